What follows belongs to an exercise in optimizing a design on an open flow for small area; a production flow would make more cautious choices. RTL that was checked went through simulation tests only; none was proved equivalent to the original. Runs are listed by start time; runs that overlapped did not see each other's results, and the first one shown may already differ from the original design. The series may have gaps, and a smaller design here may also do less where the tests do not look. No functional check of the RTL was part of runs 8, 9, 17, 18 and 21. In runs 7 to 15 and 17 to 23 the design's own scripts or RTL, not TritonCTS, make the clock network. The clock input has no modelled driver; a real chip could not lean on it and would need a root buffer or a full tree.

`flow/design.v`:
```
module SAM (str, mode, clk, reset, msg, frame);
	input str;
	input mode;
	input clk;
	input reset;
	output reg [31:0] msg;
	output reg frame;
	reg [3:0] n;
	reg [31:0] d;
	reg [31:0] capsN;
	reg [2:0] counter0;		 
	reg [15:0] counter1;		 
	reg [15:0] counter2;
	reg [15:0] countZeros;
	reg [15:0] countOnes;
	reg [5:0] bitPeriod;
	reg prevBit;
	reg [15:0] msgSize;
	reg configured;
	reg stop_count;
	reg [15:0] cz, co;
	reg [5:0] bp;
	reg pb;
	reg boundary;
	always @(*) begin
		cz = countZeros;
		co = countOnes;
		bp = bitPeriod;
		pb = prevBit;
		if (!stop_count) begin
			if (str) co = countOnes + 16'd1;
			else begin
				cz = countZeros + 16'd1;
				pb = 1'b1;
			end
			bp = bitPeriod + 6'd1;
		end
		boundary = pb & str;
	end
	always @(posedge clk, negedge reset) begin
		if (!reset) begin
			msg <= 32'b0;
			frame <= 1'b0;
			n <= 4'b0;
			d <= 32'b0;
			capsN <= 32'b0;
			counter0 <= 3'b100;
			counter1 <= 16'b0;
			counter2 <= 16'b0;
			countZeros <= 16'b0;
			countOnes <= 16'b0;
			bitPeriod <= 6'b0;
			prevBit <= 1'b0;
			msgSize <= 16'b0;
			configured <= 1'b0;
			stop_count <= 1'b0;
		end
		else if (mode) begin
			if (counter0 != 3'b000) begin
				n[counter0-1] <= str;
				counter0 <= counter0 - 3'b001;
				if (counter0 == 3'b001) begin
					counter1 <= 16'd1 << {n[3:1], str};	 
					counter2 <= 16'd1 << {n[3:1], str};
				end
			end
			else if (counter1 != 16'b0) begin
				if (counter1 <= 16'd32) d[counter1-1] <= str;
				counter1 <= counter1 - 16'd1;
			end
			else if (counter2 != 16'b0) begin
				if (counter2 <= 16'd32) capsN[counter2-1] <= str;
				counter2 <= counter2 - 16'd1;
			end
			configured <= 1'b1;
		end
		else if (configured) begin
			countZeros <= cz;
			countOnes <= co;
			bitPeriod <= bp;
			prevBit <= pb;
			if (bp > 6'b111100) begin
				frame <= 1'b0;
				stop_count <= 1'b1;
			end
			else if (boundary & (bp < 6'd10)) begin
				frame <= 1'b0;
			end
			else if (boundary) begin
				frame <= 1'b1;
				if (msgSize != 16'b0) begin
					if (cz < co) msg <= (~d) | capsN;	 
					else msg <= d | capsN;			 
				end
				prevBit <= 1'b0;
				countZeros <= 16'b0;
				countOnes <= 16'b0;
				bitPeriod <= 6'b0;
				msgSize <= msgSize + 16'd1;
				stop_count <= 1'b0;
			end
		end
	end
endmodule
```
`flow/constraint.sdc`:
```
create_clock -name core_clock -period 10.0 [get_ports {clk}]
set_input_delay 2.0000 -clock core_clock [delete_from_list [all_inputs] [get_ports {clk}]]
set_output_delay 2.0000 -clock core_clock [all_outputs]
set_load 0.01 [all_outputs]
```
`flow/run.sh`:
```
#!/bin/bash
# synth_recipe.tcl (not shown) runs the flow's synth.tcl, then flattens the netlist and writes it again
# the make line also repeats each setting of config.mk as NAME=value (left out here)
make -C /OpenROAD-flow-scripts/flow DESIGN_CONFIG=/design/flow/config.mk WORK_HOME=/design/flow/orfs CLKGATE_MAP_FILE= SYNTH_SCRIPT=/design/flow/synth_recipe.tcl finish
```
`flow/config.mk`:
```
export PLATFORM = sky130hd
export DESIGN_NAME = SAM
export DESIGN_NICKNAME = SAM
export VERILOG_FILES = /design/flow/design.v
export SDC_FILE = /design/flow/constraint.sdc
export NUM_CORES = 4
export LEC_CHECK = 0
export CAP_MARGIN = 20
export CORE_MARGIN = 2
export CORE_UTILIZATION = 40
export SLEW_MARGIN = 20
```
==> results.yml, run 1 <==
clock_tree:
  postCtsHoldBufs: 0
  cts_buffers: 17
  post_cts_repair_timing_setup_buffer_count: 0
  clk-insertion-delay-late_ns: 0.45
  htree_levels: 4
  tritoncts_num_sinks: 192
  gates_resized_cts_repair: 0
  clkSlewWorstSetupHoldPaths_ns: 0.08
  clockBufferDepth: 2
  tritoncts_clock_tree: "built"
  root_buffer: "sky130_fd_sc_hd__clkbuf_16"
sta:
  final.min_clock_period_ns: 5.75
  setup-tns-final_ns: 0
  max_slew.worst_pin.slew_ns: 0.982
  timing.max_slew.rel_slack_pct: 33.6
  setup_repair_after_global_routing_missed_its_margin: "false"
  timing.final.crit_share_pct: 57.5
  achievable-frequency_mhz: 174
  finalMaxSlewViolations: 0
  final-setup-viol-count: 0
  report.final.hold_viol_count: 0
  final.setup.worst_slack_ns: 4.25
  clock_skew_ns: 0.0204
floorplanning:
  fp-row-count: 62
  starting_density_of_the_core_pct: 40.7
  floorplan.io_pins: 37
  die-width_um: 175
  die-height_um: 175
  core_area_sq_mm: 0.0287
  die-area_sq_mm: 0.0306
cells_and_area:
  fill_cells: 2828
  design.final.nets: 1327
  drive_above_1_share_pct: 8.08
  area_growth_syn_to_layout_pct: 10.4
  n_antenna_cell: 0
synth:
  synth_seq_area_share_pct: 41.1
  synth_area_leader_cell: "sky130_fd_sc_hd__dfrtp_1"
  synthesized_area_sq_mm: 0.0117
  synth_area_per_cell_sq_um: 9.00
  netlist-cell-type-count: 72
  async_reset_ff_share_pct: 100
  synth_top_area_share_pct: 40.9
  number_of_nets_produced_by_synthesis: 1340
  synth_seq_cells: 192
  top_count_cell_post_synth: "sky130_fd_sc_hd__dfrtp_1"
  ys.warnings.count: 1
  synth.cells.most_frequent: "sky130_fd_sc_hd__dfrtp_1, sky130_fd_sc_hd__nor2_1, sky130_fd_sc_hd__nand2_1"
  post_synth_inst_count: 1299
  synth_enable_flop_cells: 0
  synthTopCellsByArea: "sky130_fd_sc_hd__dfrtp_1, sky130_fd_sc_hd__xnor2_1, sky130_fd_sc_hd__nor2_1"
  synth_top_flop_cell: "sky130_fd_sc_hd__dfrtp_1"
drt:
  drt-total-wl_um: 27700
  drtIter0Drc: 728
  routed_wire_length_per_instance_um: 16.4
  routed-via-count: 9358
  via_per_inst: 5.56
  firstDrtPassIters: 5
  drtAntennaViolNets: 0
  drc_errors: 0
global_route:
  grt_start_max_net_pins: 117
  antenna_found_initial: 0
  globalRouteOverflowTotal: 0
  grt_pass1_wl_um: 46800
  grtUsageTotal_pct: 18.7
  first_global_vias: 9073
placement:
  port-buffer-count: 36
  finalWeightedCongestion: 0.868
  place_worst_setup_slack_ns: 3.80
  dp_hpwl_um: 18600
worst_setup_path:
  critical_path_peak_fanout: 77
  cpLargestDelayFamily: "simple AND/OR/NAND/NOR gates"
  startpoint_type: "input pin"
  worstSetupEndpointType: "flop"
  setup.worst_path.class: "input pin to flop"
  crit_path_top_delay_cell: "sky130_fd_sc_hd__buf_4"
  setup.reg_to_reg.worst_slack_ns: 5.21
  worstSetupStartpoint: "str"
  required_ns: 10.33
  worst_ep_arrival_time_ns: 6.08
  crit_path_cell_trace: "buf_2 > buf_4 > nor2_1 > and4_1 > and4_1 > and3_1 > and3_1 > xor2_1 > ha_1 > a21o_1 > a21o_1 > a21oi_1 > o21ai_0 > a21oi_4 > buf_4 > xnor2_1 > a21oi_1"
  worst-path-buf-inv: 3
  rr_startpoint: "counter1[0]"
  worst_path_largest_cell_delay_ns: 0.58
run_status:
  status: "timing/DRC/antenna clean"
min_path:
  worst_hold_path_type: "flop to flop"
  holdCritStartpoint: "msgSize[15]"
flow_run:
  max_cap_viol_count: 0
-- placed cells by master (no fill, tap or decap), drive strengths merged, types with 5 or more instances in the layout --
master,n
xor2,39
buf,15
mux2,66
clkdlybuf4s50,34
nand4,42
nand3,43
nand2,125
o22ai,6
o21ai,96
nor3b,6
xnor2,74
and3,20
ha,37
dfrtp,191
nor2b,12
nor4b,5
nor2,153
or2,5
a31oi,14
a22o,10
and4,7
o21a,6
nor3,31
inv,32
clkinv,9
a21oi,63
o31ai,19
nor4,28
or3,13
nand2b,13
clkbuf,19
-- per-stage QoR --
| step | area (sq um) | std cells | hold slack (ns) | util (%) |
|---|---|---|---|---|
| after floorplan | 11700 | 1299 | 0.443 | - |
| after global placement | 12300 | 1650 | 0.460 | 42.8 |
| after detailed placement | 12300 | 1650 | 0.464 | 42.8 |
| after CTS | 12900 | 1682 | 0.476 | 44.9 |
| after global routing | 12900 | 1683 | 0.488 | 44.9 |
| final | 12900 | 1683 | 0.472 | 44.9 |
-- flip-flops by register name, indices dropped and copies added (netlist names), 3 cells and up --
signal / flops
capsN: 32
counter2: 16
msgSize: 16
counter1: 16
bitPeriod: 6
countZeros: 16
msg: 32
n: 3
d: 32
countOnes: 16
counter0: 3
-- layer usage --
| layer | up-vias | wire length [um] | GRT usage [%] |
|---|---|---|---|
| met5 | - | 0 | 0 |
| met4 | 0 | 457 | 5.03 |
| met3 | 31 | 960 | 3.22 |
| met2 | 181 | 12500 | 29.4 |
| met1 | 4561 | 13700 | 26.6 |
| li1 | 4585 | - | - |
-- final timing paths --
| kind | endpoint | cells past startpoint |
|---|---|---|
| worst max register to register | d[25] | 14 |
| worst max-delay path | msg[2] | 17 |
| min in group asynchronous | n[1] | 1 |
| worst min register to register | msgSize[15] | 1 |
| max in group asynchronous | d[25] | 2 |
| worst min-delay path | msgSize[15] | 1 |
-- layout make-up --
cell class | count | area (sq um) | share of cell area [%]
Timing Repair Buffer | 50 | 462 | 3.58
Sequential cell | 192 | 4810 | 37.3
Clock inverter | 14 | 171 | 1.33
Inverter | 28 | 105 | 0.815
Clock buffer | 18 | 429 | 3.33
Multi-Input combinational cell | 997 | 6450 | 50.0
Tap cell | 384 | 480 | 3.72
-- worst reg2reg max path: cells and delay by family, from the launching register on --
kind                       cells  cell delay, ns
and+or+nand+nor                5            1.52
AOI/OAI and AO/OA              3            0.88
adders and majority gates      2            0.62
DFF                            1            0.57
buffers and inverters          2            0.57
muxes                          2            0.50
-- kinds of logic after synthesis --
family                   share of synthesized area, %
flip-flops                                       41.1
buffers and inverters                            4.04
AO/OA/AOI/OAI                                    13.8
adder cells (fa/ha/maj)                          3.96
AND/OR/NAND/NOR                                  21.9
multiplexers                                     6.70
XOR/XNOR                                         8.47
Power of run 1 is not shown: the default activity estimate is doubtful for this run.
==> inputs of run 2 (changes only) <==
==> flow/design.v (replaced) <==
module SAM (str, mode, clk, reset, msg, frame);
	input str;
	input mode;
	input clk;
	input reset;
	output [31:0] msg;
	output reg frame;
	reg [2:0] s;
	reg [5:0] p;		 
	reg [5:0] z;		 
	reg [31:0] Ac;		 
	reg [31:0] Bc;		 
	wire [2:0] n = z[2:0];
	wire st_n = (s == 3'b000);
	wire st_d = (s == 3'b001);
	wire st_c = (s == 3'b010);
	wire cfg = mode & ~s[2];
	wire clr = mode & st_n;
	wire shift = mode & (st_d | st_c);
	wire dec = ~mode & s[2];
	wire [5:0] win = {n >= 3'd5, n >= 3'd4, n >= 3'd3, n >= 3'd2, n >= 3'd1, 1'b1};
	wire [5:0] sh = {6{shift}} & win;
	wire [5:0] keep = ~sh & ~{6{clr}};
	reg tap;
	always @(*) begin
		case (n)
			3'd0: tap = Ac[0];
			3'd1: tap = Ac[1];
			3'd2: tap = Ac[3];
			3'd3: tap = Ac[7];
			3'd4: tap = Ac[15];
			default: tap = Ac[31];
		endcase
	end
	wire ac_in = ~str & (st_d | tap);
	wire bc_in = ~str & ~tap;
	wire [31:0] ac_sh = {Ac[30:0], ac_in};
	wire [31:0] bc_sh = {Bc[30:0], bc_in};
	function [31:0] grp;
		input [5:0] g;
		grp = {{16{g[5]}}, {8{g[4]}}, {4{g[3]}}, {2{g[2]}}, g[1], g[0]};
	endfunction
	wire [31:0] sh32 = grp(sh);
	wire [31:0] keep32 = grp(keep);
	always @(posedge clk) begin
		Ac <= (ac_sh | ~sh32) & (Ac | ~keep32);
		Bc <= (bc_sh & sh32) | (Bc & keep32);
	end
	wire P = s[2] & s[1] & s[0];
	wire Q = s[2] & s[1] & ~s[0];
	assign msg = ~((~{32{Q}} | Ac) & (~{32{P}} | Bc));
	wire [4:0] need = st_n ? 5'b00011 : {n >= 3'd5, n >= 3'd4, n >= 3'd3, n >= 3'd2, n >= 3'd1};
	wire last = &(p[4:0] | ~need);
	wire stop = &p[5:2];
	wire bnd = str & (z != 6'd0);
	wire shortp = (p <= 6'd8);
	wire accept = dec & ~stop & bnd & ~shortp;
	wire ob = ({z, 1'b0} <= {1'b0, p});
	always @(posedge clk) begin
		if (cfg) begin
			if (st_n) z <= {z[4:0], str};
			else if (st_c & last) z <= 6'd0;
		end
		else if (dec & ~stop & ~str) z <= z + 6'd1;
		else if (accept) z <= 6'd0;
	end
	always @(posedge clk, negedge reset) begin
		if (!reset) begin
			s <= 3'b000;
			p <= 6'd0;
			frame <= 1'b0;
		end
		else if (cfg) begin
			if (last) begin
				p <= 6'd0;
				if (st_n) s <= 3'b001;
				else if (st_d) s <= 3'b010;
				else if (st_c) s <= 3'b100;
			end
			else p <= p + 6'd1;
		end
		else if (dec) begin
			if (stop) frame <= 1'b0;
			else if (accept) begin
				frame <= 1'b1;
				p <= 6'd0;
				s[1] <= s[1] | s[0];
				s[0] <= (s[1] | s[0]) ? ob : 1'b1;
			end
			else begin
				if (bnd) frame <= 1'b0;
				p <= p + 6'd1;
			end
		end
	end
endmodule
==> run 2 against run 1 <==
Compared with the run above:
- sequential share of layout area rose by 0.42 points
- critical path depth fell by 13
- routed wire length fell by 68%
- design area fell by 65%
- first-iteration DRC count fell by 77%
- flip-flop and latch count fell by 112
- maximum frequency rose by 25%
- worst setup slack improved by 1.2 ns
- cell count fell by 62%
- count of clock-buffer cells in the layout fell by 9
- register-to-register slack improved by 2.2 ns
- largest cell class unchanged
- highest routed layer unchanged
==> results.yml, run 2 <==
drt:
  via_per_inst: 5.36
  routed-via-count: 3390
  drt-total-wl_um: 8990
  firstDrtPassIters: 4
  drc_errors: 0
  routed_wire_length_per_instance_um: 14.2
  drtAntennaViolNets: 0
  drtIter0Drc: 168
synth:
  number_of_nets_produced_by_synthesis: 492
  synth_enable_flop_cells: 6
  synth_seq_area_share_pct: 44.4
  synth.cells.most_frequent: "sky130_fd_sc_hd__nand2_1, sky130_fd_sc_hd__dfxtp_1, sky130_fd_sc_hd__nor2_1"
  synth_seq_cells: 80
  async_reset_ff_share_pct: 12.5
  synth_top_flop_cell: "sky130_fd_sc_hd__dfxtp_1"
  top_count_cell_post_synth: "sky130_fd_sc_hd__nand2_1"
  netlist-cell-type-count: 57
  synth_top_area_share_pct: 33.2
  ys.warnings.count: 1
  synthTopCellsByArea: "sky130_fd_sc_hd__dfxtp_1, sky130_fd_sc_hd__nand2_1, sky130_fd_sc_hd__dfrtp_1"
  synth_area_leader_cell: "sky130_fd_sc_hd__dfxtp_1"
  synth_area_per_cell_sq_um: 8.14
  synthesized_area_sq_mm: 0.00386
  post_synth_inst_count: 474
floorplanning:
  floorplan.io_pins: 37
  starting_density_of_the_core_pct: 41.5
  core_area_sq_mm: 0.00928
  die-height_um: 102
  die-area_sq_mm: 0.0104
  fp-row-count: 35
  die-width_um: 102
worst_setup_path:
  cpLargestDelayFamily: "buffers and inverters"
  crit_path_cell_trace: "nand3_1 > buf_4 > o22ai_1 > clkdlybuf4s50_1"
  crit_path_top_delay_cell: "sky130_fd_sc_hd__dfrtp_1"
  worst_ep_arrival_time_ns: 2.58
  startpoint_type: "flop"
  worstSetupEndpointType: "primary output"
  required_ns: 8.00
  critical_path_peak_fanout: 24
  setup.worst_path.class: "flop to primary output"
  worst_path_largest_cell_delay_ns: 0.62
  worst-path-buf-inv: 2
clock_tree:
  gates_resized_cts_repair: 0
  cts_buffers: 9
  clk-insertion-delay-late_ns: 0.36
  htree_levels: 3
  tritoncts_clock_tree: "built"
  post_cts_repair_timing_setup_buffer_count: 0
  postCtsHoldBufs: 0
  clockBufferDepth: 2
  clkSlewWorstSetupHoldPaths_ns: 0.09
  root_buffer: "sky130_fd_sc_hd__clkbuf_8"
  tritoncts_num_sinks: 80
sta:
  clock_skew_ns: 0.0135
  setup_repair_after_global_routing_missed_its_margin: "false"
  timing.max_slew.rel_slack_pct: 43.7
  max_slew.worst_pin.slew_ns: 0.841
  final.min_clock_period_ns: 4.58
  report.final.hold_viol_count: 0
  achievable-frequency_mhz: 218
  finalMaxSlewViolations: 0
  final.setup.worst_slack_ns: 5.42
  timing.final.crit_share_pct: 45.8
  final-setup-viol-count: 0
  setup-tns-final_ns: 0
cells_and_area:
  mostFrequentLayoutCell: "sky130_fd_sc_hd__nand2_1"
  registers_with_the_most_flip_flops: "Ac: 32 flops, Bc: 32 flops"
  area_growth_syn_to_layout_pct: 17.8
  most-common-layout-cells: "sky130_fd_sc_hd__nand2_1, sky130_fd_sc_hd__dfxtp_1, sky130_fd_sc_hd__nor2_1, sky130_fd_sc_hd__o22ai_1, sky130_fd_sc_hd__clkdlybuf4s50_1"
  design.final.nets: 517
  drive_above_1_share_pct: 6.94
  n_antenna_cell: 0
  fill_cells: 944
placement:
  place_worst_setup_slack_ns: 5.17
  finalWeightedCongestion: 0.859
  dp_hpwl_um: 6060
  port-buffer-count: 36
global_route:
  first_global_vias: 3169
  grt_start_max_net_pins: 34
  grt_pass1_wl_um: 15500
  antenna_found_initial: 0
  globalRouteOverflowTotal: 0
  grtUsageTotal_pct: 18.7
flow_run:
  max_cap_viol_count: 0
min_path:
  worst_hold_path_type: "flop to flop"
run_status:
  status: "timing/DRC/antenna clean"
## run 2: cell types whose count changed after synthesis, sizes merged, moves of 32 or more
cell	change
o22ai	+32
nand4	-35
xnor2	-73
a21oi	-50
mux2	-65
xor2	-38
dfxtp	+64
nor2	-103
dfrtp	-181
clkbuf	-58
o21ai	-38
## run 2: worst reg2reg max path: stages, from the launching register on
cell,delay [ns]
sky130_fd_sc_hd__edfxtp_1,0.62
sky130_fd_sc_hd__ha_1,0.34
sky130_fd_sc_hd__ha_1,0.22
sky130_fd_sc_hd__a211oi_1,0.32
sky130_fd_sc_hd__o32a_2,0.25
sky130_fd_sc_hd__nand3_1,0.08
sky130_fd_sc_hd__a211oi_1,0.23
sky130_fd_sc_hd__mux2_2,0.29
## run 2: cell type report
cell class,count,area (sq um),area share [%]
multi-input combinational,353,1960,43.1
tap,129,161,3.55
sequential,80,1710,37.7
timing repair buffer,42,429,9.45
clock inverter,7,111,2.45
clock buffer,9,124,2.73
inverter,13,48.8,1.07
## run 2: kinds of logic (layout without fill, tap and decap cells)
kind of cell / after synthesis / in the layout / share of synthesized area (%)
xor+xnor: 2 / 2 / 0.454
buf+inv: 41 / 71 / 5.00
fa+ha+maj: 14 / 14 / 4.54
compound gates: 137 / 137 / 21.8
flops: 80 / 80 / 44.4
simple gates: 199 / 199 / 23.5
mux: 1 / 1 / 0.292
## run 2: per-stage QoR
stage,std cells,area [sq um],utilization [%],hold WS (ns)
after CTS,632,4530,48.8,0.456
after floorplan,474,3860,-,0.431
after global placement,615,4270,46.0,0.445
after global routing,633,4540,48.9,0.484
after detailed placement,616,4300,46.3,0.451
final,633,4540,48.9,0.456
## run 2: worst paths after layout
path | startpoint | end | slack (ns) | depth (start not counted)
worst min register to register | Bc[10] | Bc[11] | 0.46 | 2
worst max-delay path | s[1] | msg[16] | 5.42 | 4
min in group asynchronous | reset | p[0] | 1.95 | 1
worst min-delay path | Bc[10] | Bc[11] | 0.46 | 2
max in group asynchronous | reset | s[0] | 7.74 | 1
worst max register to register | z[0] | z[3] | 7.36 | 7
## run 2: routing by layer
metal,global-route usage (%),vias up,share of wire (%)
met5,0,-,0
met4,6.36,0,1.3
met3,2.80,11,2.8
met2,28.0,62,44
met1,27.5,1587,51
li1,-,1730,-
Power of run 2 is not shown: the default activity estimate is doubtful for this run.
==> inputs of run 3 (changes only) <==
==> flow/flow/run.sh (new file) <==
#!/bin/bash
# Standard ORFS layout with three changes:
#  - synthesis uses an area-oriented ABC script (flow/abc_area.script)
#    in place of ORFS's own; registers are left as the standard synthesis makes them
#  - ports are buffered with buf_1
#  - CTS uses no dummy loads and a list of small clock buffers
set -euo pipefail
W=$(pwd)
rm -rf "$W/scripts_abc"
cp -r "$FLOW_HOME/scripts" "$W/scripts_abc"
cp "$W/flow/abc_area.script" "$W/scripts_abc/abc_area.script"
SCRIPTS_DIR="$W/scripts_abc" bash standard.sh synth > "$W/synth.log" 2>&1
export BUFFER_PORTS_ARGS="-buffer_cell sky130_fd_sc_hd__buf_1"
export CTS_ARGS="-sink_clustering_enable -repair_clock_nets -dont_use_dummy_load -buf_list {sky130_fd_sc_hd__clkbuf_8 sky130_fd_sc_hd__clkbuf_16}"
bash standard.sh > "$W/layout.log" 2>&1
==> flow/flow/abc_area.script (new file) <==
strash
dc2
&get -n
&dch -f
&nf -R 1000
&put
==> flow/standard.sh (new file) <==
#!/bin/bash
# synth_recipe.tcl (not shown) runs the flow's synth.tcl, then flattens the netlist and writes it again
# the make line also repeats each setting of config.mk as NAME=value (left out here)
make -C /OpenROAD-flow-scripts/flow DESIGN_CONFIG=/design/flow/config.mk WORK_HOME=/design/flow/orfs CLKGATE_MAP_FILE= SYNTH_SCRIPT=/design/flow/synth_recipe.tcl "${@:-finish}"
--- a/flow/config.mk
+++ b/flow/config.mk
@@ -5,7 +5,8 @@
 export SDC_FILE = /design/flow/constraint.sdc
 export NUM_CORES = 4
 export LEC_CHECK = 0
+export ABC_AREA = 1
 export CAP_MARGIN = 20
 export CORE_MARGIN = 2
-export CORE_UTILIZATION = 40
+export CORE_UTILIZATION = 55
 export SLEW_MARGIN = 20
removed: flow/run.sh
==> run 3 against run 2 <==
Compared with the run above:
- still clean on timing, DRC and antenna
- synthesized area down 13%
- count of clock-buffer cells in the layout is the same
- routed wire length is 18% lower
- sequential share of layout area rose by 8.4 points
- hold slack better by 0.030 ns
- maximum frequency is 13% higher
- highest routed layer unchanged
- clock skew increased by 0.0089 ns
- flip-flop and latch count stayed put
- die area down 35%
- first-iteration DRC count decreased by 12%
==> results.yml, run 3 <==
worst_setup_path:
  critical_path.reg2reg.endpoint: "Ac[16]"
  required_ns: 10.28
  startpoint_type: "input pin"
  worstSetupEndpointType: "flop"
  critical_path_peak_fanout: 17
  setup.worst_path.class: "input pin to flop"
  rr_startpoint: "s[0]"
  worst_ep_arrival_time_ns: 4.35
  worst-r2r-cell-count: 7
  setup.reg_to_reg.worst_slack_ns: 6.83
floorplanning:
  core_area_sq_mm: 0.00592
  floorplan.io_pins: 37
  starting_density_of_the_core_pct: 56.7
  die-area_sq_mm: 0.00674
  die-height_um: 82.1
  fp-row-count: 28
  die-width_um: 82.1
cells_and_area:
  design.final.nets: 396
  n_antenna_cell: 0
  most-common-layout-cells: "sky130_fd_sc_hd__dfxtp_1, sky130_fd_sc_hd__buf_1, sky130_fd_sc_hd__o22ai_1, sky130_fd_sc_hd__a22o_1, sky130_fd_sc_hd__o22a_1"
  registers_with_the_most_flip_flops: "Ac: 32 flops, Bc: 32 flops"
  drive_above_1_share_pct: 3.19
  mostFrequentLayoutCell: "sky130_fd_sc_hd__dfxtp_1"
  area_growth_syn_to_layout_pct: 10.8
  fill_cells: 531
clock_tree:
  clk-insertion-delay-late_ns: 0.34
  htree_levels: 3
  post_cts_repair_timing_setup_buffer_count: 0
  postCtsHoldBufs: 0
  gates_resized_cts_repair: 0
  tritoncts_clock_tree: "built"
  root_buffer: "sky130_fd_sc_hd__clkbuf_8"
  cts_buffers: 9
  clockBufferDepth: 2
  tritoncts_num_sinks: 80
  clkSlewWorstSetupHoldPaths_ns: 0.07
synth:
  synth.cells.most_frequent: "sky130_fd_sc_hd__dfxtp_1, sky130_fd_sc_hd__o22ai_1, sky130_fd_sc_hd__a22o_1"
  async_reset_ff_share_pct: 12.5
  synth_top_flop_cell: "sky130_fd_sc_hd__dfxtp_1"
  synth_enable_flop_cells: 6
  synth_area_per_cell_sq_um: 10.2
  netlist-cell-type-count: 35
  synthTopCellsByArea: "sky130_fd_sc_hd__dfxtp_1, sky130_fd_sc_hd__a22o_1, sky130_fd_sc_hd__o22a_1"
  ys.warnings.count: 1
  synth_seq_area_share_pct: 51.0
  top_count_cell_post_synth: "sky130_fd_sc_hd__dfxtp_1"
  post_synth_inst_count: 330
  synthesized_area_sq_mm: 0.00336
  synth_seq_cells: 80
  synth_area_leader_cell: "sky130_fd_sc_hd__dfxtp_1"
  number_of_nets_produced_by_synthesis: 348
  synth_top_area_share_pct: 38.2
global_route:
  grtUsageTotal_pct: 23.1
  grt_start_max_net_pins: 33
  first_global_vias: 2458
  globalRouteOverflowTotal: 0
  antenna_found_initial: 0
  grt_pass1_wl_um: 11900
sta:
  timing.final.crit_share_pct: 40.7
  setup_repair_after_global_routing_missed_its_margin: "false"
  max_slew.worst_pin.slew_ns: 1.04
  final-setup-viol-count: 0
  timing.max_slew.rel_slack_pct: 30.3
  setup-tns-final_ns: 0
  achievable-frequency_mhz: 246
  report.final.hold_viol_count: 0
  final.min_clock_period_ns: 4.07
  finalMaxSlewViolations: 0
  clock_skew_ns: 0.0224
placement:
  dp_hpwl_um: 5090
  finalWeightedCongestion: 0.855
  port-buffer-count: 36
drt:
  drtAntennaViolNets: 0
  routed-via-count: 2772
  firstDrtPassIters: 4
  routed_wire_length_per_instance_um: 16.3
  drt-total-wl_um: 7330
  drtIter0Drc: 148
  drc_errors: 0
  via_per_inst: 6.15
min_path:
  holdCritStartpoint: "Bc[31]"
  worst_hold_path.endpoint: "Bc[31]"
  min_path_cells: 1
  worst_hold_path_type: "flop to flop"
flow_run:
  max_cap_viol_count: 0
run_status:
  status: "timing/DRC/antenna clean"
-- run 3: cell types whose count changed after synthesis, sizes merged, moves of 14 or more --
cell	previous run	this run
buf	17	0
clkinv	0	14
nor2	50	27
o22a	0	30
o21ai	58	14
nand2	101	27
a22o	0	31
-- run 3: final cells by class --
class	count	area, sq um	area share, %
clock buffers	9	124	3.33
inverters	14	52.6	1.41
multi-input cells	236	1590	42.9
flip-flops and latches	80	1710	46.0
well taps	75	93.8	2.52
repair buffers	37	143	3.84
-- run 3: through the flow --
stage | setup WS, ns | util [%] | hold slack, ns | instance area, sq um | instances
2_1_floorplan | 6.28 | - | 0.443 | 3360 | 330
3_3_place_gp | 5.50 | 60.7 | 0.459 | 3590 | 442
3_5_place_dp | 5.45 | 60.7 | 0.460 | 3590 | 442
4_1_cts | 5.73 | 62.8 | 0.484 | 3720 | 451
5_1_grt | 5.76 | 62.8 | 0.501 | 3720 | 451
6_report | 5.93 | 62.8 | 0.486 | 3720 | 451
-- run 3: worst max-delay path by stage --
| stage | startpoint | to | slack (ns) | cells past startpoint |
|---|---|---|---|---|
| final | mode | Ac[16] | 5.93 | 6 |
| after global routing | mode | Ac[31] | 5.76 | 6 |
| after CTS | s[0] | msg[29] | 5.73 | 4 |
| after detailed placement | mode | Bc[25] | 5.45 | 6 |
| after global placement | mode | Bc[25] | 5.50 | 6 |
| after floorplan | s[0] | msg[0] | 6.28 | 3 |
-- run 3: cell families (layout without fill, tap and decap cells) --
logic type               Yosys count  after routing  synth area share, %
multiplexers                       3              3                 1.01
AND/OR/NAND/NOR                   84             84                 11.3
AO/OA/AOI/OAI                    128            128                 28.1
buffers and inverters             14             60                 1.57
flip-flops                        80             80                 51.0
adder cells (fa/ha/maj)           14             14                 5.22
XOR/XNOR                           7              7                 1.83
-- run 3: metal layers --
metal / up-vias / wire, um / GRT usage, %
li1: 1366 / - / -
met5: - / 0 / 0
met3: 11 / 210 / 3.70
met2: 47 / 3180 / 34.7
met1: 1348 / 3830 / 33.1
met4: 0 / 108 / 10.2
-- run 3: worst max-delay path: stages --
cell,delay [ns]
sky130_fd_sc_hd__buf_1,0.17
sky130_fd_sc_hd__nand2_1,0.21
sky130_fd_sc_hd__nor2_1,0.60
sky130_fd_sc_hd__nand2_1,0.55
sky130_fd_sc_hd__nand2_1,0.60
sky130_fd_sc_hd__o22a_1,0.23
Power of run 3 is not shown: the default activity estimate is doubtful for this run.
==> inputs of run 4 (changes only) <==
--- a/flow/flow/run.sh
+++ b/flow/flow/run.sh
@@ -11,5 +11,5 @@
 cp "$W/flow/abc_area.script" "$W/scripts_abc/abc_area.script"
 SCRIPTS_DIR="$W/scripts_abc" bash standard.sh synth > "$W/synth.log" 2>&1
 export BUFFER_PORTS_ARGS="-buffer_cell sky130_fd_sc_hd__buf_1"
-export CTS_ARGS="-sink_clustering_enable -repair_clock_nets -dont_use_dummy_load -buf_list {sky130_fd_sc_hd__clkbuf_8 sky130_fd_sc_hd__clkbuf_16}"
+export CTS_ARGS="-sink_clustering_enable -sink_clustering_size 80 -sink_clustering_max_diameter 300 -repair_clock_nets -dont_use_dummy_load -buf_list {sky130_fd_sc_hd__clkbuf_16} -root_buf sky130_fd_sc_hd__clkbuf_16"
 bash standard.sh > "$W/layout.log" 2>&1
==> run 4 against run 3 <==
Compared with the run above:
- design area up 2.7%
- die area unchanged
- cell count unchanged
- synthesized cell count unchanged
- synthesized area unchanged
- flip-flop and latch count unchanged
- worst setup slack worse by 0.014 ns
- sequential share of layout area down 1.2 points
- count of clock-buffer cells in the layout unchanged
- global-route usage up 0.31 points
- register-to-register slack about the same
- maximum frequency down 0.34%
- critical path type unchanged
- highest routed layer unchanged
==> results.yml, run 4 <==
run_status:
  status: "timing/DRC/antenna clean"
clock_tree:
  tritoncts_clock_tree: "built"
  root_buffer: "sky130_fd_sc_hd__clkbuf_16"
  tritoncts_num_sinks: 80
  clockBufferDepth: 2
  clk-insertion-delay-late_ns: 0.33
  htree_levels: 3
  postCtsHoldBufs: 0
  gates_resized_cts_repair: 0
  post_cts_repair_timing_setup_buffer_count: 0
  cts_buffers: 9
  clkSlewWorstSetupHoldPaths_ns: 0.05
synth:
  netlist-cell-type-count: 35
  number_of_nets_produced_by_synthesis: 348
  synthesized_area_sq_mm: 0.00336
  synth_area_leader_cell: "sky130_fd_sc_hd__dfxtp_1"
  synth_seq_cells: 80
  ys.warnings.count: 1
  synth_enable_flop_cells: 6
  synth_top_area_share_pct: 38.2
  async_reset_ff_share_pct: 12.5
  top_count_cell_post_synth: "sky130_fd_sc_hd__dfxtp_1"
  synth_area_per_cell_sq_um: 10.2
  synth_seq_area_share_pct: 51.0
  synth_top_flop_cell: "sky130_fd_sc_hd__dfxtp_1"
  synthTopCellsByArea: "sky130_fd_sc_hd__dfxtp_1, sky130_fd_sc_hd__a22o_1, sky130_fd_sc_hd__o22a_1"
  post_synth_inst_count: 330
  synth.cells.most_frequent: "sky130_fd_sc_hd__dfxtp_1, sky130_fd_sc_hd__o22ai_1, sky130_fd_sc_hd__a22o_1"
worst_setup_path:
  worstSetupEndpointType: "flop"
  worst-r2r-cell-count: 7
  required_ns: 10.27
  critical_path.reg2reg.endpoint: "Ac[16]"
  critical_path_peak_fanout: 17
  worst_ep_arrival_time_ns: 4.35
  crit_path_top_delay_cell: "sky130_fd_sc_hd__nor2_1"
  path_common_cell: "sky130_fd_sc_hd__nand2_1"
  crit_end: "Ac[16]"
  setup.worst_path.class: "input pin to flop"
  worstSetupStartpoint: "mode"
  rr_startpoint: "s[0]"
  worst_path_largest_cell_delay_ns: 0.61
  crit_path_cell_trace: "buf_1 > nand2_1 > nor2_1 > nand2_1 > nand2_1 > o22a_1"
  setup.reg_to_reg.worst_slack_ns: 6.84
  startpoint_type: "input pin"
min_path:
  worst_hold_path_type: "flop to flop"
cells_and_area:
  drive_above_1_share_pct: 3.19
  layout.cells.non_filler: 451
  mostFrequentLayoutCell: "sky130_fd_sc_hd__dfxtp_1"
  fin_area_sq_mm: 0.00382
  final_util_pct: 64.5
  area_growth_syn_to_layout_pct: 13.8
  design.final.nets: 396
  registers_with_the_most_flip_flops: "Ac: 32 flops, Bc: 32 flops"
  most-common-layout-cells: "sky130_fd_sc_hd__dfxtp_1, sky130_fd_sc_hd__buf_1, sky130_fd_sc_hd__o22ai_1, sky130_fd_sc_hd__a22o_1, sky130_fd_sc_hd__o22a_1"
  n_antenna_cell: 0
global_route:
  globalRouteOverflowTotal: 0
  first_global_vias: 2484
  grt_start_max_net_pins: 33
  grtUsageTotal_pct: 23.5
  antenna_found_initial: 0
  grt_pass1_wl_um: 12000
sta:
  setup_repair_after_global_routing_missed_its_margin: "false"
  achievable-frequency_mhz: 245
  setup-tns-final_ns: 0
  final-setup-viol-count: 0
  finalMaxSlewViolations: 0
  report.final.hold_viol_count: 0
  timing.final.crit_share_pct: 40.8
  final.min_clock_period_ns: 4.08
  max_slew.worst_pin.slew_ns: 1.06
  clock_skew_ns: 0.0139
  timing.max_slew.rel_slack_pct: 29.2
drt:
  routed-via-count: 2803
  drtIter0Drc: 142
  drc_errors: 0
  routed_wire_length_per_instance_um: 16.5
  via_per_inst: 6.22
  drt-total-wl_um: 7450
  firstDrtPassIters: 4
  drtAntennaViolNets: 0
floorplanning:
  starting_density_of_the_core_pct: 56.7
  core_area_sq_mm: 0.00592
  die-area_sq_mm: 0.00674
  fp-row-count: 28
  floorplan.io_pins: 37
  die-height_um: 82.1
  die-width_um: 82.1
placement:
  place_area_sq_mm: 0.00359
  finalWeightedCongestion: 0.855
  placed_cells_incl_taps: 442
  port-buffer-count: 36
  dp_hpwl_um: 5090
flow_run:
  max_cap_viol_count: 0
[run 4: cell counts after synthesis]
Identical to the previous run, type by type.
[run 4: per-stage QoR]
step	hold WS [ns]	setup WS, ns
finish	0.481	5.92
global route	0.495	5.74
CTS	0.481	5.74
detailed placement	0.460	5.45
global placement	0.459	5.50
floorplan	0.443	6.28
[run 4: critical path: cells and delay by family]
kind | cells | cell delay (ns)
AOI/OAI and AO/OA | 1 | 0.23
buffers and inverters | 1 | 0.17
and+or+nand+nor | 4 | 1.95
[run 4: per-layer routing]
layer	vias up	track usage, %	routed length (um)	part of all wire [%]
met5	-	0	0	0
met4	0	10.2	121	1.6
met3	11	4.35	237	3.2
met2	56	35.7	3340	45
met1	1365	32.8	3750	50
li1	1371	-	-	-
[run 4: layout make-up]
| class | count | area [sq um] |
|---|---|---|
| clock buffer | 9 | 225 |
| fill | 509 | 2100 |
| inverter | 14 | 52.6 |
| multi-input combinational | 236 | 1590 |
| sequential | 80 | 1710 |
| tap | 75 | 93.8 |
| timing repair buffer | 37 | 143 |
[run 4: worst min-delay path by stage]
stage	start	to	slack, ns	cells past startpoint
2_1_floorplan	Bc[31]	Bc[31]	0.44	1
3_3_place_gp	Bc[31]	Bc[31]	0.46	1
3_5_place_dp	Bc[31]	Bc[31]	0.46	1
4_1_cts	Bc[31]	Bc[31]	0.48	1
5_1_grt	Bc[31]	Bc[31]	0.50	1
6_report	Bc[31]	Bc[31]	0.48	1
[run 4: kinds of logic after synthesis]
family | count (synthesis) | share of synthesized area (%)
AO/OA/AOI/OAI | 128 | 28.1
AND/OR/NAND/NOR | 84 | 11.3
flip-flops | 80 | 51.0
buffers and inverters | 14 | 1.57
adder cells (fa/ha/maj) | 14 | 5.22
XOR/XNOR | 7 | 1.83
multiplexers | 3 | 1.01
Power of run 4 is not shown: the default activity estimate is doubtful for this run.
==> inputs of run 5 (changes only) <==
--- a/flow/flow/run.sh
+++ b/flow/flow/run.sh
@@ -11,5 +11,5 @@
 cp "$W/flow/abc_area.script" "$W/scripts_abc/abc_area.script"
 SCRIPTS_DIR="$W/scripts_abc" bash standard.sh synth > "$W/synth.log" 2>&1
 export BUFFER_PORTS_ARGS="-buffer_cell sky130_fd_sc_hd__buf_1"
-export CTS_ARGS="-sink_clustering_enable -sink_clustering_size 80 -sink_clustering_max_diameter 300 -repair_clock_nets -dont_use_dummy_load -buf_list {sky130_fd_sc_hd__clkbuf_16} -root_buf sky130_fd_sc_hd__clkbuf_16"
+export CTS_ARGS="-repair_clock_nets -dont_use_dummy_load -buf_list {sky130_fd_sc_hd__clkbuf_8 sky130_fd_sc_hd__clkbuf_16} -root_buf sky130_fd_sc_hd__clkbuf_16"
 bash standard.sh > "$W/layout.log" 2>&1
==> run 5 against run 4 <==
Compared with the run above:
- first-iteration DRC count unchanged
- routed wire length is the same
- design area stayed put
- sequential share of layout area unchanged
- synthesized area unchanged
- global-route usage is the same
- clock skew did not move
- critical endpoint unchanged
==> results.yml, run 5 <==
placement:
  dp_hpwl_um: 5090
  place_area_sq_mm: 0.00359
  port-buffer-count: 36
  place_worst_setup_slack_ns: 5.45
  finalWeightedCongestion: 0.855
floorplanning:
  floorplan.io_pins: 37
  starting_density_of_the_core_pct: 56.7
  core_area_sq_mm: 0.00592
  die-width_um: 82.1
  die-area_sq_mm: 0.00674
  die-height_um: 82.1
  fp-row-count: 28
drt:
  drc_errors: 0
  drtIter0Drc: 142
  routed-via-count: 2803
  drt-total-wl_um: 7450
  firstDrtPassIters: 4
  via_per_inst: 6.22
  drtAntennaViolNets: 0
  routed_wire_length_per_instance_um: 16.5
global_route:
  grt_pass1_wl_um: 12000
  antenna_found_initial: 0
  globalRouteOverflowTotal: 0
  grtUsageTotal_pct: 23.5
  first_global_vias: 2484
  grt_start_max_net_pins: 33
synth:
  synth_top_flop_cell: "sky130_fd_sc_hd__dfxtp_1"
  synth_enable_flop_cells: 6
  number_of_nets_produced_by_synthesis: 348
  post_synth_mux_area_share_pct: 1.01
  synth_area_leader_cell: "sky130_fd_sc_hd__dfxtp_1"
  top_count_cell_post_synth: "sky130_fd_sc_hd__dfxtp_1"
  synthesized_area_sq_mm: 0.00336
  ys.warnings.count: 1
  synth_top_area_share_pct: 38.2
  async_reset_ff_share_pct: 12.5
  synth_seq_cells: 80
  synth.cells.most_frequent: "sky130_fd_sc_hd__dfxtp_1, sky130_fd_sc_hd__o22ai_1, sky130_fd_sc_hd__a22o_1"
  post_synth_inst_count: 330
  yosys.area_share.xor_xnor_pct: 1.83
  synthTopCellsByArea: "sky130_fd_sc_hd__dfxtp_1, sky130_fd_sc_hd__a22o_1, sky130_fd_sc_hd__o22a_1"
  netlist-cell-type-count: 35
  synth-compound-area-share_pct: 28.1
  synth_area_per_cell_sq_um: 10.2
  synth_simple_gate_area_share_pct: 11.3
  synth_seq_area_share_pct: 51.0
  synth_top_family_by_area: "compound AO/OA/AOI/OAI gates"
  yosys.area_share.adder_pct: 5.22
worst_setup_path:
  setup.worst_path.class: "input pin to flop"
  startpoint_type: "input pin"
  worst_ep_arrival_time_ns: 4.35
  required_ns: 10.27
  critical_path.reg2reg.endpoint: "Ac[16]"
  rr_startpoint: "s[0]"
  worst-r2r-cell-count: 7
  critical_path_peak_fanout: 17
  setup.reg_to_reg.worst_slack_ns: 6.84
  worstSetupEndpointType: "flop"
min_path:
  worst_hold_path_type: "flop to flop"
  holdCritStartpoint: "Bc[31]"
  min_path_cells: 1
  worst_hold_path.endpoint: "Bc[31]"
clock_tree:
  gates_resized_cts_repair: 0
  htree_levels: 3
  root_buffer: "sky130_fd_sc_hd__clkbuf_16"
  clockBufferDepth: 2
  tritoncts_num_sinks: 80
  post_cts_repair_timing_setup_buffer_count: 0
  cts_buffers: 9
  tritoncts_clock_tree: "built"
  postCtsHoldBufs: 0
  clk-insertion-delay-late_ns: 0.33
  clkSlewWorstSetupHoldPaths_ns: 0.05
sta:
  final.setup.worst_slack_ns: 5.92
  final.min_clock_period_ns: 4.08
  final-setup-viol-count: 0
  achievable-frequency_mhz: 245
  max_slew.worst_pin.slew_ns: 1.06
  timing.hold.ws_ns: 0.481
  setup_repair_after_global_routing_missed_its_margin: "false"
  setup-tns-final_ns: 0
  report.final.hold_viol_count: 0
  finalMaxSlewViolations: 0
  timing.final.crit_share_pct: 40.8
  timing.max_slew.rel_slack_pct: 29.2
  clock_skew_ns: 0.0139
run_status:
  status: "timing/DRC/antenna clean"
cells_and_area:
  design.final.nets: 396
  registers_with_the_most_flip_flops: "Ac: 32 flops, Bc: 32 flops"
  n_antenna_cell: 0
  most-common-layout-cells: "sky130_fd_sc_hd__dfxtp_1, sky130_fd_sc_hd__buf_1, sky130_fd_sc_hd__o22ai_1, sky130_fd_sc_hd__a22o_1, sky130_fd_sc_hd__o22a_1"
  fin_area_sq_mm: 0.00382
  drive_above_1_share_pct: 3.19
  mostFrequentLayoutCell: "sky130_fd_sc_hd__dfxtp_1"
  area_growth_syn_to_layout_pct: 13.8
flow_run:
  max_cap_viol_count: 0
==> run 5: final cells by class <==
type                            instances  area (sq um)
Fill cell                             509          2100
Sequential cell                        80          1710
Multi-Input combinational cell        236          1590
Clock buffer                            9           225
Timing Repair Buffer                   37           143
Tap cell                               75          93.8
Inverter                               14          52.6
==> run 5: per-layer routing <==
metal	track usage (%)	vias up	wire length (um)
li1	-	1371	-
met1	32.8	1365	3750
met2	35.7	56	3340
met3	4.35	11	237
met4	10.2	0	121
met5	0	-	0
==> run 5: worst max-delay path by stage <==
stage               start       to  slack (ns)  depth (start not counted)
floorplan            s[0]   msg[0]        6.28                          3
global placement     mode   Bc[25]        5.50                          6
detailed placement   mode   Bc[25]        5.45                          6
CTS                  s[0]  msg[29]        5.74                          4
global route         mode   Ac[31]        5.74                          6
finish               mode   Ac[16]        5.92                          6
==> run 5: worst max-delay path, stage by stage <==
cell and delay, ns:
sky130_fd_sc_hd__buf_1 0.17, sky130_fd_sc_hd__nand2_1 0.21, sky130_fd_sc_hd__nor2_1 0.61, sky130_fd_sc_hd__nand2_1 0.54
sky130_fd_sc_hd__nand2_1 0.59, sky130_fd_sc_hd__o22a_1 0.23
==> run 5: logic make-up (layout without fill, tap and decap cells) <==
| logic type | after synthesis | count (layout) |
|---|---|---|
| AOI/OAI and AO/OA | 128 | 128 |
| xor gates and xnor gates | 7 | 7 |
| adders and majority gates | 14 | 14 |
| buffers and inverters | 14 | 60 |
| DFF | 80 | 80 |
| muxes | 3 | 3 |
| and+or+nand+nor | 84 | 84 |
==> run 5: metrics by stage <==
stage,cells,utilization (%)
finish,451,64.5
global route,451,64.5
CTS,451,64.5
detailed placement,442,60.7
global placement,442,60.7
floorplan,330,-
Power of run 5 is not shown: the default activity estimate is doubtful for this run.
==> inputs of run 6 (changes only) <==
--- a/flow/design.v
+++ b/flow/design.v
@@ -49,20 +49,21 @@
 	wire P = s[2] & s[1] & s[0];
 	wire Q = s[2] & s[1] & ~s[0];
 	assign msg = ~((~{32{Q}} | Ac) & (~{32{P}} | Bc));
-	wire [4:0] need = st_n ? 5'b00011 : {n >= 3'd5, n >= 3'd4, n >= 3'd3, n >= 3'd2, n >= 3'd1};
+	wire [4:0] need = st_n ? 5'b00011 : win[5:1];
 	wire last = &(p[4:0] | ~need);
 	wire stop = &p[5:2];
 	wire bnd = str & (z != 6'd0);
 	wire shortp = (p <= 6'd8);
 	wire accept = dec & ~stop & bnd & ~shortp;
 	wire ob = ({z, 1'b0} <= {1'b0, p});
+	wire p_clr = (cfg & last) | accept;
+	wire p_inc = cfg | (dec & ~stop);
+	wire z_clr = (cfg & st_c & last) | accept;
+	wire z_inc = dec & ~stop & ~str;
 	always @(posedge clk) begin
-		if (cfg) begin
-			if (st_n) z <= {z[4:0], str};
-			else if (st_c & last) z <= 6'd0;
-		end
-		else if (dec & ~stop & ~str) z <= z + 6'd1;
-		else if (accept) z <= 6'd0;
+		if (z_clr) z <= 6'd0;
+		else if (clr) z[2:0] <= {z[1:0], str};
+		else if (z_inc) z <= z + 6'd1;
 	end
 	always @(posedge clk, negedge reset) begin
 		if (!reset) begin
@@ -70,27 +71,19 @@
 			p <= 6'd0;
 			frame <= 1'b0;
 		end
-		else if (cfg) begin
-			if (last) begin
-				p <= 6'd0;
+		else begin
+			if (p_clr) p <= 6'd0;
+			else if (p_inc) p <= p + 6'd1;
+			if (cfg & last) begin
 				if (st_n) s <= 3'b001;
 				else if (st_d) s <= 3'b010;
 				else if (st_c) s <= 3'b100;
 			end
-			else p <= p + 6'd1;
-		end
-		else if (dec) begin
-			if (stop) frame <= 1'b0;
-			else if (accept) begin
-				frame <= 1'b1;
-				p <= 6'd0;
+			if (accept) begin
 				s[1] <= s[1] | s[0];
 				s[0] <= (s[1] | s[0]) ? ob : 1'b1;
 			end
-			else begin
-				if (bnd) frame <= 1'b0;
-				p <= p + 6'd1;
-			end
+			if (dec & (stop | bnd)) frame <= accept;
 		end
 	end
 endmodule
==> flow/flow/run.sh (replaced) <==
#!/bin/bash
# Standard ORFS layout with three changes:
#  - synthesis uses an area-oriented ABC script (flow/abc_area.script)
#    in place of ORFS's own, and leaves adders to ABC (no half-adder cells);
#    registers are left as the standard synthesis makes them
#  - ports are buffered with buf_1
#  - CTS uses no dummy loads and a list of small clock buffers
set -euo pipefail
W=$(pwd)
rm -rf "$W/scripts_abc"
cp -r "$FLOW_HOME/scripts" "$W/scripts_abc"
cp "$W/flow/abc_area.script" "$W/scripts_abc/abc_area.script"
ADDER_MAP_FILE= SCRIPTS_DIR="$W/scripts_abc" bash standard.sh synth > "$W/synth.log" 2>&1
export BUFFER_PORTS_ARGS="-buffer_cell sky130_fd_sc_hd__buf_1"
export CTS_ARGS="-sink_clustering_enable -repair_clock_nets -dont_use_dummy_load -buf_list {sky130_fd_sc_hd__clkbuf_8 sky130_fd_sc_hd__clkbuf_16}"
bash standard.sh > "$W/layout.log" 2>&1
==> run 6 against run 5 <==
Compared with the run above:
- register-to-register slack about the same
- clock skew grew 0.0094 ns
- maximum frequency is 1.8% lower
- synthesized area is 9.0% lower
- flip-flop and latch count is the same
- core utilization decreased by 1.5 points
- synthesized cell count decreased by 9.1%
- highest routed layer unchanged
- cell count fell by 6.9%
==> results.yml, run 6 <==
run_status:
  status: "timing/DRC/antenna clean"
global_route:
  globalRouteOverflowTotal: 0
  grt_pass1_wl_um: 11200
  antenna_found_initial: 0
  grt_start_max_net_pins: 33
  first_global_vias: 2391
  grtUsageTotal_pct: 23.1
floorplanning:
  fp-row-count: 27
  core_area_sq_mm: 0.00544
  floorplan.io_pins: 37
  starting_density_of_the_core_pct: 56.2
  die-width_um: 78.5
  die-area_sq_mm: 0.00617
  die-height_um: 78.5
synth:
  synth_top_flop_cell: "sky130_fd_sc_hd__dfxtp_1"
  post_synth_mux_area_share_pct: 0.369
  synthesized_area_sq_mm: 0.00305
  synth-compound-area-share_pct: 32.7
  synth.cells.most_frequent: "sky130_fd_sc_hd__dfxtp_1, sky130_fd_sc_hd__o22ai_1, sky130_fd_sc_hd__o22a_1"
  yosys.area_share.adder_pct: 0.328
  async_reset_ff_share_pct: 12.5
  synth_seq_area_share_pct: 54.1
  synth_area_leader_cell: "sky130_fd_sc_hd__dfxtp_1"
  yosys.area_share.xor_xnor_pct: 0.574
  synthTopCellsByArea: "sky130_fd_sc_hd__dfxtp_1, sky130_fd_sc_hd__o22a_1, sky130_fd_sc_hd__a22o_1"
  post_synth_inst_count: 300
  synth_top_area_share_pct: 45.9
  synth_enable_flop_cells: 0
  ys.warnings.count: 1
  synth_simple_gate_area_share_pct: 11.2
  number_of_nets_produced_by_synthesis: 304
  synth_area_per_cell_sq_um: 10.2
  netlist-cell-type-count: 36
  synth_seq_cells: 80
  synth_top_family_by_area: "compound AO/OA/AOI/OAI gates"
  top_count_cell_post_synth: "sky130_fd_sc_hd__dfxtp_1"
cells_and_area:
  most-common-layout-cells: "sky130_fd_sc_hd__dfxtp_1, sky130_fd_sc_hd__buf_1, sky130_fd_sc_hd__o22ai_1, sky130_fd_sc_hd__o22a_1, sky130_fd_sc_hd__a22o_1"
  drive_above_1_share_pct: 3.45
  area_growth_syn_to_layout_pct: 12.2
  mostFrequentLayoutCell: "sky130_fd_sc_hd__dfxtp_1"
  design.final.nets: 354
  registers_with_the_most_flip_flops: "Ac: 32 flops, Bc: 32 flops"
  n_antenna_cell: 0
  fill_cells: 495
sta:
  achievable-frequency_mhz: 241
  setup-tns-final_ns: 0
  timing.final.crit_share_pct: 41.5
  final-setup-viol-count: 0
  setup_repair_after_global_routing_missed_its_margin: "false"
  finalMaxSlewViolations: 0
  final.setup.worst_slack_ns: 5.85
  clock_skew_ns: 0.0233
  max_slew.worst_pin.slew_ns: 1.03
  report.final.hold_viol_count: 0
  final.min_clock_period_ns: 4.15
  timing.max_slew.rel_slack_pct: 31.2
worst_setup_path:
  rr_startpoint: "s[2]"
  crit_path_top_delay_cell: "sky130_fd_sc_hd__nor2_1"
  worst_ep_arrival_time_ns: 4.38
  critical_path_peak_fanout: 17
  required_ns: 10.23
  path_common_cell: "sky130_fd_sc_hd__nor2_1"
  worstSetupStartpoint: "mode"
  crit_path_cell_trace: "buf_1 > o21a_1 > nand2_1 > nor2_1 > nor2_1 > a22o_1"
  worstSetupEndpointType: "flop"
  worst_path_largest_cell_delay_ns: 0.86
  startpoint_type: "input pin"
  setup.worst_path.class: "input pin to flop"
clock_tree:
  cts_buffers: 9
  tritoncts_num_sinks: 80
  clockBufferDepth: 2
  root_buffer: "sky130_fd_sc_hd__clkbuf_8"
  tritoncts_clock_tree: "built"
  gates_resized_cts_repair: 0
  post_cts_repair_timing_setup_buffer_count: 0
  clk-insertion-delay-late_ns: 0.35
  clkSlewWorstSetupHoldPaths_ns: 0.06
  htree_levels: 3
  postCtsHoldBufs: 0
placement:
  port-buffer-count: 36
  finalWeightedCongestion: 0.881
  dp_hpwl_um: 4500
  place_worst_setup_slack_ns: 5.52
drt:
  routed-via-count: 2568
  routed_wire_length_per_instance_um: 15.9
  firstDrtPassIters: 4
  drtAntennaViolNets: 0
  drt-total-wl_um: 6670
  drc_errors: 0
  via_per_inst: 6.11
  drtIter0Drc: 117
min_path:
  holdCritStartpoint: "frame"
  worst_hold_path_type: "flop to flop"
flow_run:
  max_cap_viol_count: 0
run 6: cell families after synthesis:
group / count (synthesis)
compound gates: 137
xor+xnor: 2
fa+ha+maj: 1
buf+inv: 6
flops: 80
mux: 1
simple gates: 73
run 6: path summary, 6_finish.rpt:
kind	to	depth (start not counted)	slack, ns
hold reg to reg	frame	2	0.47
setup reg to reg	Bc[18]	6	6.85
hold / removal	frame	2	0.47
setup / recovery	Bc[18]	6	5.85
min in group asynchronous	s[1]	1	1.64
max in group asynchronous	p[4]	1	7.98
run 6: worst max-delay path, delay by kind of cell:
family | cells | cell delay, ns
buf+inv | 1 | 0.20
simple gates | 3 | 1.60
compound gates | 2 | 0.58
run 6: area by class of cell:
type / instances / area (sq um) / area share [%]
Inverter: 6 / 22.5 / 0.657
Clock buffer: 9 / 124 / 3.62
Tap cell: 72 / 90.1 / 2.63
Sequential cell: 80 / 1650 / 48.2
Multi-Input combinational cell: 214 / 1380 / 40.3
Timing Repair Buffer: 39 / 158 / 4.60
run 6: layer usage:
| layer | up-vias | wire [um] | track usage (%) |
|---|---|---|---|
| met3 | 14 | 205 | 4.25 |
| met5 | - | 0 | 0 |
| li1 | 1291 | - | - |
| met1 | 1221 | 3350 | 31.5 |
| met2 | 42 | 2990 | 34.9 |
| met4 | 0 | 125 | 11.8 |
run 6: through the flow:
step | instance area (sq um) | instances | util (%) | hold WS (ns)
floorplan | 3050 | 300 | - | 0.443
global placement | 3300 | 411 | 60.7 | 0.457
detailed placement | 3300 | 411 | 60.7 | 0.467
CTS | 3430 | 420 | 63.0 | 0.480
global route | 3430 | 420 | 63.0 | 0.512
finish | 3430 | 420 | 63.0 | 0.474
Power of run 6 is not shown: the default activity estimate is doubtful for this run.
==> inputs of run 7 (changes only) <==
==> flow/flow/run.sh (replaced) <==
#!/bin/bash
# Standard ORFS layout with these changes:
#  - synthesis uses an area-oriented ABC script (flow/abc_area.script)
#    in place of ORFS's own, and leaves adders to ABC (no half-adder cells);
#    registers are left as the standard synthesis makes them
#  - ports are buffered with buf_1
#  - the clock tree is MANUAL_CTS_N clock buffers placed at the centres of
#    their groups of registers (flow/manual_cts.tcl) in place of TritonCTS
set -euo pipefail
W=$(pwd)
S="$W/scripts_own"
rm -rf "$S"
cp -r "$FLOW_HOME/scripts" "$S"
cp "$W/flow/abc_area.script" "$S/abc_area.script"
cp "$W/flow/manual_cts.tcl" "$S/manual_cts.tcl"
grep -q '^log_cmd clock_tree_synthesis {\*}\$cts_args$' "$S/cts.tcl"
sed -i 's|^log_cmd clock_tree_synthesis {\*}\$cts_args$|source $::env(SCRIPTS_DIR)/manual_cts.tcl\nmanual_cts $::env(MANUAL_CTS_BUF) $::env(MANUAL_CTS_N)\nset_propagated_clock [all_clocks]|' "$S/cts.tcl"
export SCRIPTS_DIR="$S"
export MANUAL_CTS_BUF=sky130_fd_sc_hd__clkbuf_8
export MANUAL_CTS_N=4
ADDER_MAP_FILE= bash standard.sh synth > "$W/synth.log" 2>&1
export BUFFER_PORTS_ARGS="-buffer_cell sky130_fd_sc_hd__buf_1"
bash standard.sh > "$W/layout.log" 2>&1
==> flow/flow/manual_cts.tcl (new file) <==
# Manual clock buffering: split the clock sinks into NBUF groups by position
# and drive each group from its own clock buffer placed at the group's centre.
proc manual_cts { bufcell nbuf } {
  set block [ord::get_db_block]
  set db [ord::get_db]
  set master [$db findMaster $bufcell]
  set bterm [$block findBTerm clk]
  set clknet [$bterm getNet]
  set sinks {}
  foreach it [$clknet getITerms] {
    set inst [$it getInst]
    set bb [$inst getBBox]
    set x [expr {([$bb xMin] + [$bb xMax]) / 2}]
    set y [expr {([$bb yMin] + [$bb yMax]) / 2}]
    lappend sinks [list $it $x $y]
  }
  set n [llength $sinks]
  # split: by x into nbuf groups (nbuf 1, 2 or 4: 4 = 2 by x then 2 by y)
  set groups [list $sinks]
  if { $nbuf >= 2 } {
    set s [lsort -integer -index 1 $sinks]
    set h [expr {$n / 2}]
    set groups [list [lrange $s 0 [expr {$h - 1}]] [lrange $s $h end]]
  }
  if { $nbuf >= 4 } {
    set g2 {}
    foreach g $groups {
      set s [lsort -integer -index 2 $g]
      set h [expr {[llength $s] / 2}]
      lappend g2 [lrange $s 0 [expr {$h - 1}]] [lrange $s $h end]
    }
    set groups $g2
  }
  set i 0
  foreach g $groups {
    set sx 0
    set sy 0
    foreach e $g {
      set sx [expr {$sx + [lindex $e 1]}]
      set sy [expr {$sy + [lindex $e 2]}]
    }
    set cx [expr {$sx / [llength $g]}]
    set cy [expr {$sy / [llength $g]}]
    set net [odb::dbNet_create $block "clknet_leaf_$i"]
    $net setSigType CLOCK
    set inst [odb::dbInst_create $block $master "clkbuf_leaf_$i"]
    foreach e $g {
      set it [lindex $e 0]
      $it disconnect
      $it connect $net
    }
    [$inst findITerm A] connect $clknet
    [$inst findITerm X] connect $net
    $inst setLocation $cx $cy
    $inst setPlacementStatus PLACED
    puts "manual_cts: $bufcell clkbuf_leaf_$i drives [llength $g] sinks at $cx $cy"
    incr i
  }
}
--- a/flow/config.mk
+++ b/flow/config.mk
@@ -8,5 +8,5 @@
 export ABC_AREA = 1
 export CAP_MARGIN = 20
 export CORE_MARGIN = 2
-export CORE_UTILIZATION = 55
+export CORE_UTILIZATION = 70
 export SLEW_MARGIN = 20
==> run 7 against run 6 <==
Compared with the run above:
- register-to-register slack about the same
- global-route usage increased by 2.7 points
- synthesized area unchanged
- clock skew decreased by 0.014 ns
- hold slack improved by 0.014 ns
- largest cell class unchanged
- highest routed layer unchanged
==> results.yml, run 7 <==
clock_tree:
  gates_resized_cts_repair: 0
  clkSlewWorstSetupHoldPaths_ns: 0.12
  postCtsHoldBufs: 0
  post_cts_repair_timing_setup_buffer_count: 0
  clk-insertion-delay-late_ns: 0.17
placement:
  port-buffer-count: 36
  placed_cells_incl_taps: 389
  dp_hpwl_um: 4440
  finalWeightedCongestion: 0.860
  place_area_sq_mm: 0.00327
worst_setup_path:
  worst_ep_arrival_time_ns: 4.33
  cpLargestDelayFamily: "simple AND/OR/NAND/NOR gates"
  worstSetupEndpointType: "flop"
  path_common_cell: "sky130_fd_sc_hd__nor2_1"
  setup.reg_to_reg.worst_slack_ns: 6.86
  critical_path_peak_fanout: 17
  startpoint_type: "input pin"
  worst_path_largest_cell_delay_ns: 0.83
  worst-path-buf-inv: 1
  required_ns: 10.07
  crit_path_cell_trace: "buf_1 > o21a_1 > nand2_1 > nor2_1 > nor2_1 > a22o_1"
  crit_path_top_delay_cell: "sky130_fd_sc_hd__nor2_1"
  setup.worst_path.class: "input pin to flop"
synth:
  synth_top_area_share_pct: 45.9
  post_synth_inst_count: 300
  top_count_cell_post_synth: "sky130_fd_sc_hd__dfxtp_1"
  synth.cells.most_frequent: "sky130_fd_sc_hd__dfxtp_1, sky130_fd_sc_hd__o22ai_1, sky130_fd_sc_hd__o22a_1"
  synth_seq_cells: 80
  synthTopCellsByArea: "sky130_fd_sc_hd__dfxtp_1, sky130_fd_sc_hd__o22a_1, sky130_fd_sc_hd__a22o_1"
  ys.warnings.count: 1
  synth_enable_flop_cells: 0
  synth_seq_area_share_pct: 54.1
  synthesized_area_sq_mm: 0.00305
  async_reset_ff_share_pct: 12.5
  synth_area_leader_cell: "sky130_fd_sc_hd__dfxtp_1"
  synth_area_per_cell_sq_um: 10.2
  number_of_nets_produced_by_synthesis: 304
  netlist-cell-type-count: 36
  synth_top_flop_cell: "sky130_fd_sc_hd__dfxtp_1"
cells_and_area:
  layout.cells.non_filler: 393
  fill_cells: 316
  multi_input_area_sq_mm: 0.00139
  design.final.nets: 347
  most-common-layout-cells: "sky130_fd_sc_hd__dfxtp_1, sky130_fd_sc_hd__buf_1, sky130_fd_sc_hd__o22ai_1, sky130_fd_sc_hd__o22a_1, sky130_fd_sc_hd__a22o_1"
  fin_area_sq_mm: 0.00333
  registers_with_the_most_flip_flops: "Ac: 32 flops, Bc: 32 flops"
  n_antenna_cell: 0
  final_util_pct: 78.0
  drive_above_1_share_pct: 2.05
  seq_area_sq_mm: 0.00165
  mostFrequentLayoutCell: "sky130_fd_sc_hd__dfxtp_1"
  area_growth_syn_to_layout_pct: 8.93
sta:
  finalMaxSlewViolations: 0
  setup_repair_after_global_routing_missed_its_margin: "false"
  final-setup-viol-count: 0
  timing.max_slew.rel_slack_pct: 33.4
  clock_skew_ns: 0.00946
  report.final.hold_viol_count: 0
  achievable-frequency_mhz: 235
  final.min_clock_period_ns: 4.26
  setup-tns-final_ns: 0
  max_slew.worst_pin.slew_ns: 0.995
  timing.final.crit_share_pct: 42.6
drt:
  drtIter0Drc: 207
  routed-via-count: 2536
  drc_errors: 0
  firstDrtPassIters: 4
  via_per_inst: 6.45
  drtAntennaViolNets: 0
  drt-total-wl_um: 6370
  routed_wire_length_per_instance_um: 16.2
run_status:
  status: "timing/DRC/antenna clean"
global_route:
  first_global_vias: 2316
  globalRouteOverflowTotal: 0
  grtUsageTotal_pct: 25.8
  antenna_found_initial: 0
  grt_pass1_wl_um: 10800
  grt_start_max_net_pins: 33
floorplanning:
  starting_density_of_the_core_pct: 71.6
  die-width_um: 70.1
  fp-row-count: 24
  die-height_um: 70.1
  die-area_sq_mm: 0.00491
  floorplan.io_pins: 37
  core_area_sq_mm: 0.00426
flow_run:
  max_cap_viol_count: 0
min_path:
  worst_hold_path_type: "flop to flop"
## run 7: cell types whose count changed in the layout (fill, tap and decap cells not counted)
cell / delta
sky130_fd_sc_hd__nand3_1: -2
sky130_fd_sc_hd__clkbuf_8: -5
sky130_fd_sc_hd__nand3_2: +2
sky130_fd_sc_hd__buf_4: -2
## run 7: stage by stage
| step | hold WS [ns] | setup WS (ns) |
|---|---|---|
| 2_1_floorplan | 0.443 | 6.15 |
| 3_3_place_gp | 0.456 | 5.71 |
| 3_5_place_dp | 0.463 | 5.57 |
| 4_1_cts | 0.490 | 5.76 |
| 5_1_grt | 0.527 | 5.41 |
| 6_report | 0.488 | 5.74 |
## run 7: cells by family (layout without fill, tap and decap cells)
logic type	count (synthesis)	after routing	synth area share, %
simple gates	73	73	11.2
fa+ha+maj	1	1	0.328
xor+xnor	2	2	0.574
buf+inv	6	47	0.737
mux	1	1	0.369
flops	80	80	54.1
compound gates	137	137	32.7
## run 7: metal layers
layer	share of wire (%)	track usage (%)
met5	0	0
met4	1.5	4.27
met3	3.1	1.15
met2	46	43.3
met1	49	37.9
## run 7: worst min-delay path: cells and delay by family, from the launching register on
family	cells	cell delay, ns
flip-flops	1	0.36
AND/OR/NAND/NOR	2	0.10
## run 7: worst paths after layout
path / from / end / depth (start not counted)
worst min-delay path: frame / frame / 2
worst min register to register: frame / frame / 2
max in group asynchronous: reset / s[0] / 1
worst max register to register: s[2] / Bc[23] / 6
worst max-delay path: mode / Bc[23] / 6
min in group asynchronous: reset / frame / 1
## run 7: cell type report
cell class,instances,share of cell area [%]
Sequential cell,80,49.6
Tap cell,52,1.96
Multi-Input combinational cell,214,41.8
Inverter,6,0.677
Timing Repair Buffer,37,4.29
Buffer,4,1.65
Power of run 7 is not shown: the default activity estimate is doubtful for this run.
==> inputs of run 8 (changes only) <==
--- a/flow/design.v
+++ b/flow/design.v
@@ -18,38 +18,30 @@
 	wire clr = mode & st_n;
 	wire shift = mode & (st_d | st_c);
 	wire dec = ~mode & s[2];
-	wire [5:0] win = {n >= 3'd5, n >= 3'd4, n >= 3'd3, n >= 3'd2, n >= 3'd1, 1'b1};
-	wire [5:0] sh = {6{shift}} & win;
-	wire [5:0] keep = ~sh & ~{6{clr}};
-	reg tap;
-	always @(*) begin
-		case (n)
-			3'd0: tap = Ac[0];
-			3'd1: tap = Ac[1];
-			3'd2: tap = Ac[3];
-			3'd3: tap = Ac[7];
-			3'd4: tap = Ac[15];
-			default: tap = Ac[31];
-		endcase
-	end
+	wire [5:0] ng;
+	assign ng[0] = (n == 3'd0);
+	assign ng[1] = (n == 3'd1);
+	assign ng[2] = (n == 3'd2);
+	assign ng[3] = (n == 3'd3);
+	assign ng[4] = (n == 3'd4);
+	assign ng[5] = ~(ng[0] | ng[1] | ng[2] | ng[3] | ng[4]);
+	wire tap = (ng[0] & Ac[0]) | (ng[1] & Ac[1]) | (ng[2] & Ac[3]) |
+		(ng[3] & Ac[7]) | (ng[4] & Ac[15]) | (ng[5] & Ac[31]);
 	wire ac_in = ~str & (st_d | tap);
-	wire bc_in = ~str & ~tap;
-	wire [31:0] ac_sh = {Ac[30:0], ac_in};
+	wire bc_in = ~str & st_c & ~tap;
+	wire [31:0] ac_sh = {Ac[30:16], Ac[15] | (st_c & ng[4]), Ac[14:8],
+		Ac[7] | (st_c & ng[3]), Ac[6:4], Ac[3] | (st_c & ng[2]), Ac[2],
+		Ac[1] | (st_c & ng[1]), Ac[0] | (st_c & ng[0]), ac_in};
 	wire [31:0] bc_sh = {Bc[30:0], bc_in};
-	function [31:0] grp;
-		input [5:0] g;
-		grp = {{16{g[5]}}, {8{g[4]}}, {4{g[3]}}, {2{g[2]}}, g[1], g[0]};
-	endfunction
-	wire [31:0] sh32 = grp(sh);
-	wire [31:0] keep32 = grp(keep);
+	wire keep = ~shift & ~clr;
 	always @(posedge clk) begin
-		Ac <= (ac_sh | ~sh32) & (Ac | ~keep32);
-		Bc <= (bc_sh & sh32) | (Bc & keep32);
+		Ac <= (ac_sh | {32{~shift}}) & (Ac | {32{~keep}});
+		Bc <= (bc_sh & {32{shift}}) | (Bc & {32{keep}});
 	end
 	wire P = s[2] & s[1] & s[0];
 	wire Q = s[2] & s[1] & ~s[0];
 	assign msg = ~((~{32{Q}} | Ac) & (~{32{P}} | Bc));
-	wire [4:0] need = st_n ? 5'b00011 : win[5:1];
+	wire [4:0] need = st_n ? 5'b00011 : {ng[5], ng[5] | ng[4], ng[5] | ng[4] | ng[3], ~(ng[0] | ng[1]), ~ng[0]};
 	wire last = &(p[4:0] | ~need);
 	wire stop = &p[5:2];
 	wire bnd = str & (z != 6'd0);
==> run 8 against run 7 <==
Compared with the run above:
- first-iteration DRC count shrank 33%
- sequential share of layout area grew 0.28 points
- flip-flop and latch count is the same
- synthesized area shrank 0.82%
- clock skew grew 0.0027 ns
- global-route usage shrank 0.27 points
- design area shrank 0.56%
- synthesized cell count shrank 3.7%
- worst setup slack gained 0.18 ns
- core utilization grew 2.9 points
- maximum frequency grew 4.5%
- highest routed layer unchanged
==> results.yml, run 8 <==
worst_setup_path:
  setup.worst_path.class: "flop to primary output"
  crit_path_cell_trace: "clkinv_1 > or3_2 > o22ai_1 > buf_1"
  worst_ep_arrival_time_ns: 2.08
  critical_path_peak_fanout: 32
  worstSetupEndpointType: "primary output"
  crit_path_top_delay_cell: "sky130_fd_sc_hd__or3_2"
  worst_path_largest_cell_delay_ns: 0.80
  required_ns: 8.00
  startpoint_type: "flop"
drt:
  drc_errors: 0
  drtIter0Drc: 138
  via_per_inst: 6.72
  routed_wire_length_per_instance_um: 16.9
  routed-via-count: 2562
  drt-total-wl_um: 6440
  firstDrtPassIters: 5
  drtAntennaViolNets: 0
sta:
  finalMaxSlewViolations: 0
  timing.final.crit_share_pct: 40.8
  final.setup.worst_slack_ns: 5.92
  achievable-frequency_mhz: 245
  setup_repair_after_global_routing_missed_its_margin: "false"
  setup-tns-final_ns: 0
  final.min_clock_period_ns: 4.08
  report.final.hold_viol_count: 0
  timing.max_slew.rel_slack_pct: 27.7
  clock_skew_ns: 0.0122
  final-setup-viol-count: 0
  max_slew.worst_pin.slew_ns: 1.08
cells_and_area:
  final_util_pct: 81.0
  area_growth_syn_to_layout_pct: 9.21
  most-common-layout-cells: "sky130_fd_sc_hd__dfxtp_1, sky130_fd_sc_hd__buf_1, sky130_fd_sc_hd__o22ai_1, sky130_fd_sc_hd__a22o_1, sky130_fd_sc_hd__o22a_1"
  multi_input_area_sq_mm: 0.00137
  design.final.nets: 337
  registers_with_the_most_flip_flops: "Ac: 32 flops, Bc: 32 flops"
  fin_area_sq_mm: 0.00331
  mostFrequentLayoutCell: "sky130_fd_sc_hd__dfxtp_1"
  drive_above_1_share_pct: 3.02
  n_antenna_cell: 0
  fill_cells: 269
  seq_area_sq_mm: 0.00165
synth:
  synth_seq_area_share_pct: 54.5
  yosys.area_share.xor_xnor_pct: 0.867
  synth_area_leader_cell: "sky130_fd_sc_hd__dfxtp_1"
  ys.warnings.count: 1
  synth_top_flop_cell: "sky130_fd_sc_hd__dfxtp_1"
  synth_top_family_by_area: "compound AO/OA/AOI/OAI gates"
  synth_area_per_cell_sq_um: 10.5
  synth-compound-area-share_pct: 31.0
  number_of_nets_produced_by_synthesis: 293
  async_reset_ff_share_pct: 12.5
  synth_simple_gate_area_share_pct: 11.9
  post_synth_mux_area_share_pct: 0
  synthesized_area_sq_mm: 0.00303
  synth_seq_cells: 80
  synth_top_area_share_pct: 46.3
  yosys.area_share.adder_pct: 0.991
  synth_enable_flop_cells: 0
  top_count_cell_post_synth: "sky130_fd_sc_hd__dfxtp_1"
  synth.cells.most_frequent: "sky130_fd_sc_hd__dfxtp_1, sky130_fd_sc_hd__o22ai_1, sky130_fd_sc_hd__a22o_1"
  synthTopCellsByArea: "sky130_fd_sc_hd__dfxtp_1, sky130_fd_sc_hd__a22o_1, sky130_fd_sc_hd__dfrtp_1"
  post_synth_inst_count: 289
  netlist-cell-type-count: 35
run_status:
  status: "timing/DRC/antenna clean"
global_route:
  antenna_found_initial: 0
  grtUsageTotal_pct: 25.5
  first_global_vias: 2209
  globalRouteOverflowTotal: 0
  grt_pass1_wl_um: 10700
  grt_start_max_net_pins: 34
clock_tree:
  postCtsHoldBufs: 0
  gates_resized_cts_repair: 0
  clkSlewWorstSetupHoldPaths_ns: 0.12
  post_cts_repair_timing_setup_buffer_count: 0
  clk-insertion-delay-late_ns: 0.17
floorplanning:
  die-width_um: 69.8
  die-area_sq_mm: 0.00487
  fp-row-count: 23
  die-height_um: 69.8
  core_area_sq_mm: 0.00409
  floorplan.io_pins: 37
  starting_density_of_the_core_pct: 74.1
placement:
  place_area_sq_mm: 0.00325
  place_worst_setup_slack_ns: 5.47
  port-buffer-count: 36
  finalWeightedCongestion: 0.872
  dp_hpwl_um: 4240
min_path:
  worst_hold_path_type: "flop to flop"
flow_run:
  max_cap_viol_count: 0
==> run 8: changes by cell type after synthesis, moves of 3 or more <==
cell,change
sky130_fd_sc_hd__a21oi_1,-3
sky130_fd_sc_hd__nor2_1,-8
sky130_fd_sc_hd__o21ai_0,-9
sky130_fd_sc_hd__o22a_1,-4
sky130_fd_sc_hd__o32a_1,+5
==> run 8: final cells by class <==
| type | instances | area share (%) |
|---|---|---|
| sequential | 80 | 49.9 |
| multi-input combinational | 203 | 41.3 |
| timing repair buffer | 38 | 4.54 |
| tap | 50 | 1.89 |
| buffer | 4 | 1.66 |
| inverter | 6 | 0.681 |
==> run 8: final timing paths <==
kind,start,endpoint,slack (ns),depth (start not counted)
setup / recovery,s[1],msg[1],5.92,4
hold / removal,Bc[0],Bc[0],0.50,2
setup reg to reg,s[1],Ac[4],6.90,6
hold reg to reg,Bc[0],Bc[0],0.50,2
max in group asynchronous,reset,s[1],7.90,1
min in group asynchronous,reset,p[2],1.75,1
==> run 8: routing by layer <==
metal / vias to the layer above / track usage (%) / part of all wire [%]
met5: - / 0 / 0
met4: 0 / 3.85 / 1.1
met2: 84 / 40.7 / 46
met1: 1235 / 39.2 / 47
li1: 1236 / - / -
met3: 7 / 1.31 / 5.6
==> run 8: stage by stage <==
stage | hold WS [ns] | std cells
final | 0.499 | 381
after global routing | 0.518 | 381
after CTS | 0.498 | 381
after detailed placement | 0.469 | 377
after global placement | 0.456 | 377
after floorplan | 0.443 | 289
==> run 8: kinds of logic (layout without fill, tap and decap cells) <==
kind of cell | after synthesis | count (layout)
flops | 80 | 80
compound gates | 124 | 124
fa+ha+maj | 3 | 3
simple gates | 73 | 73
xor+xnor | 3 | 3
buf+inv | 6 | 48
==> run 8: worst max-delay path: cells and delay by family (launching register included) <==
family / cells / cell delay [ns]
compound gates: 1 / 0.26
buf+inv: 2 / 0.35
flops: 1 / 0.49
simple gates: 1 / 0.80
Power of run 8 is not shown: the default activity estimate is doubtful for this run.
==> inputs of run 9 (changes only) <==
--- a/flow/config.mk
+++ b/flow/config.mk
@@ -8,5 +8,5 @@
 export ABC_AREA = 1
 export CAP_MARGIN = 20
 export CORE_MARGIN = 2
-export CORE_UTILIZATION = 70
+export CORE_UTILIZATION = 80
 export SLEW_MARGIN = 20
==> run 9 against run 8 <==
Compared with the run above:
- design area grew 0.26%
- worst setup slack lost 0.14 ns
- global-route usage grew 8.3 points
- clock skew shrank 0.0091 ns
- maximum frequency shrank 3.3%
- critical path type unchanged
- largest cell class unchanged
==> results.yml, run 9 <==
worst_setup_path:
  required_ns: 8.00
  worst-r2r-cell-count: 6
  worst_ep_arrival_time_ns: 2.21
  crit_path_cell_trace: "clkinv_1 > or3_1 > o22ai_1 > buf_1"
  setup.reg_to_reg.worst_slack_ns: 7.15
  rr_startpoint: "s[1]"
  startpoint_type: "flop"
  worst_path_largest_cell_delay_ns: 0.84
  critical_path.reg2reg.endpoint: "Ac[21]"
  critical_path_peak_fanout: 32
  setup.worst_path.class: "flop to primary output"
  worstSetupEndpointType: "primary output"
  crit_path_top_delay_cell: "sky130_fd_sc_hd__or3_1"
sta:
  final.setup.worst_slack_ns: 5.79
  max_slew.worst_pin.slew_ns: 1.11
  timing.max_slew.rel_slack_pct: 26.2
  final.min_clock_period_ns: 4.21
  final-setup-viol-count: 0
  timing.final.crit_share_pct: 42.1
  clock_skew_ns: 0.00302
  report.final.hold_viol_count: 0
  setup-tns-final_ns: 0
  timing.hold.ws_ns: 0.497
  achievable-frequency_mhz: 237
  setup_repair_after_global_routing_missed_its_margin: "false"
  finalMaxSlewViolations: 0
floorplanning:
  die-height_um: 65.5
  core_area_sq_mm: 0.00366
  fp-row-count: 22
  die-area_sq_mm: 0.00429
  die-width_um: 65.5
  starting_density_of_the_core_pct: 82.7
  floorplan.io_pins: 37
synth:
  synth_seq_area_share_pct: 54.5
  number_of_nets_produced_by_synthesis: 293
  synth_area_leader_cell: "sky130_fd_sc_hd__dfxtp_1"
  synth_seq_cells: 80
  synth_area_per_cell_sq_um: 10.5
  synth.cells.most_frequent: "sky130_fd_sc_hd__dfxtp_1, sky130_fd_sc_hd__o22ai_1, sky130_fd_sc_hd__a22o_1"
  ys.warnings.count: 1
  async_reset_ff_share_pct: 12.5
  synthesized_area_sq_mm: 0.00303
  netlist-cell-type-count: 35
  synth_top_flop_cell: "sky130_fd_sc_hd__dfxtp_1"
  synth_enable_flop_cells: 0
  top_count_cell_post_synth: "sky130_fd_sc_hd__dfxtp_1"
  post_synth_inst_count: 289
  synthTopCellsByArea: "sky130_fd_sc_hd__dfxtp_1, sky130_fd_sc_hd__a22o_1, sky130_fd_sc_hd__dfrtp_1"
  synth_top_area_share_pct: 46.3
clock_tree:
  clk-insertion-delay-late_ns: 0.17
  clkSlewWorstSetupHoldPaths_ns: 0.11
  post_cts_repair_timing_setup_buffer_count: 0
  gates_resized_cts_repair: 0
  postCtsHoldBufs: 0
drt:
  drt-total-wl_um: 7240
  via_per_inst: 7.08
  routed_wire_length_per_instance_um: 19.1
  drtIter0Drc: 309
  firstDrtPassIters: 5
  drc_errors: 0
  drtAntennaViolNets: 0
  routed-via-count: 2691
cells_and_area:
  design.final.nets: 338
  drive_above_1_share_pct: 2.71
  area_growth_syn_to_layout_pct: 9.50
  mostFrequentLayoutCell: "sky130_fd_sc_hd__dfxtp_1"
  most-common-layout-cells: "sky130_fd_sc_hd__dfxtp_1, sky130_fd_sc_hd__buf_1, sky130_fd_sc_hd__o22ai_1, sky130_fd_sc_hd__a22o_1, sky130_fd_sc_hd__o22a_1"
  registers_with_the_most_flip_flops: "Ac: 32 flops, Bc: 32 flops"
  n_antenna_cell: 0
  fill_cells: 163
global_route:
  grt_start_max_net_pins: 34
  grt_pass1_wl_um: 11800
  grtUsageTotal_pct: 33.8
  globalRouteOverflowTotal: 0
  antenna_found_initial: 0
  first_global_vias: 2500
min_path:
  worst_hold_path_type: "flop to flop"
  holdCritStartpoint: "Bc[31]"
  worst_hold_path.endpoint: "Bc[31]"
  min_path_cells: 1
placement:
  finalWeightedCongestion: 0.869
  place_worst_setup_slack_ns: 5.57
  dp_hpwl_um: 4860
  port-buffer-count: 36
flow_run:
  max_cap_viol_count: 0
run_status:
  status: "timing/DRC/antenna clean"
-- run 9: cell counts after synthesis --
Identical to the previous run, type by type.
-- run 9: logic make-up (layout without fill, tap and decap cells) --
kind of cell	after synthesis	in the layout	share of synthesized area (%)
AO/OA/AOI/OAI	124	124	31.0
flip-flops	80	80	54.5
AND/OR/NAND/NOR	73	73	11.9
buffers and inverters	6	49	0.743
adder cells (fa/ha/maj)	3	3	0.991
XOR/XNOR	3	3	0.868
-- run 9: metal layers --
layer | routed length (um) | vias up | GRT usage, %
met1 | 3110 | 1315 | 45.2
met3 | 434 | 15 | 3.42
met2 | 3590 | 122 | 59.3
met5 | 0 | - | 0
met4 | 103 | 0 | 8.07
li1 | - | 1239 | -
-- run 9: worst max path at each step --
stage                     startpoint       to  slack (ns)  depth (start not counted)
final                           s[1]  msg[13]        5.79                          4
after global routing            s[1]  msg[13]        5.67                          4
after CTS                       s[0]  msg[22]        5.72                          3
after detailed placement        mode    Ac[0]        5.57                          4
after global placement          mode    Ac[0]        5.59                          4
after floorplan                 mode   Bc[10]        5.98                          3
-- run 9: layout make-up --
type / instances / area [sq um] / share of cell area, %
Buffer: 4 / 55.1 / 1.66
Inverter: 6 / 22.5 / 0.679
Multi-Input combinational cell: 203 / 1360 / 41.1
Sequential cell: 80 / 1650 / 49.8
Tap cell: 48 / 60.1 / 1.81
Timing Repair Buffer: 39 / 165 / 4.98
-- run 9: through the flow --
stage | utilization, % | instances | cell area (sq um)
final | 90.6 | 380 | 3320
after global routing | 90.6 | 380 | 3320
after CTS | 90.1 | 379 | 3300
after detailed placement | 88.6 | 375 | 3240
after global placement | 88.6 | 375 | 3240
after floorplan | - | 289 | 3030
-- run 9: critical path, delay by kind of cell, from the launching register on --
| family | cells | cell delay, ns |
|---|---|---|
| compound gates | 1 | 0.38 |
| buf+inv | 2 | 0.33 |
| flops | 1 | 0.49 |
| simple gates | 1 | 0.84 |
Power of run 9 is not shown: the default activity estimate is doubtful for this run.
==> inputs of run 10 (changes only) <==
==> flow/design.v (replaced) <==
module SAM (str, mode, clk, reset, msg, frame);
	input str;
	input mode;
	input clk;
	input reset;
	output [31:0] msg;
	output reg frame;
	reg [2:0] s;
	reg [5:0] p;
	reg [5:0] z;
	reg [31:0] Ac;
	reg [31:0] Bc;
	wire [2:0] n = z[2:0];
	wire st_n = (s == 3'b000);
	wire st_k = (s == 3'b001);
	wire cfg = mode & ~s[2];
	wire clr = mode & st_n;
	wire shift = mode & st_k;
	wire dec = ~mode & s[2];
	wire [5:0] ng;
	assign ng[0] = (n == 3'd0);
	assign ng[1] = (n == 3'd1);
	assign ng[2] = (n == 3'd2);
	assign ng[3] = (n == 3'd3);
	assign ng[4] = (n == 3'd4);
	assign ng[5] = ~(ng[0] | ng[1] | ng[2] | ng[3] | ng[4]);
	wire tap = (ng[0] & Ac[0]) | (ng[1] & Ac[1]) | (ng[2] & Ac[3]) |
		(ng[3] & Ac[7]) | (ng[4] & Ac[15]) | (ng[5] & Ac[31]);
	wire [31:0] ac_sh = {Ac[30:16], Ac[15] | ng[4], Ac[14:8], Ac[7] | ng[3],
		Ac[6:4], Ac[3] | ng[2], Ac[2], Ac[1] | ng[1], Ac[0] | ng[0],
		~str & tap};
	wire [31:0] bc_sh = {Bc[30:0], ~str & ~tap};
	wire keep = ~shift & ~clr;
	always @(posedge clk) begin
		Ac <= (ac_sh | {32{~shift}}) & (Ac | {32{~keep}});
		Bc <= (bc_sh & {32{shift}}) | (Bc & {32{keep}});
	end
	wire P = s[2] & s[1] & s[0];
	wire Q = s[2] & s[1] & ~s[0];
	assign msg = ~((~{32{Q}} | Ac) & (~{32{P}} | Bc));
	wire [5:0] need = st_n ? 6'b000011 :
		{ng[5], ng[5] | ng[4], ~(ng[0] | ng[1] | ng[2]), ~(ng[0] | ng[1]), ~ng[0], 1'b1};
	wire last = &(p | ~need);
	wire stop = &p[5:2];
	wire bnd = str & (z != 6'd0);
	wire shortp = (p <= 6'd8);
	wire accept = dec & ~stop & bnd & ~shortp;
	wire ob = ({z, 1'b0} <= {1'b0, p});
	wire p_clr = (cfg & last) | accept;
	wire p_inc = cfg | (dec & ~stop);
	wire z_clr = (cfg & st_k & last) | accept;
	wire z_inc = dec & ~stop & ~str;
	always @(posedge clk) begin
		if (z_clr) z <= 6'd0;
		else if (clr) z[2:0] <= {z[1:0], str};
		else if (z_inc) z <= z + 6'd1;
	end
	always @(posedge clk, negedge reset) begin
		if (!reset) begin
			s <= 3'b000;
			p <= 6'd0;
			frame <= 1'b0;
		end
		else begin
			if (p_clr) p <= 6'd0;
			else if (p_inc) p <= p + 6'd1;
			if (cfg & last) s <= st_n ? 3'b001 : 3'b100;
			if (accept) begin
				s[1] <= s[1] | s[0];
				s[0] <= (s[1] | s[0]) ? ob : 1'b1;
			end
			if (dec & (stop | bnd)) frame <= accept;
		end
	end
endmodule
--- a/flow/flow/run.sh
+++ b/flow/flow/run.sh
@@ -16,7 +16,7 @@
 grep -q '^log_cmd clock_tree_synthesis {\*}\$cts_args$' "$S/cts.tcl"
 sed -i 's|^log_cmd clock_tree_synthesis {\*}\$cts_args$|source $::env(SCRIPTS_DIR)/manual_cts.tcl\nmanual_cts $::env(MANUAL_CTS_BUF) $::env(MANUAL_CTS_N)\nset_propagated_clock [all_clocks]|' "$S/cts.tcl"
 export SCRIPTS_DIR="$S"
-export MANUAL_CTS_BUF=sky130_fd_sc_hd__clkbuf_8
+export MANUAL_CTS_BUF=sky130_fd_sc_hd__buf_8
 export MANUAL_CTS_N=4
 ADDER_MAP_FILE= bash standard.sh synth > "$W/synth.log" 2>&1
 export BUFFER_PORTS_ARGS="-buffer_cell sky130_fd_sc_hd__buf_1"
--- a/flow/flow/manual_cts.tcl
+++ b/flow/flow/manual_cts.tcl
@@ -1,5 +1,6 @@
-# Manual clock buffering: split the clock sinks into NBUF groups by position
-# and drive each group from its own clock buffer placed at the group's centre.
+# Manual clock buffering: split the clock sinks into nbuf groups by position
+# (repeatedly halving the largest group across its longer side) and drive
+# each group from its own clock buffer placed at the group's centre.
 proc manual_cts { bufcell nbuf } {
   set block [ord::get_db_block]
   set db [ord::get_db]
@@ -14,22 +15,28 @@
     set y [expr {([$bb yMin] + [$bb yMax]) / 2}]
     lappend sinks [list $it $x $y]
   }
-  set n [llength $sinks]
-  # split: by x into nbuf groups (nbuf 1, 2 or 4: 4 = 2 by x then 2 by y)
   set groups [list $sinks]
-  if { $nbuf >= 2 } {
-    set s [lsort -integer -index 1 $sinks]
-    set h [expr {$n / 2}]
-    set groups [list [lrange $s 0 [expr {$h - 1}]] [lrange $s $h end]]
-  }
-  if { $nbuf >= 4 } {
-    set g2 {}
+  while { [llength $groups] < $nbuf } {
+    # the largest group
+    set bi 0
+    set bn -1
+    set i 0
     foreach g $groups {
-      set s [lsort -integer -index 2 $g]
-      set h [expr {[llength $s] / 2}]
-      lappend g2 [lrange $s 0 [expr {$h - 1}]] [lrange $s $h end]
+      if { [llength $g] > $bn } {
+        set bn [llength $g]
+        set bi $i
+      }
+      incr i
     }
-    set groups $g2
+    set g [lindex $groups $bi]
+    set xs [lsort -integer [lmap e $g {lindex $e 1}]]
+    set ys [lsort -integer [lmap e $g {lindex $e 2}]]
+    set dx [expr {[lindex $xs end] - [lindex $xs 0]}]
+    set dy [expr {[lindex $ys end] - [lindex $ys 0]}]
+    set k [expr {$dx >= $dy ? 1 : 2}]
+    set s [lsort -integer -index $k $g]
+    set h [expr {[llength $s] / 2}]
+    set groups [lreplace $groups $bi $bi [lrange $s 0 [expr {$h - 1}]] [lrange $s $h end]]
   }
   set i 0
   foreach g $groups {
--- a/flow/config.mk
+++ b/flow/config.mk
@@ -8,5 +8,5 @@
 export ABC_AREA = 1
 export CAP_MARGIN = 20
 export CORE_MARGIN = 2
-export CORE_UTILIZATION = 80
+export CORE_UTILIZATION = 70
 export SLEW_MARGIN = 20
==> run 10 against run 9 <==
Compared with the run above:
- first-iteration DRC count decreased by 50%
- worst setup slack gained 0.14 ns
- global-route usage down 7.4 points
- core utilization fell by 9.6 points
- critical path depth rose by 2
- cell count decreased by 0.26%
- design area decreased by 0.94%
- synthesized area decreased by 1.4%
==> results.yml, run 10 <==
worst_setup_path:
  crit_path_top_delay_cell: "sky130_fd_sc_hd__nand2_1"
  worst_path_largest_cell_delay_ns: 0.67
  setup.worst_path.class: "input pin to flop"
  crit_path_cell_trace: "buf_1 > nor2b_1 > nor2b_2 > buf_4 > nand2_1 > o32a_1"
  required_ns: 10.02
  worst-r2r-cell-count: 5
  critical_path_cell_count: 6
  worst-path-buf-inv: 2
  cpLargestDelayFamily: "simple AND/OR/NAND/NOR gates"
  startpoint_type: "input pin"
  critical_path_peak_fanout: 34
  worst_ep_arrival_time_ns: 4.10
  worstSetupEndpointType: "flop"
min_path:
  min_path_cells: 2
  worst_hold_path_type: "flop to flop"
cells_and_area:
  design.final.nets: 335
  final_util_pct: 81.0
  most-common-layout-cells: "sky130_fd_sc_hd__dfxtp_1, sky130_fd_sc_hd__buf_1, sky130_fd_sc_hd__o22ai_1, sky130_fd_sc_hd__a22o_1, sky130_fd_sc_hd__o22a_1"
  area_growth_syn_to_layout_pct: 9.97
  registers_with_the_most_flip_flops: "Ac: 32 flops, Bc: 32 flops"
  fill_cells: 278
  drive_above_1_share_pct: 3.04
  mostFrequentLayoutCell: "sky130_fd_sc_hd__dfxtp_1"
  n_antenna_cell: 0
  fin_area_sq_mm: 0.00329
sta:
  finalMaxSlewViolations: 0
  setup-tns-final_ns: 0
  achievable-frequency_mhz: 246
  final-setup-viol-count: 0
  timing.final.crit_share_pct: 40.7
  clock_skew_ns: 0.00654
  timing.hold.ws_ns: 0.491
  setup_repair_after_global_routing_missed_its_margin: "false"
  report.final.hold_viol_count: 0
  timing.max_slew.rel_slack_pct: 33.1
  max_slew.worst_pin.slew_ns: 1.00
  final.min_clock_period_ns: 4.07
synth:
  post_synth_inst_count: 284
  synth.cells.most_frequent: "sky130_fd_sc_hd__dfxtp_1, sky130_fd_sc_hd__o22ai_1, sky130_fd_sc_hd__a22o_1"
  synth-compound-area-share_pct: 31.5
  synth_area_leader_cell: "sky130_fd_sc_hd__dfxtp_1"
  synth_top_area_share_pct: 46.9
  yosys.area_share.xor_xnor_pct: 1.17
  synth_enable_flop_cells: 0
  synthTopCellsByArea: "sky130_fd_sc_hd__dfxtp_1, sky130_fd_sc_hd__a22o_1, sky130_fd_sc_hd__dfrtp_1"
  synth_top_flop_cell: "sky130_fd_sc_hd__dfxtp_1"
  async_reset_ff_share_pct: 12.5
  top_count_cell_post_synth: "sky130_fd_sc_hd__dfxtp_1"
  netlist-cell-type-count: 34
  number_of_nets_produced_by_synthesis: 288
  synth_simple_gate_area_share_pct: 11.0
  yosys.area_share.adder_pct: 0
  synth_area_per_cell_sq_um: 10.5
  synthesized_area_sq_mm: 0.00299
  ys.warnings.count: 1
  post_synth_mux_area_share_pct: 0.335
  synth_top_family_by_area: "compound AO/OA/AOI/OAI gates"
  synth_seq_area_share_pct: 55.3
  synth_seq_cells: 80
clock_tree:
  post_cts_repair_timing_setup_buffer_count: 0
  clkSlewWorstSetupHoldPaths_ns: 0.10
  gates_resized_cts_repair: 0
  postCtsHoldBufs: 0
  clk-insertion-delay-late_ns: 0.13
drt:
  drtAntennaViolNets: 0
  drt-total-wl_um: 6440
  routed-via-count: 2504
  firstDrtPassIters: 4
  via_per_inst: 6.61
  drc_errors: 0
  routed_wire_length_per_instance_um: 17.0
  drtIter0Drc: 156
floorplanning:
  floorplan.io_pins: 37
  core_area_sq_mm: 0.00406
  starting_density_of_the_core_pct: 73.6
  die-height_um: 69.3
  die-width_um: 69.3
  fp-row-count: 23
  die-area_sq_mm: 0.00481
global_route:
  grt_start_max_net_pins: 35
  grtUsageTotal_pct: 26.4
  grt_pass1_wl_um: 11100
  antenna_found_initial: 0
  globalRouteOverflowTotal: 0
  first_global_vias: 2391
run_status:
  status: "timing/DRC/antenna clean"
placement:
  dp_hpwl_um: 4220
  finalWeightedCongestion: 0.867
  place_area_sq_mm: 0.00323
  port-buffer-count: 36
flow_run:
  max_cap_viol_count: 0
## run 10: changes by cell type after synthesis, moves of 3 or more
cell,change
sky130_fd_sc_hd__a21oi_1,+4
sky130_fd_sc_hd__maj3_1,-3
sky130_fd_sc_hd__nor2_1,+3
sky130_fd_sc_hd__nor3_1,-5
## run 10: layout make-up
| type | count | area (sq um) | area share [%] |
|---|---|---|---|
| Timing Repair Buffer | 41 | 173 | 5.26 |
| Sequential cell | 80 | 1650 | 50.3 |
| Inverter | 6 | 22.5 | 0.685 |
| Buffer | 4 | 60.1 | 1.83 |
| Tap cell | 50 | 62.6 | 1.90 |
| Multi-Input combinational cell | 198 | 1320 | 40.1 |
## run 10: final timing paths
kind	slack (ns)	from	end
setup / recovery	5.93	mode	Ac[4]
hold / removal	0.49	Bc[0]	Bc[0]
setup reg to reg	7.42	s[2]	Ac[4]
hold reg to reg	0.49	Bc[0]	Bc[0]
max in group asynchronous	7.84	reset	s[0]
min in group asynchronous	1.81	reset	p[3]
## run 10: routing by layer
layer	vias up	share of wire (%)	track usage, %
li1	1219	-	-
met1	1195	46	38.9
met2	85	47	44.1
met3	5	6.1	1.74
met4	0	0.88	4.14
met5	-	0	0
## run 10: through the flow
stage,cells,worst slack [ns]
after floorplan,284,5.12
final,379,5.93
after global placement,375,5.88
after CTS,379,5.94
after global routing,379,5.74
after detailed placement,375,5.78
## run 10: cells by family after synthesis
group           after synthesis
buf+inv                       6
simple gates                 67
xor+xnor                      4
compound gates              126
mux                           1
flops                        80
## run 10: worst min-delay path: cells and delay by family (launching register included)
kind / cells / cell delay (ns)
compound gates: 1 / 0.05
flops: 1 / 0.34
simple gates: 1 / 0.06
Power of run 10 is not shown: the default activity estimate is doubtful for this run.
==> inputs of run 11 (changes only) <==
--- a/flow/config.mk
+++ b/flow/config.mk
@@ -6,7 +6,7 @@
 export NUM_CORES = 4
 export LEC_CHECK = 0
 export ABC_AREA = 1
-export CAP_MARGIN = 20
+export CAP_MARGIN = 0
 export CORE_MARGIN = 2
 export CORE_UTILIZATION = 70
-export SLEW_MARGIN = 20
+export SLEW_MARGIN = 0
==> run 11 against run 10 <==
Compared with the run above:
- still clean
- design area is the same
- flip-flop and latch count is the same
- clock skew is the same
- first-iteration DRC count is the same
- synthesized area is the same
- sequential share of layout area is the same
- routed wire length is the same
- core utilization is the same
==> results.yml, run 11 <==
global_route:
  antenna_found_initial: 0
  first_global_vias: 2391
  globalRouteOverflowTotal: 0
  grt_start_max_net_pins: 35
  grt_pass1_wl_um: 11100
  grtUsageTotal_pct: 26.4
clock_tree:
  clkSlewWorstSetupHoldPaths_ns: 0.10
  post_cts_repair_timing_setup_buffer_count: 0
  postCtsHoldBufs: 0
  gates_resized_cts_repair: 0
  clk-insertion-delay-late_ns: 0.13
sta:
  report.final.hold_viol_count: 0
  timing.max_slew.rel_slack_pct: 33.1
  finalMaxSlewViolations: 0
  clock_skew_ns: 0.00654
  final-setup-viol-count: 0
  setup_repair_after_global_routing_missed_its_margin: "false"
  setup-tns-final_ns: 0
  final.min_clock_period_ns: 4.07
  achievable-frequency_mhz: 246
  max_slew.worst_pin.slew_ns: 1.00
  timing.final.crit_share_pct: 40.7
synth:
  ys.warnings.count: 1
  synth_area_leader_cell: "sky130_fd_sc_hd__dfxtp_1"
  synth_enable_flop_cells: 0
  post_synth_inst_count: 284
  synthesized_area_sq_mm: 0.00299
  synth_top_area_share_pct: 46.9
  synth.cells.most_frequent: "sky130_fd_sc_hd__dfxtp_1, sky130_fd_sc_hd__o22ai_1, sky130_fd_sc_hd__a22o_1"
  top_count_cell_post_synth: "sky130_fd_sc_hd__dfxtp_1"
  synthTopCellsByArea: "sky130_fd_sc_hd__dfxtp_1, sky130_fd_sc_hd__a22o_1, sky130_fd_sc_hd__dfrtp_1"
  synth_seq_cells: 80
  synth_top_flop_cell: "sky130_fd_sc_hd__dfxtp_1"
  netlist-cell-type-count: 34
  number_of_nets_produced_by_synthesis: 288
  async_reset_ff_share_pct: 12.5
  synth_area_per_cell_sq_um: 10.5
  synth_seq_area_share_pct: 55.3
worst_setup_path:
  critical_path.reg2reg.endpoint: "Ac[4]"
  crit_path_cell_trace: "buf_1 > nor2b_1 > nor2b_2 > buf_4 > nand2_1 > o32a_1"
  worst-r2r-cell-count: 5
  required_ns: 10.02
  crit_path_top_delay_cell: "sky130_fd_sc_hd__nand2_1"
  worstSetupEndpointType: "flop"
  worst_ep_arrival_time_ns: 4.10
  worst_path_largest_cell_delay_ns: 0.67
  setup.reg_to_reg.worst_slack_ns: 7.42
  startpoint_type: "input pin"
  rr_startpoint: "s[2]"
  critical_path_peak_fanout: 34
  setup.worst_path.class: "input pin to flop"
  worstSetupStartpoint: "mode"
  worst-path-buf-inv: 2
  cpLargestDelayFamily: "simple AND/OR/NAND/NOR gates"
floorplanning:
  core_area_sq_mm: 0.00406
  starting_density_of_the_core_pct: 73.6
  fp-row-count: 23
  die-area_sq_mm: 0.00481
  floorplan.io_pins: 37
  die-height_um: 69.3
  die-width_um: 69.3
cells_and_area:
  drive_above_1_share_pct: 3.04
  design.final.nets: 335
  registers_with_the_most_flip_flops: "Ac: 32 flops, Bc: 32 flops"
  multi_input_area_sq_mm: 0.00132
  layout.cells.non_filler: 379
  most-common-layout-cells: "sky130_fd_sc_hd__dfxtp_1, sky130_fd_sc_hd__buf_1, sky130_fd_sc_hd__o22ai_1, sky130_fd_sc_hd__a22o_1, sky130_fd_sc_hd__o22a_1"
  n_antenna_cell: 0
  area_growth_syn_to_layout_pct: 9.97
  mostFrequentLayoutCell: "sky130_fd_sc_hd__dfxtp_1"
  seq_area_sq_mm: 0.00165
  fill_cells: 278
min_path:
  worst_hold_path_type: "flop to flop"
  min_path_cells: 2
  holdCritStartpoint: "Bc[0]"
  worst_hold_path.endpoint: "Bc[0]"
placement:
  finalWeightedCongestion: 0.867
  port-buffer-count: 36
  dp_hpwl_um: 4220
  placed_cells_incl_taps: 375
flow_run:
  max_cap_viol_count: 0
drt:
  drtIter0Drc: 156
  firstDrtPassIters: 4
  drc_errors: 0
  drtAntennaViolNets: 0
  routed_wire_length_per_instance_um: 17.0
  routed-via-count: 2504
  via_per_inst: 6.61
  drt-total-wl_um: 6440
run_status:
  status: "timing/DRC/antenna clean"
## run 11: cell counts after synthesis
No cell type changed its count.
## run 11: worst max-delay path by stage
stage                        to  depth (start not counted)  slack [ns]
final                     Ac[4]                          6        5.93
after global routing      Ac[4]                          6        5.74
after CTS                 Ac[4]                          6        5.94
after detailed placement  Ac[4]                          6        5.78
after global placement    Ac[4]                          6        5.88
after floorplan            z[4]                          5        5.12
## run 11: routing by layer
metal | vias to the layer above | global-route usage (%) | wire length (um)
met5 | - | 0 | 0
met3 | 5 | 1.74 | 394
met1 | 1195 | 38.9 | 2940
met2 | 85 | 44.1 | 3050
met4 | 0 | 4.14 | 57
li1 | 1219 | - | -
## run 11: metrics by stage
stage / utilization [%] / hold WS [ns] / area, sq um / worst slack [ns]
after floorplan: - / 0.447 / 2990 / 5.12
after global routing: 81.0 / 0.530 / 3290 / 5.74
after detailed placement: 79.5 / 0.473 / 3230 / 5.78
after CTS: 81.0 / 0.498 / 3290 / 5.94
after global placement: 79.5 / 0.459 / 3230 / 5.88
final: 81.0 / 0.491 / 3290 / 5.93
## run 11: area by class of cell
cell class	instances	share of cell area, %
tap	50	1.90
inverter	6	0.685
buffer	4	1.83
multi-input combinational	198	40.1
timing repair buffer	41	5.26
sequential	80	50.3
## run 11: cells by family after synthesis
group	after synthesis	share of synthesized area, %
AO/OA/AOI/OAI	126	31.5
flip-flops	80	55.3
AND/OR/NAND/NOR	67	11.0
buffers and inverters	6	0.754
XOR/XNOR	4	1.17
multiplexers	1	0.335
## run 11: worst reg2reg max path, cell delays in order (launching register included)
cell and delay (ns):
sky130_fd_sc_hd__dfrtp_1 0.46, sky130_fd_sc_hd__nor2b_1 0.24, sky130_fd_sc_hd__nor2b_2 0.18, sky130_fd_sc_hd__buf_4 0.33, sky130_fd_sc_hd__nand2_1 0.67, sky130_fd_sc_hd__o32a_1 0.59
Power of run 11 is not shown: the default activity estimate is doubtful for this run.
==> inputs of run 12 (changes only) <==
--- a/flow/design.v
+++ b/flow/design.v
@@ -6,17 +6,23 @@
 	output [31:0] msg;
 	output reg frame;
 	reg [2:0] s;
+	localparam [2:0] SN = 3'd0;
+	localparam [2:0] SK = 3'd1;
+	localparam [2:0] S0 = 3'd2;
+	localparam [2:0] S1 = 3'd3;
+	localparam [2:0] B0 = 3'd6;
+	localparam [2:0] B1 = 3'd7;
 	reg [5:0] p;
-	reg [5:0] z;
+	reg [4:0] z;
 	reg [31:0] Ac;
 	reg [31:0] Bc;
 	wire [2:0] n = z[2:0];
-	wire st_n = (s == 3'b000);
-	wire st_k = (s == 3'b001);
-	wire cfg = mode & ~s[2];
+	wire st_n = (s == SN);
+	wire st_k = (s == SK);
+	wire cfg = mode & (st_n | st_k);
 	wire clr = mode & st_n;
 	wire shift = mode & st_k;
-	wire dec = ~mode & s[2];
+	wire dec = ~mode & ~(st_n | st_k);
 	wire [5:0] ng;
 	assign ng[0] = (n == 3'd0);
 	assign ng[1] = (n == 3'd1);
@@ -35,39 +41,38 @@
 		Ac <= (ac_sh | {32{~shift}}) & (Ac | {32{~keep}});
 		Bc <= (bc_sh & {32{shift}}) | (Bc & {32{keep}});
 	end
-	wire P = s[2] & s[1] & s[0];
-	wire Q = s[2] & s[1] & ~s[0];
+	wire P = (s == B1);
+	wire Q = (s == B0);
 	assign msg = ~((~{32{Q}} | Ac) & (~{32{P}} | Bc));
 	wire [5:0] need = st_n ? 6'b000011 :
 		{ng[5], ng[5] | ng[4], ~(ng[0] | ng[1] | ng[2]), ~(ng[0] | ng[1]), ~ng[0], 1'b1};
 	wire last = &(p | ~need);
 	wire stop = &p[5:2];
-	wire bnd = str & (z != 6'd0);
+	wire bnd = str & (z != 5'd0);
 	wire shortp = (p <= 6'd8);
 	wire accept = dec & ~stop & bnd & ~shortp;
-	wire ob = ({z, 1'b0} <= {1'b0, p});
+	wire ob = ({z, 1'b0} <= p);
 	wire p_clr = (cfg & last) | accept;
 	wire p_inc = cfg | (dec & ~stop);
 	wire z_clr = (cfg & st_k & last) | accept;
-	wire z_inc = dec & ~stop & ~str;
+	wire z_inc = dec & ~stop & ~str & ~&z;
 	always @(posedge clk) begin
-		if (z_clr) z <= 6'd0;
+		if (z_clr) z <= 5'd0;
 		else if (clr) z[2:0] <= {z[1:0], str};
-		else if (z_inc) z <= z + 6'd1;
+		else if (z_inc) z <= z + 5'd1;
 	end
 	always @(posedge clk, negedge reset) begin
 		if (!reset) begin
-			s <= 3'b000;
+			s <= SN;
 			p <= 6'd0;
 			frame <= 1'b0;
 		end
 		else begin
 			if (p_clr) p <= 6'd0;
 			else if (p_inc) p <= p + 6'd1;
-			if (cfg & last) s <= st_n ? 3'b001 : 3'b100;
+			if (cfg & last) s <= st_n ? SK : S0;
 			if (accept) begin
-				s[1] <= s[1] | s[0];
-				s[0] <= (s[1] | s[0]) ? ob : 1'b1;
+				s <= (s == S0) ? S1 : (ob ? B1 : B0);
 			end
 			if (dec & (stop | bnd)) frame <= accept;
 		end
--- a/flow/config.mk
+++ b/flow/config.mk
@@ -6,7 +6,7 @@
 export NUM_CORES = 4
 export LEC_CHECK = 0
 export ABC_AREA = 1
-export CAP_MARGIN = 0
+export CAP_MARGIN = 20
 export CORE_MARGIN = 2
 export CORE_UTILIZATION = 70
-export SLEW_MARGIN = 0
+export SLEW_MARGIN = 20
==> run 12 against run 11 <==
Compared with the run above:
- still clean on timing, DRC and antenna
- via count shrank 0.92%
- global-route usage grew 0.51 points
- synthesized cell count shrank 2.1%
- largest cell class unchanged
==> results.yml, run 12 <==
sta:
  max_slew.worst_pin.slew_ns: 0.724
  setup-tns-final_ns: 0
  final-setup-viol-count: 0
  finalMaxSlewViolations: 0
  final.setup.worst_slack_ns: 6.00
  final.min_clock_period_ns: 4.00
  timing.hold.ws_ns: 0.475
  report.final.hold_viol_count: 0
  clock_skew_ns: 0.00766
  achievable-frequency_mhz: 250
  timing.max_slew.rel_slack_pct: 51.6
  timing.final.crit_share_pct: 40.0
  setup_repair_after_global_routing_missed_its_margin: "false"
worst_setup_path:
  worstSetupEndpointType: "primary output"
  worst_ep_arrival_time_ns: 2.00
  required_ns: 8.00
  critical_path_peak_fanout: 17
  critical_path.reg2reg.endpoint: "s[0]"
  startpoint_type: "flop"
  rr_startpoint: "z[1]"
  setup.worst_path.class: "flop to primary output"
  worst-r2r-cell-count: 10
  setup.reg_to_reg.worst_slack_ns: 7.29
synth:
  post_synth_inst_count: 278
  synth_seq_cells: 79
  async_reset_ff_share_pct: 12.7
  synthesized_area_sq_mm: 0.00292
  synth_top_flop_cell: "sky130_fd_sc_hd__dfxtp_1"
  netlist-cell-type-count: 31
  top_count_cell_post_synth: "sky130_fd_sc_hd__dfxtp_1"
  synth.cells.most_frequent: "sky130_fd_sc_hd__dfxtp_1, sky130_fd_sc_hd__o22ai_1, sky130_fd_sc_hd__a22o_1"
  synth_enable_flop_cells: 0
  ys.warnings.count: 1
  number_of_nets_produced_by_synthesis: 282
  synth_area_leader_cell: "sky130_fd_sc_hd__dfxtp_1"
  synth_area_per_cell_sq_um: 10.5
  synthTopCellsByArea: "sky130_fd_sc_hd__dfxtp_1, sky130_fd_sc_hd__a22o_1, sky130_fd_sc_hd__dfrtp_1"
  synth_top_area_share_pct: 47.3
  synth_seq_area_share_pct: 55.8
global_route:
  grtUsageTotal_pct: 27.0
  grt_pass1_wl_um: 9940
  first_global_vias: 2048
  globalRouteOverflowTotal: 0
  grt_start_max_net_pins: 38
  antenna_found_initial: 0
clock_tree:
  gates_resized_cts_repair: 0
  clkSlewWorstSetupHoldPaths_ns: 0.10
  postCtsHoldBufs: 0
  clk-insertion-delay-late_ns: 0.13
  post_cts_repair_timing_setup_buffer_count: 0
cells_and_area:
  fin_area_sq_mm: 0.00323
  design.final.nets: 329
  n_antenna_cell: 0
  mostFrequentLayoutCell: "sky130_fd_sc_hd__dfxtp_1"
  registers_with_the_most_flip_flops: "Ac: 32 flops, Bc: 32 flops, p: 6 flops"
  area_growth_syn_to_layout_pct: 10.4
  drive_above_1_share_pct: 3.10
  most-common-layout-cells: "sky130_fd_sc_hd__dfxtp_1, sky130_fd_sc_hd__buf_1, sky130_fd_sc_hd__o22ai_1, sky130_fd_sc_hd__a22o_1, sky130_fd_sc_hd__o22a_1"
placement:
  port-buffer-count: 36
  place_worst_setup_slack_ns: 5.99
  place_area_sq_mm: 0.00315
  dp_hpwl_um: 4030
  finalWeightedCongestion: 0.867
drt:
  drc_errors: 0
  drtAntennaViolNets: 0
  via_per_inst: 6.65
  drtIter0Drc: 195
  routed_wire_length_per_instance_um: 17.0
  drt-total-wl_um: 6340
  routed-via-count: 2481
  firstDrtPassIters: 4
min_path:
  worst_hold_path.endpoint: "Bc[0]"
  min_path_cells: 2
  holdCritStartpoint: "Bc[0]"
  worst_hold_path_type: "flop to flop"
floorplanning:
  floorplan.io_pins: 37
  die-width_um: 68.6
  starting_density_of_the_core_pct: 73.0
  fp-row-count: 23
  die-area_sq_mm: 0.00471
  die-height_um: 68.6
  core_area_sq_mm: 0.00400
run_status:
  status: "timing/DRC/antenna clean"
flow_run:
  max_cap_viol_count: 0
-- run 12: worst max-delay path, stage by stage, from the launching register on --
cell                      delay (ns)
sky130_fd_sc_hd__dfrtp_1        0.50
sky130_fd_sc_hd__nand3_1        0.56
sky130_fd_sc_hd__buf_4          0.43
sky130_fd_sc_hd__o22ai_1        0.19
sky130_fd_sc_hd__buf_1          0.18
-- run 12: per-stage QoR --
step | util [%] | instances
after floorplan | - | 278
after global placement | 78.7 | 368
after detailed placement | 78.7 | 368
after CTS | 80.2 | 372
after global routing | 80.7 | 373
final | 80.7 | 373
-- run 12: per-layer routing --
layer	up-vias	track usage, %	share of wire (%)
met4	0	4.75	1.5
met3	7	1.14	5.3
li1	1204	-	-
met1	1196	40.2	45
met5	-	0	0
met2	74	44.2	48
-- run 12: worst max path at each step --
stage | start | endpoint | slack (ns) | cells after the start
3_5_place_dp | mode | Ac[1] | 5.99 | 5
6_report | s[0] | msg[5] | 6.00 | 4
5_1_grt | s[0] | msg[2] | 5.85 | 4
2_1_floorplan | mode | Ac[1] | 5.78 | 3
3_3_place_gp | mode | Ac[1] | 6.06 | 5
4_1_cts | s[0] | msg[6] | 5.89 | 4
-- run 12: final cells by class --
type | instances | area (sq um)
buffer | 4 | 60.1
fill | 272 | 773
inverter | 7 | 26.3
multi-input combinational | 192 | 1270
sequential | 79 | 1630
tap | 50 | 62.6
timing repair buffer | 41 | 180
-- run 12: kinds of logic after synthesis --
logic type      after synthesis  synth area share [%]
compound gates              131                  32.9
buf+inv                       7                 0.900
simple gates                 57                  9.16
flops                        79                  55.8
xor+xnor                      4                  1.20
Power of run 12 is not shown: the default activity estimate is doubtful for this run.
==> inputs of run 13 (changes only) <==
--- a/flow/config.mk
+++ b/flow/config.mk
@@ -9,4 +9,5 @@
 export CAP_MARGIN = 20
 export CORE_MARGIN = 2
 export CORE_UTILIZATION = 70
+export GPL_TIMING_DRIVEN = 0
 export SLEW_MARGIN = 20
==> run 13 against run 12 <==
Compared with the run above:
- still clean on timing, DRC and antenna
- register-to-register slack got worse by 0.11 ns
- routed wire length decreased by 1.6%
- synthesized area unchanged
- worst setup slack got worse by 0.12 ns
- flip-flop and latch count unchanged
- sequential share of layout area increased by 0.55 points
- via count decreased by 2.0%
- global-route usage about the same
- critical path depth unchanged
- design area decreased by 1.1%
- synthesized cell count unchanged
- largest cell class unchanged
==> results.yml, run 13 <==
run_status:
  status: "timing/DRC/antenna clean"
cells_and_area:
  drive_above_1_share_pct: 2.83
  registers_with_the_most_flip_flops: "Ac: 32 flops, Bc: 32 flops, p: 6 flops"
  layout.cells.non_filler: 368
  n_antenna_cell: 0
  area_growth_syn_to_layout_pct: 9.25
  design.final.nets: 324
  fill_cells: 283
  most-common-layout-cells: "sky130_fd_sc_hd__dfxtp_1, sky130_fd_sc_hd__buf_1, sky130_fd_sc_hd__o22ai_1, sky130_fd_sc_hd__a22o_1, sky130_fd_sc_hd__o22a_1"
  mostFrequentLayoutCell: "sky130_fd_sc_hd__dfxtp_1"
global_route:
  globalRouteOverflowTotal: 0
  grt_start_max_net_pins: 38
  grtUsageTotal_pct: 26.9
  grt_pass1_wl_um: 9990
  antenna_found_initial: 0
  first_global_vias: 2191
sta:
  timing.final.crit_share_pct: 41.1
  final.min_clock_period_ns: 4.11
  final-setup-viol-count: 0
  achievable-frequency_mhz: 243
  timing.max_slew.rel_slack_pct: 28.2
  setup_repair_after_global_routing_missed_its_margin: "false"
  clock_skew_ns: 0.00723
  report.final.hold_viol_count: 0
  setup-tns-final_ns: 0
  max_slew.worst_pin.slew_ns: 1.07
  finalMaxSlewViolations: 0
synth:
  post_synth_inst_count: 278
  synth_top_family_by_area: "compound AO/OA/AOI/OAI gates"
  synthTopCellsByArea: "sky130_fd_sc_hd__dfxtp_1, sky130_fd_sc_hd__a22o_1, sky130_fd_sc_hd__dfrtp_1"
  async_reset_ff_share_pct: 12.7
  number_of_nets_produced_by_synthesis: 282
  synthesized_area_sq_mm: 0.00292
  synth_top_area_share_pct: 47.3
  synth_simple_gate_area_share_pct: 9.16
  synth_enable_flop_cells: 0
  yosys.area_share.xor_xnor_pct: 1.20
  synth.cells.most_frequent: "sky130_fd_sc_hd__dfxtp_1, sky130_fd_sc_hd__o22ai_1, sky130_fd_sc_hd__a22o_1"
  synth_seq_area_share_pct: 55.8
  ys.warnings.count: 1
  synth_area_leader_cell: "sky130_fd_sc_hd__dfxtp_1"
  synth-compound-area-share_pct: 32.9
  yosys.area_share.adder_pct: 0
  netlist-cell-type-count: 31
  top_count_cell_post_synth: "sky130_fd_sc_hd__dfxtp_1"
  synth_seq_cells: 79
  synth_area_per_cell_sq_um: 10.5
  synth_top_flop_cell: "sky130_fd_sc_hd__dfxtp_1"
  post_synth_mux_area_share_pct: 0
worst_setup_path:
  startpoint_type: "input pin"
  worstSetupEndpointType: "flop"
  critical_path.reg2reg.endpoint: "Ac[1]"
  critical_path_peak_fanout: 33
  required_ns: 10.02
  rr_startpoint: "s[2]"
  worst_ep_arrival_time_ns: 4.14
  setup.reg_to_reg.worst_slack_ns: 7.18
  worstSetupStartpoint: "mode"
  worst-r2r-cell-count: 4
  setup.worst_path.class: "input pin to flop"
clock_tree:
  post_cts_repair_timing_setup_buffer_count: 0
  clk-insertion-delay-late_ns: 0.13
  postCtsHoldBufs: 0
  gates_resized_cts_repair: 0
  clkSlewWorstSetupHoldPaths_ns: 0.10
min_path:
  worst_hold_path_type: "flop to flop"
  min_path_cells: 2
  holdCritStartpoint: "Bc[0]"
  worst_hold_path.endpoint: "Bc[0]"
floorplanning:
  starting_density_of_the_core_pct: 73.0
  die-area_sq_mm: 0.00471
  die-height_um: 68.6
  core_area_sq_mm: 0.00400
  floorplan.io_pins: 37
  fp-row-count: 23
  die-width_um: 68.6
drt:
  routed-via-count: 2432
  via_per_inst: 6.61
  routed_wire_length_per_instance_um: 17.0
  drtIter0Drc: 123
  drt-total-wl_um: 6240
  drtAntennaViolNets: 0
  drc_errors: 0
  firstDrtPassIters: 4
placement:
  dp_hpwl_um: 3960
  port-buffer-count: 36
  placed_cells_incl_taps: 364
  finalWeightedCongestion: 0.894
flow_run:
  max_cap_viol_count: 0
## run 13: layout make-up
class / count / area [sq um] / area share, %
Sequential cell: 79 / 1630 / 51.1
Buffer: 4 / 60.1 / 1.88
Timing Repair Buffer: 36 / 135 / 4.23
Tap cell: 50 / 62.6 / 1.96
Multi-Input combinational cell: 192 / 1280 / 40.0
Inverter: 7 / 26.3 / 0.823
## run 13: routing by layer
| metal | vias to the layer above | share of wire [%] | GRT usage, % |
|---|---|---|---|
| met5 | - | 0 | 0 |
| met4 | 0 | 1.1 | 5.50 |
| met3 | 6 | 3.6 | 1.79 |
| met2 | 50 | 48 | 46.3 |
| met1 | 1181 | 47 | 37.5 |
| li1 | 1195 | - | - |
## run 13: cells by family after synthesis
group	after synthesis
buf+inv	7
compound gates	131
simple gates	57
xor+xnor	4
flops	79
## run 13: metrics by stage
| stage | instance area [sq um] | util [%] | hold WS (ns) | worst slack [ns] |
|---|---|---|---|---|
| floorplan | 2920 | - | 0.447 | 5.78 |
| global placement | 3120 | 78.0 | 0.463 | 4.76 |
| detailed placement | 3130 | 78.2 | 0.469 | 5.78 |
| CTS | 3190 | 79.7 | 0.483 | 5.85 |
| global route | 3190 | 79.8 | 0.501 | 5.69 |
| finish | 3190 | 79.8 | 0.489 | 5.89 |
## run 13: worst max-delay path by stage
stage | endpoint | slack (ns) | depth (start not counted)
2_1_floorplan | Ac[1] | 5.78 | 3
3_3_place_gp | Ac[8] | 4.76 | 4
3_5_place_dp | Ac[1] | 5.78 | 4
4_1_cts | msg[7] | 5.85 | 4
5_1_grt | Ac[4] | 5.69 | 4
6_report | Ac[1] | 5.89 | 4
## run 13: critical path, stage by stage
cell and delay, ns:
sky130_fd_sc_hd__buf_1 0.14, sky130_fd_sc_hd__and2_2 0.59, sky130_fd_sc_hd__nand2_1 0.80, sky130_fd_sc_hd__o32a_1 0.60
Power of run 13 is not shown: the default activity estimate is doubtful for this run.
==> inputs of run 14 (changes only) <==
--- a/flow/design.v
+++ b/flow/design.v
@@ -56,6 +56,11 @@
 	wire p_inc = cfg | (dec & ~stop);
 	wire z_clr = (cfg & st_k & last) | accept;
 	wire z_inc = dec & ~stop & ~str & ~&z;
+	wire [5:0] p_next = {p[5:2] + {3'd0, &p[1:0]}, p[1:0] + 2'd1};
+	always @(posedge clk) begin
+		if (p_clr) p[5:2] <= 4'd0;
+		else if (p_inc) p[5:2] <= p_next[5:2];
+	end
 	always @(posedge clk) begin
 		if (z_clr) z <= 5'd0;
 		else if (clr) z[2:0] <= {z[1:0], str};
@@ -64,12 +69,12 @@
 	always @(posedge clk, negedge reset) begin
 		if (!reset) begin
 			s <= SN;
-			p <= 6'd0;
+			p[1:0] <= 2'd0;
 			frame <= 1'b0;
 		end
 		else begin
-			if (p_clr) p <= 6'd0;
-			else if (p_inc) p <= p + 6'd1;
+			if (p_clr) p[1:0] <= 2'd0;
+			else if (p_inc) p[1:0] <= p_next[1:0];
 			if (cfg & last) s <= st_n ? SK : S0;
 			if (accept) begin
 				s <= (s == S0) ? S1 : (ob ? B1 : B0);
==> run 14 against run 13 <==
Compared with the run above:
- still clean
- routed wire length grew 5.9%
- global-route usage grew 1.2 points
- cell count grew 0.82%
- core utilization grew 0.31 points
- register-to-register slack lost 0.18 ns
- die area is essentially flat
- critical path depth grew 2
- clock skew grew 0.0038 ns
- sequential share of layout area shrank 0.82 points
- worst setup slack lost 0.13 ns
- synthesized area is essentially flat
==> results.yml, run 14 <==
run_status:
  status: "timing/DRC/antenna clean"
synth:
  synth_top_flop_cell: "sky130_fd_sc_hd__dfxtp_1"
  synth_area_per_cell_sq_um: 10.4
  synthesized_area_sq_mm: 0.00292
  yosys.area_share.adder_pct: 1.03
  synth_enable_flop_cells: 0
  synth_top_area_share_pct: 50.1
  synth_simple_gate_area_share_pct: 10.3
  yosys.area_share.xor_xnor_pct: 1.20
  synth_seq_area_share_pct: 55.2
  synth-compound-area-share_pct: 31.4
  synth_top_family_by_area: "compound AO/OA/AOI/OAI gates"
  post_synth_inst_count: 280
  async_reset_ff_share_pct: 7.59
  synthTopCellsByArea: "sky130_fd_sc_hd__dfxtp_1, sky130_fd_sc_hd__a22o_1, sky130_fd_sc_hd__o22a_1"
  number_of_nets_produced_by_synthesis: 284
  synth_area_leader_cell: "sky130_fd_sc_hd__dfxtp_1"
  top_count_cell_post_synth: "sky130_fd_sc_hd__dfxtp_1"
  post_synth_mux_area_share_pct: 0.386
  ys.warnings.count: 1
  netlist-cell-type-count: 33
  synth_seq_cells: 79
  synth.cells.most_frequent: "sky130_fd_sc_hd__dfxtp_1, sky130_fd_sc_hd__o22ai_1, sky130_fd_sc_hd__a22o_1"
global_route:
  grt_pass1_wl_um: 10200
  globalRouteOverflowTotal: 0
  grtUsageTotal_pct: 28.1
  antenna_found_initial: 0
  first_global_vias: 2203
  grt_start_max_net_pins: 37
sta:
  timing.max_slew.rel_slack_pct: 47.5
  setup_repair_after_global_routing_missed_its_margin: "false"
  timing.final.crit_share_pct: 42.5
  achievable-frequency_mhz: 235
  clock_skew_ns: 0.0110
  final-setup-viol-count: 0
  report.final.hold_viol_count: 0
  max_slew.worst_pin.slew_ns: 0.782
  finalMaxSlewViolations: 0
  setup-tns-final_ns: 0
  final.min_clock_period_ns: 4.25
min_path:
  worst_hold_path_type: "flop to flop"
  worst_hold_path.endpoint: "Bc[0]"
  min_path_cells: 2
  holdCritStartpoint: "Bc[0]"
clock_tree:
  postCtsHoldBufs: 0
  clkSlewWorstSetupHoldPaths_ns: 0.10
  post_cts_repair_timing_setup_buffer_count: 0
  gates_resized_cts_repair: 0
  clk-insertion-delay-late_ns: 0.14
placement:
  finalWeightedCongestion: 0.892
  dp_hpwl_um: 4290
  port-buffer-count: 36
worst_setup_path:
  worstSetupEndpointType: "flop"
  required_ns: 10.01
  rr_startpoint: "s[2]"
  worst_ep_arrival_time_ns: 4.26
  setup.reg_to_reg.worst_slack_ns: 7.00
  critical_path.reg2reg.endpoint: "z[2]"
  crit_path_top_delay_cell: "sky130_fd_sc_hd__and2_2"
  startpoint_type: "input pin"
  worst-path-buf-inv: 1
  crit_path_cell_trace: "buf_1 > and2_2 > nand2_2 > nor3_1 > or2_0 > a21oi_1"
  setup.worst_path.class: "input pin to flop"
  worst-r2r-cell-count: 6
  worst_path_largest_cell_delay_ns: 0.65
  cpLargestDelayFamily: "simple AND/OR/NAND/NOR gates"
  critical_path_peak_fanout: 36
drt:
  routed-via-count: 2474
  firstDrtPassIters: 4
  routed_wire_length_per_instance_um: 17.8
  drt-total-wl_um: 6610
  drc_errors: 0
  drtAntennaViolNets: 0
  drtIter0Drc: 154
  via_per_inst: 6.67
floorplanning:
  die-height_um: 68.6
  starting_density_of_the_core_pct: 73.0
  fp-row-count: 23
  die-width_um: 68.6
  floorplan.io_pins: 37
  die-area_sq_mm: 0.00470
  core_area_sq_mm: 0.00400
cells_and_area:
  design.final.nets: 327
  mostFrequentLayoutCell: "sky130_fd_sc_hd__dfxtp_1"
  most-common-layout-cells: "sky130_fd_sc_hd__dfxtp_1, sky130_fd_sc_hd__buf_1, sky130_fd_sc_hd__o22ai_1, sky130_fd_sc_hd__a22o_1, sky130_fd_sc_hd__o22a_1"
  seq_area_sq_mm: 0.00161
  drive_above_1_share_pct: 3.12
  registers_with_the_most_flip_flops: "Ac: 32 flops, Bc: 32 flops, p: 6 flops"
  n_antenna_cell: 0
  area_growth_syn_to_layout_pct: 9.77
  multi_input_area_sq_mm: 0.00131
  fill_cells: 292
flow_run:
  max_cap_viol_count: 0
## run 14: changes by cell type in the layout (fill, tap and decap cells not counted), sizes merged, moves of 4 or more
cell / delta
nand3: -5
a21oi: -4
dfrtp: -4
nor2: +9
dfxtp: +4
nand2: +5
## run 14: through the flow
stage / worst slack [ns] / util (%) / std cells / instance area [sq um] / hold WS [ns]
global placement: 4.18 / 77.9 / 366 / 3120 / 0.461
detailed placement: 5.29 / 78.4 / 367 / 3140 / 0.467
CTS: 5.42 / 80.0 / 371 / 3200 / 0.482
global route: 5.58 / 80.1 / 371 / 3200 / 0.516
floorplan: 5.47 / - / 280 / 2920 / 0.447
finish: 5.75 / 80.1 / 371 / 3200 / 0.484
## run 14: worst max path at each step
stage / slack [ns] / cells after the start / to / from
3_3_place_gp: 4.18 / 6 / z[2] / mode
4_1_cts: 5.42 / 6 / z[2] / mode
2_1_floorplan: 5.47 / 5 / z[1] / mode
3_5_place_dp: 5.29 / 6 / z[3] / mode
5_1_grt: 5.58 / 6 / z[2] / mode
6_report: 5.75 / 6 / z[2] / mode
## run 14: cells by family after synthesis
group           Yosys count
mux                       1
xor+xnor                  4
buf+inv                   4
fa+ha+maj                 3
compound gates          122
simple gates             67
flops                    79
## run 14: metal layers
layer	vias up	share of wire, %	GRT usage (%)
met3	6	5.8	3.73
li1	1195	-	-
met1	1180	43	37.4
met2	93	50	49.2
met4	0	0.64	5.75
met5	-	0	0
## run 14: final cells by class
cell class | count | share of cell area [%]
plain buffers | 4 | 1.87
well taps | 50 | 1.95
multi-input cells | 197 | 40.7
inverters | 4 | 0.469
flip-flops and latches | 79 | 50.3
repair buffers | 37 | 4.69
## run 14: worst min-delay path: cells and delay by family (launching register included)
kind	cells	cell delay, ns
flops	1	0.34
simple gates	1	0.06
compound gates	1	0.05
Power of run 14 is not shown: the default activity estimate is doubtful for this run.
==> inputs of run 15 (changes only) <==
--- a/flow/design.v
+++ b/flow/design.v
@@ -56,11 +56,6 @@
 	wire p_inc = cfg | (dec & ~stop);
 	wire z_clr = (cfg & st_k & last) | accept;
 	wire z_inc = dec & ~stop & ~str & ~&z;
-	wire [5:0] p_next = {p[5:2] + {3'd0, &p[1:0]}, p[1:0] + 2'd1};
-	always @(posedge clk) begin
-		if (p_clr) p[5:2] <= 4'd0;
-		else if (p_inc) p[5:2] <= p_next[5:2];
-	end
 	always @(posedge clk) begin
 		if (z_clr) z <= 5'd0;
 		else if (clr) z[2:0] <= {z[1:0], str};
@@ -69,12 +64,12 @@
 	always @(posedge clk, negedge reset) begin
 		if (!reset) begin
 			s <= SN;
-			p[1:0] <= 2'd0;
+			p <= 6'd0;
 			frame <= 1'b0;
 		end
 		else begin
-			if (p_clr) p[1:0] <= 2'd0;
-			else if (p_inc) p[1:0] <= p_next[1:0];
+			if (p_clr) p <= 6'd0;
+			else if (p_inc) p <= p + 6'd1;
 			if (cfg & last) s <= st_n ? SK : S0;
 			if (accept) begin
 				s <= (s == S0) ? S1 : (ob ? B1 : B0);
--- a/flow/config.mk
+++ b/flow/config.mk
@@ -8,6 +8,6 @@
 export ABC_AREA = 1
 export CAP_MARGIN = 20
 export CORE_MARGIN = 2
-export CORE_UTILIZATION = 70
+export CORE_UTILIZATION = 60
 export GPL_TIMING_DRIVEN = 0
 export SLEW_MARGIN = 20
==> run 15 against run 14 <==
Compared with the run above:
- still clean
- first-iteration DRC count is 17% higher
- synthesized cell count is 0.71% lower
- hold slack better by 0.013 ns
- global-route usage is 4.1 points lower
- sequential share of layout area is 0.45 points higher
- critical path type unchanged
- critical endpoint is now s[0]
- highest routed layer unchanged
==> results.yml, run 15 <==
drt:
  routed-via-count: 2423
  drtAntennaViolNets: 0
  firstDrtPassIters: 5
  drc_errors: 0
  drt-total-wl_um: 6210
  via_per_inst: 6.29
  routed_wire_length_per_instance_um: 16.1
  drtIter0Drc: 180
synth:
  synth_top_area_share_pct: 47.3
  top_count_cell_post_synth: "sky130_fd_sc_hd__dfxtp_1"
  synth.cells.most_frequent: "sky130_fd_sc_hd__dfxtp_1, sky130_fd_sc_hd__o22ai_1, sky130_fd_sc_hd__a22o_1"
  synth_seq_cells: 79
  number_of_nets_produced_by_synthesis: 282
  async_reset_ff_share_pct: 12.7
  synth_seq_area_share_pct: 55.8
  synthTopCellsByArea: "sky130_fd_sc_hd__dfxtp_1, sky130_fd_sc_hd__a22o_1, sky130_fd_sc_hd__dfrtp_1"
  ys.warnings.count: 1
  synthesized_area_sq_mm: 0.00292
  synth_top_flop_cell: "sky130_fd_sc_hd__dfxtp_1"
  post_synth_inst_count: 278
  synth_area_leader_cell: "sky130_fd_sc_hd__dfxtp_1"
  netlist-cell-type-count: 31
  synth_area_per_cell_sq_um: 10.5
  synth_enable_flop_cells: 0
cells_and_area:
  registers_with_the_most_flip_flops: "Ac: 32 flops, Bc: 32 flops, p: 6 flops"
  drive_above_1_share_pct: 3.14
  mostFrequentLayoutCell: "sky130_fd_sc_hd__dfxtp_1"
  area_growth_syn_to_layout_pct: 10.1
  n_antenna_cell: 0
  fill_cells: 398
  fin_area_sq_mm: 0.00322
  most-common-layout-cells: "sky130_fd_sc_hd__dfxtp_1, sky130_fd_sc_hd__buf_1, sky130_fd_sc_hd__o22ai_1, sky130_fd_sc_hd__a22o_1, sky130_fd_sc_hd__o22a_1"
  layout.cells.non_filler: 385
  design.final.nets: 324
sta:
  setup_repair_after_global_routing_missed_its_margin: "false"
  timing.hold.ws_ns: 0.497
  final-setup-viol-count: 0
  timing.max_slew.rel_slack_pct: 50.7
  report.final.hold_viol_count: 0
  timing.final.crit_share_pct: 39.7
  achievable-frequency_mhz: 252
  setup-tns-final_ns: 0
  clock_skew_ns: 0.0109
  max_slew.worst_pin.slew_ns: 0.736
  final.min_clock_period_ns: 3.97
  finalMaxSlewViolations: 0
worst_setup_path:
  critical_path_peak_fanout: 37
  startpoint_type: "input pin"
  required_ns: 10.04
  crit_path_top_delay_cell: "sky130_fd_sc_hd__nor2b_1"
  worst_path_largest_cell_delay_ns: 0.45
  worst_ep_arrival_time_ns: 4.01
  setup.worst_path.class: "input pin to flop"
  crit_path_cell_trace: "buf_1 > nand2_2 > nor3_1 > nand2b_1 > nor2b_1 > o21ai_0 > o21a_1"
  worstSetupEndpointType: "flop"
global_route:
  antenna_found_initial: 0
  grt_start_max_net_pins: 38
  grtUsageTotal_pct: 24.0
  globalRouteOverflowTotal: 0
  first_global_vias: 2330
  grt_pass1_wl_um: 10700
placement:
  placed_cells_incl_taps: 381
  finalWeightedCongestion: 0.881
  port-buffer-count: 36
  place_area_sq_mm: 0.00315
  dp_hpwl_um: 3930
floorplanning:
  die-height_um: 73.8
  core_area_sq_mm: 0.00472
  starting_density_of_the_core_pct: 61.9
  die-area_sq_mm: 0.00544
  die-width_um: 73.8
  fp-row-count: 25
  floorplan.io_pins: 37
clock_tree:
  gates_resized_cts_repair: 0
  postCtsHoldBufs: 0
  clk-insertion-delay-late_ns: 0.14
  post_cts_repair_timing_setup_buffer_count: 0
  clkSlewWorstSetupHoldPaths_ns: 0.11
run_status:
  status: "timing/DRC/antenna clean"
flow_run:
  max_cap_viol_count: 0
min_path:
  worst_hold_path_type: "flop to flop"
-- run 15: cell families (layout without fill, tap and decap cells) --
| kind of cell | after synthesis | after routing | synth area share, % |
|---|---|---|---|
| AOI/OAI and AO/OA | 131 | 131 | 32.9 |
| xor gates and xnor gates | 4 | 4 | 1.20 |
| buffers and inverters | 7 | 47 | 0.900 |
| and+or+nand+nor | 57 | 57 | 9.16 |
| DFF | 79 | 79 | 55.8 |
-- run 15: path summary, 6_finish.rpt --
kind	start	to	slack, ns	cells after the start
max reg2reg	z[1]	s[0]	7.29	10
min in group asynchronous	reset	p[4]	1.79	1
min	Bc[31]	Bc[31]	0.50	1
min reg2reg	Bc[31]	Bc[31]	0.50	1
max	mode	s[0]	6.03	7
max in group asynchronous	reset	s[2]	7.88	1
-- run 15: critical path: cells and delay by family --
family | cells | cell delay, ns
and+or+nand+nor | 4 | 1.55
AOI/OAI and AO/OA | 2 | 0.31
buffers and inverters | 1 | 0.15
-- run 15: routing by layer --
metal | vias up | global-route usage (%) | part of all wire (%)
li1 | 1190 | - | -
met2 | 43 | 43.5 | 48
met3 | 6 | 1.37 | 3.0
met5 | - | 0 | 0
met4 | 0 | 4.44 | 1.3
met1 | 1184 | 31.9 | 48
-- run 15: cell type report --
| class | count | area (sq um) | share of cell area [%] |
|---|---|---|---|
| buffer | 4 | 60.1 | 1.87 |
| inverter | 7 | 26.3 | 0.817 |
| multi-input combinational | 192 | 1280 | 39.8 |
| sequential | 79 | 1630 | 50.7 |
| tap | 67 | 83.8 | 2.61 |
| timing repair buffer | 36 | 135 | 4.20 |
-- run 15: through the flow --
step                      util [%]  setup slack (ns)
after global routing          68.1              5.77
after CTS                     68.0              5.78
after global placement        66.5              4.59
after detailed placement      66.7              5.61
after floorplan                  -              5.78
final                         68.1              6.03
Power of run 15 is not shown: the default activity estimate is doubtful for this run.
==> inputs of run 16 (changes only) <==
--- a/flow/config.mk
+++ b/flow/config.mk
@@ -8,6 +8,6 @@
 export ABC_AREA = 1
 export CAP_MARGIN = 20
 export CORE_MARGIN = 2
-export CORE_UTILIZATION = 60
+export CORE_UTILIZATION = 80
 export GPL_TIMING_DRIVEN = 0
 export SLEW_MARGIN = 20
==> run 16 against run 15 <==
Compared with the run above:
- the run now fails in global placement
- synthesized area unchanged
- synthesized cell count unchanged
==> results.yml, run 16 <==
run_status:
  status: "aborted with a tool error"
  stop_stage: "global placement"
  tool.error: "[ERROR GPL-0301] Utilization 101.964 % exceeds 100%."
floorplanning:
  fp-row-count: 21
  starting_density_of_the_core_pct: 85.5
  floorplan.io_pins: 37
  die-height_um: 64.4
  die-width_um: 64.4
synth:
  synth_area_leader_cell: "sky130_fd_sc_hd__dfxtp_1"
  synthesized_area_sq_mm: 0.00292
  top_count_cell_post_synth: "sky130_fd_sc_hd__dfxtp_1"
  post_synth_inst_count: 278
  synth_top_area_share_pct: 47.3
  synth_seq_cells: 79
  synth.cells.most_frequent: "sky130_fd_sc_hd__dfxtp_1, sky130_fd_sc_hd__o22ai_1, sky130_fd_sc_hd__a22o_1"
  number_of_nets_produced_by_synthesis: 282
  synth_enable_flop_cells: 0
  ys.warnings.count: 1
  synth_top_flop_cell: "sky130_fd_sc_hd__dfxtp_1"
  synthTopCellsByArea: "sky130_fd_sc_hd__dfxtp_1, sky130_fd_sc_hd__a22o_1, sky130_fd_sc_hd__dfrtp_1"
  netlist-cell-type-count: 31
  async_reset_ff_share_pct: 12.7
  synth_seq_area_share_pct: 55.8
  synth_area_per_cell_sq_um: 10.5
placement:
  port-buffer-count: 36
## run 16: kinds of logic after synthesis
| group | count (synthesis) | share of synthesized area, % |
|---|---|---|
| compound gates | 131 | 32.9 |
| xor+xnor | 4 | 1.20 |
| buf+inv | 7 | 0.900 |
| flops | 79 | 55.8 |
| simple gates | 57 | 9.16 |
==> inputs of run 17 (changes only) <==
--- a/flow/design.v
+++ b/flow/design.v
@@ -19,9 +19,9 @@
 	wire [2:0] n = z[2:0];
 	wire st_n = (s == SN);
 	wire st_k = (s == SK);
-	wire cfg = mode & (st_n | st_k);
-	wire clr = mode & st_n;
-	wire shift = mode & st_k;
+	wire cfg = (mode & st_n) | st_k;
+	wire clr = st_n;
+	wire shift = st_k;
 	wire dec = ~mode & ~(st_n | st_k);
 	wire [5:0] ng;
 	assign ng[0] = (n == 3'd0);
@@ -55,21 +55,26 @@
 	wire p_clr = (cfg & last) | accept;
 	wire p_inc = cfg | (dec & ~stop);
 	wire z_clr = (cfg & st_k & last) | accept;
-	wire z_inc = dec & ~stop & ~str & ~&z;
+	wire z_inc = dec & ~str & ~&z;
+	wire [5:0] p_next = {p[5:2] + {3'd0, &p[1:0]}, p[1:0] + 2'd1};
+	always @(posedge clk) begin
+		if (p_clr) p[5:2] <= 4'd0;
+		else if (p_inc) p[5:2] <= p_next[5:2];
+	end
 	always @(posedge clk) begin
 		if (z_clr) z <= 5'd0;
-		else if (clr) z[2:0] <= {z[1:0], str};
+		else if (mode & st_n) z[2:0] <= {z[1:0], str};
 		else if (z_inc) z <= z + 5'd1;
 	end
 	always @(posedge clk, negedge reset) begin
 		if (!reset) begin
 			s <= SN;
-			p <= 6'd0;
+			p[1:0] <= 2'd0;
 			frame <= 1'b0;
 		end
 		else begin
-			if (p_clr) p <= 6'd0;
-			else if (p_inc) p <= p + 6'd1;
+			if (p_clr) p[1:0] <= 2'd0;
+			else if (p_inc) p[1:0] <= p_next[1:0];
 			if (cfg & last) s <= st_n ? SK : S0;
 			if (accept) begin
 				s <= (s == S0) ? S1 : (ob ? B1 : B0);
--- a/flow/config.mk
+++ b/flow/config.mk
@@ -8,6 +8,6 @@
 export ABC_AREA = 1
 export CAP_MARGIN = 20
 export CORE_MARGIN = 2
-export CORE_UTILIZATION = 80
+export CORE_UTILIZATION = 70
 export GPL_TIMING_DRIVEN = 0
 export SLEW_MARGIN = 20
==> run 17 against run 16 <==
Compared with the run above:
- synthesized area is 0.56% lower
- synthesized cell count fell by 1.8%
- the run now finishes clean
==> results.yml, run 17 <==
run_status:
  status: "timing/DRC/antenna clean"
worst_setup_path:
  setup.reg_to_reg.worst_slack_ns: 7.03
  startpoint_type: "flop"
  setup.worst_path.class: "flop to primary output"
  critical_path.reg2reg.endpoint: "p[4]"
  worstSetupEndpointType: "primary output"
  worst-r2r-cell-count: 8
  critical_path_peak_fanout: 17
  rr_startpoint: "s[2]"
  worstSetupStartpoint: "s[0]"
  worst_ep_arrival_time_ns: 1.96
  required_ns: 8.00
  crit_end: "msg[1]"
cells_and_area:
  n_antenna_cell: 0
  mostFrequentLayoutCell: "sky130_fd_sc_hd__dfxtp_1"
  drive_above_1_share_pct: 3.17
  fill_cells: 281
  area_growth_syn_to_layout_pct: 10.4
  registers_with_the_most_flip_flops: "Ac: 32 flops, Bc: 32 flops, p: 6 flops"
  design.final.nets: 321
  most-common-layout-cells: "sky130_fd_sc_hd__dfxtp_1, sky130_fd_sc_hd__buf_1, sky130_fd_sc_hd__o22ai_1, sky130_fd_sc_hd__a22o_1, sky130_fd_sc_hd__o22a_1"
synth:
  top_count_cell_post_synth: "sky130_fd_sc_hd__dfxtp_1"
  synth.cells.most_frequent: "sky130_fd_sc_hd__dfxtp_1, sky130_fd_sc_hd__o22ai_1, sky130_fd_sc_hd__a22o_1"
  ys.warnings.count: 1
  synth_enable_flop_cells: 0
  synth_top_flop_cell: "sky130_fd_sc_hd__dfxtp_1"
  yosys.area_share.xor_xnor_pct: 0.904
  synth_area_leader_cell: "sky130_fd_sc_hd__dfxtp_1"
  synth-compound-area-share_pct: 31.1
  synthesized_area_sq_mm: 0.00291
  netlist-cell-type-count: 32
  synth_seq_area_share_pct: 55.5
  async_reset_ff_share_pct: 7.59
  synth_simple_gate_area_share_pct: 10.6
  post_synth_inst_count: 273
  yosys.area_share.adder_pct: 1.38
  synth_area_per_cell_sq_um: 10.6
  synth_top_area_share_pct: 50.3
  synth_seq_cells: 79
  post_synth_mux_area_share_pct: 0
  synthTopCellsByArea: "sky130_fd_sc_hd__dfxtp_1, sky130_fd_sc_hd__a22o_1, sky130_fd_sc_hd__o22a_1"
  synth_top_family_by_area: "compound AO/OA/AOI/OAI gates"
  number_of_nets_produced_by_synthesis: 277
floorplanning:
  core_area_sq_mm: 0.00400
  fp-row-count: 23
  die-area_sq_mm: 0.00468
  starting_density_of_the_core_pct: 72.6
  die-height_um: 68.4
  floorplan.io_pins: 37
  die-width_um: 68.4
global_route:
  met3_layer_usage_reported_by_global_route_pct: 1.32
  first_global_vias: 2133
  grt_pass1_wl_um: 9540
  globalRouteOverflowTotal: 0
  grtUsageMet2_pct: 46.9
  grtUsageTotal_pct: 25.7
  globalRoute.busiestLayer: "met2"
  grt.met1_usage_pct: 34.0
  grt_start_max_net_pins: 35
  antenna_found_initial: 0
drt:
  firstDrtPassIters: 4
  drc_errors: 0
  routed-via-count: 2365
  drtAntennaViolNets: 0
  drt-total-wl_um: 6000
  via_per_inst: 6.48
  routed_wire_length_per_instance_um: 16.4
  drtIter0Drc: 139
clock_tree:
  clk-insertion-delay-late_ns: 0.13
  postCtsHoldBufs: 0
  clkSlewWorstSetupHoldPaths_ns: 0.10
  gates_resized_cts_repair: 0
  post_cts_repair_timing_setup_buffer_count: 0
flow_run:
  max_cap_viol_count: 0
sta:
  report.final.hold_viol_count: 0
  timing.max_slew.rel_slack_pct: 51.0
  setup_repair_after_global_routing_missed_its_margin: "false"
  timing.final.crit_share_pct: 39.6
  setup-tns-final_ns: 0
  max_slew.worst_pin.slew_ns: 0.733
  final-setup-viol-count: 0
  final.min_clock_period_ns: 3.96
  clock_skew_ns: 0.00565
  finalMaxSlewViolations: 0
  achievable-frequency_mhz: 253
placement:
  port-buffer-count: 36
  finalWeightedCongestion: 0.880
  dp_hpwl_um: 3970
min_path:
  worst_hold_path_type: "flop to flop"
## run 17: changes by cell type after synthesis, sizes merged, moves of 4 or more
cell,previous run,this run
a21oi,16,9
nor2,15,22
dfrtp,10,6
dfxtp,69,73
maj3,0,4
nand2,13,9
nand2b,1,5
nor3,9,5
## run 17: per-layer routing
layer | vias to the layer above | wire, um
li1 | 1170 | -
met1 | 1128 | 2730
met2 | 60 | 2930
met3 | 7 | 246
met4 | 0 | 95
met5 | - | 0
## run 17: worst min-delay path by stage
stage	start	endpoint	slack, ns	cells after the start
after floorplan	Bc[0]	Bc[0]	0.45	2
after global placement	Bc[0]	Bc[0]	0.46	2
after detailed placement	Bc[0]	Bc[0]	0.46	2
after CTS	Bc[0]	Bc[0]	0.48	2
after global routing	Bc[0]	Bc[0]	0.51	2
final	Bc[0]	Bc[0]	0.47	2
## run 17: final cells by class
type / instances / area, sq um / share of cell area, %
sequential: 79 / 1610 / 50.3
multi-input combinational: 189 / 1290 / 40.2
timing repair buffer: 38 / 165 / 5.15
tap: 50 / 62.6 / 1.95
buffer: 4 / 60.1 / 1.87
inverter: 5 / 18.8 / 0.585
## run 17: logic make-up after synthesis
family | after synthesis
fa+ha+maj | 4
simple gates | 63
compound gates | 119
flops | 79
buf+inv | 5
xor+xnor | 3
## run 17: through the flow
stage | util [%] | std cells | setup WS (ns) | area [sq um] | hold WS, ns
final | 80.2 | 365 | 6.04 | 3210 | 0.473
after global routing | 80.2 | 365 | 5.94 | 3210 | 0.506
after CTS | 79.8 | 364 | 6.05 | 3190 | 0.476
after detailed placement | 78.3 | 360 | 6.23 | 3130 | 0.462
after global placement | 77.6 | 359 | 5.36 | 3100 | 0.460
after floorplan | - | 273 | 6.46 | 2910 | 0.447
## run 17: worst max-delay path, stage by stage, from the launching register on
cell,delay [ns]
sky130_fd_sc_hd__dfrtp_1,0.46
sky130_fd_sc_hd__nand3b_1,0.61
sky130_fd_sc_hd__buf_8,0.37
sky130_fd_sc_hd__o22ai_1,0.20
sky130_fd_sc_hd__buf_1,0.18
Power of run 17 is not shown: the default activity estimate is doubtful for this run.
==> inputs of run 18 (changes only) <==
--- a/flow/design.v
+++ b/flow/design.v
@@ -19,9 +19,9 @@
 	wire [2:0] n = z[2:0];
 	wire st_n = (s == SN);
 	wire st_k = (s == SK);
-	wire cfg = (mode & st_n) | st_k;
-	wire clr = st_n;
-	wire shift = st_k;
+	wire cfg = mode & (st_n | st_k);
+	wire clr = mode & st_n;
+	wire shift = mode & st_k;
 	wire dec = ~mode & ~(st_n | st_k);
 	wire [5:0] ng;
 	assign ng[0] = (n == 3'd0);
@@ -44,9 +44,14 @@
 	wire P = (s == B1);
 	wire Q = (s == B0);
 	assign msg = ~((~{32{Q}} | Ac) & (~{32{P}} | Bc));
-	wire [5:0] need = st_n ? 6'b000011 :
-		{ng[5], ng[5] | ng[4], ~(ng[0] | ng[1] | ng[2]), ~(ng[0] | ng[1]), ~ng[0], 1'b1};
-	wire last = &(p | ~need);
+	wire [6:1] c;
+	assign c[1] = p[0];
+	assign c[2] = c[1] & p[1];
+	assign c[3] = c[2] & p[2];
+	assign c[4] = c[3] & p[3];
+	assign c[5] = c[4] & p[4];
+	assign c[6] = c[5] & p[5];
+	wire last = st_n ? c[2] : |(ng & c[6:1]);
 	wire stop = &p[5:2];
 	wire bnd = str & (z != 5'd0);
 	wire shortp = (p <= 6'd8);
@@ -55,15 +60,15 @@
 	wire p_clr = (cfg & last) | accept;
 	wire p_inc = cfg | (dec & ~stop);
 	wire z_clr = (cfg & st_k & last) | accept;
-	wire z_inc = dec & ~str & ~&z;
-	wire [5:0] p_next = {p[5:2] + {3'd0, &p[1:0]}, p[1:0] + 2'd1};
+	wire z_inc = dec & ~stop & ~str & ~&z;
+	wire [5:0] p_next = p ^ {c[5:1], 1'b1};
 	always @(posedge clk) begin
 		if (p_clr) p[5:2] <= 4'd0;
 		else if (p_inc) p[5:2] <= p_next[5:2];
 	end
 	always @(posedge clk) begin
 		if (z_clr) z <= 5'd0;
-		else if (mode & st_n) z[2:0] <= {z[1:0], str};
+		else if (clr) z[2:0] <= {z[1:0], str};
 		else if (z_inc) z <= z + 5'd1;
 	end
 	always @(posedge clk, negedge reset) begin
==> run 18 against run 17 <==
Compared with the run above:
- critical path depth stayed put
- sequential share of layout area is 0.22 points higher
- design area is 0.43% lower
- flip-flop and latch count stayed put
- cell count stayed put
- first-iteration DRC count is 40% higher
- routed wire length is 0.80% higher
- register-to-register slack better by 0.48 ns
- global-route usage is 1.2 points higher
- hold slack better by 0.0098 ns
- synthesized area is 0.26% lower
- maximum frequency is 0.50% higher
==> results.yml, run 18 <==
synth:
  top_count_cell_post_synth: "sky130_fd_sc_hd__dfxtp_1"
  synthTopCellsByArea: "sky130_fd_sc_hd__dfxtp_1, sky130_fd_sc_hd__a22o_1, sky130_fd_sc_hd__o22a_1"
  synth_area_leader_cell: "sky130_fd_sc_hd__dfxtp_1"
  synthesized_area_sq_mm: 0.00290
  synth_top_flop_cell: "sky130_fd_sc_hd__dfxtp_1"
  netlist-cell-type-count: 34
  synth_seq_area_share_pct: 55.6
  number_of_nets_produced_by_synthesis: 277
  synth_area_per_cell_sq_um: 10.6
  post_synth_inst_count: 273
  synth_top_area_share_pct: 50.4
  synth_enable_flop_cells: 0
  synth.cells.most_frequent: "sky130_fd_sc_hd__dfxtp_1, sky130_fd_sc_hd__o22ai_1, sky130_fd_sc_hd__a22o_1"
  async_reset_ff_share_pct: 7.59
  synth_seq_cells: 79
  ys.warnings.count: 1
cells_and_area:
  area_growth_syn_to_layout_pct: 10.2
  design.final.nets: 321
  mostFrequentLayoutCell: "sky130_fd_sc_hd__dfxtp_1"
  final_util_pct: 79.8
  most-common-layout-cells: "sky130_fd_sc_hd__dfxtp_1, sky130_fd_sc_hd__buf_1, sky130_fd_sc_hd__o22ai_1, sky130_fd_sc_hd__a22o_1, sky130_fd_sc_hd__o22a_1"
  n_antenna_cell: 0
  registers_with_the_most_flip_flops: "Ac: 32 flops, Bc: 32 flops, p: 6 flops"
  drive_above_1_share_pct: 3.17
  layout.cells.non_filler: 365
floorplanning:
  floorplan.io_pins: 37
  fp-row-count: 23
  die-area_sq_mm: 0.00467
  core_area_sq_mm: 0.00400
  die-height_um: 68.3
  starting_density_of_the_core_pct: 72.4
  die-width_um: 68.3
drt:
  via_per_inst: 6.47
  drc_errors: 0
  drtIter0Drc: 195
  drt-total-wl_um: 6050
  drtAntennaViolNets: 0
  routed_wire_length_per_instance_um: 16.6
  routed-via-count: 2361
  firstDrtPassIters: 4
sta:
  setup-tns-final_ns: 0
  final.min_clock_period_ns: 3.94
  finalMaxSlewViolations: 0
  timing.max_slew.rel_slack_pct: 54.6
  max_slew.worst_pin.slew_ns: 0.680
  final-setup-viol-count: 0
  report.final.hold_viol_count: 0
  achievable-frequency_mhz: 254
  timing.final.crit_share_pct: 39.4
  clock_skew_ns: 0.00624
  setup_repair_after_global_routing_missed_its_margin: "false"
worst_setup_path:
  required_ns: 8.00
  crit_path_top_delay_cell: "sky130_fd_sc_hd__nand3b_1"
  startpoint_type: "flop"
  setup.worst_path.class: "flop to primary output"
  worstSetupEndpointType: "primary output"
  worst-path-buf-inv: 2
  worst_path_largest_cell_delay_ns: 0.59
  worst_ep_arrival_time_ns: 1.94
  crit_path_cell_trace: "nand3b_1 > buf_8 > o22ai_1 > buf_1"
  critical_path_peak_fanout: 18
  cpLargestDelayFamily: "simple AND/OR/NAND/NOR gates"
placement:
  finalWeightedCongestion: 0.936
  placed_cells_incl_taps: 361
  dp_hpwl_um: 3990
  port-buffer-count: 36
global_route:
  globalRouteOverflowTotal: 0
  grt_start_max_net_pins: 37
  antenna_found_initial: 0
  first_global_vias: 2120
  grt_pass1_wl_um: 9880
  grtUsageTotal_pct: 26.9
min_path:
  worst_hold_path_type: "flop to flop"
clock_tree:
  post_cts_repair_timing_setup_buffer_count: 0
  postCtsHoldBufs: 0
  clk-insertion-delay-late_ns: 0.13
  clkSlewWorstSetupHoldPaths_ns: 0.10
  gates_resized_cts_repair: 0
run_status:
  status: "timing/DRC/antenna clean"
flow_run:
  max_cap_viol_count: 0
-- run 18: cells by family after synthesis --
group	count (synthesis)	share of synthesized area, %
AND/OR/NAND/NOR	58	9.24
AO/OA/AOI/OAI	126	33.2
buffers and inverters	6	0.777
XOR/XNOR	4	1.21
flip-flops	79	55.6
-- run 18: stage by stage --
stage | area [sq um] | hold slack [ns] | worst slack (ns)
2_1_floorplan | 2900 | 0.446 | 5.66
5_1_grt | 3190 | 0.513 | 5.95
3_5_place_dp | 3130 | 0.473 | 5.69
3_3_place_gp | 3100 | 0.462 | 4.65
6_report | 3190 | 0.483 | 6.06
4_1_cts | 3190 | 0.487 | 5.83
-- run 18: final timing paths --
| kind | from | endpoint | slack, ns | depth (start not counted) |
|---|---|---|---|---|
| max | s[0] | msg[4] | 6.06 | 4 |
| min | Bc[0] | Bc[0] | 0.48 | 2 |
| max reg2reg | s[1] | Ac[2] | 7.51 | 4 |
| min reg2reg | Bc[0] | Bc[0] | 0.48 | 2 |
| max in group asynchronous | reset | s[0] | 8.05 | 1 |
| min in group asynchronous | reset | p[0] | 1.72 | 1 |
-- run 18: routing by layer --
metal	wire, um	track usage [%]
met1	2750	38.9
met2	2930	45.1
met3	280	1.64
met4	89	4.50
met5	0	0
-- run 18: layout make-up --
type	instances	area, sq um
buffer	4	60.1
inverter	6	22.5
timing repair buffer	38	165
multi-input combinational	188	1270
tap	50	62.6
sequential	79	1610
fill	296	807
-- run 18: worst min-delay path, stage by stage (launching register included) --
cell and delay [ns]:
sky130_fd_sc_hd__dfxtp_1 0.33, sky130_fd_sc_hd__nand2_1 0.06, sky130_fd_sc_hd__o31ai_1 0.06
Power of run 18 is not shown: the default activity estimate is doubtful for this run.
==> inputs of run 19 (changes only) <==
--- a/flow/design.v
+++ b/flow/design.v
@@ -44,14 +44,9 @@
 	wire P = (s == B1);
 	wire Q = (s == B0);
 	assign msg = ~((~{32{Q}} | Ac) & (~{32{P}} | Bc));
-	wire [6:1] c;
-	assign c[1] = p[0];
-	assign c[2] = c[1] & p[1];
-	assign c[3] = c[2] & p[2];
-	assign c[4] = c[3] & p[3];
-	assign c[5] = c[4] & p[4];
-	assign c[6] = c[5] & p[5];
-	wire last = st_n ? c[2] : |(ng & c[6:1]);
+	wire [5:0] need = st_n ? 6'b000011 :
+		{ng[5], ng[5] | ng[4], ~(ng[0] | ng[1] | ng[2]), ~(ng[0] | ng[1]), ~ng[0], 1'b1};
+	wire last = &(p | ~need);
 	wire stop = &p[5:2];
 	wire bnd = str & (z != 5'd0);
 	wire shortp = (p <= 6'd8);
@@ -61,7 +56,7 @@
 	wire p_inc = cfg | (dec & ~stop);
 	wire z_clr = (cfg & st_k & last) | accept;
 	wire z_inc = dec & ~stop & ~str & ~&z;
-	wire [5:0] p_next = p ^ {c[5:1], 1'b1};
+	wire [5:0] p_next = {p[5:2] + {3'd0, &p[1:0]}, p[1:0] + 2'd1};
 	always @(posedge clk) begin
 		if (p_clr) p[5:2] <= 4'd0;
 		else if (p_inc) p[5:2] <= p_next[5:2];
==> flow/flow/run.sh (replaced) <==
#!/bin/bash
# Standard ORFS layout with these changes:
#  - synthesis runs once per area-oriented ABC script flow/abc_*.script
#    (in place of ORFS's own abc_area.script), with adders left to ABC
#    (no half-adder cells), and keeps the run whose netlist has the least
#    cell area; registers are left as the standard synthesis makes them
#  - ports are buffered with buf_1
#  - the clock tree is MANUAL_CTS_N clock buffers placed at the centres of
#    their groups of registers (flow/manual_cts.tcl) in place of TritonCTS
set -euo pipefail
W=$(pwd)
S="$W/scripts_own"
rm -rf "$S"
cp -r "$FLOW_HOME/scripts" "$S"
cp "$W/flow/manual_cts.tcl" "$S/manual_cts.tcl"
grep -q '^log_cmd clock_tree_synthesis {\*}\$cts_args$' "$S/cts.tcl"
sed -i 's|^log_cmd clock_tree_synthesis {\*}\$cts_args$|source $::env(SCRIPTS_DIR)/manual_cts.tcl\nmanual_cts $::env(MANUAL_CTS_BUF) $::env(MANUAL_CTS_N)\nset_propagated_clock [all_clocks]|' "$S/cts.tcl"
export SCRIPTS_DIR="$S"
export MANUAL_CTS_BUF=sky130_fd_sc_hd__buf_8
export MANUAL_CTS_N=4
STAT="$W/orfs/reports/sky130hd/SAM/base/synth_stat.txt"
best=""
best_area=""
for f in "$W"/flow/abc_*.script; do
  name=$(basename "$f" .script)
  cp "$f" "$S/abc_area.script"
  rm -rf "$W/orfs"
  ADDER_MAP_FILE= bash standard.sh synth > "$W/synth_$name.log" 2>&1
  area=$(grep "Chip area for module" "$STAT" | awk '{print $NF}')
  echo "$name $area" >> "$W/synth_areas.txt"
  if [[ -z "$best" ]] || awk -v a="$area" -v b="$best_area" 'BEGIN { exit !(a < b) }'; then
    best="$f"
    best_area="$area"
  fi
done
echo "chosen $(basename "$best") $best_area" >> "$W/synth_areas.txt"
cp "$best" "$S/abc_area.script"
rm -rf "$W/orfs"
ADDER_MAP_FILE= bash standard.sh synth > "$W/synth.log" 2>&1
export BUFFER_PORTS_ARGS="-buffer_cell sky130_fd_sc_hd__buf_1"
bash standard.sh > "$W/layout.log" 2>&1
==> flow/flow/abc_s2.script (new file) <==
strash
dc2
&get -n
&dch -f
&nf -R 1000
&put
==> flow/flow/abc_t1.script (new file) <==
strash
dc2
&get -n
&dch -f
&nf -R 1000
&put
mfs2
strash
dc2
&get -n
&dch -f
&nf -R 1000
&put
==> flow/flow/abc_u6.script (new file) <==
strash
dc2
&get -n
&dch
&nf -R 1000
&put
==> flow/flow/abc_u7.script (new file) <==
strash
&get -n
&fraig -x
&put
dc2
&get -n
&dch -f
&nf -R 1000
&put
removed: flow/flow/abc_area.script
==> run 19 against run 18 <==
Compared with the run above:
- critical path depth unchanged
- flip-flop and latch count unchanged
- global-route usage decreased by 2.2 points
- register-to-register slack got worse by 0.44 ns
- clock skew increased by 0.0033 ns
- synthesized area decreased by 0.39%
- first-iteration DRC count decreased by 24%
- still clean on timing, DRC and antenna
- synthesized cell count unchanged
==> results.yml, run 19 <==
synth:
  synth_area_per_cell_sq_um: 10.6
  synth_area_leader_cell: "sky130_fd_sc_hd__dfxtp_1"
  post_synth_mux_area_share_pct: 0
  synth_simple_gate_area_share_pct: 9.93
  top_count_cell_post_synth: "sky130_fd_sc_hd__dfxtp_1"
  synth_seq_cells: 79
  synth_enable_flop_cells: 0
  synthesized_area_sq_mm: 0.00289
  synth_top_area_share_pct: 50.6
  yosys.area_share.adder_pct: 0.694
  synth_seq_area_share_pct: 55.8
  post_synth_inst_count: 273
  synthTopCellsByArea: "sky130_fd_sc_hd__dfxtp_1, sky130_fd_sc_hd__a22o_1, sky130_fd_sc_hd__o22a_1"
  number_of_nets_produced_by_synthesis: 277
  netlist-cell-type-count: 36
  synth-compound-area-share_pct: 32.4
  yosys.area_share.xor_xnor_pct: 0.607
  ys.warnings.count: 1
  synth_top_flop_cell: "sky130_fd_sc_hd__dfxtp_1"
  synth.cells.most_frequent: "sky130_fd_sc_hd__dfxtp_1, sky130_fd_sc_hd__o22ai_1, sky130_fd_sc_hd__a22o_1"
  async_reset_ff_share_pct: 7.59
  synth_top_family_by_area: "compound AO/OA/AOI/OAI gates"
placement:
  port-buffer-count: 36
  finalWeightedCongestion: 0.864
  dp_hpwl_um: 3890
  place_worst_setup_slack_ns: 5.62
clock_tree:
  postCtsHoldBufs: 0
  post_cts_repair_timing_setup_buffer_count: 0
  gates_resized_cts_repair: 0
  clk-insertion-delay-late_ns: 0.13
  clkSlewWorstSetupHoldPaths_ns: 0.10
drt:
  firstDrtPassIters: 4
  drtIter0Drc: 149
  via_per_inst: 6.55
  routed_wire_length_per_instance_um: 16.2
  drtAntennaViolNets: 0
  drt-total-wl_um: 5930
  routed-via-count: 2397
  drc_errors: 0
global_route:
  globalRouteOverflowTotal: 0
  grt_pass1_wl_um: 9090
  antenna_found_initial: 0
  first_global_vias: 2000
  grtUsageTotal_pct: 24.6
  grt_start_max_net_pins: 36
floorplanning:
  die-height_um: 68.2
  die-width_um: 68.2
  starting_density_of_the_core_pct: 72.7
  floorplan.io_pins: 37
  die-area_sq_mm: 0.00465
  fp-row-count: 23
  core_area_sq_mm: 0.00397
cells_and_area:
  registers_with_the_most_flip_flops: "Ac: 32 flops, Bc: 32 flops, p: 6 flops"
  area_growth_syn_to_layout_pct: 10.5
  design.final.nets: 322
  drive_above_1_share_pct: 2.85
  n_antenna_cell: 0
  final_util_pct: 80.3
  most-common-layout-cells: "sky130_fd_sc_hd__dfxtp_1, sky130_fd_sc_hd__buf_1, sky130_fd_sc_hd__o22ai_1, sky130_fd_sc_hd__a22o_1, sky130_fd_sc_hd__o22a_1"
  mostFrequentLayoutCell: "sky130_fd_sc_hd__dfxtp_1"
run_status:
  status: "timing/DRC/antenna clean"
sta:
  final.min_clock_period_ns: 4.30
  setup-tns-final_ns: 0
  timing.max_slew.rel_slack_pct: 31.3
  clock_skew_ns: 0.00952
  final.setup.worst_slack_ns: 5.70
  report.final.hold_viol_count: 0
  finalMaxSlewViolations: 0
  timing.final.crit_share_pct: 43.0
  achievable-frequency_mhz: 233
  setup_repair_after_global_routing_missed_its_margin: "false"
  final-setup-viol-count: 0
  max_slew.worst_pin.slew_ns: 1.03
worst_setup_path:
  critical_path_peak_fanout: 31
  crit_path_cell_trace: "buf_1 > and2_1 > nand2_1 > o32a_1"
  crit_path_top_delay_cell: "sky130_fd_sc_hd__nand2_1"
  worst_path_largest_cell_delay_ns: 0.83
  worstSetupEndpointType: "flop"
  worst_ep_arrival_time_ns: 4.31
  startpoint_type: "input pin"
  setup.worst_path.class: "input pin to flop"
  worst-path-buf-inv: 1
  required_ns: 10.02
  cpLargestDelayFamily: "simple AND/OR/NAND/NOR gates"
flow_run:
  max_cap_viol_count: 0
min_path:
  worst_hold_path_type: "flop to flop"
-- run 19: stage by stage --
step / instances / cell area, sq um / hold slack (ns)
after global placement: 359 / 3080 / 0.462
final: 366 / 3190 / 0.489
after floorplan: 273 / 2890 / 0.447
after global routing: 366 / 3190 / 0.509
after detailed placement: 362 / 3130 / 0.467
after CTS: 366 / 3190 / 0.494
-- run 19: logic make-up (layout without fill, tap and decap cells) --
family | after synthesis | count (layout)
buf+inv | 4 | 47
flops | 79 | 79
xor+xnor | 2 | 2
compound gates | 125 | 125
simple gates | 61 | 61
fa+ha+maj | 2 | 2
-- run 19: tightest hold or removal path, stage by stage, from the launching register on --
cell and delay, ns:
sky130_fd_sc_hd__dfxtp_1 0.34, sky130_fd_sc_hd__nand2_1 0.06, sky130_fd_sc_hd__o31ai_1 0.05
-- run 19: path summary, 6_finish.rpt --
| kind | from | to | slack, ns | cells after the start |
|---|---|---|---|---|
| min in group asynchronous | reset | p[0] | 1.71 | 1 |
| worst max-delay path | mode | Ac[8] | 5.70 | 4 |
| worst min register to register | Bc[0] | Bc[0] | 0.49 | 2 |
| max in group asynchronous | reset | frame | 8.07 | 1 |
| worst max register to register | s[2] | Ac[8] | 7.07 | 4 |
| worst min-delay path | Bc[0] | Bc[0] | 0.49 | 2 |
-- run 19: layer usage --
layer | track usage (%) | wire, um | vias to the layer above
li1 | - | - | 1181
met1 | 34.9 | 2590 | 1130
met2 | 40.5 | 2870 | 75
met3 | 2.47 | 364 | 11
met4 | 6.50 | 99 | 0
met5 | 0 | 0 | -
-- run 19: area by class of cell --
cell class                 count  area, sq um
sequential                    79         1610
multi-input combinational    190         1270
tap                           50         62.6
timing repair buffer          39          173
inverter                       4         15.0
buffer                         4         60.1
fill                         269          782
Power of run 19 is not shown: the default activity estimate is doubtful for this run.
==> inputs of run 20 (changes only) <==
--- a/flow/config.mk
+++ b/flow/config.mk
@@ -6,8 +6,8 @@
 export NUM_CORES = 4
 export LEC_CHECK = 0
 export ABC_AREA = 1
-export CAP_MARGIN = 20
+export CAP_MARGIN = 0
 export CORE_MARGIN = 2
 export CORE_UTILIZATION = 70
 export GPL_TIMING_DRIVEN = 0
-export SLEW_MARGIN = 20
+export SLEW_MARGIN = 0
==> run 20 against run 19 <==
Compared with the run above:
- still clean on timing, DRC and antenna
- sequential share of layout area rose by 0.28 points
- die area is the same
- flip-flop and latch count is the same
- register-to-register slack better by 0.45 ns
- routed wire length decreased by 2.8%
- critical path type is now flop to primary output
==> results.yml, run 20 <==
synth:
  synthesized_area_sq_mm: 0.00289
  synth_area_leader_cell: "sky130_fd_sc_hd__dfxtp_1"
  netlist-cell-type-count: 36
  post_synth_mux_area_share_pct: 0
  post_synth_inst_count: 273
  synth-compound-area-share_pct: 32.4
  async_reset_ff_share_pct: 7.59
  synth_enable_flop_cells: 0
  synth_top_area_share_pct: 50.6
  synth.cells.most_frequent: "sky130_fd_sc_hd__dfxtp_1, sky130_fd_sc_hd__o22ai_1, sky130_fd_sc_hd__a22o_1"
  synth_top_flop_cell: "sky130_fd_sc_hd__dfxtp_1"
  synth_top_family_by_area: "compound AO/OA/AOI/OAI gates"
  top_count_cell_post_synth: "sky130_fd_sc_hd__dfxtp_1"
  synth_area_per_cell_sq_um: 10.6
  synth_seq_area_share_pct: 55.8
  synthTopCellsByArea: "sky130_fd_sc_hd__dfxtp_1, sky130_fd_sc_hd__a22o_1, sky130_fd_sc_hd__o22a_1"
  yosys.area_share.xor_xnor_pct: 0.607
  synth_seq_cells: 79
  number_of_nets_produced_by_synthesis: 277
  ys.warnings.count: 1
  yosys.area_share.adder_pct: 0.694
  synth_simple_gate_area_share_pct: 9.93
drt:
  drt-total-wl_um: 5760
  via_per_inst: 6.50
  drtAntennaViolNets: 0
  drc_errors: 0
  drtIter0Drc: 145
  firstDrtPassIters: 4
  routed-via-count: 2367
  routed_wire_length_per_instance_um: 15.8
global_route:
  globalRouteOverflowTotal: 0
  antenna_found_initial: 0
  grtUsageTotal_pct: 24.8
  first_global_vias: 1964
  grt_start_max_net_pins: 36
  grt_pass1_wl_um: 9030
floorplanning:
  die-area_sq_mm: 0.00465
  fp-row-count: 23
  die-width_um: 68.2
  starting_density_of_the_core_pct: 72.7
  core_area_sq_mm: 0.00397
  die-height_um: 68.2
  floorplan.io_pins: 37
cells_and_area:
  mostFrequentLayoutCell: "sky130_fd_sc_hd__dfxtp_1"
  area_growth_syn_to_layout_pct: 9.88
  n_antenna_cell: 0
  registers_with_the_most_flip_flops: "Ac: 32 flops, Bc: 32 flops, p: 6 flops"
  most-common-layout-cells: "sky130_fd_sc_hd__dfxtp_1, sky130_fd_sc_hd__buf_1, sky130_fd_sc_hd__o22ai_1, sky130_fd_sc_hd__a22o_1, sky130_fd_sc_hd__o22a_1"
  drive_above_1_share_pct: 1.59
  design.final.nets: 320
worst_setup_path:
  setup.worst_path.class: "flop to primary output"
  critical_path_peak_fanout: 32
  crit_end: "msg[7]"
  worstSetupStartpoint: "s[0]"
  worst-r2r-cell-count: 4
  setup.reg_to_reg.worst_slack_ns: 7.52
  critical_path.reg2reg.endpoint: "Ac[8]"
  startpoint_type: "flop"
  rr_startpoint: "s[2]"
  worst_path_largest_cell_delay_ns: 0.99
  worstSetupEndpointType: "primary output"
  worst_ep_arrival_time_ns: 2.24
  required_ns: 8.00
  crit_path_cell_trace: "nand3b_1 > o22ai_1 > buf_1"
  crit_path_top_delay_cell: "sky130_fd_sc_hd__nand3b_1"
sta:
  achievable-frequency_mhz: 236
  clock_skew_ns: 0.00912
  final-setup-viol-count: 0
  report.final.hold_viol_count: 0
  final.min_clock_period_ns: 4.24
  setup-tns-final_ns: 0
  timing.max_slew.rel_slack_pct: 13.3
  finalMaxSlewViolations: 0
  setup_repair_after_global_routing_missed_its_margin: "false"
  timing.final.crit_share_pct: 42.4
  timing.hold.ws_ns: 0.492
  max_slew.worst_pin.slew_ns: 1.30
clock_tree:
  clkSlewWorstSetupHoldPaths_ns: 0.11
  clk-insertion-delay-late_ns: 0.13
  postCtsHoldBufs: 0
  gates_resized_cts_repair: 0
  post_cts_repair_timing_setup_buffer_count: 0
run_status:
  status: "timing/DRC/antenna clean"
placement:
  port-buffer-count: 36
  finalWeightedCongestion: 0.864
  dp_hpwl_um: 3740
min_path:
  worst_hold_path_type: "flop to flop"
flow_run:
  max_cap_viol_count: 0
[run 20: cell type report]
cell class / count / area (sq um)
Timing Repair Buffer: 37 / 163
Tap cell: 50 / 62.6
Inverter: 4 / 15.0
Fill cell: 286 / 800
Multi-Input combinational cell: 190 / 1260
Sequential cell: 79 / 1610
Buffer: 4 / 60.1
[run 20: how the worst min path moves through the flow]
| stage | from | end | slack [ns] | depth (start not counted) |
|---|---|---|---|---|
| 2_1_floorplan | Bc[0] | Bc[0] | 0.45 | 2 |
| 3_3_place_gp | frame | frame | 0.46 | 2 |
| 3_5_place_dp | frame | frame | 0.47 | 2 |
| 4_1_cts | Bc[0] | Bc[0] | 0.49 | 2 |
| 5_1_grt | Bc[0] | Bc[0] | 0.51 | 2 |
| 6_report | Bc[0] | Bc[0] | 0.49 | 2 |
[run 20: layer usage]
metal | up-vias | track usage [%] | part of all wire, % | routed length (um)
met3 | 7 | 2.30 | 5.7 | 329
met4 | 0 | 2.75 | 0.90 | 52
met2 | 61 | 41.4 | 47 | 2730
met5 | - | 0 | 0 | 0
li1 | 1183 | - | - | -
met1 | 1116 | 36.1 | 46 | 2650
[run 20: kinds of logic after synthesis]
logic type,count (synthesis)
AOI/OAI and AO/OA,125
DFF,79
and+or+nand+nor,61
buffers and inverters,4
xor gates and xnor gates,2
adders and majority gates,2
[run 20: through the flow]
| step | setup slack, ns | util, % | area (sq um) | instances |
|---|---|---|---|---|
| floorplan | 5.74 | - | 2890 | 273 |
| global placement | 4.72 | 77.7 | 3080 | 359 |
| detailed placement | 5.94 | 78.4 | 3110 | 360 |
| CTS | 5.77 | 79.9 | 3170 | 364 |
| global route | 5.52 | 79.9 | 3170 | 364 |
| finish | 5.76 | 79.9 | 3170 | 364 |
[run 20: critical path: cells and delay by family, from the launching register on]
family	cells	cell delay (ns)
and+or+nand+nor	1	0.99
buffers and inverters	1	0.19
DFF	1	0.47
AOI/OAI and AO/OA	1	0.44
Power of run 20 is not shown: the default activity estimate is doubtful for this run.
==> inputs of run 21 (changes only) <==
--- a/flow/design.v
+++ b/flow/design.v
@@ -44,9 +44,14 @@
 	wire P = (s == B1);
 	wire Q = (s == B0);
 	assign msg = ~((~{32{Q}} | Ac) & (~{32{P}} | Bc));
-	wire [5:0] need = st_n ? 6'b000011 :
-		{ng[5], ng[5] | ng[4], ~(ng[0] | ng[1] | ng[2]), ~(ng[0] | ng[1]), ~ng[0], 1'b1};
-	wire last = &(p | ~need);
+	wire [6:1] c;
+	assign c[1] = p[0];
+	assign c[2] = c[1] & p[1];
+	assign c[3] = c[2] & p[2];
+	assign c[4] = c[3] & p[3];
+	assign c[5] = c[4] & p[4];
+	assign c[6] = c[5] & p[5];
+	wire last = st_n ? c[2] : |(ng & c[6:1]);
 	wire stop = &p[5:2];
 	wire bnd = str & (z != 5'd0);
 	wire shortp = (p <= 6'd8);
@@ -56,7 +61,7 @@
 	wire p_inc = cfg | (dec & ~stop);
 	wire z_clr = (cfg & st_k & last) | accept;
 	wire z_inc = dec & ~stop & ~str & ~&z;
-	wire [5:0] p_next = {p[5:2] + {3'd0, &p[1:0]}, p[1:0] + 2'd1};
+	wire [5:0] p_next = p ^ {c[5:1], 1'b1};
 	always @(posedge clk) begin
 		if (p_clr) p[5:2] <= 4'd0;
 		else if (p_inc) p[5:2] <= p_next[5:2];
==> run 21 against run 20 <==
Compared with the run above:
- still clean on timing, DRC and antenna
- cell count is 0.82% lower
- register-to-register slack worse by 0.46 ns
- design area is 0.32% higher
- core utilization is 0.32 points lower
- maximum frequency is 1.9% lower
- synthesized area is 0.35% higher
- global-route usage is 1.7 points higher
- critical endpoint is now msg[1]
- largest cell class unchanged
==> results.yml, run 21 <==
cells_and_area:
  drive_above_1_share_pct: 1.61
  n_antenna_cell: 0
  seq_area_sq_mm: 0.00161
  most-common-layout-cells: "sky130_fd_sc_hd__dfxtp_1, sky130_fd_sc_hd__buf_1, sky130_fd_sc_hd__o22ai_1, sky130_fd_sc_hd__a22o_1, sky130_fd_sc_hd__o22a_1"
  design.final.nets: 317
  registers_with_the_most_flip_flops: "Ac: 32 flops, Bc: 32 flops, p: 6 flops"
  multi_input_area_sq_mm: 0.00126
  mostFrequentLayoutCell: "sky130_fd_sc_hd__dfxtp_1"
  fill_cells: 281
  area_growth_syn_to_layout_pct: 9.85
worst_setup_path:
  worst_path_largest_cell_delay_ns: 0.93
  crit_path_top_delay_cell: "sky130_fd_sc_hd__nand3_1"
  startpoint_type: "flop"
  crit_path_cell_trace: "nand3_1 > o22ai_1 > buf_1"
  cpLargestDelayFamily: "simple AND/OR/NAND/NOR gates"
  critical_path_peak_fanout: 32
  worstSetupStartpoint: "s[0]"
  worst_ep_arrival_time_ns: 2.32
  worst-path-buf-inv: 1
  worst-r2r-cell-count: 5
  crit_end: "msg[1]"
  critical_path_cell_count: 3
  setup.worst_path.class: "flop to primary output"
  critical_path.reg2reg.endpoint: "Ac[4]"
  rr_startpoint: "s[1]"
  worstSetupEndpointType: "primary output"
  required_ns: 8.00
  setup.reg_to_reg.worst_slack_ns: 7.06
synth:
  synth_seq_cells: 79
  synthTopCellsByArea: "sky130_fd_sc_hd__dfxtp_1, sky130_fd_sc_hd__a22o_1, sky130_fd_sc_hd__o22a_1"
  number_of_nets_produced_by_synthesis: 274
  ys.warnings.count: 1
  top_count_cell_post_synth: "sky130_fd_sc_hd__dfxtp_1"
  synth_enable_flop_cells: 0
  synth_seq_area_share_pct: 55.6
  netlist-cell-type-count: 35
  synth.cells.most_frequent: "sky130_fd_sc_hd__dfxtp_1, sky130_fd_sc_hd__o22ai_1, sky130_fd_sc_hd__a22o_1"
  async_reset_ff_share_pct: 7.59
  synthesized_area_sq_mm: 0.00290
  synth_area_leader_cell: "sky130_fd_sc_hd__dfxtp_1"
  synth_top_flop_cell: "sky130_fd_sc_hd__dfxtp_1"
  synth_top_area_share_pct: 50.5
  post_synth_inst_count: 270
  synth_area_per_cell_sq_um: 10.7
floorplanning:
  die-width_um: 68.3
  die-height_um: 68.3
  floorplan.io_pins: 37
  fp-row-count: 23
  core_area_sq_mm: 0.00400
  starting_density_of_the_core_pct: 72.4
  die-area_sq_mm: 0.00467
sta:
  timing.max_slew.rel_slack_pct: 11.9
  final.min_clock_period_ns: 4.32
  achievable-frequency_mhz: 231
  setup-tns-final_ns: 0
  final-setup-viol-count: 0
  timing.final.crit_share_pct: 43.2
  finalMaxSlewViolations: 0
  setup_repair_after_global_routing_missed_its_margin: "false"
  report.final.hold_viol_count: 0
  max_slew.worst_pin.slew_ns: 1.32
  clock_skew_ns: 0.0114
drt:
  firstDrtPassIters: 4
  routed_wire_length_per_instance_um: 17.2
  drc_errors: 0
  drt-total-wl_um: 6220
  drtAntennaViolNets: 0
  routed-via-count: 2434
  drtIter0Drc: 144
  via_per_inst: 6.74
placement:
  dp_hpwl_um: 4040
  finalWeightedCongestion: 0.844
  port-buffer-count: 36
run_status:
  status: "timing/DRC/antenna clean"
global_route:
  grt_start_max_net_pins: 35
  antenna_found_initial: 0
  globalRouteOverflowTotal: 0
  grtUsageTotal_pct: 26.5
  grt_pass1_wl_um: 9820
  first_global_vias: 2134
clock_tree:
  post_cts_repair_timing_setup_buffer_count: 0
  gates_resized_cts_repair: 0
  clk-insertion-delay-late_ns: 0.14
  postCtsHoldBufs: 0
  clkSlewWorstSetupHoldPaths_ns: 0.11
min_path:
  worst_hold_path_type: "flop to flop"
flow_run:
  max_cap_viol_count: 0
run 21: cell types whose count changed after synthesis, moves of 4 or more:
| cell | change |
|---|---|
| sky130_fd_sc_hd__a21oi_1 | -5 |
| sky130_fd_sc_hd__nand2_1 | -5 |
| sky130_fd_sc_hd__nand3_1 | +4 |
| sky130_fd_sc_hd__nor2_1 | -4 |
run 21: cells by family after synthesis:
| group | after synthesis | synth area share, % |
|---|---|---|
| DFF | 79 | 55.6 |
| adders and majority gates | 2 | 0.691 |
| buffers and inverters | 6 | 0.777 |
| AOI/OAI and AO/OA | 126 | 33.0 |
| and+or+nand+nor | 54 | 9.03 |
| xor gates and xnor gates | 3 | 0.907 |
run 21: stage by stage:
step                      hold WS [ns]  setup slack [ns]  utilization [%]  cells  instance area [sq um]
after CTS                        0.485              5.72             79.5    361                   3180
after floorplan                  0.446              5.69                -    270                   2900
final                            0.483              5.68             79.5    361                   3180
after global placement           0.456              4.58             77.4    356                   3090
after detailed placement         0.469              5.61             78.0    357                   3120
after global routing             0.510              5.51             79.5    361                   3180
run 21: per-layer routing:
layer	part of all wire [%]	GRT usage (%)	up-vias	routed length, um
li1	-	-	1180	-
met1	45	35.9	1181	2820
met2	49	45.5	65	3040
met3	4.5	1.97	8	279
met4	1.2	7.25	0	74
met5	0	0	-	0
run 21: final cells by class:
cell class	count	area share, %
plain buffers	4	1.89
inverters	6	0.708
multi-input cells	185	39.7
flip-flops and latches	79	50.6
well taps	50	1.97
repair buffers	37	5.11
run 21: worst min path at each step:
| stage | start | depth (start not counted) | endpoint |
|---|---|---|---|
| finish | Bc[0] | 2 | Bc[0] |
| global route | Bc[0] | 2 | Bc[0] |
| CTS | Bc[0] | 2 | Bc[0] |
| detailed placement | Bc[0] | 2 | Bc[0] |
| global placement | Bc[0] | 2 | Bc[0] |
| floorplan | Bc[0] | 2 | Bc[0] |
run 21: tightest hold or removal path, delay by kind of cell, from the launching register on:
family | cells | cell delay, ns
flip-flops | 1 | 0.34
AND/OR/NAND/NOR | 1 | 0.06
AO/OA/AOI/OAI | 1 | 0.05
Power of run 21 is not shown: the default activity estimate is doubtful for this run.
==> inputs of run 22 (changes only) <==
--- a/flow/design.v
+++ b/flow/design.v
@@ -44,14 +44,9 @@
 	wire P = (s == B1);
 	wire Q = (s == B0);
 	assign msg = ~((~{32{Q}} | Ac) & (~{32{P}} | Bc));
-	wire [6:1] c;
-	assign c[1] = p[0];
-	assign c[2] = c[1] & p[1];
-	assign c[3] = c[2] & p[2];
-	assign c[4] = c[3] & p[3];
-	assign c[5] = c[4] & p[4];
-	assign c[6] = c[5] & p[5];
-	wire last = st_n ? c[2] : |(ng & c[6:1]);
+	wire [5:0] need = st_n ? 6'b000011 :
+		{ng[5], ng[5] | ng[4], ~(ng[0] | ng[1] | ng[2]), ~(ng[0] | ng[1]), ~ng[0], 1'b1};
+	wire last = &(p | ~need);
 	wire stop = &p[5:2];
 	wire bnd = str & (z != 5'd0);
 	wire shortp = (p <= 6'd8);
@@ -61,7 +56,7 @@
 	wire p_inc = cfg | (dec & ~stop);
 	wire z_clr = (cfg & st_k & last) | accept;
 	wire z_inc = dec & ~stop & ~str & ~&z;
-	wire [5:0] p_next = p ^ {c[5:1], 1'b1};
+	wire [5:0] p_next = {p[5:2] + {3'd0, &p[1:0]}, p[1:0] + 2'd1};
 	always @(posedge clk) begin
 		if (p_clr) p[5:2] <= 4'd0;
 		else if (p_inc) p[5:2] <= p_next[5:2];
--- a/flow/config.mk
+++ b/flow/config.mk
@@ -10,4 +10,5 @@
 export CORE_MARGIN = 2
 export CORE_UTILIZATION = 70
 export GPL_TIMING_DRIVEN = 0
+export PLACE_DENSITY = 0.9
 export SLEW_MARGIN = 0
==> run 22 against run 21 <==
Compared with the run above:
- sequential share of layout area up 0.16 points
- highest routed layer unchanged
- register-to-register slack improved by 0.45 ns
- first-iteration DRC count grew 21%
- still clean
- flip-flop and latch count unchanged
- die area shrank 0.32%
- critical path depth is the same
- maximum frequency grew 0.48%
- hold slack gained 0.00058 ns
==> results.yml, run 22 <==
cells_and_area:
  drive_above_1_share_pct: 1.59
  registers_with_the_most_flip_flops: "Ac: 32 flops, Bc: 32 flops, p: 6 flops"
  area_growth_syn_to_layout_pct: 9.88
  seq_area_sq_mm: 0.00161
  fill_cells: 270
  multi_input_area_sq_mm: 0.00126
  n_antenna_cell: 0
  design.final.nets: 320
  layout.cells.non_filler: 364
  most-common-layout-cells: "sky130_fd_sc_hd__dfxtp_1, sky130_fd_sc_hd__buf_1, sky130_fd_sc_hd__o22ai_1, sky130_fd_sc_hd__a22o_1, sky130_fd_sc_hd__o22a_1"
  mostFrequentLayoutCell: "sky130_fd_sc_hd__dfxtp_1"
synth:
  synth_area_leader_cell: "sky130_fd_sc_hd__dfxtp_1"
  synth_seq_cells: 79
  async_reset_ff_share_pct: 7.59
  post_synth_inst_count: 273
  number_of_nets_produced_by_synthesis: 277
  synth_area_per_cell_sq_um: 10.6
  netlist-cell-type-count: 36
  synth_top_area_share_pct: 50.6
  ys.warnings.count: 1
  synth_enable_flop_cells: 0
  synthTopCellsByArea: "sky130_fd_sc_hd__dfxtp_1, sky130_fd_sc_hd__a22o_1, sky130_fd_sc_hd__o22a_1"
  synth_top_flop_cell: "sky130_fd_sc_hd__dfxtp_1"
  synth.cells.most_frequent: "sky130_fd_sc_hd__dfxtp_1, sky130_fd_sc_hd__o22ai_1, sky130_fd_sc_hd__a22o_1"
  synthesized_area_sq_mm: 0.00289
  top_count_cell_post_synth: "sky130_fd_sc_hd__dfxtp_1"
  synth_seq_area_share_pct: 55.8
sta:
  finalMaxSlewViolations: 0
  setup-tns-final_ns: 0
  final-setup-viol-count: 0
  setup_repair_after_global_routing_missed_its_margin: "false"
  clock_skew_ns: 0.00783
  timing.max_slew.rel_slack_pct: 14.9
  max_slew.worst_pin.slew_ns: 1.27
  achievable-frequency_mhz: 233
  final.min_clock_period_ns: 4.30
  report.final.hold_viol_count: 0
  final.setup.worst_slack_ns: 5.70
  timing.hold.ws_ns: 0.483
  timing.final.crit_share_pct: 43.0
worst_setup_path:
  setup.reg_to_reg.worst_slack_ns: 7.51
  crit_end: "msg[6]"
  worst_ep_arrival_time_ns: 2.30
  required_ns: 8.00
  startpoint_type: "flop"
  critical_path_peak_fanout: 32
  worstSetupEndpointType: "primary output"
  critical_path.reg2reg.endpoint: "Ac[4]"
  setup.worst_path.class: "flop to primary output"
  worst-r2r-cell-count: 4
  rr_startpoint: "s[2]"
  worstSetupStartpoint: "s[0]"
floorplanning:
  floorplan.io_pins: 37
  die-height_um: 68.2
  die-area_sq_mm: 0.00465
  die-width_um: 68.2
  starting_density_of_the_core_pct: 72.7
  fp-row-count: 23
  core_area_sq_mm: 0.00397
global_route:
  grt_start_max_net_pins: 36
  first_global_vias: 2126
  grtUsageTotal_pct: 26.1
  globalRouteOverflowTotal: 0
  antenna_found_initial: 0
  grt_pass1_wl_um: 9670
clock_tree:
  post_cts_repair_timing_setup_buffer_count: 0
  gates_resized_cts_repair: 0
  clk-insertion-delay-late_ns: 0.13
  postCtsHoldBufs: 0
  clkSlewWorstSetupHoldPaths_ns: 0.10
drt:
  routed_wire_length_per_instance_um: 16.4
  drc_errors: 0
  routed-via-count: 2392
  drt-total-wl_um: 5980
  firstDrtPassIters: 5
  drtAntennaViolNets: 0
  via_per_inst: 6.57
  drtIter0Drc: 174
flow_run:
  max_cap_viol_count: 0
placement:
  finalWeightedCongestion: 0.926
  placed_cells_incl_taps: 360
  dp_hpwl_um: 3900
  port-buffer-count: 36
  place_worst_setup_slack_ns: 5.92
run_status:
  status: "timing/DRC/antenna clean"
min_path:
  worst_hold_path_type: "flop to flop"
run 22: changes by cell type in the layout (fill, tap and decap cells not counted), sizes merged, moves of 4 or more:
cell   previous run  this run
nand2            12        17
nor2             14        18
a21oi             9        14
nand3             7         3
run 22: cells by family (layout without fill, tap and decap cells):
group / count (synthesis) / in the layout / synth area share, %
compound gates: 125 / 125 / 32.4
flops: 79 / 79 / 55.8
buf+inv: 4 / 45 / 0.520
fa+ha+maj: 2 / 2 / 0.694
simple gates: 61 / 61 / 9.93
xor+xnor: 2 / 2 / 0.607
run 22: layout make-up:
class	instances	area share, %
multi-input cells	190	39.7
repair buffers	37	5.13
well taps	50	1.97
plain buffers	4	1.89
flip-flops and latches	79	50.8
inverters	4	0.473
run 22: metrics by stage:
stage	instance area, sq um	utilization, %
3_5_place_dp	3110	78.4
2_1_floorplan	2890	-
3_3_place_gp	3080	77.7
6_report	3170	79.9
5_1_grt	3170	79.9
4_1_cts	3170	79.9
run 22: per-layer routing:
| layer | track usage, % | part of all wire, % |
|---|---|---|
| met3 | 1.32 | 4.8 |
| met2 | 47.1 | 49 |
| met4 | 3.00 | 0.69 |
| met1 | 35.6 | 46 |
| met5 | 0 | 0 |
run 22: how the worst min path moves through the flow:
stage	from	end	slack, ns	depth (start not counted)
final	Bc[0]	Bc[0]	0.48	2
after global routing	Bc[0]	Bc[0]	0.50	2
after CTS	Bc[0]	Bc[0]	0.48	2
after detailed placement	Bc[0]	Bc[0]	0.47	2
after global placement	Bc[0]	Bc[0]	0.46	2
after floorplan	Bc[0]	Bc[0]	0.45	2
run 22: critical path, stage by stage, from the launching register on:
cell,delay [ns]
sky130_fd_sc_hd__dfrtp_1,0.50
sky130_fd_sc_hd__nand3_1,0.91
sky130_fd_sc_hd__o22ai_1,0.56
sky130_fd_sc_hd__buf_1,0.19
Power of run 22 is not shown: the default activity estimate is doubtful for this run.
==> inputs of run 23 (changes only) <==
--- a/flow/design.v
+++ b/flow/design.v
@@ -32,8 +32,9 @@
 	assign ng[5] = ~(ng[0] | ng[1] | ng[2] | ng[3] | ng[4]);
 	wire tap = (ng[0] & Ac[0]) | (ng[1] & Ac[1]) | (ng[2] & Ac[3]) |
 		(ng[3] & Ac[7]) | (ng[4] & Ac[15]) | (ng[5] & Ac[31]);
-	wire [31:0] ac_sh = {Ac[30:16], Ac[15] | ng[4], Ac[14:8], Ac[7] | ng[3],
-		Ac[6:4], Ac[3] | ng[2], Ac[2], Ac[1] | ng[1], Ac[0] | ng[0],
+	wire [5:1] ge = {ng[5], ng[5] | ng[4], ~(ng[0] | ng[1] | ng[2]), ~(ng[0] | ng[1]), ~ng[0]};
+	wire [31:0] ac_sh = {Ac[30:16], Ac[15] | ~ge[5], Ac[14:8], Ac[7] | ~ge[4],
+		Ac[6:4], Ac[3] | ~ge[3], Ac[2], Ac[1] | ~ge[2], Ac[0] | ~ge[1],
 		~str & tap};
 	wire [31:0] bc_sh = {Bc[30:0], ~str & ~tap};
 	wire keep = ~shift & ~clr;
@@ -44,8 +45,7 @@
 	wire P = (s == B1);
 	wire Q = (s == B0);
 	assign msg = ~((~{32{Q}} | Ac) & (~{32{P}} | Bc));
-	wire [5:0] need = st_n ? 6'b000011 :
-		{ng[5], ng[5] | ng[4], ~(ng[0] | ng[1] | ng[2]), ~(ng[0] | ng[1]), ~ng[0], 1'b1};
+	wire [5:0] need = st_n ? 6'b000011 : {ge, 1'b1};
 	wire last = &(p | ~need);
 	wire stop = &p[5:2];
 	wire bnd = str & (z != 5'd0);
==> flow/flow/abc_w4.script (new file) <==
strash
ifraig
scorr
dc2
strash
&get -n
&dch -f
&nf -R 1000
&put
--- a/flow/config.mk
+++ b/flow/config.mk
@@ -10,5 +10,4 @@
 export CORE_MARGIN = 2
 export CORE_UTILIZATION = 70
 export GPL_TIMING_DRIVEN = 0
-export PLACE_DENSITY = 0.9
 export SLEW_MARGIN = 0
==> run 23 against run 22 <==
Compared with the run above:
- still clean
- synthesized area hardly changed
- core utilization shrank 0.38 points
- die area barely moved
- clock skew fell by 0.0013 ns
- critical path depth rose by 3
- design area down 0.47%
- register-to-register slack got worse by 0.70 ns
- critical endpoint is now z[3]
- highest routed layer unchanged
==> results.yml, run 23 <==
sta:
  timing.final.crit_share_pct: 45.2
  final-setup-viol-count: 0
  report.final.hold_viol_count: 0
  setup_repair_after_global_routing_missed_its_margin: "false"
  finalMaxSlewViolations: 0
  timing.max_slew.rel_slack_pct: 16.0
  final.setup.worst_slack_ns: 5.48
  clock_skew_ns: 0.00654
  achievable-frequency_mhz: 221
  max_slew.worst_pin.slew_ns: 1.26
  final.min_clock_period_ns: 4.52
  setup-tns-final_ns: 0
worst_setup_path:
  worst_path_largest_cell_delay_ns: 0.86
  worst_ep_arrival_time_ns: 4.52
  startpoint_type: "input pin"
  required_ns: 10.00
  crit_path_top_delay_cell: "sky130_fd_sc_hd__o21ai_0"
  setup.worst_path.class: "input pin to flop"
  crit_path_cell_trace: "buf_1 > and2_1 > buf_8 > nand2_1 > o21ai_0 > nor3_1"
  worstSetupEndpointType: "flop"
  critical_path_peak_fanout: 35
synth:
  synth_seq_cells: 79
  synth.cells.most_frequent: "sky130_fd_sc_hd__dfxtp_1, sky130_fd_sc_hd__o22ai_1, sky130_fd_sc_hd__a22o_1"
  synth_top_flop_cell: "sky130_fd_sc_hd__dfxtp_1"
  number_of_nets_produced_by_synthesis: 271
  async_reset_ff_share_pct: 7.59
  synthTopCellsByArea: "sky130_fd_sc_hd__dfxtp_1, sky130_fd_sc_hd__a22o_1, sky130_fd_sc_hd__o22a_1"
  synth_area_per_cell_sq_um: 10.8
  synthesized_area_sq_mm: 0.00288
  synth_seq_area_share_pct: 55.9
  synth_enable_flop_cells: 0
  top_count_cell_post_synth: "sky130_fd_sc_hd__dfxtp_1"
  synth_top_area_share_pct: 50.7
  synth_area_leader_cell: "sky130_fd_sc_hd__dfxtp_1"
  ys.warnings.count: 1
  post_synth_inst_count: 267
  netlist-cell-type-count: 30
floorplanning:
  die-width_um: 68.2
  core_area_sq_mm: 0.00397
  starting_density_of_the_core_pct: 72.6
  die-area_sq_mm: 0.00465
  die-height_um: 68.2
  fp-row-count: 23
  floorplan.io_pins: 37
cells_and_area:
  final_util_pct: 79.5
  seq_area_sq_mm: 0.00161
  n_antenna_cell: 0
  drive_above_1_share_pct: 1.95
  layout.cells.non_filler: 358
  registers_with_the_most_flip_flops: "Ac: 32 flops, Bc: 32 flops, p: 6 flops"
  most-common-layout-cells: "sky130_fd_sc_hd__dfxtp_1, sky130_fd_sc_hd__buf_1, sky130_fd_sc_hd__o22ai_1, sky130_fd_sc_hd__a22o_1, sky130_fd_sc_hd__o22a_1"
  multi_input_area_sq_mm: 0.00125
  mostFrequentLayoutCell: "sky130_fd_sc_hd__dfxtp_1"
  area_growth_syn_to_layout_pct: 9.46
  fill_cells: 258
  design.final.nets: 314
drt:
  drc_errors: 0
  routed-via-count: 2335
  drtAntennaViolNets: 0
  drt-total-wl_um: 5720
  drtIter0Drc: 175
  routed_wire_length_per_instance_um: 16.0
  via_per_inst: 6.52
  firstDrtPassIters: 4
placement:
  finalWeightedCongestion: 0.905
  place_worst_setup_slack_ns: 5.34
  placed_cells_incl_taps: 354
  port-buffer-count: 36
  dp_hpwl_um: 3730
global_route:
  first_global_vias: 2041
  grtUsageTotal_pct: 24.7
  antenna_found_initial: 0
  globalRouteOverflowTotal: 0
  grt_start_max_net_pins: 37
  grt_pass1_wl_um: 9120
clock_tree:
  clkSlewWorstSetupHoldPaths_ns: 0.10
  post_cts_repair_timing_setup_buffer_count: 0
  clk-insertion-delay-late_ns: 0.13
  gates_resized_cts_repair: 0
  postCtsHoldBufs: 0
min_path:
  worst_hold_path_type: "flop to flop"
run_status:
  status: "timing/DRC/antenna clean"
flow_run:
  max_cap_viol_count: 0
## run 23: worst max-delay path, delay by kind of cell
kind | cells | cell delay [ns]
and+or+nand+nor | 3 | 1.29
AOI/OAI and AO/OA | 1 | 0.86
buffers and inverters | 2 | 0.36
## run 23: routing by layer
metal	GRT usage, %	share of wire [%]	wire length, um	vias to the layer above
li1	-	-	-	1154
met2	43.7	47	2680	63
met1	32.9	47	2690	1114
met3	2.47	5.4	307	4
met5	0	0	0	-
met4	4.75	0.75	43	0
## run 23: through the flow
step / hold slack (ns) / area (sq um)
floorplan: 0.449 / 2880
global placement: 0.465 / 3080
detailed placement: 0.471 / 3100
CTS: 0.487 / 3160
global route: 0.529 / 3160
finish: 0.488 / 3160
## run 23: layout make-up
class | instances | area share, %
Multi-Input combinational cell | 182 | 39.6
Sequential cell | 79 | 51.1
Tap cell | 50 | 1.98
Buffer | 4 | 1.90
Inverter | 6 | 0.713
Timing Repair Buffer | 37 | 4.76
## run 23: kinds of logic (layout without fill, tap and decap cells)
| family | after synthesis | count (layout) | synth area share (%) |
|---|---|---|---|
| AO/OA/AOI/OAI | 125 | 125 | 32.4 |
| flip-flops | 79 | 79 | 55.9 |
| AND/OR/NAND/NOR | 50 | 50 | 8.16 |
| buffers and inverters | 6 | 47 | 0.781 |
| adder cells (fa/ha/maj) | 3 | 3 | 1.04 |
| XOR/XNOR | 2 | 2 | 0.607 |
| multiplexers | 2 | 2 | 1.13 |
## run 23: final timing paths
| check | startpoint | endpoint | slack (ns) | cells after the start |
|---|---|---|---|---|
| setup / recovery | mode | z[3] | 5.48 | 6 |
| hold / removal | Bc[0] | Bc[0] | 0.49 | 2 |
| setup reg to reg | s[2] | z[3] | 6.81 | 6 |
| hold reg to reg | Bc[0] | Bc[0] | 0.49 | 2 |
| max in group asynchronous | reset | s[1] | 8.05 | 1 |
| min in group asynchronous | reset | p[0] | 1.71 | 1 |
Power of run 23 is not shown: the default activity estimate is doubtful for this run.

## what the ideal ports hide
In the flow no input, the clock included, has a driving cell. The finished layouts below were timed again as built, in two steps. Step 1: set_driving_cell puts a clkbuf_16 on clk and a buf_2 on each other input, an assumption about the parent block. Step 2 adds t to the input delays and takes it off the output delays; t is the mean of the earliest and latest rising clock arrival at the registers after step 1. Input paths then give back, and output paths get back, about the clock's delay inside the block. Three values: ideal, step 1, step 2; two values: the first two.
run | t, ns | slack for setup (ns) | latest minus earliest clock arrival (ns) | worst register clock-pin slew, ns | cell pins on the clock port's net
run 1 | 0.486 | 4.253 / 4.278 / 3.792 | 0.021 / 0.021 | 0.08 / 0.08 | 1
run 2 | 0.382 | 5.421 / 5.389 / 5.687 | 0.019 / 0.019 | 0.10 / 0.10 | 1
run 3 | 0.361 | 5.934 / 5.943 / 5.582 | 0.022 / 0.022 | 0.08 / 0.08 | 1
run 4 | 0.357 | 5.920 / 5.934 / 5.577 | 0.013 / 0.014 | 0.06 / 0.06 | 1
run 5 | 0.357 | 5.920 / 5.934 / 5.577 | 0.013 / 0.014 | 0.06 / 0.06 | 1
run 6 | 0.368 | 5.846 / 5.854 / 5.486 | 0.023 / 0.024 | 0.08 / 0.08 | 1
run 7 | 0.218 | 5.740 / 5.773 / 5.554 | 0.010 / 0.009 | 0.12 / 0.12 | 4
run 8 | 0.227 | 5.924 / 5.865 / 5.899 | 0.014 / 0.015 | 0.12 / 0.12 | 4
run 9 | 0.218 | 5.786 / 5.734 / 5.952 | 0.003 / 0.004 | 0.11 / 0.11 | 4
run 10 | 0.198 | 5.927 / 5.967 / 5.770 | 0.007 / 0.007 | 0.10 / 0.10 | 4
run 11 | 0.198 | 5.927 / 5.967 / 5.770 | 0.007 / 0.007 | 0.10 / 0.10 | 4
run 12 | 0.203 | 6.002 / 5.928 / 6.076 | 0.008 / 0.007 | 0.10 / 0.10 | 4
run 13 | 0.197 | 5.885 / 5.932 / 5.735 | 0.009 / 0.009 | 0.10 / 0.10 | 4
run 14 | 0.200 | 5.753 / 5.797 / 5.597 | 0.011 / 0.011 | 0.11 / 0.11 | 4
run 15 | 0.203 | 6.027 / 6.025 / 5.874 | 0.012 / 0.012 | 0.11 / 0.11 | 4
run 17 | 0.200 | 6.041 / 5.968 / 6.168 | 0.006 / 0.005 | 0.10 / 0.10 | 4
run 18 | 0.201 | 6.061 / 5.988 / 6.038 | 0.010 / 0.009 | 0.11 / 0.11 | 4
run 19 | 0.195 | 5.704 / 5.752 / 5.557 | 0.010 / 0.010 | 0.10 / 0.10 | 4
run 20 | 0.202 | 5.763 / 5.689 / 5.891 | 0.009 / 0.010 | 0.11 / 0.11 | 4
run 21 | 0.201 | 5.680 / 5.609 / 5.624 | 0.012 / 0.013 | 0.11 / 0.11 | 4
run 22 | 0.200 | 5.701 / 5.631 / 5.830 | 0.009 / 0.009 | 0.11 / 0.11 | 4
run 23 | 0.201 | 5.481 / 5.527 / 5.326 | 0.007 / 0.006 | 0.10 / 0.10 | 4
After both steps every run listed still meets setup and hold. For run 1, which loses most, drivers alone change the setup slack by +0.025 ns; drivers and shift together by -0.461 ns.
